This is an optimization exercise on Yosys and OpenROAD, whose aim is small area, not a production implementation.
Where RTL was checked, it was by simulation tests only, not by an equivalence proof against the original.
Order is by start time. A run may have started before the one above it ended, and the first run may already hold edits.
The series may have gaps, and a smaller design here may also do less where the tests do not look.
The RTL of runs 1, 8 to 14, 20, 22, 23, 26 and 28 was laid out without a check of its function.
Power is estimated from default activity; no workload was simulated.

<file path="design.v">
module alu (
  input signed [31:0] op1,
  input signed [31:0] op2, 
  input [3:0] alu_op,
  output reg zero,
  output reg signed [31:0] result,
  output reg ovf
);
  parameter [3:0] ALUOP_LSR  = 4'b0000;   
  parameter [3:0] ALUOP_LSL  = 4'b0001;   
  parameter [3:0] ALUOP_ASR  = 4'b0010;   
  parameter [3:0] ALUOP_ASL  = 4'b0011;   
  parameter [3:0] ALUOP_ADD  = 4'b0100;   
  parameter [3:0] ALUOP_SUB  = 4'b0101;   
  parameter [3:0] ALUOP_MUL  = 4'b0110;   
  parameter [3:0] ALUOP_AND  = 4'b1000;   
  parameter [3:0] ALUOP_OR   = 4'b1001;   
  parameter [3:0] ALUOP_NOR  = 4'b1010;   
  parameter [3:0] ALUOP_NAND = 4'b1011;   
  parameter [3:0] ALUOP_XOR  = 4'b1100;   
  reg signed [63:0] temp_result;
  always @(*) begin
    case(alu_op)
      ALUOP_LSR: begin  
        result = op1 >> op2;
        ovf = 0;
      end
      ALUOP_LSL: begin  
        result = op1 << op2;
        ovf = 0;
      end
      ALUOP_ASR: begin 
        result = op1 >>> op2;
        ovf = 0;
      end
      ALUOP_ASL: begin  
        result = op1 <<< op2;
        ovf = 0;
      end
      ALUOP_ADD: begin  
        result = op1 + op2;
        ovf = (op1[31] == op2[31]) && (result[31] != op1[31]);
      end
      ALUOP_SUB: begin 
        result = op1 - op2;
        ovf = (op1[31] != op2[31]) && (result[31] != op1[31]);
      end
      ALUOP_MUL: begin  
        temp_result = op1 * op2;
        result = temp_result[31:0];
        ovf = (temp_result[63:32] != {32{temp_result[31]}});
      end
      ALUOP_AND: begin  
        result = op1 & op2;
        ovf = 0;
      end
      ALUOP_OR: begin
        result = op1 | op2;
        ovf = 0;
      end
      ALUOP_NOR: begin  
        result = ~(op1 | op2);
        ovf = 0;
      end
      ALUOP_NAND: begin  
        result = ~(op1 & op2);
        ovf = 0;
      end
      ALUOP_XOR: begin 
        result = op1 ^ op2;
        ovf = 0;
      end
      default: begin
        result = 32'b0;
        ovf = 0;
      end
    endcase
    zero = (result == 0);
  end
endmodule
module calc_enc(input wire btnl,
               input wire btnr,
               input wire btnd,
               output wire [3:0] alu_op);
    wire not_btnl, not_btnr, not_btnd;
    not n1 (not_btnl, btnl);
    not n2 (not_btnr, btnr);
    not n3 (not_btnd, btnd);
    wire op0_and1, op0_and2, op0_and3;
    and (op0_and1, not_btnl, btnd);
    and (op0_and2, btnl, btnr);
    and (op0_and3, op0_and2, not_btnd);
    or  (alu_op[0], op0_and1, op0_and3);
    wire op1_or1;
    or (op1_or1, not_btnr, not_btnd);
    and (alu_op[1], btnl, op1_or1); 
    wire op2_and1, op2_and2, op2_xor, op2_not;
    and (op2_and1, not_btnl, btnr);
    xor (op2_xor, btnd, btnr);
    not (op2_not, op2_xor);
    and (op2_and2, btnl, op2_not);
    or  (alu_op[2], op2_and1, op2_and2);
    wire op3_and1, op3_and2;
    and (op3_and1, btnl, btnr);
    and (op3_and2, btnl, btnd);
    or  (alu_op[3], op3_and1, op3_and2);
endmodule
module accumulator(input wire clk, 
                   input wire btnac,
                   input wire btnc,
                   input wire [15:0] alu_result_low,
                   output reg [15:0] acc_low);
    reg btnc_d;
    always @(posedge clk) btnc_d <= btnc;
    always @(posedge clk) begin
        if (btnac)
            acc_low <= 16'b0;
        else if (btnc & ~btnc_d)   
            acc_low <= alu_result_low;
    end
endmodule
module calc(input wire clk,
            input wire btnac,
            input wire btnl,
            input wire btnr,
            input wire btnc,
            input wire btnd,
            input wire [15:0] sw,
            output wire [15:0] led);
    wire signed [31:0] sw_extended;
    assign sw_extended = {{16{sw[15]}}, sw};
    wire signed [31:0] acc_res_extended;
    assign acc_res_extended = {{16{led[15]}}, led};
    wire [3:0] alu_op;
    wire signed [31:0] alu_result;
    wire zero_flag;
    wire ovf_flag;
    calc_enc alu_decoder (
        .btnl(btnl),
        .btnr(btnr),
        .btnd(btnd),
        .alu_op(alu_op)
    );
    alu alu_inst(
        .op1(acc_res_extended),
        .op2(sw_extended),
        .alu_op(alu_op),
        .zero(zero_flag),
        .result(alu_result),
        .ovf(ovf_flag)
    );
    accumulator acc_inst(
        .clk(clk),
        .btnac(btnac),
        .btnc(btnc),
        .alu_result_low(alu_result[15:0]),
        .acc_low(led)
    );
endmodule
</file>
<file path="run.sh">
#!/bin/bash
# synth_recipe.tcl (not shown) runs the flow's synth.tcl, then flattens the netlist and writes it again
# the make line also repeats each setting of config.mk as NAME=value (left out here)
make -C /OpenROAD-flow-scripts/flow DESIGN_CONFIG=/design/flow/config.mk WORK_HOME=/design/flow/orfs CLKGATE_MAP_FILE= SYNTH_SCRIPT=/design/flow/synth_recipe.tcl finish
</file>
<file path="config.mk">
export PLATFORM = sky130hd
export DESIGN_NAME = calc
export DESIGN_NICKNAME = calc
export VERILOG_FILES = /design/flow/design.v
export SDC_FILE = /design/flow/constraint.sdc
export NUM_CORES = 4
export LEC_CHECK = 0
export CAP_MARGIN = 20
export CORE_MARGIN = 2
export CORE_UTILIZATION = 40
export SLEW_MARGIN = 20
</file>
<file path="constraint.sdc">
create_clock -name core_clock -period 10.0 [get_ports {clk}]
set_input_delay 2.0000 -clock core_clock [delete_from_list [all_inputs] [get_ports {clk}]]
set_output_delay 2.0000 -clock core_clock [all_outputs]
set_load 0.01 [all_outputs]
</file>
==> results.sh, run 1 <==
export IMPL_crit_arrival_ns=8.11
export IMPL_final_common_cell="inv_1"
export IMPL_avgSynthCellArea_um2=7.50
export IMPL_ys_types=85
export IMPL_area_delta_synth_final_pct=7.96
export IMPL_critical_path_class="in -> reg"
export IMPL_cts_tree="done"
export IMPL_clock_power_share_pct=18.9
export IMPL_use_met2_pct=45.6
export IMPL_clock_path_buffers=2
export IMPL_skew_ns=0.00852
export IMPL_grtUsageTotal_pct=29.4
export IMPL_r2r_end="acc_inst.acc_low[15]$_SDFFE_PP0P_"
export IMPL_cts_sinks=17
export IMPL_finalHoldViolCount=0
export IMPL_path_common_cell="fa_1"
export IMPL_synth_edf_count=0
export IMPL_core_area_um2=21800
export IMPL_grt_util_met1_pct=40.3
export IMPL_start_kind="input port"
export IMPL_wirelength_mm=34.7
export IMPL_clkLatencyLatePin_ns=0.27
export IMPL_combPwrFrac_pct=66.1
export IMPL_drtIter0Drc=1343
export IMPL_synth_seq_area_share_pct=3.84
export IMPL_clkTransAtPathRegs_ns=0.06
export IMPL_slew_viol_final=0
export IMPL_die_area_um2=23300
export IMPL_via_per_inst=6.18
export IMPL_ff2ff_setup_slack_ns=4.03
export IMPL_reg2reg_depth=20
export IMPL_antenna_found_initial=2
export IMPL_run_status="complete, no violations"
export IMPL_hold_path_class="reg -> reg"
export IMPL_grt_busiest_layer="met2"
export IMPL_die_height_um=153
export IMPL_rr_startpoint="acc_inst.acc_low[5]$_SDFFE_PP0P_"
export IMPL_dp_hpwl_mm=26.0
export IMPL_powerDensity_nw_per_um2=51.4
export IMPL_die_x_um=153
export IMPL_grt_first_pass_wirelength_mm=53.4
export IMPL_tritoncts_num_buffers=3
export IMPL_fin_setup_tns_ns=0
export IMPL_power_switching_uw=247
export IMPL_fin_crit_sh_pct=79.3
export IMPL_final_cell_mix="inv_1 (158), nand2_1 (145), nor2_1 (128)"
export IMPL_cts_resized=0
export IMPL_slew_headroom_pct=32.5
export IMPL_slowest_stage="clkdlybuf4s50_1"
export IMPL_critPathMaxStageDelay_ns=0.86
export IMPL_maxCapViolCount=0
export IMPL_route_detailed_drc=0
export IMPL_grt_ovfl_total=0
export IMPL_startpoint="sw[5]"
export IMPL_rsz0062_at_grt="false"
export IMPL_fmax_ghz=0.126
export IMPL_setup_worst_path_end="acc_inst.acc_low[15]$_SDFFE_PP0P_"
export IMPL_htree_levels=1
export IMPL_setup_violations=0
export IMPL_io_buffers=37
export IMPL_ys_flop_type="dfxtp_1"
export IMPL_required_ns=10.17
export IMPL_worst_pin_slew_ns=0.987
export IMPL_ioPinCount=38
export IMPL_crit_fanout=10
export IMPL_intPower_uw=244
export IMPL_cts_hold_buf=0
export IMPL_post_cts_setup_buffers=0
export IMPL_place_gp_congestion=1.00
export IMPL_fin_nets=1386
export IMPL_vias=8992
export IMPL_grt_pass1_vias=8850
export IMPL_clock_root_buffer="clkbuf_16"
export IMPL_worstPathCellList="clkdlybuf4s50_1 -> inv_2 -> nor2_1 -> fa_1 -> inv_1 -> fa_1 -> fa_1 -> fa_1 -> inv_1 -> fa_1 -> inv_1 -> fa_1 -> inv_1 -> ha_1 -> a21o_1 -> or3_1 -> o2111ai_1 -> a21oi_1 -> nand3b_1 -> a311oi_1"
export IMPL_syn_area_um2=8850
export IMPL_critPathCaptureType="register"
export IMPL_finalCriticalPeriod_ns=7.93
export IMPL_swShare_pct=50.4
export IMPL_drtPass1Iterations=6
export IMPL_use_met3_pct=5.18
export IMPL_p_leak_nw=4.08
export IMPL_total_power_uw=491
export IMPL_p_seq_share_pct=14.9
export IMPL_postRouteAntennaNets=0
export IMPL_grt_max_degree=44
export IMPL_syn_inst=1180
export IMPL_ir_drop_v=0.0000430
export IMPL_std_cell_rows=54
export IMPL_layout_drive_gt1_share_pct=6.66
export IMPL_ys_warn_count=2
export IMPL_start_util_pct=40.7
export IMPL_wl_per_cell_um=23.9
export IMPL_ys_ff_latch=17
export IMPL_async_flop_share_pct=0
==> through the flow <==
stage                     hold slack [ns]  util (%)  setup slack (ns)  instance area [um2]  instances
final                               0.706      43.9              2.07                 9560       1454
after global routing                0.745      43.9              1.86                 9550       1452
after CTS                           0.685      43.9              2.13                 9550       1452
after detailed placement            0.676      43.5              1.89                 9470       1448
after global placement              0.670      43.5              2.01                 9460       1448
after floorplan                     0.627         -              2.07                 8850       1180
==> cells in the mapped netlist, types with 3 or more instances <==
master	count	area share, %
inv_1	158	6.7
nand2_1	145	6.1
nor2_1	130	5.5
ha_1	112	16
fa_1	79	18
a21oi_1	60	3.4
clkbuf_1	52	2.2
xnor2_1	50	4.9
o21ai_0	35	2.0
nor3_1	23	1.3
a221oi_1	21	2.1
mux2i_1	18	2.0
mux4_2	18	4.6
dfxtp_1	17	3.8
nand3_1	16	0.90
o211ai_1	15	1.3
a31oi_1	14	0.99
o21ai_1	13	0.73
a211oi_1	12	1.0
buf_2	12	0.68
buf_1	10	0.42
o31ai_1	10	0.85
a21o_1	9	0.76
xor2_1	9	0.89
nand2b_1	8	0.57
nor4_1	8	0.57
o21a_1	8	0.68
a222oi_1	6	0.68
or3_1	6	0.42
inv_2	5	0.21
nand3b_1	5	0.42
o22ai_1	5	0.35
or2_1	5	0.35
a311oi_1	4	0.40
o2111ai_1	4	0.40
o221ai_1	4	0.40
a21boi_0	3	0.25
a22oi_1	3	0.25
and2_1	3	0.21
o21bai_1	3	0.25
o41ai_1	3	0.30
or3b_1	3	0.30
==> metal layers <==
| metal | up-vias | part of all wire [%] |
|---|---|---|
| li1 | 4027 | - |
| met5 | - | 0 |
| met2 | 600 | 43 |
| met3 | 143 | 10 |
| met1 | 4222 | 41 |
| met4 | 0 | 5.8 |
==> area by class of cell <==
class | count | area [um2]
Antenna cell | 2 | 5.00
Clock buffer | 4 | 78.8
Fill cell | 2270 | 12200
Inverter | 165 | 622
Multi-Input combinational cell | 920 | 7590
Sequential cell | 17 | 340
Tap cell | 280 | 350
Timing Repair Buffer | 66 | 573
==> flip-flops by register name (all words and copies together), names as in the netlist <==
| signal | flops |
|---|---|
| acc_inst.acc_low | 16 |
| acc_inst.btnc_d | 1 |
==> power groups by stage <==
stage,logic (mW),registers (mW),clock network (mW)
after global placement,0.314,0.0748,0
after CTS,0.318,0.0734,0.0902
final,0.325,0.0735,0.0930
after detailed placement,0.316,0.0749,0
after global routing,0.354,0.0738,0.0958
after floorplan,0.213,0.0757,0
==> kinds of logic (layout without fill, tap and decap cells) <==
| logic type | Yosys count | in the layout | synth area share [%] |
|---|---|---|---|
| AO/OA/AOI/OAI | 260 | 260 | 20.1 |
| XOR/XNOR | 60 | 60 | 6.09 |
| multiplexers | 39 | 39 | 7.00 |
| adder cells (fa/ha/maj) | 191 | 191 | 33.7 |
| flip-flops | 17 | 17 | 3.84 |
| other | 0 | 2 | 0 |
| AND/OR/NAND/NOR | 370 | 370 | 18.5 |
| buffers and inverters | 243 | 235 | 10.8 |
==> worst min path at each step <==
stage / from / endpoint / slack, ns / depth (start not counted)
finish: acc_inst.acc_low[14]$_SDFFE_PP0P_ / acc_inst.acc_low[14]$_SDFFE_PP0P_ / 0.71 / 3
global route: acc_inst.acc_low[14]$_SDFFE_PP0P_ / acc_inst.acc_low[14]$_SDFFE_PP0P_ / 0.74 / 3
CTS: acc_inst.acc_low[14]$_SDFFE_PP0P_ / acc_inst.acc_low[14]$_SDFFE_PP0P_ / 0.68 / 3
detailed placement: acc_inst.acc_low[14]$_SDFFE_PP0P_ / acc_inst.acc_low[14]$_SDFFE_PP0P_ / 0.68 / 3
global placement: acc_inst.acc_low[14]$_SDFFE_PP0P_ / acc_inst.acc_low[14]$_SDFFE_PP0P_ / 0.67 / 3
floorplan: acc_inst.acc_low[13]$_SDFFE_PP0P_ / acc_inst.acc_low[13]$_SDFFE_PP0P_ / 0.63 / 2
==> critical path: cells and delay by family <==
family	cells	cell delay (ns)
compound gates	4	0.84
fa+ha+maj	7	3.25
simple gates	3	0.71
buf+inv	6	1.32
==> run 2, diff against run 1 <==
==> design.v (replaced) <==
module calc(input wire clk,
            input wire btnac,
            input wire btnl,
            input wire btnr,
            input wire btnc,
            input wire btnd,
            input wire [15:0] sw,
            output wire [15:0] led);
    reg [15:0] acc;
    reg        btnc_d;
    reg [4:0]  cnt;       
    assign led = acc;
    wire press = btnc & ~btnc_d;
    wire run   = ~&cnt;
    wire k0    = ~|cnt;
    wire [2:0] op = {btnl, btnr, btnd};
    wire is_shr  = (op == 3'b000);
    wire is_shl  = (op == 3'b001);
    wire is_add  = (op == 3'b010);
    wire is_sub  = (op == 3'b011);
    wire is_mul  = (op == 3'b100);
    wire is_nor  = (op == 3'b101);
    wire is_nand = (op == 3'b110);
    wire is_xor  = (op == 3'b111);
    wire is_sh   = ~btnl & ~btnr;
    wire big     = |sw[15:5];
    wire sh_go   = cnt < sw[4:0];
    wire en = run & (is_sh ? (big ? k0 : sh_go) : is_mul ? ~cnt[4] : k0);
    wire [15:0] m;
    genvar i;
    for (i = 0; i < 16; i = i + 1) begin : g_m
        assign m[i] = (cnt[3:0] >= i);
    end
    wire [15:0] x = (is_sh & big) ? 16'd0 :
                    (is_shl | is_mul) ? {acc[14:0], 1'b0} :
                    is_shr ? {acc[15] & ~cnt[4], acc[15:1]} : acc;
    wire a = acc[15];
    wire [15:0] y = is_mul ? (sw & m & {16{a}}) :
                    (is_add | is_xor) ? sw : is_sub ? ~sw : 16'd0;
    wire [15:0] cm = is_mul ? m : (is_add | is_sub) ? 16'hffff : 16'd0;
    wire [16:0] c;
    wire [15:0] s;
    assign c[0] = is_sub;
    for (i = 0; i < 16; i = i + 1) begin : g_add
        assign s[i] = x[i] ^ y[i] ^ c[i];
        if (i < 15) begin : g_c
            assign c[i+1] = ((x[i] & y[i]) | (x[i] & c[i]) | (y[i] & c[i])) & cm[i+1];
        end
    end
    wire [15:0] nxt = is_nor ? ~(acc | sw) : is_nand ? ~(acc & sw) : s;
    always @(posedge clk) begin
        btnc_d <= btnc;
        if (btnac) begin
            acc <= 16'd0;
            cnt <= 5'd31;
        end else if (press) begin
            cnt <= 5'd0;
        end else begin
            if (run) cnt <= cnt + 5'd1;
            if (en) acc <= nxt;
        end
    end
endmodule
--- a/config.mk
+++ b/config.mk
@@ -5,6 +5,7 @@
 export SDC_FILE = /design/flow/constraint.sdc
 export NUM_CORES = 4
 export LEC_CHECK = 0
+export ABC_AREA = 1
 export CAP_MARGIN = 20
 export CORE_MARGIN = 2
 export CORE_UTILIZATION = 40
==> run 2 against run 1 <==
- still clean on timing, DRC and antenna
- first-iteration DRC count decreased by 85%
- global-route usage shrank 2.1 points
- flip-flop and latch count increased by 5
- power shrank 6.4%
- die area down 69%
- via count fell by 64%
- register-to-register slack lost 2.6 ns
- synthesized cell count decreased by 66%
- critical path type unchanged
- largest power group unchanged
==> results.sh, run 2 <==
export IMPL_p_seq_share_pct=29.2
export IMPL_fmax_ghz=0.103
export IMPL_cts_hold_buf=0
export IMPL_die_area_um2=7340
export IMPL_combPwrFrac_pct=50.6
export IMPL_slew_viol_final=0
export IMPL_swShare_pct=44.4
export IMPL_top_register="acc"
export IMPL_yosysTopAreaCell="dfxtp_1"
export IMPL_fin_setup_tns_ns=0
export IMPL_avgSynthCellArea_um2=6.61
export IMPL_cts_sinks=22
export IMPL_power_switching_uw=204
export IMPL_fin_hold_ws_ns=0.546
export IMPL_run_status="complete, no violations"
export IMPL_start_kind="input port"
export IMPL_clock_root_buffer="clkbuf_8"
export IMPL_hold_path_class="reg -> reg"
export IMPL_largest_reg_flops=16
export IMPL_fin_crit_sh_pct=97.3
export IMPL_rsz0062_at_grt="true"
export IMPL_synth_edf_count=0
export IMPL_via_per_inst=5.72
export IMPL_place_gp_congestion=0.912
export IMPL_critPathCaptureType="register"
export IMPL_wirelength_mm=9.83
export IMPL_ys_warn_count=1
export IMPL_synth_top_area_share_pct=16.5
export IMPL_ys_types=38
export IMPL_synth_top_cells_by_count="nand2_1 (55), inv_1 (48), o21ai_0 (46)"
export IMPL_ir_drop_v=0.0000873
export IMPL_stdcell_count=559
export IMPL_grtUsageTotal_pct=27.3
export IMPL_layout_drive_gt1_share_pct=25.5
export IMPL_reg_largest_list="acc (16), cnt (5), btnc_d (1)"
export IMPL_clock_path_buffers=2
export IMPL_diodes=0
export IMPL_syn_area_um2=2670
export IMPL_crit_family="adder cells"
export IMPL_vias=3195
export IMPL_wl_per_cell_um=17.6
export IMPL_fin_nets=529
export IMPL_die_height_um=85.7
export IMPL_worst_pin_slew_ns=0.666
export IMPL_dp_cells=550
export IMPL_setup_violations=0
export IMPL_pre_cts_ws_ns=-0.860
export IMPL_finalHoldViolCount=0
export IMPL_total_power_uw=460
export IMPL_std_cell_rows=29
export IMPL_drtIter0Drc=208
export IMPL_layout_setup_ws_ns=0.272
export IMPL_skew_ns=0.00440
export IMPL_async_flop_share_pct=0
export IMPL_slowest_stage="fa_2"
export IMPL_maxCapViolCount=0
export IMPL_tritoncts_num_buffers=3
export IMPL_intPower_uw=255
export IMPL_io_buffers=37
export IMPL_synth_most_common_cell="nand2_1"
export IMPL_grt_ovfl_total=0
export IMPL_final_cell_mix="buf_4 (51), nand2_1 (48), inv_1 (44), o21ai_0 (44), a21oi_1 (38)"
export IMPL_grt_max_degree=32
export IMPL_required_ns=10.22
export IMPL_ys_ff_latch=22
export IMPL_drtPass1Iterations=5
export IMPL_path_common_cell="fa_2"
export IMPL_crit_arrival_ns=9.95
export IMPL_finalCriticalPeriod_ns=9.73
export IMPL_p_leak_nw=1.59
export IMPL_synthTopCellsByArea="dfxtp_1 (16%), fa_1 (11%), o21ai_0 (8.6%)"
export IMPL_htree_levels=1
export IMPL_clkTransAtPathRegs_ns=0.11
export IMPL_start_util_pct=41.8
export IMPL_syn_inst=404
export IMPL_core_area_um2=6390
export IMPL_crit_buf_inv=7
export IMPL_final_common_cell="buf_4"
export IMPL_ioPinCount=38
export IMPL_crit_fanout=5
export IMPL_grt_pass1_vias=3105
export IMPL_cts_tree="done"
export IMPL_clkLatencyLatePin_ns=0.28
export IMPL_route_detailed_drc=0
export IMPL_clock_power_share_pct=20.3
export IMPL_synth_seq_area_share_pct=16.5
export IMPL_critical_path_class="in -> reg"
export IMPL_antenna_found_initial=0
export IMPL_postRouteAntennaNets=0
export IMPL_area_delta_synth_final_pct=37.8
export IMPL_ys_flop_type="dfxtp_1"
export IMPL_critPathMaxStageDelay_ns=0.39
export IMPL_die_x_um=85.7
export IMPL_dp_hpwl_mm=7.32
export IMPL_powerDensity_nw_per_um2=125
export IMPL_slew_headroom_pct=55.6
export IMPL_grt_first_pass_wirelength_mm=15.7
run 2: changes by cell type after synthesis, sizes merged, moves of 50 or more:
cell / before / now
fa: 79 / 15
ha: 112 / 9
inv: 164 / 52
nand2: 146 / 58
nor2: 131 / 49
xnor2: 50 / 0
run 2: cell families (layout without fill, tap and decap cells):
logic type                 after synthesis  in the layout  share of synthesized area (%)
and+or+nand+nor                        142            142                           23.9
AOI/OAI and AO/OA                      146            146                           32.9
DFF                                     22             22                           16.5
buffers and inverters                   70            148                           11.2
adders and majority gates               24             24                           15.5
run 2: layer usage:
| layer | up-vias | wire, um | global-route usage, % |
|---|---|---|---|
| met5 | - | 0 | 0 |
| met4 | 0 | 230 | 7.50 |
| met3 | 23 | 560 | 2.60 |
| met2 | 120 | 4520 | 45.0 |
| met1 | 1490 | 4520 | 38.2 |
| li1 | 1562 | - | - |
run 2: cell type report:
| cell class | count | area [um2] |
|---|---|---|
| fill | 623 | 2710 |
| timing repair buffer | 91 | 763 |
| sequential | 22 | 440 |
| tap | 77 | 96.3 |
| multi-input combinational | 312 | 2100 |
| clock inverter | 1 | 30.0 |
| clock buffer | 3 | 41.3 |
| inverter | 53 | 206 |
run 2: worst min-delay path, stage by stage (launching register included):
cell     delay (ns)
dfxtp_1        0.32
o22ai_1        0.09
o21ai_0        0.09
run 2: power by group through the flow:
stage / Sequential [mW] / Clock [mW] / Combinational [mW]
finish: 0.134 / 0.0931 / 0.232
global route: 0.137 / 0.0962 / 0.261
CTS: 0.134 / 0.0936 / 0.226
detailed placement: 0.136 / 0 / 0.223
global placement: 0.135 / 0 / 0.222
floorplan: 0.126 / 0 / 0.143
run 2: through the flow:
| step | utilization [%] | instance area [um2] |
|---|---|---|
| final | 57.6 | 3680 |
| after global routing | 57.6 | 3680 |
| after CTS | 56.5 | 3610 |
| after detailed placement | 54.3 | 3470 |
| after global placement | 54.3 | 3470 |
| after floorplan | - | 2760 |
run 2: final timing paths:
check | start | endpoint | slack, ns | depth (start not counted)
max reg2reg | cnt[1]$_SDFFE_PP1P_ | acc[15]$_SDFFE_PP0P_ | 1.41 | 50
max | btnl | acc[15]$_SDFFE_PP0P_ | 0.27 | 54
min reg2reg | btnc_d$_DFF_P_ | cnt[0]$_SDFFE_PP1P_ | 0.55 | 2
min | btnc_d$_DFF_P_ | cnt[0]$_SDFFE_PP1P_ | 0.55 | 2
run 2: repair_timing:
| action | 4_1_cts | 5_1_grt |
|---|---|---|
| pin swaps | 27 | 31 |
| gates resized for setup | 34 | 26 |
| setup endpoints to repair | 2 | 2 |
| buffers inserted | 4 | 1 |
==> run 3, diff against run 2 <==
==> design.v (replaced) <==
module calc(input wire clk,
            input wire btnac,
            input wire btnl,
            input wire btnr,
            input wire btnc,
            input wire btnd,
            input wire [15:0] sw,
            output wire [15:0] led);
    reg [15:0] acc;
    reg        btnc_d;
    reg [4:0]  cnt;
    reg        s7;       
    reg        cf;       
    assign led = acc;
    wire press = btnc & ~btnc_d;
    wire idle  = (cnt == 5'd0);
    wire act   = press | ~idle;
    wire ph    = cnt[0];
    wire [3:0] k = cnt[4:1];
    wire kz    = (k == 4'd0);
    wire [2:0] op = {btnl, btnr, btnd};
    wire big = |sw[15:5];
    wire n4  = sw[4];
    wire [3:0] nl = sw[3:0];
    wire a   = acc[15];
    wire k_lt = k < nl;
    wire k_le = k <= nl;
    reg clr, L, R, fill, YE, CE, P, NN, mul;
    always @(*) begin
        clr = 0; L = 0; R = 0; fill = 0; YE = 0; CE = 0; P = 0; NN = 0; mul = 0;
        case (op)
        3'b000: if (big) clr = 1;
                else if (!n4) begin
                    if (k_lt) begin R = 1; fill = a; end
                end else if (kz) begin clr = 1; P = a; end
                else if (k_le) R = 1;
        3'b001: if (big | n4) clr = 1;
                else if (k_lt) L = 1;
        3'b100: begin L = 1; YE = a; CE = a; mul = 1; end
        3'b010: if (kz) begin YE = 1; CE = 1; end
        3'b011: if (k == 4'd1) begin YE = 1; CE = 1; end
                else if (k == 4'd0 || k == 4'd2) P = 1;
        3'b111: if (kz) YE = 1;
        3'b110: if (kz) begin YE = 1; NN = 1; end
        3'b101: if (kz) begin YE = 1; NN = 1; P = 1; end
        endcase
    end
    wire run  = act & ~btnac;
    wire lo   = run & ~ph;
    wire hi   = run & ph;
    wire [1:0] hL  = {hi & L,  lo & L};
    wire [1:0] hR  = {hi & R,  lo & R};
    wire [1:0] hC  = {~btnac & ~(hi & (clr | L | R)), ~btnac & ~(lo & (clr | L | R))};
    wire [1:0] hYE = {hi & YE, lo & YE};
    wire [1:0] hCE = {hi & CE, lo & CE};
    wire [1:0] hP  = {hi & P,  lo & P};
    wire [1:0] hNN = {hi & NN, lo & NN};
    wire [3:0] kp = mul ? k : 4'd15;
    wire [15:0] ge;
    genvar i;
    for (i = 0; i < 16; i = i + 1) begin : g_ge
        assign ge[i] = (kp >= i);
    end
    wire [16:0] c;
    wire [15:0] co, nxt;
    assign c[0] = hP[0];
    assign c[8] = (cf & ~btnac) | hP[1];
    for (i = 0; i < 16; i = i + 1) begin : g_bit
        localparam integer H = i / 8;
        wire xl = (i == 0) ? 1'b0 : (i == 8) ? s7 : acc[i-1];
        wire xr = (i == 15) ? fill : acc[i+1];
        wire x  = (hL[H] & xl) | (hC[H] & acc[i]) | (hR[H] & xr);
        wire y  = sw[i] & ge[i] & hYE[H];
        wire s  = x ^ y ^ c[i];
        assign co[i] = (x & y) | (x & c[i]) | (y & c[i]);
        if (i != 7 && i != 15) begin : g_c
            assign c[i+1] = (co[i] & ge[i+1] & hCE[H]) | hP[H];
        end
        assign nxt[i] = hNN[H] ? ~co[i] : s;
    end
    always @(posedge clk) begin
        btnc_d <= btnc;
        s7 <= acc[7];
        cf <= co[7] & ge[8] & hCE[0];
        if (btnac) cnt <= 5'd0;
        else if (act) cnt <= cnt + 5'd1;
        acc <= nxt;
    end
endmodule
--- a/config.mk
+++ b/config.mk
@@ -5,7 +5,8 @@
 export SDC_FILE = /design/flow/constraint.sdc
 export NUM_CORES = 4
 export LEC_CHECK = 0
-export ABC_AREA = 1
+export ABC_AREA = 0
+export ABC_CLOCK_PERIOD_IN_PS = 10000
 export CAP_MARGIN = 20
 export CORE_MARGIN = 2
 export CORE_UTILIZATION = 40
==> run 3 against run 2 <==
- still clean
- sequential power increased by 22%
- die area decreased by 7.3%
- setup slack improved by 0.066 ns
- largest power group unchanged
- highest routed layer unchanged
==> results.sh, run 3 <==
export IMPL_run_status="complete, no violations"
export IMPL_tritoncts_num_buffers=3
export IMPL_largest_reg_flops=16
export IMPL_syn_area_um2=2460
export IMPL_cts_tree="done"
export IMPL_synth_most_common_cell="nand2_1"
export IMPL_reg_largest_list="acc (16), cnt (5)"
export IMPL_grt_ovfl_total=0
export IMPL_setup_violations=0
export IMPL_vias=2193
export IMPL_maxCapViolCount=0
export IMPL_async_flop_share_pct=0
export IMPL_rsz0062_at_grt="false"
export IMPL_clock_root_buffer="clkbuf_8"
export IMPL_grt_first_pass_wirelength_mm=10.8
export IMPL_synth_seq_area_share_pct=19.5
export IMPL_slew_headroom_pct=55.6
export IMPL_place_gp_congestion=0.944
export IMPL_diodes=0
export IMPL_wl_per_cell_um=16.8
export IMPL_fin_setup_tns_ns=0
export IMPL_crit_fanout=4
export IMPL_finalCriticalPeriod_ns=9.66
export IMPL_dp_hpwl_mm=5.07
export IMPL_drtPass1Iterations=5
export IMPL_wirelength_mm=6.51
export IMPL_route_detailed_drc=0
export IMPL_required_ns=10.16
export IMPL_io_buffers=37
export IMPL_ys_flop_type="dfxtp_1"
export IMPL_drtIter0Drc=177
export IMPL_cts_sinks=24
export IMPL_synth_edf_count=0
export IMPL_die_x_um=82.5
export IMPL_hold_path_class="reg -> reg"
export IMPL_synthTopCellsByArea="dfxtp_1 (19%), fa_1 (13%), buf_4 (5.8%)"
export IMPL_skew_ns=0.00229
export IMPL_final_common_cell="clkdlybuf4s50_1"
export IMPL_fin_area_um2=2860
export IMPL_avgSynthCellArea_um2=8.44
export IMPL_antenna_found_initial=0
export IMPL_area_delta_synth_final_pct=15.9
export IMPL_fin_crit_sh_pct=96.6
export IMPL_clock_path_buffers=2
export IMPL_grt_pass1_vias=2198
export IMPL_die_height_um=82.5
export IMPL_crit_arrival_ns=9.83
export IMPL_start_util_pct=41.4
export IMPL_clkLatencyLatePin_ns=0.28
export IMPL_slowest_stage="fa_1"
export IMPL_ioPinCount=38
export IMPL_worst_pin_slew_ns=0.666
export IMPL_layout_drive_gt1_share_pct=10.5
export IMPL_fin_nets=358
export IMPL_path_common_cell="fa_1"
export IMPL_grtUsageTotal_pct=20.7
export IMPL_syn_inst=292
export IMPL_finalHoldViolCount=0
export IMPL_synth_top_cells_by_count="nand2_1 (30), dfxtp_1 (24), nor2_1 (21)"
export IMPL_powerDensity_nw_per_um2=163
export IMPL_critical_path_class="in -> reg"
export IMPL_slew_viol_final=0
export IMPL_postPlaceCellArea_um2=2790
export IMPL_synth_top_area_share_pct=19.5
export IMPL_top_register="acc"
export IMPL_cts_hold_buf=0
export IMPL_clkTransAtPathRegs_ns=0.09
export IMPL_via_per_inst=5.65
export IMPL_critPathCaptureType="register"
export IMPL_postRouteAntennaNets=0
export IMPL_ys_types=54
export IMPL_ys_warn_count=1
export IMPL_start_kind="input port"
export IMPL_grt_max_degree=16
export IMPL_htree_levels=1
export IMPL_ys_ff_latch=24
export IMPL_die_area_um2=6810
export IMPL_yosysTopAreaCell="dfxtp_1"
export IMPL_fmax_ghz=0.103
export IMPL_std_cell_rows=28
export IMPL_p_leak_nw=0.996
export IMPL_ir_drop_v=0.0000870
export IMPL_final_cell_mix="clkdlybuf4s50_1 (37), nand2_1 (30), dfxtp_1 (24)"
export IMPL_core_area_um2=5960
export IMPL_critPathMaxStageDelay_ns=0.55
==> run 3: cell count changes after synthesis, sizes merged, moves of 10 or more <==
cell,before,now
nand2,58,30
nor2,49,26
mux2i,0,10
nand3,26,16
and2,1,12
a221oi,0,11
a21oi,41,16
a211oi,13,0
o21ai,52,15
buf,12,25
inv,52,20
o211ai,12,2
==> run 3: final cells by class <==
type | count | area, um2
fill | 594 | 3100
multi-input combinational | 222 | 1740
sequential | 24 | 480
timing repair buffer | 43 | 415
tap | 75 | 93.8
inverter | 20 | 75.1
clock buffer | 4 | 55.1
==> run 3: cells by family after synthesis <==
group | synth area share [%]
XOR/XNOR | 1.78
flip-flops | 19.5
multiplexers | 4.06
adder cells (fa/ha/maj) | 16.0
AND/OR/NAND/NOR | 26.3
buffers and inverters | 10.7
AO/OA/AOI/OAI | 21.6
==> run 3: path summary, 6_finish.rpt <==
kind                       start             end  slack, ns  depth (start not counted)
max                        sw[1]  acc[7]$_DFF_P_       0.34                         27
min               acc[7]$_DFF_P_      s7$_DFF_P_       0.39                          0
max reg2reg  cnt[2]$_SDFFE_PP0N_  acc[7]$_DFF_P_       1.84                         25
min reg2reg       acc[7]$_DFF_P_      s7$_DFF_P_       0.39                          0
==> run 3: through the flow <==
step	utilization, %	total power [mW]	hold slack [ns]	instances	setup slack [ns]
after global routing	48.0	0.501	0.417	388	0.0163
final	48.0	0.466	0.390	388	0.338
after detailed placement	46.8	0.396	0.380	384	0.0583
after floorplan	-	0.334	0.363	292	0.953
after CTS	47.7	0.468	0.394	388	0.304
after global placement	46.8	0.394	0.383	384	0.149
==> run 3: per-layer routing <==
layer	GRT usage [%]	share of wire, %	vias to the layer above
met5	0	0	-
met3	2.07	5.4	8
met2	34.0	45	81
met4	4.75	1.6	0
met1	29.6	48	1037
li1	-	-	1067
==> run 3: repair_timing <==
action / CTS / global route
setup buffers: 0 / 0
setup endpoints to repair: 0 / 2
resized for setup: 0 / 3
==> run 3: worst max-delay path, delay by kind of cell <==
family	cells	cell delay, ns
simple gates	4	0.61
mux	1	0.06
buf+inv	3	0.62
compound gates	10	2.67
fa+ha+maj	9	3.86
==> run 3: power breakdown <==
group          internal (mW)  switching (mW)
Sequential             0.126          0.0368
Combinational          0.112           0.121
Clock                 0.0353          0.0353
==> run 4, diff against run 3 <==
--- a/config.mk
+++ b/config.mk
@@ -10,4 +10,5 @@
 export CAP_MARGIN = 20
 export CORE_MARGIN = 2
 export CORE_UTILIZATION = 40
+export GPL_TIMING_DRIVEN = 0
 export SLEW_MARGIN = 20
==> run 4 against run 3 <==
- still clean on timing, DRC and antenna
- clock power decreased by 15%
- count of clock-buffer cells in the layout decreased by 1
- utilization increased by 2.1 points
- critical path depth decreased by 2
- combinational power increased by 18%
- final area increased by 4.3%
- die area unchanged
- non-clock buffer count increased by 20
- register-to-register slack improved by 0.17 ns
- via count increased by 2.9%
==> results.sh, run 4 <==
export IMPL_run_status="complete, no violations"
export IMPL_drtIter0Drc=171
export IMPL_cp_depth=25
export IMPL_hold_path_class="reg -> reg"
export IMPL_crit_family="adder cells"
export IMPL_layout_drive_gt1_share_pct=15.4
export IMPL_drtPass1Iterations=5
export IMPL_reg_largest_list="acc (16), cnt (5)"
export IMPL_grt_pass1_vias=2080
export IMPL_powerDensity_nw_per_um2=165
export IMPL_rsz0062_at_grt="false"
export IMPL_path_common_cell="fa_1"
export IMPL_finalCriticalPeriod_ns=9.62
export IMPL_tritoncts_num_buffers=3
export IMPL_die_x_um=82.5
export IMPL_rr_startpoint="cnt[1]$_SDFFE_PP0N_"
export IMPL_fin_hold_ws_ns=0.395
export IMPL_synth_top_cells_by_count="nand2_1 (30), dfxtp_1 (24), nor2_1 (21)"
export IMPL_setup_violations=0
export IMPL_fin_setup_tns_ns=0
export IMPL_power_switching_uw=197
export IMPL_critical_path_class="in -> reg"
export IMPL_start_util_pct=41.4
export IMPL_slowest_stage="nor4_1"
export IMPL_fin_nets=378
export IMPL_fill_cells=604
export IMPL_clock_path_buffers=2
export IMPL_diodes=0
export IMPL_start_kind="input port"
export IMPL_grt_ovfl_total=0
export IMPL_dp_cells=404
export IMPL_skew_ns=0.00325
export IMPL_grt_first_pass_wirelength_mm=10.7
export IMPL_ioPinCount=38
export IMPL_postRouteAntennaNets=0
export IMPL_clock_power_share_pct=12.3
export IMPL_place_gp_congestion=0.851
export IMPL_route_detailed_drc=0
export IMPL_async_flop_share_pct=0
export IMPL_antenna_found_initial=0
export IMPL_synthTopCellsByArea="dfxtp_1 (19%), fa_1 (13%), buf_4 (5.8%)"
export IMPL_startpoint="sw[7]"
export IMPL_synth_top_area_share_pct=19.5
export IMPL_final_common_cell="clkdlybuf4s50_1"
export IMPL_finalHoldViolCount=0
export IMPL_final_util_pct=50.1
export IMPL_swShare_pct=40.1
export IMPL_stdcell_count=407
export IMPL_top_register="acc"
export IMPL_crit_fanout=3
export IMPL_critPathCaptureType="register"
export IMPL_intPower_uw=294
export IMPL_worst_pin_slew_ns=0.635
export IMPL_vias=2257
export IMPL_cts_sinks=24
export IMPL_die_height_um=82.5
export IMPL_dp_hpwl_mm=5.09
export IMPL_final_cell_mix="clkdlybuf4s50_1 (37), nand2_1 (30), dfxtp_1 (24)"
export IMPL_area_delta_synth_final_pct=21.0
export IMPL_reg2reg_depth=26
export IMPL_fin_crit_sh_pct=96.2
export IMPL_cts_hold_buf=0
export IMPL_wl_per_cell_um=15.6
export IMPL_hold_depth=0
export IMPL_wirelength_mm=6.36
export IMPL_io_buffers=37
export IMPL_slew_headroom_pct=57.5
export IMPL_std_cell_rows=28
export IMPL_avgSynthCellArea_um2=8.44
export IMPL_synth_most_common_cell="nand2_1"
export IMPL_die_area_um2=6810
export IMPL_crit_arrival_ns=9.77
export IMPL_grtUsageTotal_pct=20.6
export IMPL_slew_viol_final=0
export IMPL_htree_levels=1
export IMPL_cts_tree="done"
export IMPL_ys_flop_type="dfxtp_1"
export IMPL_clkLatencyLatePin_ns=0.27
export IMPL_via_per_inst=5.55
export IMPL_ys_ff_latch=24
export IMPL_yosysTopAreaCell="dfxtp_1"
export IMPL_required_ns=10.15
export IMPL_combPwrFrac_pct=55.6
export IMPL_largest_reg_flops=16
export IMPL_syn_inst=292
export IMPL_synth_edf_count=0
export IMPL_maxCapViolCount=0
export IMPL_synth_seq_area_share_pct=19.5
export IMPL_ys_types=54
export IMPL_ys_warn_count=1
export IMPL_fmax_ghz=0.104
export IMPL_p_seq_share_pct=32.1
export IMPL_p_leak_nw=1.09
export IMPL_min_delay_start="acc[7]$_DFF_P_"
export IMPL_syn_area_um2=2460
export IMPL_critPathMaxStageDelay_ns=0.54
export IMPL_clock_root_buffer="clkbuf_8"
export IMPL_clkTransAtPathRegs_ns=0.09
export IMPL_core_area_um2=5960
export IMPL_grt_max_degree=13
export IMPL_ir_drop_v=0.000104
export IMPL_crit_buf_inv=2
[run 4: worst register-to-register path: stages, from the launching register on]
cell and delay (ns):
dfxtp_1 0.40, buf_2 0.27, inv_1 0.13, ha_1 0.28
and4_1 0.18, a22oi_2 0.32, o211ai_4 0.17, o221ai_1 0.20
nand2_1 0.11, fa_1 0.45, o31a_1 0.33, fa_2 0.35
o31a_1 0.32, fa_1 0.39, o31a_1 0.33, fa_1 0.41
inv_1 0.08, nand2_1 0.05, o21a_1 0.18, fa_1 0.45
o31a_1 0.34, fa_1 0.45, o31a_1 0.33, fa_1 0.44
o31a_1 0.33, fa_1 0.53, mux2i_1 0.06
[run 4: routing by layer]
metal,share of wire [%],up-vias,GRT usage [%]
met1,48,1058,31.8
met5,0,-,0
met3,5.7,11,1.85
li1,-,1103,-
met2,45,85,31.5
met4,1.2,0,3.77
[run 4: final timing paths]
path | slack [ns] | to
worst min register to register | 0.40 | s7$_DFF_P_
worst min-delay path | 0.40 | s7$_DFF_P_
worst max-delay path | 0.38 | acc[7]$_DFF_P_
worst max register to register | 2.01 | acc[7]$_DFF_P_
[run 4: layout make-up]
cell class / instances / area [um2] / share of cell area, %
inverter: 20 / 75.1 / 2.52
buffer: 26 / 189 / 6.34
tap: 75 / 93.8 / 3.15
sequential: 24 / 480 / 16.1
multi-input combinational: 222 / 1730 / 58.1
timing repair buffer: 37 / 370 / 12.4
clock buffer: 3 / 41.3 / 1.38
[run 4: repair_timing]
item | CTS | global route
resized for setup | 0 | 3
setup endpoints to repair | 0 | 2
setup buffers | 0 | 0
[run 4: metrics by stage]
step | instance area (um2) | power (mW) | setup slack [ns]
2_1_floorplan | 2460 | 0.334 | 0.953
3_3_place_gp | 2930 | 0.428 | 0.0596
3_5_place_dp | 2930 | 0.431 | 0.0370
4_1_cts | 2970 | 0.493 | 0.300
5_1_grt | 2980 | 0.532 | 0.0101
6_report | 2980 | 0.492 | 0.381
[run 4: kinds of logic (layout without fill, tap and decap cells)]
| group | after synthesis | after routing | share of synthesized area, % |
|---|---|---|---|
| AOI/OAI and AO/OA | 71 | 71 | 21.6 |
| xor gates and xnor gates | 5 | 5 | 1.78 |
| adders and majority gates | 22 | 22 | 16.0 |
| buffers and inverters | 46 | 86 | 10.7 |
| DFF | 24 | 24 | 19.5 |
| muxes | 10 | 10 | 4.06 |
| and+or+nand+nor | 114 | 114 | 26.3 |
[run 4: power groups by stage]
stage / registers [mW] / logic [mW] / clock network, mW
2_1_floorplan: 0.150 / 0.184 / 0
5_1_grt: 0.163 / 0.303 / 0.0662
3_5_place_dp: 0.160 / 0.271 / 0
3_3_place_gp: 0.160 / 0.269 / 0
6_report: 0.158 / 0.273 / 0.0603
4_1_cts: 0.158 / 0.273 / 0.0627
==> run 5, diff against run 4 <==
==> flow/run.sh (new file) <==
#!/bin/bash
# Standard layout, but the port buffers are the smallest buffer cell.
cp standard.sh standard_copy.sh.txt 2>/dev/null
export BUFFER_PORTS_ARGS="-buffer_cell sky130_fd_sc_hd__buf_1"
bash standard.sh > standard.log 2>&1
==> standard.sh (new file) <==
#!/bin/bash
# synth_recipe.tcl (not shown) runs the flow's synth.tcl, then flattens the netlist and writes it again
# the make line also repeats each setting of config.mk as NAME=value (left out here)
make -C /OpenROAD-flow-scripts/flow DESIGN_CONFIG=/design/flow/config.mk WORK_HOME=/design/flow/orfs CLKGATE_MAP_FILE= SYNTH_SCRIPT=/design/flow/synth_recipe.tcl "${@:-finish}"
--- a/config.mk
+++ b/config.mk
@@ -10,5 +10,4 @@
 export CAP_MARGIN = 20
 export CORE_MARGIN = 2
 export CORE_UTILIZATION = 40
-export GPL_TIMING_DRIVEN = 0
 export SLEW_MARGIN = 20
removed: run.sh
==> run 5 against run 4 <==
- still clean on timing, DRC and antenna
- sequential share of layout area up 2.6 points
- fmax up 3.2%
- sequential power up 3%
- routed wire length down 1.9%
- combinational power down 29%
- final cell count down 5.7%
- worst hold slack worse by 0.0015 ns
- utilization down 6.9 points
- final area down 14%
- clock skew about the same
- highest routed layer unchanged
==> results.sh, run 5 <==
export IMPL_ys_ff_latch=24
export IMPL_crit_fanout=3
export IMPL_wl_met3_um=358
export IMPL_io_buffers=37
export IMPL_setup_violations=0
export IMPL_yosysTopAreaCell="dfxtp_1"
export IMPL_grtUsageTotal_pct=20.1
export IMPL_worst_pin_slew_ns=0.653
export IMPL_postPlaceCellArea_um2=2530
export IMPL_final_common_cell="buf_1"
export IMPL_ir_drop_v=0.0000728
export IMPL_min_delay_start="acc[7]$_DFF_P_"
export IMPL_grt_ovfl_total=0
export IMPL_p_leak_nw=0.877
export IMPL_drtPass1Iterations=4
export IMPL_slew_headroom_pct=56.4
export IMPL_hold_depth=0
export IMPL_std_cell_rows=28
export IMPL_ys_warn_count=1
export IMPL_reg_largest_list="acc (16), cnt (5)"
export IMPL_ys_flop_type="dfxtp_1"
export IMPL_required_ns=10.19
export IMPL_layout_drive_gt1_share_pct=8.41
export IMPL_fin_nets=355
export IMPL_die_area_um2=6810
export IMPL_wl_met2_mm=2.83
export IMPL_die_x_um=82.5
export IMPL_fin_crit_sh_pct=93.2
export IMPL_finalCriticalPeriod_ns=9.32
export IMPL_postRouteAntennaNets=0
export IMPL_start_util_pct=41.4
export IMPL_critical_path_class="in -> reg"
export IMPL_cts_hold_buf=0
export IMPL_slew_viol_final=0
export IMPL_clkLatencyLatePin_ns=0.27
export IMPL_htree_levels=1
export IMPL_drtIter0Drc=172
export IMPL_grt_max_degree=16
export IMPL_grt_first_pass_wirelength_mm=10.3
export IMPL_ff2ff_setup_slack_ns=1.82
export IMPL_syn_inst=292
export IMPL_avgSynthCellArea_um2=8.44
export IMPL_synth_most_common_cell="nand2_1"
export IMPL_crit_arrival_ns=9.51
export IMPL_clock_path_buffers=2
export IMPL_routedLengthMet1_mm=2.94
export IMPL_wl_per_cell_um=16.3
export IMPL_via_per_inst=5.67
export IMPL_maxCapViolCount=0
export IMPL_synth_edf_count=0
export IMPL_hold_path_class="reg -> reg"
export IMPL_area_delta_synth_final_pct=4.37
export IMPL_grt_pass1_vias=2097
export IMPL_async_flop_share_pct=0
export IMPL_powerDensity_nw_per_um2=162
export IMPL_cts_tree="done"
export IMPL_vias=2176
export IMPL_core_area_um2=5960
export IMPL_die_height_um=82.5
export IMPL_cts_sinks=24
export IMPL_synth_top_cells_by_count="nand2_1 (30), dfxtp_1 (24), nor2_1 (21)"
export IMPL_run_status="complete, no violations"
export IMPL_clock_root_buffer="clkbuf_8"
export IMPL_rr_startpoint="cnt[1]$_SDFFE_PP0N_"
export IMPL_skew_ns=0.00313
export IMPL_synthTopCellsByArea="dfxtp_1 (19%), fa_1 (13%), buf_4 (5.8%)"
export IMPL_tritoncts_num_buffers=3
export IMPL_syn_area_um2=2460
export IMPL_top_register="acc"
export IMPL_fill_cells=639
export IMPL_synth_top_area_share_pct=19.5
export IMPL_reg2reg_depth=26
export IMPL_fin_setup_tns_ns=0
export IMPL_route_detailed_drc=0
export IMPL_synth_seq_area_share_pct=19.5
export IMPL_top_layer="met4"
export IMPL_fmax_ghz=0.107
export IMPL_wirelength_mm=6.24
export IMPL_rsz0062_at_grt="false"
export IMPL_largest_reg_flops=16
export IMPL_antenna_found_initial=0
export IMPL_finalHoldViolCount=0
export IMPL_fin_area_um2=2570
export IMPL_critPathCaptureType="register"
export IMPL_ioPinCount=38
export IMPL_min_to="s7$_DFF_P_"
export IMPL_ys_types=54
export IMPL_post_cts_setup_buffers=0
export IMPL_place_gp_congestion=0.874
export IMPL_final_cell_mix="buf_1 (37), nand2_1 (30), dfxtp_1 (24)"
export IMPL_start_kind="input port"
export IMPL_diodes=0
export IMPL_cts_resized=0
export IMPL_clkTransAtPathRegs_ns=0.09
export IMPL_dp_hpwl_mm=4.87
export IMPL_r2r_end="cf$_DFF_P_"
-- run 5: cell counts after synthesis --
No cell type changed its count.
-- run 5: critical path, cell delays in order --
cell      delay, ns
buf_1          0.10
inv_1          0.06
ha_1           0.30
nor2b_1        0.20
o31ai_1        0.16
a31oi_1        0.30
o211ai_4       0.17
o221ai_1       0.20
nand2_1        0.10
fa_1           0.44
o31a_1         0.33
fa_1           0.38
o31a_1         0.32
fa_1           0.39
o31a_1         0.33
fa_1           0.42
inv_1          0.08
nand2_1        0.05
o21a_1         0.19
fa_1           0.45
o31a_1         0.33
fa_1           0.45
o31a_1         0.33
fa_1           0.44
o31a_1         0.33
fa_1           0.45
nor3b_1        0.22
-- run 5: metal layers --
| layer | global-route usage (%) | up-vias |
|---|---|---|
| met4 | 5.90 | 0 |
| met2 | 32.5 | 70 |
| met1 | 28.0 | 1031 |
| met5 | 0 | - |
| li1 | - | 1065 |
| met3 | 2.61 | 10 |
-- run 5: how the worst max path moves through the flow --
stage / from / end / slack [ns] / cells past startpoint
after floorplan: sw[1] / acc[7]$_DFF_P_ / 0.95 / 26
after detailed placement: sw[1] / cf$_DFF_P_ / 0.42 / 27
final: sw[1] / cf$_DFF_P_ / 0.68 / 27
after global placement: sw[1] / cf$_DFF_P_ / 0.54 / 27
after global routing: sw[1] / cf$_DFF_P_ / 0.30 / 27
after CTS: sw[1] / cf$_DFF_P_ / 0.69 / 27
-- run 5: area by class of cell --
class / instances / area (um2) / area share [%]
multi-input combinational: 222 / 1720 / 66.9
sequential: 24 / 480 / 18.7
clock buffer: 3 / 41.3 / 1.61
timing repair buffer: 40 / 161 / 6.27
tap: 75 / 93.8 / 3.65
inverter: 20 / 75.1 / 2.92
-- run 5: per-stage QoR --
stage | setup WS [ns] | power [mW] | hold WS [ns] | utilization, % | cells
5_1_grt | 0.299 | 0.454 | 0.414 | 43.2 | 384
3_3_place_gp | 0.537 | 0.357 | 0.380 | 42.5 | 381
3_5_place_dp | 0.423 | 0.359 | 0.384 | 42.5 | 381
6_report | 0.678 | 0.417 | 0.394 | 43.2 | 384
4_1_cts | 0.689 | 0.419 | 0.396 | 43.2 | 384
2_1_floorplan | 0.953 | 0.334 | 0.363 | - | 292
-- run 5: where the power goes --
| part | leakage, nW | switching [mW] | internal [mW] | total (mW) |
|---|---|---|---|---|
| Sequential | 0.197 | 0.0370 | 0.126 | 0.163 |
| Combinational | 0.659 | 0.118 | 0.0750 | 0.193 |
| Clock | 0.0216 | 0.0329 | 0.0270 | 0.0599 |
-- run 5: cell families (layout without fill, tap and decap cells) --
kind of cell	after synthesis	after routing	synth area share [%]
compound gates	71	71	21.6
xor+xnor	5	5	1.78
fa+ha+maj	22	22	16.0
buf+inv	46	63	10.7
flops	24	24	19.5
mux	10	10	4.06
simple gates	114	114	26.3
==> run 6, diff against run 5 <==
==> design.v (replaced) <==
module calc(input wire clk,
            input wire btnac,
            input wire btnl,
            input wire btnr,
            input wire btnc,
            input wire btnd,
            input wire [15:0] sw,
            output wire [15:0] led);
    reg [15:0] acc;
    reg        btnc_d;
    reg [4:0]  cnt;
    reg        s7;       
    reg        cf;       
    assign led = acc;
    wire press = btnc & ~btnc_d;
    wire act   = press | (cnt != 5'd0);
    wire [1:0] hL, hC, hR, hYE, hCE, hP, hNN;
    wire fill, mul;
    calc_ctrl u_ctrl (.op({btnl, btnr, btnd}), .sw(sw[15:0]), .k(cnt[4:1]), .ph(cnt[0]),
                      .act(act), .clr_n(~btnac), .a(acc[15]),
                      .hL(hL), .hC(hC), .hR(hR), .hYE(hYE), .hCE(hCE), .hP(hP), .hNN(hNN),
                      .fill(fill), .mul(mul));
    wire [15:0] ge;
    calc_therm u_therm (.k(cnt[4:1]), .mul(mul), .ge(ge));
    wire [16:0] c;
    wire [15:0] nxt;
    wire c8n;
    assign c[0] = hP[0];
    assign c[8] = (cf & ~btnac) | hP[1];
    genvar i;
    for (i = 0; i < 16; i = i + 1) begin : g_bit
        localparam integer H = i / 8;
        wire cn;
        calc_bit u_bit (.xl((i == 0) ? 1'b0 : (i == 8) ? s7 : acc[i-1]), .xc(acc[i]),
                        .xr((i == 15) ? fill : acc[i+1]),
                        .sl(hL[H]), .sc(hC[H]), .sr(hR[H]), .b(sw[i]), .g(ge[i]), .ye(hYE[H]),
                        .ci(c[i]), .nn(hNN[H]), .gn((i == 15) ? 1'b0 : ge[i+1]), .ce(hCE[H]),
                        .p(hP[H]), .q(nxt[i]), .cn(cn));
        if (i == 7) begin : g_c7
            assign c8n = cn;
        end else if (i != 15) begin : g_c
            assign c[i+1] = cn;
        end
    end
    always @(posedge clk) begin
        btnc_d <= btnc;
        s7 <= acc[7];
        cf <= c8n;
        if (btnac) cnt <= 5'd0;
        else if (act) cnt <= cnt + 5'd1;
        acc <= nxt;
    end
endmodule
module calc_ctrl(input wire [2:0] op, input wire [15:0] sw, input wire [3:0] k,
                 input wire ph, act, clr_n, a,
                 output wire [1:0] hL, hC, hR, hYE, hCE, hP, hNN,
                 output wire fill, output wire mul);
    wire l = op[2], r = op[1], d = op[0];
    wire big = |sw[15:5];
    wire n4  = sw[4];
    wire [3:0] nl = sw[3:0];
    wire kz   = (k == 4'd0);
    wire k1   = (k == 4'd1);
    wire k2   = (k == 4'd2);
    wire k_lt = k < nl;
    wire k_le = k <= nl;
    wire sh      = ~l & ~r;
    wire lsr     = sh & ~d;
    wire lsl     = sh & d;
    wire addsub  = ~l & r;
    wire sub     = addsub & d;
    assign mul   = l & ~r & ~d;
    wire logic_  = l & (r | d);
    wire nn      = l & (r ^ d);
    wire nor_    = l & ~r & d;
    wire clr  = sh & (big | (d & n4));
    wire fst  = lsr & ~big & n4 & kz;                  
    wire R    = lsr & ~big & (n4 ? (~kz & k_le) : k_lt);
    wire L    = mul | (lsl & ~big & ~n4 & k_lt);
    wire YE   = (mul & a) | (addsub & k1) | (logic_ & kz);
    wire CE   = (mul & a) | (addsub & k1);
    wire P    = (sub & (kz | k2)) | (nor_ & kz) | (fst & a);
    wire NN   = nn & kz;
    assign fill = a & ~n4;
    wire run = act & clr_n;
    wire lo  = run & ~ph;
    wire hi  = run & ph;
    wire nc  = clr | fst | L | R;
    assign hL  = {hi & L,  lo & L};
    assign hR  = {hi & R,  lo & R};
    assign hC  = {clr_n & ~(hi & nc), clr_n & ~(lo & nc)};
    assign hYE = {hi & YE, lo & YE};
    assign hCE = {hi & CE, lo & CE};
    assign hP  = {hi & P,  lo & P};
    assign hNN = {hi & NN, lo & NN};
endmodule
module calc_therm(input wire [3:0] k, input wire mul, output wire [15:0] ge);
    wire [3:0] kp = mul ? k : 4'd15;
    genvar i;
    for (i = 0; i < 16; i = i + 1) begin : g_ge
        assign ge[i] = (kp >= i);
    end
endmodule
module calc_bit(input wire xl, xc, xr, sl, sc, sr, b, g, ye, ci, nn, gn, ce, p,
                output wire q, cn);
    wire x = (sl & xl) | (sc & xc) | (sr & xr);
    wire y = b & g & ye;
    wire s = x ^ y ^ ci;
    wire co = (x & y) | (x & ci) | (y & ci);
    assign q = nn ? ~co : s;
    assign cn = (co & gn & ce) | p;
endmodule
==> flow/run.sh (replaced) <==
#!/bin/bash
# Standard layout, with two changes: the port buffers are the smallest
# buffer cell, and after floorplan every combinational cell gets the smallest
# drive strength that keeps timing (flow/downsize.tcl).
export BUFFER_PORTS_ARGS="-buffer_cell sky130_fd_sc_hd__buf_1"
export POST_FLOORPLAN_TCL="$PWD/flow/downsize.tcl"
bash standard.sh > standard.log 2>&1
==> flow/downsize.tcl (new file) <==
# Run at the end of floorplan: give every combinational cell the smallest
# drive strength of its kind (drive 1) unless that lowers the worst setup
# slack by more than 20 ps.
set base_ws [sta::worst_slack_cmd max]
set n 0
foreach inst [get_cells *] {
  set ref [get_property $inst ref_name]
  if {![regexp {^(sky130_fd_sc_hd__[a-z0-9]+)_([0-9]+)$} $ref -> base drv]} { continue }
  if {[regexp {df|dl|clk|tap|fill|decap|conb|buf|inv} $base]} { continue }
  if {$drv <= 1} { continue }
  set cand [get_lib_cells -quiet */${base}_1]
  if {[llength $cand] == 0} { continue }
  replace_cell $inst [lindex $cand 0]
  if {[sta::worst_slack_cmd max] < $base_ws - 20e-12} {
    replace_cell $inst [lindex [get_lib_cells */$ref] 0]
  } else {
    incr n
  }
}
puts "downsize: $n cells set to drive 1, worst slack [sta::worst_slack_cmd max] (was $base_ws)"
--- a/config.mk
+++ b/config.mk
@@ -9,5 +9,8 @@
 export ABC_CLOCK_PERIOD_IN_PS = 10000
 export CAP_MARGIN = 20
 export CORE_MARGIN = 2
-export CORE_UTILIZATION = 40
+export CORE_UTILIZATION = 75
+export CTS_BUF_LIST = sky130_fd_sc_hd__clkbuf_8
 export SLEW_MARGIN = 20
+export SYNTH_HIERARCHICAL = 1
+export SYNTH_MINIMUM_KEEP_SIZE = 0
==> run 6 against run 5 <==
- still clean on timing, DRC and antenna
- combinational power fell by 13%
- routed wire length fell by 13%
- final cell count fell by 11%
- clock skew rose by 0.0028 ns
- register-to-register slack barely moved
- clock power rose by 14%
==> results.sh, run 6 <==
export IMPL_run_status="complete, no violations"
export IMPL_setup_violations=0
export IMPL_cts_tree="done"
export IMPL_ir_drop_v=0.000152
export IMPL_grt_ovfl_total=0
export IMPL_worst_pin_slew_ns=0.923
export IMPL_diodes=0
export IMPL_avgSynthCellArea_um2=7.90
export IMPL_critPathCaptureType="register"
export IMPL_fin_hold_ws_ns=0.389
export IMPL_critical_path_class="in -> reg"
export IMPL_power_switching_uw=174
export IMPL_grt_max_degree=17
export IMPL_largest_reg_flops=16
export IMPL_die_area_um2=3280
export IMPL_std_cell_rows=19
export IMPL_wirelength_mm=5.45
export IMPL_route_detailed_drc=0
export IMPL_finalHoldViolCount=0
export IMPL_ff2ff_setup_slack_ns=1.82
export IMPL_syn_area_um2=2130
export IMPL_place_gp_congestion=0.921
export IMPL_die_height_um=57.2
export IMPL_intPower_uw=229
export IMPL_cts_resized=0
export IMPL_ys_warn_count=7
export IMPL_clock_power_share_pct=17.0
export IMPL_swShare_pct=43.1
export IMPL_layout_drive_gt1_share_pct=1.94
export IMPL_fin_area_um2=2310
export IMPL_drtIter0Drc=321
export IMPL_top_register="acc"
export IMPL_grt_first_pass_wirelength_mm=8.97
export IMPL_skew_ns=0.00596
export IMPL_tritoncts_num_buffers=3
export IMPL_fin_setup_tns_ns=0
export IMPL_via_per_inst=6.51
export IMPL_slew_viol_final=0
export IMPL_clkTransAtPathRegs_ns=0.09
export IMPL_start_kind="input port"
export IMPL_p_leak_nw=0.697
export IMPL_final_cell_mix="nand2_1 (49), buf_1 (37), inv_1 (28)"
export IMPL_finalCriticalPeriod_ns=9.33
export IMPL_slowest_stage="nor2_1"
export IMPL_fin_crit_sh_pct=93.3
export IMPL_syn_inst=269
export IMPL_crit_fanout=8
export IMPL_clock_path_buffers=2
export IMPL_hold_path_class="reg -> reg"
export IMPL_postPlaceCellArea_um2=2250
export IMPL_routedLengthMet1_mm=2.24
export IMPL_htree_levels=1
export IMPL_clock_root_buffer="clkbuf_8"
export IMPL_dp_hpwl_mm=4.15
export IMPL_vias=2213
export IMPL_required_ns=10.12
export IMPL_io_buffers=37
export IMPL_final_common_cell="nand2_1"
export IMPL_die_x_um=57.2
export IMPL_cts_sinks=24
export IMPL_grt_pass1_vias=2005
export IMPL_maxCapViolCount=0
export IMPL_ioPinCount=38
export IMPL_postRouteAntennaNets=0
export IMPL_wl_met3_um=502
export IMPL_wl_per_cell_um=16.0
export IMPL_slew_headroom_pct=38.3
export IMPL_post_cts_setup_buffers=0
export IMPL_cts_hold_buf=0
export IMPL_clkLatencyLatePin_ns=0.27
export IMPL_core_area_um2=2730
export IMPL_combPwrFrac_pct=41.5
export IMPL_total_power_uw=403
export IMPL_start_util_pct=77.8
export IMPL_rsz0062_at_grt="false"
export IMPL_drtPass1Iterations=6
export IMPL_fin_nets=355
export IMPL_p_seq_share_pct=41.5
export IMPL_antenna_found_initial=0
export IMPL_area_delta_synth_final_pct=8.65
export IMPL_top_layer="met4"
export IMPL_reg_largest_list="acc (16), cnt (5)"
export IMPL_crit_arrival_ns=9.45
export IMPL_powerDensity_nw_per_um2=174
export IMPL_fmax_ghz=0.107
export IMPL_critPathMaxStageDelay_ns=0.59
export IMPL_grtUsageTotal_pct=34.9
export IMPL_wl_met2_mm=2.54
==> run 6: per-stage QoR <==
step                      util (%)  cells  worst slack (ns)
after floorplan                  -    269              1.46
after global placement        82.5    336             0.822
after detailed placement      82.5    336             0.506
after CTS                     84.5    340             0.816
after global routing          84.5    340             0.256
final                         84.5    340             0.665
==> run 6: routing by layer <==
metal  up-vias  track usage, %
li1       1039               -
met1      1008            46.4
met2       143            57.5
met3        23            5.67
met4         0            13.0
met5         -               0
==> run 6: cell type report <==
class                   instances  area [um2]
multi-input cells             214        1480
flip-flops and latches         24         480
fillers                       174         424
repair buffers                 39         154
inverters                      28         105
clock buffers                   4        55.1
well taps                      31        38.8
==> run 6: power groups by stage <==
stage	sequential, mW	clock [mW]	combinational (mW)
final	0.167	0.0683	0.167
after global routing	0.171	0.0723	0.187
after CTS	0.166	0.0673	0.166
after detailed placement	0.168	0	0.164
after global placement	0.166	0	0.157
after floorplan	0.172	0	0.115
==> run 6: worst max-delay path: cells and delay by family <==
kind | cells | cell delay, ns
AND/OR/NAND/NOR | 3 | 0.98
AO/OA/AOI/OAI | 11 | 1.80
adder cells (fa/ha/maj) | 9 | 3.95
buffers and inverters | 9 | 0.69
==> run 6: path summary, 6_finish.rpt <==
path                       startpoint               to  cells after the start
setup / recovery                sw[1]  acc[15]$_DFF_P_                     32
hold / removal         acc[7]$_DFF_P_       s7$_DFF_P_                      0
setup reg to reg  cnt[2]$_SDFFE_PP0P_  acc[15]$_DFF_P_                     30
hold reg to reg        acc[7]$_DFF_P_       s7$_DFF_P_                      0
==> run 7, diff against run 6 <==
--- a/config.mk
+++ b/config.mk
@@ -9,7 +9,7 @@
 export ABC_CLOCK_PERIOD_IN_PS = 10000
 export CAP_MARGIN = 20
 export CORE_MARGIN = 2
-export CORE_UTILIZATION = 75
+export CORE_UTILIZATION = 60
 export CTS_BUF_LIST = sky130_fd_sc_hd__clkbuf_8
 export SLEW_MARGIN = 20
 export SYNTH_HIERARCHICAL = 1
==> run 7 against run 6 <==
- setup slack improved by 0.44 ns
- clock skew fell by 0.0036 ns
- sequential share of layout area barely moved
- die area rose by 23%
- clock power fell by 17%
- fmax rose by 4.9%
- synthesized area did not move
- combinational power fell by 4%
- register-to-register slack improved by 0.30 ns
- final area fell by 0.11%
- global-route usage fell by 8.1 points
- final cell count rose by 3.8%
- critical endpoint is now acc[7]$_DFF_P_
==> results.sh, run 7 <==
export IMPL_worst_pin_slew_ns=0.895
export IMPL_run_status="complete, no violations"
export IMPL_clkTransAtPathRegs_ns=0.08
export IMPL_fmax_ghz=0.112
export IMPL_slew_headroom_pct=40.1
export IMPL_startpoint="sw[1]"
export IMPL_ys_warn_count=7
export IMPL_critical_path_class="in -> reg"
export IMPL_ir_drop_v=0.000148
export IMPL_skew_ns=0.00232
export IMPL_grt_pass1_vias=1966
export IMPL_fin_nets=354
export IMPL_clock_path_buffers=2
export IMPL_grt_first_pass_wirelength_mm=8.76
export IMPL_fin_crit_sh_pct=89.0
export IMPL_place_gp_congestion=0.875
export IMPL_critPathMaxStageDelay_ns=0.52
export IMPL_drtIter0Drc=135
export IMPL_hold_path_class="reg -> reg"
export IMPL_grt_max_degree=17
export IMPL_critPathCaptureType="register"
export IMPL_cp_depth=32
export IMPL_wirelength_mm=4.92
export IMPL_die_height_um=63.5
export IMPL_start_kind="input port"
export IMPL_ff2ff_setup_slack_ns=2.12
export IMPL_via_per_inst=5.89
export IMPL_final_common_cell="nand2_1"
export IMPL_fill_cells=334
export IMPL_antenna_found_initial=0
export IMPL_ioPinCount=38
export IMPL_postRouteAntennaNets=0
export IMPL_setup_violations=0
export IMPL_avgSynthCellArea_um2=7.90
export IMPL_post_cts_setup_buffers=0
export IMPL_rsz0062_at_grt="false"
export IMPL_rr_startpoint="cnt[1]$_SDFFE_PP0P_"
export IMPL_reg2reg_depth=32
export IMPL_reg_largest_list="acc (16), cnt (5)"
export IMPL_area_delta_synth_final_pct=8.53
export IMPL_std_cell_rows=21
export IMPL_fin_hold_ws_ns=0.397
export IMPL_required_ns=10.12
export IMPL_top_layer="met4"
export IMPL_syn_area_um2=2130
export IMPL_fin_setup_tns_ns=0
export IMPL_slowest_stage="fa_1"
export IMPL_clkLatencyLatePin_ns=0.26
export IMPL_cts_hold_buf=0
export IMPL_crit_family="adder cells"
export IMPL_cts_resized=0
export IMPL_finalCriticalPeriod_ns=8.90
export IMPL_powerDensity_nw_per_um2=167
export IMPL_htree_levels=1
export IMPL_largest_reg_flops=16
export IMPL_multiInputGateArea_um2=1480
export IMPL_maxCapViolCount=0
export IMPL_top_register="acc"
export IMPL_stdcell_count=353
export IMPL_cts_sinks=24
export IMPL_crit_buf_inv=9
export IMPL_start_util_pct=63.2
export IMPL_wl_met2_mm=2.39
export IMPL_route_detailed_drc=0
export IMPL_dp_cells=350
export IMPL_slew_viol_final=0
export IMPL_hold_depth=0
export IMPL_layout_drive_gt1_share_pct=1.30
export IMPL_finalHoldViolCount=0
export IMPL_cts_tree="done"
export IMPL_clock_root_buffer="clkbuf_8"
export IMPL_drtPass1Iterations=5
export IMPL_core_area_um2=3360
export IMPL_io_buffers=37
export IMPL_seq_area_um2=480
export IMPL_syn_inst=269
export IMPL_dp_hpwl_mm=3.85
export IMPL_p_leak_nw=0.685
export IMPL_diodes=0
export IMPL_wl_per_cell_um=13.9
export IMPL_die_x_um=63.5
export IMPL_grtUsageTotal_pct=26.8
export IMPL_crit_fanout=8
export IMPL_grt_ovfl_total=0
export IMPL_r2r_end="acc[15]$_DFF_P_"
export IMPL_setup_worst_path_end="acc[7]$_DFF_P_"
export IMPL_vias=2080
export IMPL_tritoncts_num_buffers=3
export IMPL_crit_arrival_ns=9.02
export IMPL_final_cell_mix="nand2_1 (49), buf_1 (37), inv_1 (28)"
export IMPL_wl_met3_um=209
export IMPL_routedLengthMet1_mm=2.29
export IMPL_die_area_um2=4030
-- run 7: how the worst min path moves through the flow --
stage | slack, ns | start | to
CTS | 0.40 | acc[7]$_DFF_P_ | s7$_DFF_P_
detailed placement | 0.38 | acc[7]$_DFF_P_ | s7$_DFF_P_
global placement | 0.38 | acc[7]$_DFF_P_ | s7$_DFF_P_
floorplan | 0.40 | acc[7]$_DFF_P_ | s7$_DFF_P_
global route | 0.41 | acc[7]$_DFF_P_ | s7$_DFF_P_
finish | 0.40 | acc[7]$_DFF_P_ | s7$_DFF_P_
-- run 7: final cells by class --
class,instances,area share [%]
flip-flops and latches,24,20.8
inverters,28,4.56
repair buffers,38,6.34
multi-input cells,214,64.0
clock buffers,3,1.79
well taps,46,2.49
-- run 7: through the flow --
stage / total power [mW] / area (um2) / setup slack [ns] / util (%)
6_report: 0.385 / 2310 / 1.10 / 68.6
3_5_place_dp: 0.330 / 2270 / 0.809 / 67.4
2_1_floorplan: 0.286 / 2130 / 1.46 / -
5_1_grt: 0.421 / 2310 / 0.410 / 68.6
3_3_place_gp: 0.327 / 2270 / 0.922 / 67.4
4_1_cts: 0.388 / 2310 / 1.09 / 68.6
-- run 7: report_power, final --
group          internal, mW  total, mW  switching, mW
combinational        0.0651      0.161         0.0963
sequential            0.128      0.166         0.0381
clock                0.0269     0.0569         0.0299
total                 0.220      0.385          0.164
-- run 7: metal layers --
metal  vias up  global-route usage (%)
met4         0                    5.43
met2        53                    45.8
met1       985                    35.7
met3         4                    4.46
met5         -                       0
li1       1038                       -
==> run 8, diff against run 7 <==
--- a/design.v
+++ b/design.v
@@ -22,24 +22,24 @@
                       .fill(fill), .mul(mul));
     wire [15:0] ge;
     calc_therm u_therm (.k(cnt[4:1]), .mul(mul), .ge(ge));
-    wire [16:0] c;
+    wire [16:0] cn;      
     wire [15:0] nxt;
     wire c8n;
-    assign c[0] = hP[0];
-    assign c[8] = (cf & ~btnac) | hP[1];
+    assign cn[0] = ~hP[0];
+    assign cn[8] = ~((cf & ~btnac) | hP[1]);
     genvar i;
     for (i = 0; i < 16; i = i + 1) begin : g_bit
         localparam integer H = i / 8;
-        wire cn;
+        wire con;
         calc_bit u_bit (.xl((i == 0) ? 1'b0 : (i == 8) ? s7 : acc[i-1]), .xc(acc[i]),
                         .xr((i == 15) ? fill : acc[i+1]),
                         .sl(hL[H]), .sc(hC[H]), .sr(hR[H]), .b(sw[i]), .g(ge[i]), .ye(hYE[H]),
-                        .ci(c[i]), .nn(hNN[H]), .gn((i == 15) ? 1'b0 : ge[i+1]), .ce(hCE[H]),
-                        .p(hP[H]), .q(nxt[i]), .cn(cn));
+                        .cin_n(cn[i]), .nn(hNN[H]), .gn((i == 15) ? 1'b0 : ge[i+1]), .ce(hCE[H]),
+                        .p(hP[H]), .q(nxt[i]), .cout_n(con));
         if (i == 7) begin : g_c7
-            assign c8n = cn;
+            assign c8n = ~con;
         end else if (i != 15) begin : g_c
-            assign c[i+1] = cn;
+            assign cn[i+1] = con;
         end
     end
     always @(posedge clk) begin
@@ -95,18 +95,17 @@
     assign hNN = {hi & NN, lo & NN};
 endmodule
 module calc_therm(input wire [3:0] k, input wire mul, output wire [15:0] ge);
-    wire [3:0] kp = mul ? k : 4'd15;
-    genvar i;
-    for (i = 0; i < 16; i = i + 1) begin : g_ge
-        assign ge[i] = (kp >= i);
-    end
+    wire [3:0] kp = k | {4{~mul}};
+    wire [3:0] t2 = {kp[1] & kp[0], kp[1], kp[1] | kp[0], 1'b1};
+    wire [7:0] t3 = {t2 & {4{kp[2]}}, t2 | {4{kp[2]}}};
+    assign ge = {t3 & {8{kp[3]}}, t3 | {8{kp[3]}}};
 endmodule
-module calc_bit(input wire xl, xc, xr, sl, sc, sr, b, g, ye, ci, nn, gn, ce, p,
-                output wire q, cn);
-    wire x = (sl & xl) | (sc & xc) | (sr & xr);
-    wire y = b & g & ye;
-    wire s = x ^ y ^ ci;
-    wire co = (x & y) | (x & ci) | (y & ci);
-    assign q = nn ? ~co : s;
-    assign cn = (co & gn & ce) | p;
+module calc_bit(input wire xl, xc, xr, sl, sc, sr, b, g, ye, cin_n, nn, gn, ce, p,
+                output wire q, cout_n);
+    wire xn = ~((sl & xl) | (sc & xc) | (sr & xr));
+    wire yn = ~(b & g & ye);
+    wire sn = xn ^ yn ^ cin_n;
+    wire con = (xn & yn) | (xn & cin_n) | (yn & cin_n);
+    assign q = nn ? con : ~sn;
+    assign cout_n = ~((~con & gn & ce) | p);
 endmodule
==> run 8 against run 7 <==
- still clean on timing, DRC and antenna
- register-to-register slack improved by 0.27 ns
- critical path depth decreased by 2
- routed wire length up 0.45%
- critical path type unchanged
==> results.sh, run 8 <==
export IMPL_run_status="complete, no violations"
export IMPL_slew_viol_final=0
export IMPL_rsz0062_at_grt="false"
export IMPL_critPathCaptureType="register"
export IMPL_final_cell_mix="buf_1 (37), nand2_1 (34), inv_1 (31)"
export IMPL_vias=2027
export IMPL_die_x_um=62.5
export IMPL_fin_setup_tns_ns=0
export IMPL_grt_ovfl_total=0
export IMPL_post_cts_setup_buffers=0
export IMPL_start_kind="input port"
export IMPL_cp_depth=30
export IMPL_grt_pass1_vias=1890
export IMPL_reg2reg_depth=32
export IMPL_antenna_found_initial=0
export IMPL_clock_path_buffers=2
export IMPL_cts_hold_buf=0
export IMPL_p_leak_nw=0.824
export IMPL_cts_tree="done"
export IMPL_slew_headroom_pct=40.7
export IMPL_critPathMaxStageDelay_ns=0.55
export IMPL_grt_first_pass_wirelength_mm=8.55
export IMPL_clkTransAtPathRegs_ns=0.08
export IMPL_powerDensity_nw_per_um2=175
export IMPL_worst_pin_slew_ns=0.886
export IMPL_fmax_ghz=0.115
export IMPL_io_buffers=37
export IMPL_postRouteAntennaNets=0
export IMPL_wirelength_mm=4.94
export IMPL_ff2ff_setup_slack_ns=2.39
export IMPL_ir_drop_v=0.000161
export IMPL_top_register="acc"
export IMPL_syn_inst=254
export IMPL_grtUsageTotal_pct=26.6
export IMPL_skew_ns=0.00707
export IMPL_cts_resized=0
export IMPL_fin_crit_sh_pct=87.0
export IMPL_drtIter0Drc=212
export IMPL_place_gp_congestion=0.896
export IMPL_crit_family="adder cells"
export IMPL_std_cell_rows=21
export IMPL_ioPinCount=38
export IMPL_hold_depth=0
export IMPL_dp_hpwl_mm=3.89
export IMPL_final_common_cell="buf_1"
export IMPL_die_area_um2=3900
export IMPL_wl_per_cell_um=14.4
export IMPL_clkLatencyLatePin_ns=0.27
export IMPL_clock_root_buffer="clkbuf_8"
export IMPL_tritoncts_num_buffers=3
export IMPL_slowest_stage="fa_1"
export IMPL_cts_sinks=24
export IMPL_core_area_um2=3310
export IMPL_start_util_pct=61.9
export IMPL_grt_max_degree=17
export IMPL_crit_fanout=11
export IMPL_drtPass1Iterations=5
export IMPL_fin_hold_ws_ns=0.392
export IMPL_area_delta_synth_final_pct=10.0
export IMPL_crit_buf_inv=8
export IMPL_finalCriticalPeriod_ns=8.70
export IMPL_maxCapViolCount=0
export IMPL_crit_arrival_ns=8.82
export IMPL_fin_nets=342
export IMPL_finalHoldViolCount=0
export IMPL_route_detailed_drc=0
export IMPL_hold_path_class="reg -> reg"
export IMPL_syn_area_um2=2050
export IMPL_setup_violations=0
export IMPL_largest_reg_flops=16
export IMPL_die_height_um=62.5
export IMPL_htree_levels=1
export IMPL_via_per_inst=5.93
export IMPL_required_ns=10.12
export IMPL_avgSynthCellArea_um2=8.07
export IMPL_reg_largest_list="acc (16), cnt (5)"
export IMPL_critical_path_class="in -> reg"
export IMPL_diodes=0
export IMPL_path_common_cell="fa_1"
export IMPL_layout_drive_gt1_share_pct=2.70
export IMPL_ys_warn_count=7
run 8: final timing paths:
path                                     startpoint              to
worst min register to register       acc[7]$_DFF_P_      s7$_DFF_P_
worst max register to register  cnt[1]$_SDFFE_PP0P_  acc[7]$_DFF_P_
worst min-delay path                 acc[7]$_DFF_P_      s7$_DFF_P_
worst max-delay path                           btnl  acc[7]$_DFF_P_
run 8: cell type report:
type	instances	area, um2
timing repair buffer	40	161
inverter	32	120
clock buffer	4	55.1
fill	306	1050
multi-input combinational	196	1380
sequential	24	480
tap	46	57.6
run 8: stage by stage:
stage                     cell area, um2  setup WS (ns)  cells  power (mW)  util, %
after floorplan                     2050           1.70    254       0.285        -
after global placement              2200           1.08    338       0.326     66.5
after detailed placement            2200           1.04    338       0.329     66.5
after CTS                           2260           1.32    342       0.397     68.1
after global routing                2260          0.676    342       0.429     68.1
final                               2260           1.30    342       0.395     68.1
run 8: worst reg2reg max path: cells and delay by family (launching register included):
kind	cells	cell delay (ns)
adder cells (fa/ha/maj)	9	3.92
flip-flops	1	0.42
buffers and inverters	9	0.66
AO/OA/AOI/OAI	11	1.69
AND/OR/NAND/NOR	3	0.78
run 8: where the power goes:
group,switching [mW],total (mW),internal [mW]
clock,0.0314,0.0665,0.0351
combinational,0.100,0.163,0.0631
sequential,0.0373,0.166,0.128
total,0.169,0.395,0.227
run 8: per-layer routing:
layer,vias up,global-route usage [%],share of wire [%]
li1,1011,-,-
met3,7,5.23,6.1
met1,936,35.6,45
met5,-,0,0
met4,0,5.56,0.93
met2,73,44.9,48
==> run 9, diff against run 8 <==
==> design.v (replaced) <==
module calc(input wire clk,
            input wire btnac,
            input wire btnl,
            input wire btnr,
            input wire btnc,
            input wire btnd,
            input wire [15:0] sw,
            output wire [15:0] led);
    reg [15:0] acc;
    reg        btnc_d;
    reg [4:0]  cnt;
    reg        s7;       
    reg        cf;       
    assign led = acc;
    wire press = btnc & ~btnc_d;
    wire act   = press | (cnt != 5'd0);
    wire [1:0] hL, hC, hR, hYE, hP, hNN;
    wire CE, fill, mul, lsl;
    calc_ctrl u_ctrl (.op({btnl, btnr, btnd}), .sw(sw[15:0]), .cnt(cnt),
                      .act(act), .clr_n(~btnac), .a(acc[15]),
                      .hL(hL), .hC(hC), .hR(hR), .hYE(hYE), .hP(hP), .hNN(hNN),
                      .CE(CE), .fill(fill), .mul(mul), .lsl(lsl));
    wire [15:0] ge;
    calc_therm u_therm (.k(cnt[4:1]), .mul(mul), .ge(ge));
    wire [16:0] cn;      
    wire [15:0] nxt;
    wire c8n;
    assign cn[0] = ~hP[0];
    assign cn[8] = ~((cf & ~btnac) | hP[1]);
    genvar i;
    for (i = 0; i < 16; i = i + 1) begin : g_bit
        localparam integer H = i / 8;
        wire con;
        calc_bit u_bit (.xl((i == 0) ? 1'b0 : (i == 8) ? (lsl ? acc[7] : s7) : acc[i-1]), .xc(acc[i]),
                        .xr((i == 15) ? fill : acc[i+1]),
                        .sl(hL[H]), .sc(hC[H]), .sr(hR[H]), .b(sw[i]), .g(ge[i]), .ye(hYE[H]),
                        .cin_n(cn[i]), .nn(hNN[H]), .gn((i == 15) ? 1'b0 : ge[i+1]), .ce(CE),
                        .p(hP[H]), .q(nxt[i]), .cout_n(con));
        if (i == 7) begin : g_c7
            assign c8n = ~con;
        end else if (i != 15) begin : g_c
            assign cn[i+1] = con;
        end
    end
    always @(posedge clk) begin
        btnc_d <= btnc;
        s7 <= acc[7];
        cf <= c8n;
        if (btnac) cnt <= 5'd0;
        else if (act) cnt <= cnt + 5'd1;
        acc <= nxt;
    end
endmodule
module calc_ctrl(input wire [2:0] op, input wire [15:0] sw, input wire [4:0] cnt,
                 input wire act, clr_n, a,
                 output wire [1:0] hL, hC, hR, hYE, hP, hNN,
                 output wire CE, fill, mul, lsl);
    wire l = op[2], r = op[1], d = op[0];
    wire [3:0] k = cnt[4:1];
    wire ph  = cnt[0];
    wire big = |sw[15:5];
    wire kz  = (k == 4'd0);
    wire k1  = (k == 4'd1);
    wire k2  = (k == 4'd2);
    wire sh      = ~l & ~r;
    assign lsl   = sh & d;
    wire addsub  = ~l & r;
    wire sub     = addsub & d;
    assign mul   = l & ~r & ~d;
    wire logic_  = l & (r | d);
    wire nn      = l & (r ^ d);
    wire nor_    = l & ~r & d;
    wire [5:0] lt;
    assign lt[0] = 1'b0;
    genvar j;
    for (j = 0; j < 5; j = j + 1) begin : g_lt
        assign lt[j+1] = (~cnt[j] & sw[j]) | (~cnt[j] & lt[j]) | (sw[j] & lt[j]);
    end
    wire shgo = ~big & lt[5];
    wire clr  = sh & (big | (d & sw[4]));
    wire R    = sh & ~d & shgo;
    wire L    = mul | (lsl & shgo);
    wire YE   = (mul & a) | (addsub & k1) | (logic_ & kz);
    assign CE = (mul & a) | (addsub & k1);
    wire P    = (sub & (kz | k2)) | (nor_ & kz);
    wire NN   = nn & kz;
    assign fill = a & ~cnt[4];
    wire run = act & clr_n;
    wire lo  = run & (sh | ~ph);
    wire hi  = run & (sh | ph);
    wire nc  = clr | L | R;
    assign hL  = {hi & L,  lo & L};
    assign hR  = {hi & R,  lo & R};
    assign hC  = {clr_n & ~(hi & nc), clr_n & ~(lo & nc)};
    assign hYE = {hi & YE, lo & YE};
    assign hP  = {hi & P,  lo & P};
    assign hNN = {hi & NN, lo & NN};
endmodule
module calc_therm(input wire [3:0] k, input wire mul, output wire [15:0] ge);
    wire [3:0] kp = k | {4{~mul}};
    wire [3:0] t2 = {kp[1] & kp[0], kp[1], kp[1] | kp[0], 1'b1};
    wire [7:0] t3 = {t2 & {4{kp[2]}}, t2 | {4{kp[2]}}};
    assign ge = {t3 & {8{kp[3]}}, t3 | {8{kp[3]}}};
endmodule
module calc_bit(input wire xl, xc, xr, sl, sc, sr, b, g, ye, cin_n, nn, gn, ce, p,
                output wire q, cout_n);
    wire xn = ~((sl & xl) | (sc & xc) | (sr & xr));
    wire yn = ~(b & g & ye);
    wire sn = xn ^ yn ^ cin_n;
    wire con = (xn & yn) | (xn & cin_n) | (yn & cin_n);
    assign q = nn ? con : ~sn;
    assign cout_n = ~((~con & gn & ce) | p);
endmodule
==> run 9 against run 8 <==
- count of clock-buffer cells in the layout is the same
- synthesized area shrank 0.92%
- utilization shrank 0.18 points
- clock power grew 0.8%
- non-clock buffer count grew 2
- global-route usage grew 1.1 points
- synthesized cell count shrank 3.5%
- power shrank 1.5%
- final area shrank 1.1%
- worst hold slack gained 0.029 ns
==> results.sh, run 9 <==
export IMPL_wirelength_mm=5.02
export IMPL_antenna_found_initial=0
export IMPL_grt_pass1_vias=1937
export IMPL_die_height_um=62.2
export IMPL_layout_drive_gt1_share_pct=4.17
export IMPL_layout_setup_ws_ns=1.31
export IMPL_io_buffers=37
export IMPL_fmax_ghz=0.115
export IMPL_final_common_cell="buf_1"
export IMPL_area_delta_synth_final_pct=9.85
export IMPL_wl_per_cell_um=15.0
export IMPL_reg2reg_depth=31
export IMPL_seq_area_um2=480
export IMPL_top_register="acc"
export IMPL_finalCriticalPeriod_ns=8.69
export IMPL_drtPass1Iterations=8
export IMPL_crit_arrival_ns=8.81
export IMPL_ys_warn_count=7
export IMPL_clkLatencyLatePin_ns=0.26
export IMPL_fin_setup_tns_ns=0
export IMPL_min_delay_start="acc[7]$_DFF_P_"
export IMPL_tritoncts_num_buffers=3
export IMPL_std_cell_rows=21
export IMPL_fill_cells=307
export IMPL_power_switching_uw=167
export IMPL_largest_reg_flops=16
export IMPL_clock_power_share_pct=17.2
export IMPL_avgSynthCellArea_um2=8.29
export IMPL_ioPinCount=38
export IMPL_critPathCaptureType="register"
export IMPL_clock_root_buffer="clkbuf_8"
export IMPL_rr_startpoint="cnt[1]$_SDFFE_PP0P_"
export IMPL_grt_first_pass_wirelength_mm=8.80
export IMPL_grt_max_degree=17
export IMPL_core_area_um2=3280
export IMPL_cts_tree="done"
export IMPL_diodes=0
export IMPL_combPwrFrac_pct=40.7
export IMPL_hold_depth=0
export IMPL_intPower_uw=222
export IMPL_worst_pin_slew_ns=0.903
export IMPL_reg_largest_list="acc (16), cnt (5)"
export IMPL_pre_cts_ws_ns=1.05
export IMPL_via_per_inst=6.13
export IMPL_clock_path_buffers=2
export IMPL_final_cell_mix="buf_1 (37), inv_1 (31), nand2_1 (28)"
export IMPL_p_seq_share_pct=42.1
export IMPL_powerDensity_nw_per_um2=175
export IMPL_die_x_um=62.2
export IMPL_slew_viol_final=0
export IMPL_route_detailed_drc=0
export IMPL_rsz0062_at_grt="false"
export IMPL_postRouteAntennaNets=0
export IMPL_drtIter0Drc=161
export IMPL_maxCapViolCount=0
export IMPL_critical_path_class="in -> reg"
export IMPL_cts_hold_buf=0
export IMPL_dp_hpwl_mm=3.88
export IMPL_die_area_um2=3870
export IMPL_start_util_pct=61.9
export IMPL_fin_nets=330
export IMPL_grt_ovfl_total=0
export IMPL_grtUsageTotal_pct=27.7
export IMPL_run_status="complete, no violations"
export IMPL_cts_resized=0
export IMPL_startpoint="sw[11]"
export IMPL_vias=2046
export IMPL_place_gp_congestion=0.952
export IMPL_syn_area_um2=2030
export IMPL_htree_levels=1
export IMPL_slowest_stage="fa_1"
export IMPL_fin_crit_sh_pct=86.9
export IMPL_multiInputGateArea_um2=1340
export IMPL_slew_headroom_pct=39.6
export IMPL_swShare_pct=42.9
export IMPL_p_leak_nw=0.783
export IMPL_path_common_cell="fa_1"
export IMPL_finalHoldViolCount=0
export IMPL_post_cts_setup_buffers=0
export IMPL_setup_violations=0
export IMPL_required_ns=10.12
export IMPL_start_kind="input port"
export IMPL_ir_drop_v=0.000160
export IMPL_clkTransAtPathRegs_ns=0.09
export IMPL_hold_path_class="reg -> reg"
export IMPL_critPathMaxStageDelay_ns=0.55
export IMPL_crit_fanout=8
export IMPL_syn_inst=245
export IMPL_cts_sinks=24
export IMPL_skew_ns=0.00328
## run 9: cell type report
class | instances | area share [%]
Timing Repair Buffer | 42 | 7.90
Clock buffer | 4 | 2.47
Tap cell | 46 | 2.58
Inverter | 33 | 5.55
Multi-Input combinational cell | 185 | 60.0
Sequential cell | 24 | 21.5
## run 9: critical path, delay by kind of cell
| kind | cells | cell delay [ns] |
|---|---|---|
| adder cells (fa/ha/maj) | 8 | 3.74 |
| buffers and inverters | 8 | 0.54 |
| AND/OR/NAND/NOR | 4 | 1.36 |
| AO/OA/AOI/OAI | 10 | 1.15 |
## run 9: stage by stage
stage	cell area (um2)	power, mW	cells	hold slack (ns)	utilization (%)
finish	2230	0.390	334	0.421	68.0
global route	2230	0.420	334	0.444	68.0
CTS	2230	0.391	334	0.424	68.0
detailed placement	2180	0.322	330	0.410	66.3
global placement	2180	0.320	330	0.419	66.3
floorplan	2030	0.275	245	0.412	-
## run 9: final timing paths
kind	to	slack, ns
min reg2reg	s7$_DFF_P_	0.42
max reg2reg	acc[7]$_DFF_P_	2.41
max	acc[15]$_DFF_P_	1.31
min	s7$_DFF_P_	0.42
## run 9: per-layer routing
layer  routed length [um]  GRT usage [%]  vias to the layer above  part of all wire, %
met5                    0              0                        -                    0
met4                   49           9.72                        0                 0.98
met3                  325           4.35                        6                  6.5
met2                 2450           45.7                       78                   49
met1                 2190           37.4                      969                   44
li1                     -              -                      993                    -
## run 9: power groups by stage
stage | registers, mW | logic [mW] | clock network, mW
2_1_floorplan | 0.167 | 0.108 | 0
3_3_place_gp | 0.164 | 0.157 | 0
3_5_place_dp | 0.165 | 0.157 | 0
4_1_cts | 0.163 | 0.159 | 0.0692
5_1_grt | 0.168 | 0.181 | 0.0714
6_report | 0.164 | 0.159 | 0.0670
==> run 10, diff against run 9 <==
--- a/config.mk
+++ b/config.mk
@@ -11,6 +11,8 @@
 export CORE_MARGIN = 2
 export CORE_UTILIZATION = 60
 export CTS_BUF_LIST = sky130_fd_sc_hd__clkbuf_8
+export CTS_CLUSTER_DIAMETER = 200
+export CTS_CLUSTER_SIZE = 30
 export SLEW_MARGIN = 20
 export SYNTH_HIERARCHICAL = 1
 export SYNTH_MINIMUM_KEEP_SIZE = 0
==> run 10 against run 9 <==
- still clean on timing, DRC and antenna
- combinational power hardly changed
- clock power hardly changed
- flip-flop and latch count stayed put
- via count stayed put
- clock skew stayed put
- synthesized cell count stayed put
- critical path depth stayed put
- global-route usage stayed put
- first-iteration DRC count stayed put
- critical path type unchanged
- critical endpoint unchanged
- largest power group unchanged
==> results.sh, run 10 <==
export IMPL_run_status="complete, no violations"
export IMPL_grt_first_pass_wirelength_mm=8.80
export IMPL_vias=2046
export IMPL_core_area_um2=3280
export IMPL_min_delay_start="acc[7]$_DFF_P_"
export IMPL_syn_inst=245
export IMPL_die_x_um=62.2
export IMPL_via_per_inst=6.13
export IMPL_start_kind="input port"
export IMPL_slew_headroom_pct=39.6
export IMPL_rsz0062_at_grt="false"
export IMPL_rr_startpoint="cnt[1]$_SDFFE_PP0P_"
export IMPL_htree_levels=1
export IMPL_path_common_cell="fa_1"
export IMPL_post_cts_setup_buffers=0
export IMPL_hold_path_class="reg -> reg"
export IMPL_grtUsageTotal_pct=27.7
export IMPL_io_buffers=37
export IMPL_maxCapViolCount=0
export IMPL_hold_depth=0
export IMPL_cts_sinks=24
export IMPL_cts_hold_buf=0
export IMPL_clock_path_buffers=2
export IMPL_cts_resized=0
export IMPL_largest_reg_flops=16
export IMPL_critPathCaptureType="register"
export IMPL_skew_ns=0.00328
export IMPL_worst_pin_slew_ns=0.903
export IMPL_postPlaceCellArea_um2=2180
export IMPL_crit_fanout=8
export IMPL_power_switching_uw=167
export IMPL_postRouteAntennaNets=0
export IMPL_clkTransAtPathRegs_ns=0.09
export IMPL_min_to="s7$_DFF_P_"
export IMPL_grt_pass1_vias=1937
export IMPL_final_cell_mix="buf_1 (37), inv_1 (31), nand2_1 (28)"
export IMPL_tritoncts_num_buffers=3
export IMPL_powerDensity_nw_per_um2=175
export IMPL_slowest_stage="fa_1"
export IMPL_stdcell_count=334
export IMPL_die_height_um=62.2
export IMPL_dp_hpwl_mm=3.88
export IMPL_finalCriticalPeriod_ns=8.69
export IMPL_fin_nets=330
export IMPL_r2r_end="acc[7]$_DFF_P_"
export IMPL_place_gp_congestion=0.952
export IMPL_ys_warn_count=7
export IMPL_clock_power_share_pct=17.2
export IMPL_ir_drop_v=0.000160
export IMPL_route_detailed_drc=0
export IMPL_top_register="acc"
export IMPL_reg_largest_list="acc (16), cnt (5)"
export IMPL_dp_cells=330
export IMPL_p_leak_nw=0.783
export IMPL_start_util_pct=61.9
export IMPL_crit_buf_inv=8
export IMPL_grt_max_degree=17
export IMPL_critPathMaxStageDelay_ns=0.55
export IMPL_std_cell_rows=21
export IMPL_clock_root_buffer="clkbuf_8"
export IMPL_layout_drive_gt1_share_pct=4.17
export IMPL_clkLatencyLatePin_ns=0.26
export IMPL_fin_area_um2=2230
export IMPL_critical_path_class="in -> reg"
export IMPL_setup_violations=0
export IMPL_slew_viol_final=0
export IMPL_fmax_ghz=0.115
export IMPL_finalHoldViolCount=0
export IMPL_cts_tree="done"
export IMPL_reg2reg_depth=31
export IMPL_crit_family="adder cells"
export IMPL_antenna_found_initial=0
export IMPL_syn_area_um2=2030
export IMPL_grt_ovfl_total=0
export IMPL_drtPass1Iterations=8
export IMPL_final_util_pct=68.0
export IMPL_die_area_um2=3870
export IMPL_ff2ff_setup_slack_ns=2.41
export IMPL_intPower_uw=222
export IMPL_drtIter0Drc=161
export IMPL_final_common_cell="buf_1"
export IMPL_crit_arrival_ns=8.81
export IMPL_fin_setup_tns_ns=0
export IMPL_area_delta_synth_final_pct=9.85
export IMPL_diodes=0
export IMPL_combPwrFrac_pct=40.7
export IMPL_p_seq_share_pct=42.1
export IMPL_avgSynthCellArea_um2=8.29
export IMPL_fin_crit_sh_pct=86.9
export IMPL_wirelength_mm=5.02
export IMPL_swShare_pct=42.9
export IMPL_ioPinCount=38
export IMPL_required_ns=10.12
export IMPL_wl_per_cell_um=15.0
==> run 10: worst register-to-register path: cells and delay by family (launching register included) <==
kind,cells,cell delay (ns)
fa+ha+maj,9,3.92
buf+inv,9,0.67
flops,1,0.42
simple gates,1,0.43
compound gates,12,2.01
==> run 10: area by class of cell <==
type / count / area, um2
multi-input cells: 185 / 1340
fillers: 307 / 1050
flip-flops and latches: 24 / 480
repair buffers: 42 / 176
inverters: 33 / 124
well taps: 46 / 57.6
clock buffers: 4 / 55.1
==> run 10: per-stage QoR <==
step                      hold slack, ns  worst slack [ns]  total power, mW
after CTS                          0.424              1.37            0.391
after global routing               0.444             0.666            0.420
final                              0.421              1.31            0.390
after floorplan                    0.412              1.68            0.275
after detailed placement           0.410              1.05            0.322
after global placement             0.419              1.15            0.320
==> run 10: power by group through the flow <==
| stage | Sequential (mW) | Clock, mW | Combinational, mW |
|---|---|---|---|
| floorplan | 0.167 | 0 | 0.108 |
| detailed placement | 0.165 | 0 | 0.157 |
| finish | 0.164 | 0.0670 | 0.159 |
| global route | 0.168 | 0.0714 | 0.181 |
| CTS | 0.163 | 0.0692 | 0.159 |
| global placement | 0.164 | 0 | 0.157 |
==> run 10: worst max-delay path by stage <==
stage          cells past startpoint    from               to
6_report                          30  sw[11]  acc[15]$_DFF_P_
5_1_grt                           30  sw[11]  acc[15]$_DFF_P_
4_1_cts                           30  sw[11]  acc[15]$_DFF_P_
3_5_place_dp                      30  sw[11]  acc[15]$_DFF_P_
3_3_place_gp                      30  sw[11]   acc[7]$_DFF_P_
2_1_floorplan                     29  sw[11]  acc[15]$_DFF_P_
==> run 10: routing by layer <==
layer | share of wire, % | wire, um | up-vias | track usage, %
li1 | - | - | 993 | -
met1 | 44 | 2190 | 969 | 37.4
met2 | 49 | 2450 | 78 | 45.7
met3 | 6.5 | 325 | 6 | 4.35
met4 | 0.98 | 49 | 0 | 9.72
met5 | 0 | 0 | - | 0
==> run 11, diff against run 10 <==
--- a/config.mk
+++ b/config.mk
@@ -10,7 +10,7 @@
 export CAP_MARGIN = 20
 export CORE_MARGIN = 2
 export CORE_UTILIZATION = 60
-export CTS_BUF_LIST = sky130_fd_sc_hd__clkbuf_8
+export CTS_BUF_LIST = sky130_fd_sc_hd__clkbuf_16
 export CTS_CLUSTER_DIAMETER = 200
 export CTS_CLUSTER_SIZE = 30
 export SLEW_MARGIN = 20
==> run 11 against run 10 <==
- still clean
- sequential share of layout area down 0.23 points
- sequential power about the same
- worst hold slack worse by 0.00052 ns
- setup slack improved by 0.038 ns
- register-to-register slack better by 0.03 ns
- synthesized cell count stayed put
- synthesized area stayed put
- utilization is 0.72 points higher
- clock skew fell by 0.0020 ns
- critical path type unchanged
- critical endpoint unchanged
- largest power group unchanged
- highest routed layer unchanged
==> results.sh, run 11 <==
export IMPL_startpoint="sw[11]"
export IMPL_skew_ns=0.00132
export IMPL_maxCapViolCount=0
export IMPL_grtUsageTotal_pct=28.2
export IMPL_avgSynthCellArea_um2=8.29
export IMPL_path_common_cell="fa_1"
export IMPL_finalCriticalPeriod_ns=8.65
export IMPL_die_area_um2=3870
export IMPL_clock_root_buffer="clkbuf_16"
export IMPL_largest_reg_flops=16
export IMPL_cts_hold_buf=0
export IMPL_slowest_stage="fa_1"
export IMPL_fin_crit_sh_pct=86.5
export IMPL_dp_hpwl_mm=3.88
export IMPL_clock_power_share_pct=21.2
export IMPL_grt_max_degree=17
export IMPL_min_delay_start="acc[7]$_DFF_P_"
export IMPL_cts_tree="done"
export IMPL_intPower_uw=241
export IMPL_htree_levels=1
export IMPL_reg_largest_list="acc (16), cnt (5)"
export IMPL_fin_hold_ws_ns=0.421
export IMPL_worst_pin_slew_ns=0.896
export IMPL_critical_path_class="in -> reg"
export IMPL_drtPass1Iterations=5
export IMPL_clock_path_buffers=2
export IMPL_cts_resized=0
export IMPL_final_common_cell="buf_1"
export IMPL_setup_violations=0
export IMPL_area_delta_synth_final_pct=11.0
export IMPL_ir_drop_v=0.000171
export IMPL_fin_nets=330
export IMPL_crit_fanout=8
export IMPL_crit_arrival_ns=8.76
export IMPL_start_util_pct=61.9
export IMPL_antenna_found_initial=0
export IMPL_ys_warn_count=7
export IMPL_drtIter0Drc=168
export IMPL_clkLatencyLatePin_ns=0.26
export IMPL_postPlaceCellArea_um2=2180
export IMPL_postRouteAntennaNets=0
export IMPL_post_cts_setup_buffers=0
export IMPL_grt_pass1_vias=1944
export IMPL_final_cell_mix="buf_1 (37), inv_1 (31), nand2_1 (28)"
export IMPL_critPathCaptureType="register"
export IMPL_tritoncts_num_buffers=3
export IMPL_slew_viol_final=0
export IMPL_hold_path_class="reg -> reg"
export IMPL_syn_inst=245
export IMPL_route_detailed_drc=0
export IMPL_grt_ovfl_total=0
export IMPL_top_register="acc"
export IMPL_cts_sinks=24
export IMPL_swShare_pct=41.2
export IMPL_finalHoldViolCount=0
export IMPL_clkTransAtPathRegs_ns=0.06
export IMPL_fin_area_um2=2260
export IMPL_powerDensity_nw_per_um2=182
export IMPL_p_leak_nw=0.793
export IMPL_syn_area_um2=2030
export IMPL_vias=2052
export IMPL_power_switching_uw=169
export IMPL_layout_drive_gt1_share_pct=3.82
export IMPL_ioPinCount=38
export IMPL_rsz0062_at_grt="false"
export IMPL_wirelength_mm=5.05
export IMPL_start_kind="input port"
export IMPL_required_ns=10.11
export IMPL_die_x_um=62.2
export IMPL_diodes=0
export IMPL_die_height_um=62.2
export IMPL_via_per_inst=6.14
export IMPL_core_area_um2=3280
export IMPL_rr_startpoint="cnt[1]$_SDFFE_PP0P_"
export IMPL_io_buffers=37
export IMPL_fill_cells=303
export IMPL_place_gp_congestion=0.952
export IMPL_fmax_ghz=0.116
export IMPL_critPathMaxStageDelay_ns=0.55
export IMPL_run_status="complete, no violations"
export IMPL_grt_first_pass_wirelength_mm=8.89
export IMPL_total_power_uw=410
export IMPL_fin_setup_tns_ns=0
export IMPL_p_seq_share_pct=40.1
export IMPL_combPwrFrac_pct=38.7
export IMPL_std_cell_rows=21
export IMPL_wl_per_cell_um=15.1
export IMPL_slew_headroom_pct=40.0
[run 11: cell types whose count changed in the layout (fill, tap and decap cells not counted), sizes merged]
cell,before,now
clkbuf,4,3
clkinv,0,1
[run 11: worst paths after layout]
check,end,slack [ns],cells past startpoint
hold reg to reg,s7$_DFF_P_,0.42,0
hold / removal,s7$_DFF_P_,0.42,0
setup reg to reg,acc[7]$_DFF_P_,2.44,31
setup / recovery,acc[15]$_DFF_P_,1.35,30
[run 11: metal layers]
metal | vias up | routed length [um] | track usage, %
li1 | 996 | - | -
met1 | 963 | 2150 | 38.3
met2 | 84 | 2520 | 46.7
met3 | 9 | 314 | 3.62
met4 | 0 | 70 | 9.44
met5 | - | 0 | 0
[run 11: per-stage QoR]
step / setup slack [ns] / utilization, % / cells
after floorplan: 1.68 / - / 245
after global placement: 1.15 / 66.3 / 330
after detailed placement: 1.05 / 66.3 / 330
after CTS: 1.36 / 68.7 / 334
after global routing: 0.658 / 68.7 / 334
final: 1.35 / 68.7 / 334
[run 11: cell type report]
type | count | area [um2] | share of cell area, %
Clock inverter | 1 | 3.75 | 0.166
Tap cell | 46 | 57.6 | 2.55
Timing Repair Buffer | 42 | 176 | 7.82
Sequential cell | 24 | 480 | 21.3
Inverter | 33 | 124 | 5.49
Multi-Input combinational cell | 185 | 1340 | 59.3
Clock buffer | 3 | 75.1 | 3.33
[run 11: power groups by stage]
stage | combinational [mW] | clock, mW | sequential [mW]
after floorplan | 0.108 | 0 | 0.167
after global placement | 0.157 | 0 | 0.164
after detailed placement | 0.157 | 0 | 0.165
after CTS | 0.159 | 0.0886 | 0.163
after global routing | 0.181 | 0.0919 | 0.168
final | 0.159 | 0.0868 | 0.164
[run 11: critical path, delay by kind of cell]
kind | cells | cell delay [ns]
and+or+nand+nor | 4 | 1.32
AOI/OAI and AO/OA | 10 | 1.14
adders and majority gates | 8 | 3.74
buffers and inverters | 8 | 0.55
==> run 12, diff against run 11 <==
==> design.v (replaced) <==
module calc(input wire clk,
            input wire btnac,
            input wire btnl,
            input wire btnr,
            input wire btnc,
            input wire btnd,
            input wire [15:0] sw,
            output wire [15:0] led);
    reg [15:0] acc;
    reg        btnc_d;
    reg [4:0]  cnt;
    reg        s7;       
    reg        cf;       
    assign led = acc;
    wire press = btnc & ~btnc_d;
    wire act   = press | (cnt != 5'd0);
    wire [1:0] hL, hC, hR, hYE, hP, hNN;
    wire CE, fill, mul, lsl;
    wire [2:0] op = {btnl, btnr, btnd};
    wire clr_n = ~btnac;
    wire a = acc[15];
    wire l = op[2], r = op[1], d = op[0];
    wire [3:0] k = cnt[4:1];
    wire ph  = cnt[0];
    wire big = |sw[15:5];
    wire kz  = (k == 4'd0);
    wire k1  = (k == 4'd1);
    wire k2  = (k == 4'd2);
    wire sh      = ~l & ~r;
    assign lsl   = sh & d;
    wire addsub  = ~l & r;
    wire sub     = addsub & d;
    assign mul   = l & ~r & ~d;
    wire logic_  = l & (r | d);
    wire nn      = l & (r ^ d);
    wire nor_    = l & ~r & d;
    wire [5:0] lt;
    assign lt[0] = 1'b0;
    genvar j;
    for (j = 0; j < 5; j = j + 1) begin : g_lt
        assign lt[j+1] = (~cnt[j] & sw[j]) | (~cnt[j] & lt[j]) | (sw[j] & lt[j]);
    end
    wire shgo = ~big & lt[5];
    wire clr  = sh & (big | (d & sw[4]));
    wire R    = sh & ~d & shgo;
    wire L    = mul | (lsl & shgo);
    wire YE   = (mul & a) | (addsub & k1) | (logic_ & kz);
    assign CE = (mul & a) | (addsub & k1);
    wire P    = (sub & (kz | k2)) | (nor_ & kz);
    wire NN   = nn & kz;
    assign fill = a & ~cnt[4];
    wire run = act & clr_n;
    wire lo  = run & (sh | ~ph);
    wire hi  = run & (sh | ph);
    wire nc  = clr | L | R;
    assign hL  = {hi & L,  lo & L};
    assign hR  = {hi & R,  lo & R};
    assign hC  = {clr_n & ~(hi & nc), clr_n & ~(lo & nc)};
    assign hYE = {hi & YE, lo & YE};
    assign hP  = {hi & P,  lo & P};
    assign hNN = {hi & NN, lo & NN};
    wire [3:0] k_m = cnt[4:1];
    wire [15:0] ge;
    wire [3:0] kp = k_m | {4{~mul}};
    wire [3:0] t2 = {kp[1] & kp[0], kp[1], kp[1] | kp[0], 1'b1};
    wire [7:0] t3 = {t2 & {4{kp[2]}}, t2 | {4{kp[2]}}};
    assign ge = {t3 & {8{kp[3]}}, t3 | {8{kp[3]}}};
    wire [16:0] cn;      
    wire [15:0] nxt;
    wire c8n;
    assign cn[0] = ~hP[0];
    assign cn[8] = ~((cf & ~btnac) | hP[1]);
    genvar i;
    for (i = 0; i < 16; i = i + 1) begin : g_bit
        localparam integer H = i / 8;
        wire con;
        calc_bit u_bit (.xl((i == 0) ? 1'b0 : (i == 8) ? (lsl ? acc[7] : s7) : acc[i-1]), .xc(acc[i]),
                        .xr((i == 15) ? fill : acc[i+1]),
                        .sl(hL[H]), .sc(hC[H]), .sr(hR[H]), .b(sw[i]), .g(ge[i]), .ye(hYE[H]),
                        .cin_n(cn[i]), .nn(hNN[H]), .gn((i == 15) ? 1'b0 : ge[i+1]), .ce(CE),
                        .p(hP[H]), .q(nxt[i]), .cout_n(con));
        if (i == 7) begin : g_c7
            assign c8n = ~con;
        end else if (i != 15) begin : g_c
            assign cn[i+1] = con;
        end
    end
    always @(posedge clk) begin
        btnc_d <= btnc;
        s7 <= acc[7];
        cf <= c8n;
        if (btnac) cnt <= 5'd0;
        else if (act) cnt <= cnt + 5'd1;
        acc <= nxt;
    end
endmodule
module calc_bit(input wire xl, xc, xr, sl, sc, sr, b, g, ye, cin_n, nn, gn, ce, p,
                output wire q, cout_n);
    wire xn = ~((sl & xl) | (sc & xc) | (sr & xr));
    wire yn = ~(b & g & ye);
    wire sn = xn ^ yn ^ cin_n;
    wire con = (xn & yn) | (xn & cin_n) | (yn & cin_n);
    assign q = nn ? con : ~sn;
    assign cout_n = ~((~con & gn & ce) | p);
endmodule
--- a/config.mk
+++ b/config.mk
@@ -10,9 +10,7 @@
 export CAP_MARGIN = 20
 export CORE_MARGIN = 2
 export CORE_UTILIZATION = 60
-export CTS_BUF_LIST = sky130_fd_sc_hd__clkbuf_16
-export CTS_CLUSTER_DIAMETER = 200
-export CTS_CLUSTER_SIZE = 30
+export CTS_BUF_LIST = sky130_fd_sc_hd__clkbuf_8
 export SLEW_MARGIN = 20
 export SYNTH_HIERARCHICAL = 1
 export SYNTH_MINIMUM_KEEP_SIZE = 0
==> run 12 against run 11 <==
- still clean on timing, DRC and antenna
- global-route usage is 1.0 points higher
- synthesized cell count is 6.1% lower
- power rose by 6.5%
- routed wire length rose by 1.4%
- clock power grew 2%
- sequential power is 4% higher
- non-clock buffer count shrank 5
- highest routed layer unchanged
==> results.sh, run 12 <==
export IMPL_largest_reg_flops=16
export IMPL_ioPinCount=38
export IMPL_start_util_pct=63.7
export IMPL_wl_per_cell_um=16.6
export IMPL_cts_resized=0
export IMPL_clock_root_buffer="clkbuf_8"
export IMPL_finalCriticalPeriod_ns=8.75
export IMPL_cts_hold_buf=0
export IMPL_powerDensity_nw_per_um2=199
export IMPL_dp_hpwl_mm=3.95
export IMPL_die_height_um=61.2
export IMPL_start_kind="input port"
export IMPL_fin_area_um2=2200
export IMPL_postPlaceCellArea_um2=2130
export IMPL_avgSynthCellArea_um2=8.52
export IMPL_layout_drive_gt1_share_pct=2.64
export IMPL_reg_largest_list="acc (16), cnt (5)"
export IMPL_fmax_ghz=0.114
export IMPL_fin_nets=307
export IMPL_area_delta_synth_final_pct=12.2
export IMPL_seq_area_um2=480
export IMPL_syn_inst=230
export IMPL_run_status="complete, no violations"
export IMPL_p_leak_nw=0.787
export IMPL_post_cts_setup_buffers=0
export IMPL_worst_pin_slew_ns=1.06
export IMPL_fin_setup_tns_ns=0
export IMPL_startpoint="btnl"
export IMPL_clock_power_share_pct=20.2
export IMPL_tritoncts_num_buffers=3
export IMPL_combPwrFrac_pct=40.7
export IMPL_fin_crit_sh_pct=87.5
export IMPL_finalHoldViolCount=0
export IMPL_hold_path_class="reg -> reg"
export IMPL_clock_path_buffers=2
export IMPL_critPathMaxStageDelay_ns=0.62
export IMPL_core_area_um2=3080
export IMPL_drtPass1Iterations=5
export IMPL_swShare_pct=41.6
export IMPL_ys_warn_count=7
export IMPL_die_area_um2=3740
export IMPL_final_common_cell="buf_1"
export IMPL_crit_fanout=16
export IMPL_critical_path_class="in -> reg"
export IMPL_crit_family="adder cells"
export IMPL_clkTransAtPathRegs_ns=0.10
export IMPL_cts_sinks=24
export IMPL_clkLatencyLatePin_ns=0.27
export IMPL_rsz0062_at_grt="false"
export IMPL_die_x_um=61.2
export IMPL_critPathCaptureType="register"
export IMPL_via_per_inst=6.24
export IMPL_slew_headroom_pct=29.1
export IMPL_fill_cells=270
export IMPL_wirelength_mm=5.12
export IMPL_slew_viol_final=0
export IMPL_final_cell_mix="buf_1 (37), inv_1 (28), dfxtp_1 (24)"
export IMPL_syn_area_um2=1960
export IMPL_antenna_found_initial=0
export IMPL_p_seq_share_pct=39.1
export IMPL_multiInputGateArea_um2=1340
export IMPL_ir_drop_v=0.000115
export IMPL_skew_ns=0.00554
export IMPL_vias=1927
export IMPL_htree_levels=1
export IMPL_drtIter0Drc=203
export IMPL_maxCapViolCount=0
export IMPL_rr_startpoint="cnt[2]$_SDFFE_PP0N_"
export IMPL_required_ns=10.13
export IMPL_slowest_stage="a32o_1"
export IMPL_crit_buf_inv=8
export IMPL_grt_ovfl_total=0
export IMPL_path_common_cell="fa_1"
export IMPL_min_delay_start="acc[7]$_DFF_P_"
export IMPL_setup_violations=0
export IMPL_cts_tree="done"
export IMPL_top_register="acc"
export IMPL_intPower_uw=255
export IMPL_grt_first_pass_wirelength_mm=8.27
export IMPL_power_switching_uw=182
export IMPL_std_cell_rows=20
export IMPL_route_detailed_drc=0
export IMPL_grt_max_degree=17
export IMPL_postRouteAntennaNets=0
export IMPL_crit_arrival_ns=8.88
export IMPL_io_buffers=37
export IMPL_grt_pass1_vias=1803
export IMPL_place_gp_congestion=0.897
export IMPL_diodes=0
export IMPL_grtUsageTotal_pct=29.2
-- run 12: area by class of cell --
| type | count | area share, % |
|---|---|---|
| Tap cell | 44 | 2.50 |
| Multi-Input combinational cell | 170 | 61.0 |
| Timing Repair Buffer | 37 | 6.31 |
| Sequential cell | 24 | 21.8 |
| Clock buffer | 3 | 1.88 |
| Inverter | 30 | 5.12 |
| Clock inverter | 1 | 1.37 |
-- run 12: final timing paths --
path | end | slack [ns] | depth (start not counted)
min reg2reg | s7$_DFF_P_ | 0.41 | 0
min | s7$_DFF_P_ | 0.41 | 0
max reg2reg | acc[15]$_DFF_P_ | 2.66 | 29
max | acc[15]$_DFF_P_ | 1.25 | 30
-- run 12: through the flow --
step	hold slack [ns]	instances	setup slack, ns	power, mW	util (%)
finish	0.409	309	1.25	0.437	71.5
global route	0.420	309	0.743	0.468	71.5
CTS	0.407	309	1.35	0.435	71.5
detailed placement	0.393	305	1.09	0.348	69.1
global placement	0.396	305	1.13	0.345	69.1
floorplan	0.413	230	2.20	0.290	-
-- run 12: power groups by stage --
stage                     registers, mW  logic (mW)  clock network [mW]
after CTS                         0.170       0.178              0.0882
after global routing              0.176       0.201              0.0920
after global placement            0.171       0.173                   0
after floorplan                   0.175       0.114                   0
final                             0.171       0.178              0.0882
after detailed placement          0.172       0.175                   0
-- run 12: layer usage --
| layer | wire length (um) | vias to the layer above | global-route usage, % |
|---|---|---|---|
| met5 | 0 | - | 0 |
| met2 | 2410 | 100 | 49.7 |
| li1 | - | 924 | - |
| met4 | 95 | 0 | 7.14 |
| met1 | 2270 | 893 | 40.1 |
| met3 | 348 | 10 | 2.52 |
==> run 13, diff against run 12 <==
--- a/flow/run.sh
+++ b/flow/run.sh
@@ -4,4 +4,5 @@
 # drive strength that keeps timing (flow/downsize.tcl).
 export BUFFER_PORTS_ARGS="-buffer_cell sky130_fd_sc_hd__buf_1"
 export POST_FLOORPLAN_TCL="$PWD/flow/downsize.tcl"
+export CTS_ARGS="-sink_clustering_enable -repair_clock_nets -dont_use_dummy_load -buf_list sky130_fd_sc_hd__clkbuf_8"
 bash standard.sh > standard.log 2>&1
==> run 13 against run 12 <==
- still clean on timing, DRC and antenna
- critical path depth unchanged
- worst hold slack about the same
- register-to-register slack improved by 0.05 ns
- setup slack improved by 0.0091 ns
- routed wire length decreased by 0.76%
- final cell count decreased by 0.32%
- clock power decreased by 34%
- critical endpoint unchanged
- largest cell class unchanged
- largest power group unchanged
==> results.sh, run 13 <==
export IMPL_diodes=0
export IMPL_avgSynthCellArea_um2=8.52
export IMPL_die_height_um=61.2
export IMPL_slew_headroom_pct=32.0
export IMPL_postPlaceCellArea_um2=2130
export IMPL_clock_power_share_pct=14.3
export IMPL_cts_hold_buf=0
export IMPL_die_area_um2=3740
export IMPL_r2r_end="acc[15]$_DFF_P_"
export IMPL_critPathCaptureType="register"
export IMPL_skew_ns=0.0141
export IMPL_clkLatencyLatePin_ns=0.27
export IMPL_ff2ff_setup_slack_ns=2.71
export IMPL_start_kind="input port"
export IMPL_syn_area_um2=1960
export IMPL_grt_max_degree=17
export IMPL_rsz0062_at_grt="false"
export IMPL_route_detailed_drc=0
export IMPL_fill_cells=273
export IMPL_tritoncts_num_buffers=3
export IMPL_place_gp_congestion=0.897
export IMPL_rr_startpoint="cnt[2]$_SDFFE_PP0N_"
export IMPL_reg2reg_depth=29
export IMPL_cts_tree="done"
export IMPL_crit_buf_inv=8
export IMPL_clkTransAtPathRegs_ns=0.09
export IMPL_drtIter0Drc=208
export IMPL_syn_inst=230
export IMPL_top_register="acc"
export IMPL_path_common_cell="fa_1"
export IMPL_htree_levels=1
export IMPL_grt_pass1_vias=1771
export IMPL_core_area_um2=3080
export IMPL_vias=1936
export IMPL_hold_path_class="reg -> reg"
export IMPL_final_common_cell="buf_1"
export IMPL_finalCriticalPeriod_ns=8.74
export IMPL_io_buffers=37
export IMPL_slowest_stage="a32o_1"
export IMPL_postRouteAntennaNets=0
export IMPL_powerDensity_nw_per_um2=188
export IMPL_crit_family="adder cells"
export IMPL_cts_sinks=24
export IMPL_std_cell_rows=20
export IMPL_crit_arrival_ns=8.86
export IMPL_setup_violations=0
export IMPL_maxCapViolCount=0
export IMPL_slew_viol_final=0
export IMPL_ir_drop_v=0.000106
export IMPL_fin_crit_sh_pct=87.4
export IMPL_combPwrFrac_pct=43.7
export IMPL_fmax_ghz=0.114
export IMPL_cts_resized=0
export IMPL_p_seq_share_pct=42.0
export IMPL_grt_ovfl_total=0
export IMPL_crit_fanout=16
export IMPL_intPower_uw=228
export IMPL_reg_largest_list="acc (16), cnt (5)"
export IMPL_ys_warn_count=7
export IMPL_clock_root_buffer="clkbuf_8"
export IMPL_critPathMaxStageDelay_ns=0.62
export IMPL_p_leak_nw=0.773
export IMPL_critical_path_class="in -> reg"
export IMPL_swShare_pct=43.9
export IMPL_wirelength_mm=5.08
export IMPL_ioPinCount=38
export IMPL_fin_nets=307
export IMPL_worst_pin_slew_ns=1.02
export IMPL_fin_setup_tns_ns=0
export IMPL_required_ns=10.11
export IMPL_clock_path_buffers=2
export IMPL_finalHoldViolCount=0
export IMPL_min_to="s7$_DFF_P_"
export IMPL_post_cts_setup_buffers=0
export IMPL_wl_per_cell_um=16.5
export IMPL_power_switching_uw=179
export IMPL_grt_first_pass_wirelength_mm=8.25
export IMPL_drtPass1Iterations=6
export IMPL_antenna_found_initial=0
export IMPL_final_cell_mix="buf_1 (37), inv_1 (28), dfxtp_1 (24)"
export IMPL_hold_depth=0
export IMPL_run_status="complete, no violations"
export IMPL_layout_drive_gt1_share_pct=2.27
export IMPL_dp_hpwl_mm=3.95
export IMPL_via_per_inst=6.29
export IMPL_area_delta_synth_final_pct=10.7
export IMPL_grtUsageTotal_pct=29.2
export IMPL_min_delay_start="acc[7]$_DFF_P_"
export IMPL_fin_area_um2=2170
export IMPL_die_x_um=61.2
export IMPL_start_util_pct=63.7
export IMPL_largest_reg_flops=16
[run 13: area by class of cell]
class                      count  area, um2  share of cell area [%]
timing repair buffer          37        139                    6.40
tap                           44       55.1                    2.54
sequential                    24        480                    22.1
multi-input combinational    170       1340                    61.8
clock buffer                   3       41.3                    1.90
inverter                      30        113                    5.19
[run 13: worst max-delay path by stage]
stage	end	cells after the start	slack [ns]	start
CTS	acc[15]$_DFF_P_	30	1.35	btnl
detailed placement	acc[15]$_DFF_P_	30	1.09	btnl
finish	acc[15]$_DFF_P_	30	1.26	btnl
floorplan	acc[7]$_DFF_P_	29	2.20	sw[0]
global route	acc[15]$_DFF_P_	30	0.72	btnl
global placement	acc[15]$_DFF_P_	30	1.13	btnl
[run 13: per-stage QoR]
| step | std cells | power, mW | util (%) | hold WS, ns | worst slack (ns) |
|---|---|---|---|---|---|
| 6_report | 308 | 0.407 | 70.5 | 0.409 | 1.26 |
| 3_5_place_dp | 305 | 0.348 | 69.1 | 0.393 | 1.09 |
| 3_3_place_gp | 305 | 0.345 | 69.1 | 0.396 | 1.13 |
| 4_1_cts | 308 | 0.408 | 70.5 | 0.407 | 1.35 |
| 2_1_floorplan | 230 | 0.290 | - | 0.413 | 2.20 |
| 5_1_grt | 308 | 0.440 | 70.5 | 0.420 | 0.724 |
[run 13: power by group through the flow]
stage,Combinational (mW),Sequential [mW],Clock [mW]
2_1_floorplan,0.114,0.175,0
3_3_place_gp,0.173,0.171,0
3_5_place_dp,0.175,0.172,0
4_1_cts,0.178,0.170,0.0604
5_1_grt,0.201,0.176,0.0635
6_report,0.178,0.171,0.0583
[run 13: layer usage]
| metal | vias to the layer above | part of all wire, % | track usage [%] |
|---|---|---|---|
| li1 | 919 | - | - |
| met1 | 902 | 43 | 40.9 |
| met2 | 107 | 47 | 49.1 |
| met3 | 8 | 8.4 | 2.52 |
| met4 | 0 | 1.6 | 6.83 |
| met5 | - | 0 | 0 |
[run 13: worst register-to-register path, delay by kind of cell (launching register included)]
family	cells	cell delay [ns]
adders and majority gates	8	3.27
and+or+nand+nor	4	1.35
AOI/OAI and AO/OA	9	1.24
DFF	1	0.65
buffers and inverters	7	0.59
muxes	1	0.06
==> run 14, diff against run 13 <==
==> flow/run.sh (replaced) <==
#!/bin/bash
# Standard layout, with two changes: the port buffers are the smallest
# buffer cell, and after floorplan every combinational cell gets the smallest
# drive strength that keeps timing (flow/downsize.tcl).
export BUFFER_PORTS_ARGS="-buffer_cell sky130_fd_sc_hd__buf_1"
export POST_FLOORPLAN_TCL="$PWD/flow/downsize.tcl"
export CTS_ARGS="-sink_clustering_enable -repair_clock_nets -dont_use_dummy_load -buf_list sky130_fd_sc_hd__clkbuf_8 -sink_clustering_size 30 -sink_clustering_max_diameter 300"
bash standard.sh > standard.log 2>&1
==> run 14 against run 13 <==
- still clean on timing, DRC and antenna
- setup slack stayed put
- final area stayed put
- non-clock buffer count unchanged
- first-iteration DRC count is the same
- utilization stayed put
- global-route usage stayed put
- clock skew stayed put
- flip-flop and latch count stayed put
- via count is the same
- critical path type unchanged
==> results.sh, run 14 <==
export IMPL_run_status="complete, no violations"
export IMPL_ir_drop_v=0.000106
export IMPL_startpoint="btnl"
export IMPL_routedLengthMet1_mm=2.18
export IMPL_grt_ovfl_total=0
export IMPL_wl_met3_um=429
export IMPL_cts_sinks=24
export IMPL_worst_pin_slew_ns=1.02
export IMPL_top_layer="met4"
export IMPL_grt_first_pass_wirelength_mm=8.25
export IMPL_clock_path_buffers=2
export IMPL_path_common_cell="fa_1"
export IMPL_grtUsageTotal_pct=29.2
export IMPL_wl_per_cell_um=16.5
export IMPL_crit_fanout=16
export IMPL_setup_violations=0
export IMPL_start_util_pct=63.7
export IMPL_cts_hold_buf=0
export IMPL_hold_path_class="reg -> reg"
export IMPL_post_cts_setup_buffers=0
export IMPL_layout_setup_ws_ns=1.26
export IMPL_tritoncts_num_buffers=3
export IMPL_syn_inst=230
export IMPL_dp_hpwl_mm=3.95
export IMPL_place_gp_congestion=0.897
export IMPL_finalHoldViolCount=0
export IMPL_fin_hold_ws_ns=0.409
export IMPL_wl_met2_mm=2.39
export IMPL_grt_pass1_vias=1771
export IMPL_std_cell_rows=20
export IMPL_grt_max_degree=17
export IMPL_area_delta_synth_final_pct=10.7
export IMPL_final_cell_mix="buf_1 (37), inv_1 (28), dfxtp_1 (24)"
export IMPL_largest_reg_flops=16
export IMPL_crit_arrival_ns=8.86
export IMPL_via_per_inst=6.29
export IMPL_skew_ns=0.0141
export IMPL_vias=1936
export IMPL_critPathCaptureType="register"
export IMPL_diodes=0
export IMPL_fmax_ghz=0.114
export IMPL_rr_startpoint="cnt[2]$_SDFFE_PP0N_"
export IMPL_clkTransAtPathRegs_ns=0.09
export IMPL_reg_largest_list="acc (16), cnt (5)"
export IMPL_die_x_um=61.2
export IMPL_wirelength_mm=5.08
export IMPL_cts_resized=0
export IMPL_avgSynthCellArea_um2=8.52
export IMPL_postRouteAntennaNets=0
export IMPL_finalCriticalPeriod_ns=8.74
export IMPL_layout_drive_gt1_share_pct=2.27
export IMPL_drtIter0Drc=208
export IMPL_clkLatencyLatePin_ns=0.27
export IMPL_fin_nets=307
export IMPL_route_detailed_drc=0
export IMPL_multiInputGateArea_um2=1340
export IMPL_core_area_um2=3080
export IMPL_powerDensity_nw_per_um2=188
export IMPL_die_height_um=61.2
export IMPL_slew_headroom_pct=32.0
export IMPL_die_area_um2=3740
export IMPL_pre_cts_ws_ns=1.09
export IMPL_antenna_found_initial=0
export IMPL_slowest_stage="a32o_1"
export IMPL_ys_warn_count=7
export IMPL_ioPinCount=38
export IMPL_required_ns=10.11
export IMPL_min_delay_start="acc[7]$_DFF_P_"
export IMPL_seq_area_um2=480
export IMPL_maxCapViolCount=0
export IMPL_p_leak_nw=0.773
export IMPL_fill_cells=273
export IMPL_start_kind="input port"
export IMPL_htree_levels=1
export IMPL_rsz0062_at_grt="false"
export IMPL_drtPass1Iterations=6
export IMPL_critPathMaxStageDelay_ns=0.62
export IMPL_syn_area_um2=1960
export IMPL_top_register="acc"
export IMPL_cts_tree="done"
export IMPL_fin_crit_sh_pct=87.4
export IMPL_final_common_cell="buf_1"
export IMPL_io_buffers=37
export IMPL_fin_setup_tns_ns=0
export IMPL_slew_viol_final=0
export IMPL_clock_root_buffer="clkbuf_8"
export IMPL_critical_path_class="in -> reg"
-- run 14: report_power, final --
group	total [mW]	leakage (nW)	switching (mW)	internal [mW]
Sequential	0.171	0.197	0.0395	0.131
Clock	0.0583	0.0216	0.0313	0.0269
Combinational	0.178	0.554	0.108	0.0698
-- run 14: metal layers --
metal	global-route usage (%)	up-vias
met5	0	-
met4	6.83	0
met3	2.52	8
met2	49.1	107
met1	40.9	902
li1	-	919
-- run 14: path summary, 6_finish.rpt --
| kind | endpoint | slack [ns] | depth (start not counted) |
|---|---|---|---|
| setup / recovery | acc[15]$_DFF_P_ | 1.26 | 30 |
| hold / removal | s7$_DFF_P_ | 0.41 | 0 |
| setup reg to reg | acc[15]$_DFF_P_ | 2.71 | 29 |
| hold reg to reg | s7$_DFF_P_ | 0.41 | 0 |
-- run 14: layout make-up --
type / instances / share of cell area (%)
flip-flops and latches: 24 / 22.1
well taps: 44 / 2.54
repair buffers: 37 / 6.40
inverters: 30 / 5.19
clock buffers: 3 / 1.90
multi-input cells: 170 / 61.8
-- run 14: metrics by stage --
stage / cells / util [%] / total power [mW] / instance area [um2]
final: 308 / 70.5 / 0.407 / 2170
after global routing: 308 / 70.5 / 0.440 / 2170
after CTS: 308 / 70.5 / 0.408 / 2170
after detailed placement: 305 / 69.1 / 0.348 / 2130
after global placement: 305 / 69.1 / 0.345 / 2130
after floorplan: 230 / - / 0.290 / 1960
-- run 14: worst max-delay path: cells and delay by family --
family | cells | cell delay [ns]
adders and majority gates | 8 | 3.23
AOI/OAI and AO/OA | 9 | 1.42
and+or+nand+nor | 4 | 1.30
buffers and inverters | 8 | 0.85
muxes | 1 | 0.06
==> run 15, diff against run 14 <==
--- a/design.v
+++ b/design.v
@@ -44,7 +44,7 @@
     wire clr  = sh & (big | (d & sw[4]));
     wire R    = sh & ~d & shgo;
     wire L    = mul | (lsl & shgo);
-    wire YE   = (mul & a) | (addsub & k1) | (logic_ & kz);
+    wire YE   = (mul & a & (k[3] | ~ph)) | (addsub & k1) | (logic_ & kz);
     assign CE = (mul & a) | (addsub & k1);
     wire P    = (sub & (kz | k2)) | (nor_ & kz);
     wire NN   = nn & kz;
@@ -59,12 +59,11 @@
     assign hYE = {hi & YE, lo & YE};
     assign hP  = {hi & P,  lo & P};
     assign hNN = {hi & NN, lo & NN};
-    wire [3:0] k_m = cnt[4:1];
-    wire [15:0] ge;
-    wire [3:0] kp = k_m | {4{~mul}};
-    wire [3:0] t2 = {kp[1] & kp[0], kp[1], kp[1] | kp[0], 1'b1};
-    wire [7:0] t3 = {t2 & {4{kp[2]}}, t2 | {4{kp[2]}}};
-    assign ge = {t3 & {8{kp[3]}}, t3 | {8{kp[3]}}};
+    wire [3:0] t2 = {k[1] & k[0], k[1], k[1] | k[0], 1'b1};
+    wire [7:0] t3 = {t2 & {4{k[2]}}, t2 | {4{k[2]}}};
+    wire mf = ~mul | (k[3] & ~ph);
+    wire [7:0] m = t3 | {8{mf}};
+    wire m8 = ~mul | k[3];           
     wire [16:0] cn;      
     wire [15:0] nxt;
     wire c8n;
@@ -76,8 +75,8 @@
         wire con;
         calc_bit u_bit (.xl((i == 0) ? 1'b0 : (i == 8) ? (lsl ? acc[7] : s7) : acc[i-1]), .xc(acc[i]),
                         .xr((i == 15) ? fill : acc[i+1]),
-                        .sl(hL[H]), .sc(hC[H]), .sr(hR[H]), .b(sw[i]), .g(ge[i]), .ye(hYE[H]),
-                        .cin_n(cn[i]), .nn(hNN[H]), .gn((i == 15) ? 1'b0 : ge[i+1]), .ce(CE),
+                        .sl(hL[H]), .sc(hC[H]), .sr(hR[H]), .b(sw[i]), .g(m[i % 8]), .ye(hYE[H]),
+                        .cin_n(cn[i]), .nn(hNN[H]), .gn((i == 15) ? 1'b0 : (i == 7) ? m8 : m[(i + 1) % 8]), .ce(CE),
                         .p(hP[H]), .q(nxt[i]), .cout_n(con));
         if (i == 7) begin : g_c7
             assign c8n = ~con;
==> flow/run.sh (replaced) <==
#!/bin/bash
# Standard layout, with three changes: the port buffers are the smallest
# buffer cell, after floorplan every combinational cell gets the smallest
# drive strength that keeps timing (flow/downsize.tcl), and clock tree
# synthesis uses clkbuf_8 without a dummy load.
export BUFFER_PORTS_ARGS="-buffer_cell sky130_fd_sc_hd__buf_1"
export POST_FLOORPLAN_TCL="$PWD/flow/downsize.tcl"
export CTS_ARGS="-repair_clock_nets -dont_use_dummy_load -buf_list sky130_fd_sc_hd__clkbuf_8"
bash standard.sh > standard.log 2>&1
==> run 15 against run 14 <==
- first-iteration DRC count increased by 2.9%
- critical path type unchanged
- power decreased by 11%
- worst hold slack got worse by 0.013 ns
- sequential power decreased by 6%
- final area decreased by 1.2%
==> results.sh, run 15 <==
export IMPL_start_util_pct=63.3
export IMPL_place_gp_congestion=0.944
export IMPL_layout_drive_gt1_share_pct=2.56
export IMPL_hold_path_class="reg -> reg"
export IMPL_clock_power_share_pct=16.0
export IMPL_std_cell_rows=20
export IMPL_tritoncts_num_buffers=3
export IMPL_die_height_um=61.0
export IMPL_vias=1976
export IMPL_skew_ns=0.00359
export IMPL_syn_inst=238
export IMPL_crit_family="adder cells"
export IMPL_route_detailed_drc=0
export IMPL_largest_reg_flops=16
export IMPL_critical_path_class="in -> reg"
export IMPL_crit_buf_inv=8
export IMPL_finalCriticalPeriod_ns=8.38
export IMPL_path_common_cell="fa_1"
export IMPL_die_area_um2=3720
export IMPL_avgSynthCellArea_um2=8.19
export IMPL_htree_levels=1
export IMPL_postRouteAntennaNets=0
export IMPL_grt_max_degree=17
export IMPL_syn_area_um2=1950
export IMPL_reg_largest_list="acc (16), cnt (5)"
export IMPL_setup_violations=0
export IMPL_rsz0062_at_grt="false"
export IMPL_clkTransAtPathRegs_ns=0.08
export IMPL_worst_pin_slew_ns=0.922
export IMPL_slew_headroom_pct=38.3
export IMPL_ioPinCount=38
export IMPL_cts_resized=0
export IMPL_io_buffers=37
export IMPL_fin_nets=316
export IMPL_slew_viol_final=0
export IMPL_grtUsageTotal_pct=29.5
export IMPL_post_cts_setup_buffers=0
export IMPL_cts_hold_buf=0
export IMPL_drtIter0Drc=214
export IMPL_run_status="complete, no violations"
export IMPL_slowest_stage="nor2_1"
export IMPL_diodes=0
export IMPL_cts_tree="done"
export IMPL_core_area_um2=3080
export IMPL_pre_cts_ws_ns=1.41
export IMPL_required_ns=10.12
export IMPL_grt_pass1_vias=1773
export IMPL_swShare_pct=42.7
export IMPL_final_cell_mix="buf_1 (37), inv_1 (26), nand2_1 (24), dfxtp_1 (24), nand3_1 (21)"
export IMPL_dp_hpwl_mm=3.94
export IMPL_top_register="acc"
export IMPL_clock_root_buffer="clkbuf_8"
export IMPL_fmax_ghz=0.119
export IMPL_p_seq_share_pct=44.4
export IMPL_crit_fanout=8
export IMPL_crit_arrival_ns=8.50
export IMPL_fin_crit_sh_pct=83.8
export IMPL_maxCapViolCount=0
export IMPL_fill_cells=291
export IMPL_layout_setup_ws_ns=1.62
export IMPL_grt_ovfl_total=0
export IMPL_start_kind="input port"
export IMPL_clock_path_buffers=2
export IMPL_power_switching_uw=155
export IMPL_grt_first_pass_wirelength_mm=8.14
export IMPL_combPwrFrac_pct=39.6
export IMPL_area_delta_synth_final_pct=10.0
export IMPL_ir_drop_v=0.000126
export IMPL_final_common_cell="buf_1"
export IMPL_powerDensity_nw_per_um2=169
export IMPL_drtPass1Iterations=5
export IMPL_die_x_um=61.0
export IMPL_critPathCaptureType="register"
export IMPL_fin_setup_tns_ns=0
export IMPL_intPower_uw=208
export IMPL_ys_warn_count=7
export IMPL_antenna_found_initial=0
export IMPL_p_leak_nw=0.747
export IMPL_critPathMaxStageDelay_ns=0.53
export IMPL_finalHoldViolCount=0
export IMPL_wl_per_cell_um=15.9
export IMPL_via_per_inst=6.23
export IMPL_cts_sinks=24
export IMPL_clkLatencyLatePin_ns=0.27
export IMPL_wirelength_mm=5.04
export IMPL_final_util_pct=69.6
## run 15: worst register-to-register path, delay by kind of cell (launching register included)
family	cells	cell delay (ns)
flip-flops	1	0.44
AO/OA/AOI/OAI	13	2.10
buffers and inverters	7	0.47
adder cells (fa/ha/maj)	8	3.49
AND/OR/NAND/NOR	1	0.51
## run 15: final timing paths
kind	cells past startpoint	to	start	slack (ns)
setup / recovery	30	acc[15]$_DFF_P_	sw[5]	1.62
hold / removal	0	s7$_DFF_P_	acc[7]$_DFF_P_	0.40
setup reg to reg	29	acc[15]$_DFF_P_	cnt[2]$_SDFFE_PP0N_	2.86
hold reg to reg	0	s7$_DFF_P_	acc[7]$_DFF_P_	0.40
## run 15: area by class of cell
class                           instances  area [um2]  area share, %
Sequential cell                        24         480           22.4
Tap cell                               44        55.1           2.57
Clock buffer                            3        41.3           1.93
Inverter                               27         101           4.73
Multi-Input combinational cell        180        1310           61.2
Timing Repair Buffer                   39         154           7.18
## run 15: through the flow
step | power [mW] | cell area, um2 | instances | hold slack [ns]
2_1_floorplan | 0.261 | 1950 | 239 | 0.413
3_3_place_gp | 0.303 | 2100 | 314 | 0.387
3_5_place_dp | 0.306 | 2100 | 314 | 0.386
4_1_cts | 0.364 | 2140 | 317 | 0.398
5_1_grt | 0.396 | 2140 | 317 | 0.410
6_report | 0.363 | 2140 | 317 | 0.397
## run 15: layer usage
layer | up-vias | part of all wire (%) | track usage [%]
li1 | 950 | - | -
met1 | 920 | 45 | 43.3
met2 | 98 | 46 | 46.9
met3 | 8 | 7.6 | 1.92
met4 | 0 | 1.3 | 9.01
met5 | - | 0 | 0
## run 15: power by group through the flow
stage	clock network [mW]	registers (mW)	logic (mW)
finish	0.0580	0.161	0.144
global route	0.0627	0.167	0.167
CTS	0.0583	0.161	0.144
detailed placement	0	0.163	0.143
global placement	0	0.163	0.140
floorplan	0	0.163	0.0987
==> run 16, diff against run 15 <==
--- a/flow/run.sh
+++ b/flow/run.sh
@@ -5,5 +5,5 @@
 # synthesis uses clkbuf_8 without a dummy load.
 export BUFFER_PORTS_ARGS="-buffer_cell sky130_fd_sc_hd__buf_1"
 export POST_FLOORPLAN_TCL="$PWD/flow/downsize.tcl"
-export CTS_ARGS="-repair_clock_nets -dont_use_dummy_load -buf_list sky130_fd_sc_hd__clkbuf_8"
+export CTS_ARGS="-sink_clustering_enable -repair_clock_nets -dont_use_dummy_load -buf_list sky130_fd_sc_hd__clkbuf_16 -sink_clustering_size 30 -sink_clustering_max_diameter 500"
 bash standard.sh > standard.log 2>&1
==> run 16 against run 15 <==
- still clean
- via count down 0.20%
- die area unchanged
- largest cell class unchanged
- register-to-register slack better by 0.02 ns
- flip-flop and latch count unchanged
- setup slack worse by 0.052 ns
- routed wire length up 0.64%
- power up 8.1%
- synthesized cell count unchanged
- worst hold slack worse by 0.0025 ns
==> results.sh, run 16 <==
export IMPL_total_power_uw=393
export IMPL_critPathMaxStageDelay_ns=0.56
export IMPL_fin_setup_tns_ns=0
export IMPL_pre_cts_ws_ns=1.41
export IMPL_fin_area_um2=2180
export IMPL_postRouteAntennaNets=0
export IMPL_place_gp_congestion=0.944
export IMPL_drtIter0Drc=219
export IMPL_htree_levels=1
export IMPL_clock_path_buffers=2
export IMPL_run_status="complete, no violations"
export IMPL_slowest_stage="nor2_1"
export IMPL_core_area_um2=3080
export IMPL_rsz0062_at_grt="false"
export IMPL_dp_hpwl_mm=3.94
export IMPL_clkLatencyLatePin_ns=0.25
export IMPL_stdcell_count=317
export IMPL_grt_first_pass_wirelength_mm=8.18
export IMPL_clkTransAtPathRegs_ns=0.06
export IMPL_top_register="acc"
export IMPL_start_util_pct=63.3
export IMPL_post_cts_setup_buffers=0
export IMPL_reg2reg_depth=29
export IMPL_route_detailed_drc=0
export IMPL_grt_pass1_vias=1785
export IMPL_reg_largest_list="acc (16), cnt (5)"
export IMPL_grt_max_degree=17
export IMPL_final_util_pct=70.7
export IMPL_io_buffers=37
export IMPL_drtPass1Iterations=5
export IMPL_use_met2_pct=47.2
export IMPL_fin_nets=316
export IMPL_hold_path_class="reg -> reg"
export IMPL_grt_ovfl_total=0
export IMPL_largest_reg_flops=16
export IMPL_fmax_ghz=0.119
export IMPL_finalHoldViolCount=0
export IMPL_cts_tree="done"
export IMPL_area_delta_synth_final_pct=11.8
export IMPL_diodes=0
export IMPL_syn_inst=238
export IMPL_tritoncts_num_buffers=3
export IMPL_clock_root_buffer="clkbuf_16"
export IMPL_critical_path_class="in -> reg"
export IMPL_layout_setup_ws_ns=1.57
export IMPL_hold_depth=0
export IMPL_start_kind="input port"
export IMPL_die_height_um=61.0
export IMPL_fin_hold_ws_ns=0.394
export IMPL_final_common_cell="buf_1"
export IMPL_postPlaceCellArea_um2=2100
export IMPL_critPathCaptureType="register"
export IMPL_skew_ns=0.000871
export IMPL_grtUsageTotal_pct=29.6
export IMPL_syn_area_um2=1950
export IMPL_worst_pin_slew_ns=0.907
export IMPL_wirelength_mm=5.07
export IMPL_required_ns=10.11
export IMPL_dp_cells=314
export IMPL_finalCriticalPeriod_ns=8.43
export IMPL_fill_cells=283
export IMPL_maxCapViolCount=0
export IMPL_cts_sinks=24
export IMPL_vias=1972
export IMPL_final_cell_mix="buf_1 (37), inv_1 (26), nand2_1 (24), dfxtp_1 (24), nand3_1 (21)"
export IMPL_ioPinCount=38
export IMPL_grt_busiest_layer="met2"
export IMPL_via_per_inst=6.22
export IMPL_slew_headroom_pct=39.3
export IMPL_ys_warn_count=7
export IMPL_die_x_um=61.0
export IMPL_use_met3_pct=1.92
export IMPL_cts_resized=0
export IMPL_cts_hold_buf=0
export IMPL_slew_viol_final=0
export IMPL_fin_crit_sh_pct=84.3
export IMPL_antenna_found_initial=0
export IMPL_avgSynthCellArea_um2=8.19
export IMPL_crit_fanout=8
export IMPL_wl_per_cell_um=16.0
export IMPL_setup_violations=0
export IMPL_std_cell_rows=20
export IMPL_ir_drop_v=0.000131
export IMPL_grt_util_met1_pct=43.4
export IMPL_die_area_um2=3720
export IMPL_p_leak_nw=0.763
export IMPL_layout_drive_gt1_share_pct=2.56
export IMPL_path_common_cell="fa_1"
export IMPL_crit_arrival_ns=8.54
export IMPL_powerDensity_nw_per_um2=180
run 16: worst max-delay path: cells and delay by family:
kind            cells  cell delay, ns
compound gates     10            1.21
fa+ha+maj           8            3.47
buf+inv             8            0.58
simple gates        4            1.26
run 16: power breakdown:
part           internal (mW)  switching (mW)  leakage, nW
registers              0.127          0.0351        0.197
logic                 0.0545          0.0899        0.529
clock network         0.0529          0.0335       0.0370
run 16: cell type report:
class,instances,area [um2],share of cell area (%)
Sequential cell,24,480,22.1
Timing Repair Buffer,39,154,7.07
Clock buffer,3,75.1,3.45
Inverter,27,101,4.66
Multi-Input combinational cell,180,1310,60.2
Tap cell,44,55.1,2.53
run 16: per-layer routing:
| layer | up-vias | wire, um |
|---|---|---|
| li1 | 948 | - |
| met2 | 88 | 2370 |
| met3 | 4 | 366 |
| met4 | 0 | 37 |
| met5 | - | 0 |
| met1 | 932 | 2290 |
run 16: final timing paths:
kind / startpoint / slack [ns] / to
setup / recovery: sw[5] / 1.57 / acc[15]$_DFF_P_
hold / removal: acc[7]$_DFF_P_ / 0.39 / s7$_DFF_P_
setup reg to reg: cnt[2]$_SDFFE_PP0N_ / 2.88 / acc[15]$_DFF_P_
hold reg to reg: acc[7]$_DFF_P_ / 0.39 / s7$_DFF_P_
==> run 17, diff against run 16 <==
==> flow/run.sh (replaced) <==
#!/bin/bash
# Standard layout, with three changes: the port buffers are the smallest
# buffer cell, after floorplan every combinational cell gets the smallest
# drive strength that keeps timing (flow/downsize.tcl), and clock tree
# synthesis uses clkbuf_8 without a dummy load.
export BUFFER_PORTS_ARGS="-buffer_cell sky130_fd_sc_hd__buf_1"
export POST_FLOORPLAN_TCL="$PWD/flow/downsize.tcl"
export CTS_ARGS="-sink_clustering_enable -repair_clock_nets -dont_use_dummy_load -buf_list sky130_fd_sc_hd__clkbuf_8"
bash standard.sh > standard.log 2>&1
==> run 17 against run 16 <==
- still clean
- non-clock buffer count unchanged
- clock power down 33%
- combinational power about the same
- critical path type unchanged
- largest cell class unchanged
==> results.sh, run 17 <==
export IMPL_run_status="complete, no violations"
export IMPL_crit_arrival_ns=8.50
export IMPL_startpoint="sw[5]"
export IMPL_reg_largest_list="acc (16), cnt (5)"
export IMPL_via_per_inst=6.23
export IMPL_antenna_found_initial=0
export IMPL_grtUsageTotal_pct=29.5
export IMPL_power_switching_uw=155
export IMPL_slowest_stage="nor2_1"
export IMPL_io_buffers=37
export IMPL_required_ns=10.12
export IMPL_post_cts_setup_buffers=0
export IMPL_worst_pin_slew_ns=0.922
export IMPL_postRouteAntennaNets=0
export IMPL_grt_max_degree=17
export IMPL_clock_power_share_pct=16.0
export IMPL_rr_startpoint="cnt[2]$_SDFFE_PP0N_"
export IMPL_layout_setup_ws_ns=1.62
export IMPL_clkLatencyLatePin_ns=0.27
export IMPL_tritoncts_num_buffers=3
export IMPL_cts_resized=0
export IMPL_routedLengthMet1_mm=2.26
export IMPL_final_common_cell="buf_1"
export IMPL_critical_path_class="in -> reg"
export IMPL_fin_nets=316
export IMPL_intPower_uw=208
export IMPL_maxCapViolCount=0
export IMPL_pre_cts_ws_ns=1.41
export IMPL_combPwrFrac_pct=39.6
export IMPL_dp_cells=314
export IMPL_clkTransAtPathRegs_ns=0.08
export IMPL_slew_headroom_pct=38.3
export IMPL_setup_violations=0
export IMPL_rsz0062_at_grt="false"
export IMPL_syn_area_um2=1950
export IMPL_powerDensity_nw_per_um2=169
export IMPL_critPathMaxStageDelay_ns=0.53
export IMPL_layout_drive_gt1_share_pct=2.56
export IMPL_slew_viol_final=0
export IMPL_dp_hpwl_mm=3.94
export IMPL_total_power_uw=363
export IMPL_grt_pass1_vias=1773
export IMPL_start_util_pct=63.3
export IMPL_min_delay_start="acc[7]$_DFF_P_"
export IMPL_drtPass1Iterations=5
export IMPL_finalHoldViolCount=0
export IMPL_vias=1976
export IMPL_top_layer="met4"
export IMPL_area_delta_synth_final_pct=10.0
export IMPL_std_cell_rows=20
export IMPL_reg2reg_depth=29
export IMPL_grt_ovfl_total=0
export IMPL_cts_tree="done"
export IMPL_wl_met2_mm=2.33
export IMPL_die_area_um2=3720
export IMPL_cts_sinks=24
export IMPL_stdcell_count=317
export IMPL_wl_per_cell_um=15.9
export IMPL_hold_path_class="reg -> reg"
export IMPL_clock_root_buffer="clkbuf_8"
export IMPL_path_common_cell="fa_1"
export IMPL_core_area_um2=3080
export IMPL_place_gp_congestion=0.944
export IMPL_ioPinCount=38
export IMPL_hold_depth=0
export IMPL_fin_setup_tns_ns=0
export IMPL_fill_cells=291
export IMPL_ys_warn_count=7
export IMPL_die_x_um=61.0
export IMPL_ir_drop_v=0.000126
export IMPL_cts_hold_buf=0
export IMPL_wl_met3_um=383
export IMPL_skew_ns=0.00359
export IMPL_top_register="acc"
export IMPL_finalCriticalPeriod_ns=8.38
export IMPL_fmax_ghz=0.119
export IMPL_syn_inst=238
export IMPL_route_detailed_drc=0
export IMPL_start_kind="input port"
export IMPL_largest_reg_flops=16
export IMPL_grt_first_pass_wirelength_mm=8.14
export IMPL_swShare_pct=42.7
export IMPL_critPathCaptureType="register"
export IMPL_p_leak_nw=0.747
export IMPL_avgSynthCellArea_um2=8.19
export IMPL_final_cell_mix="buf_1 (37), inv_1 (26), nand2_1 (24), dfxtp_1 (24), nand3_1 (21)"
export IMPL_diodes=0
export IMPL_crit_fanout=8
export IMPL_wirelength_mm=5.04
export IMPL_p_seq_share_pct=44.4
export IMPL_clock_path_buffers=2
export IMPL_htree_levels=1
export IMPL_die_height_um=61.0
export IMPL_fin_crit_sh_pct=83.8
export IMPL_drtIter0Drc=214
run 17: stage by stage:
| stage | instance area, um2 | util [%] | hold WS [ns] |
|---|---|---|---|
| floorplan | 1950 | - | 0.413 |
| global placement | 2100 | 68.3 | 0.387 |
| detailed placement | 2100 | 68.3 | 0.386 |
| CTS | 2140 | 69.6 | 0.398 |
| global route | 2140 | 69.6 | 0.410 |
| finish | 2140 | 69.6 | 0.397 |
run 17: final timing paths:
kind | to | slack [ns]
hold reg to reg | s7$_DFF_P_ | 0.40
setup / recovery | acc[15]$_DFF_P_ | 1.62
setup reg to reg | acc[15]$_DFF_P_ | 2.86
hold / removal | s7$_DFF_P_ | 0.40
run 17: routing by layer:
layer | GRT usage, % | up-vias
met2 | 46.9 | 98
li1 | - | 950
met4 | 9.01 | 0
met3 | 1.92 | 8
met1 | 43.3 | 920
met5 | 0 | -
run 17: power by group through the flow:
stage / clock network (mW) / registers, mW / logic [mW]
after floorplan: 0 / 0.163 / 0.0987
after global routing: 0.0627 / 0.167 / 0.167
after detailed placement: 0 / 0.163 / 0.143
after global placement: 0 / 0.163 / 0.140
final: 0.0580 / 0.161 / 0.144
after CTS: 0.0583 / 0.161 / 0.144
run 17: final cells by class:
type / count / area [um2] / area share, %
Clock buffer: 3 / 41.3 / 1.93
Sequential cell: 24 / 480 / 22.4
Inverter: 27 / 101 / 4.73
Tap cell: 44 / 55.1 / 2.57
Multi-Input combinational cell: 180 / 1310 / 61.2
Timing Repair Buffer: 39 / 154 / 7.18
run 17: worst max-delay path: cells and delay by family:
kind / cells / cell delay [ns]
buffers and inverters: 8 / 0.58
AOI/OAI and AO/OA: 10 / 1.20
and+or+nand+nor: 4 / 1.23
adders and majority gates: 8 / 3.49
==> run 18, diff against run 17 <==
--- a/design.v
+++ b/design.v
@@ -73,10 +73,10 @@
     for (i = 0; i < 16; i = i + 1) begin : g_bit
         localparam integer H = i / 8;
         wire con;
-        calc_bit u_bit (.xl((i == 0) ? 1'b0 : (i == 8) ? (lsl ? acc[7] : s7) : acc[i-1]), .xc(acc[i]),
+        calc_bit u_bit (.xl((i == 0) ? hR[0] : (i == 8) ? (lsl ? acc[7] : s7) : acc[i-1]), .xc(acc[i]),
                         .xr((i == 15) ? fill : acc[i+1]),
-                        .sl(hL[H]), .sc(hC[H]), .sr(hR[H]), .b(sw[i]), .g(m[i % 8]), .ye(hYE[H]),
-                        .cin_n(cn[i]), .nn(hNN[H]), .gn((i == 15) ? 1'b0 : (i == 7) ? m8 : m[(i + 1) % 8]), .ce(CE),
+                        .sl(hL[H]), .sc(hC[H]), .sr(hR[H]), .b(sw[i]), .g((i % 8 == 0) ? hYE[H] : m[i % 8]), .ye(hYE[H]),
+                        .cin_n(cn[i]), .nn(hNN[H]), .gn((i == 15) ? m[7] : (i == 7) ? m8 : m[(i + 1) % 8]), .ce(CE),
                         .p(hP[H]), .q(nxt[i]), .cout_n(con));
         if (i == 7) begin : g_c7
             assign c8n = ~con;
==> run 18 against run 17 <==
- sequential power barely moved
- final cell count fell by 1.3%
- via count fell by 0.56%
- clock power barely moved
- sequential share of layout area rose by 0.20 points
- utilization barely moved
- flip-flop and latch count did not move
- first-iteration DRC count fell by 6.5%
- non-clock buffer count fell by 1
==> results.sh, run 18 <==
export IMPL_largest_reg_flops=16
export IMPL_fmax_ghz=0.117
export IMPL_critPathCaptureType="register"
export IMPL_grt_first_pass_wirelength_mm=8.36
export IMPL_crit_arrival_ns=8.63
export IMPL_antenna_found_initial=0
export IMPL_clock_path_buffers=2
export IMPL_ff2ff_setup_slack_ns=2.90
export IMPL_ir_drop_v=0.000109
export IMPL_maxCapViolCount=0
export IMPL_run_status="complete, no violations"
export IMPL_syn_area_um2=1940
export IMPL_crit_fanout=8
export IMPL_hold_path_class="reg -> reg"
export IMPL_finalHoldViolCount=0
export IMPL_setup_violations=0
export IMPL_cts_tree="done"
export IMPL_critPathMaxStageDelay_ns=0.75
export IMPL_path_common_cell="fa_1"
export IMPL_fin_area_um2=2120
export IMPL_r2r_end="acc[7]$_DFF_P_"
export IMPL_postPlaceCellArea_um2=2080
export IMPL_cts_hold_buf=0
export IMPL_fill_cells=279
export IMPL_wl_per_cell_um=16.2
export IMPL_via_per_inst=6.28
export IMPL_tritoncts_num_buffers=3
export IMPL_top_register="acc"
export IMPL_rsz0062_at_grt="false"
export IMPL_io_buffers=37
export IMPL_grt_ovfl_total=0
export IMPL_htree_levels=1
export IMPL_die_x_um=60.9
export IMPL_dp_hpwl_mm=3.91
export IMPL_final_cell_mix="buf_1 (37), inv_1 (26), nand2_1 (24), dfxtp_1 (24), nand3_1 (21)"
export IMPL_required_ns=10.11
export IMPL_min_delay_start="acc[7]$_DFF_P_"
export IMPL_slowest_stage="nor3_1"
export IMPL_final_common_cell="buf_1"
export IMPL_clock_root_buffer="clkbuf_8"
export IMPL_crit_buf_inv=8
export IMPL_drtIter0Drc=200
export IMPL_wirelength_mm=5.08
export IMPL_diodes=0
export IMPL_ys_warn_count=7
export IMPL_powerDensity_nw_per_um2=170
export IMPL_ioPinCount=38
export IMPL_skew_ns=0.0112
export IMPL_p_leak_nw=0.731
export IMPL_fin_setup_tns_ns=0
export IMPL_rr_startpoint="cnt[1]$_SDFFE_PP0N_"
export IMPL_syn_inst=236
export IMPL_fin_nets=312
export IMPL_slew_headroom_pct=37.2
export IMPL_grt_max_degree=17
export IMPL_clkTransAtPathRegs_ns=0.08
export IMPL_route_detailed_drc=0
export IMPL_clkLatencyLatePin_ns=0.27
export IMPL_worst_pin_slew_ns=0.939
export IMPL_post_cts_setup_buffers=0
export IMPL_hold_depth=0
export IMPL_finalCriticalPeriod_ns=8.52
export IMPL_die_area_um2=3710
export IMPL_slew_viol_final=0
export IMPL_reg2reg_depth=29
export IMPL_avgSynthCellArea_um2=8.22
export IMPL_fin_crit_sh_pct=85.2
export IMPL_die_height_um=60.9
export IMPL_grt_pass1_vias=1841
export IMPL_drtPass1Iterations=8
export IMPL_postRouteAntennaNets=0
export IMPL_place_gp_congestion=0.963
export IMPL_cts_resized=0
export IMPL_cts_sinks=24
export IMPL_crit_family="adder cells"
export IMPL_start_kind="input port"
export IMPL_min_to="s7$_DFF_P_"
export IMPL_critical_path_class="in -> reg"
export IMPL_area_delta_synth_final_pct=9.48
export IMPL_vias=1965
export IMPL_layout_drive_gt1_share_pct=2.23
export IMPL_core_area_um2=3050
export IMPL_grtUsageTotal_pct=30.0
export IMPL_reg_largest_list="acc (16), cnt (5)"
export IMPL_std_cell_rows=20
export IMPL_start_util_pct=63.6
run 18: final cells by class:
| cell class | instances | area (um2) | area share (%) |
|---|---|---|---|
| multi-input cells | 177 | 1300 | 61.2 |
| flip-flops and latches | 24 | 480 | 22.6 |
| repair buffers | 38 | 146 | 6.89 |
| inverters | 27 | 101 | 4.77 |
| well taps | 44 | 55.1 | 2.59 |
| clock buffers | 3 | 41.3 | 1.94 |
run 18: power by group:
part	switching [mW]	internal, mW	total [mW]
clock network	0.0311	0.0270	0.0580
logic	0.0887	0.0533	0.142
registers	0.0344	0.126	0.160
total	0.154	0.206	0.360
run 18: stage by stage:
stage | hold slack (ns) | worst slack, ns | util [%] | instances | power [mW]
2_1_floorplan | 0.413 | 2.10 | - | 236 | 0.259
3_3_place_gp | 0.385 | 1.50 | 68.2 | 310 | 0.300
3_5_place_dp | 0.390 | 1.30 | 68.2 | 310 | 0.303
4_1_cts | 0.402 | 1.59 | 69.6 | 313 | 0.361
5_1_grt | 0.413 | 0.938 | 69.6 | 313 | 0.392
6_report | 0.400 | 1.48 | 69.6 | 313 | 0.360
run 18: routing by layer:
metal	vias to the layer above	part of all wire [%]	track usage (%)	wire length, um
li1	944	-	-	-
met2	101	46	47.3	2330
met5	-	0	0	0
met3	9	7.9	3.62	401
met1	911	45	43.6	2270
met4	0	1.5	8.39	77
run 18: worst max-delay path by stage:
stage	startpoint	endpoint	slack, ns	cells past startpoint
after detailed placement	sw[6]	acc[7]$_DFF_P_	1.30	30
after floorplan	sw[7]	acc[7]$_DFF_P_	2.10	29
after CTS	sw[6]	acc[7]$_DFF_P_	1.59	30
after global placement	sw[5]	acc[7]$_DFF_P_	1.50	30
final	sw[5]	acc[7]$_DFF_P_	1.48	30
after global routing	sw[6]	acc[7]$_DFF_P_	0.94	31
==> run 19, diff against run 18 <==
--- a/config.mk
+++ b/config.mk
@@ -9,7 +9,7 @@
 export ABC_CLOCK_PERIOD_IN_PS = 10000
 export CAP_MARGIN = 20
 export CORE_MARGIN = 2
-export CORE_UTILIZATION = 60
+export CORE_UTILIZATION = 67
 export CTS_BUF_LIST = sky130_fd_sc_hd__clkbuf_8
 export SLEW_MARGIN = 20
 export SYNTH_HIERARCHICAL = 1
==> run 19 against run 18 <==
- fmax is 3.1% higher
- non-clock buffer count is 1 higher
- worst hold slack better by 0.00074 ns
- sequential share of layout area is 0.094 points higher
- sequential power hardly changed
- clock skew is 0.0094 ns lower
- die area is 9.8% lower
- critical endpoint unchanged
==> results.sh, run 19 <==
export IMPL_final_util_pct=76.7
export IMPL_crit_arrival_ns=8.38
export IMPL_ir_drop_v=0.000181
export IMPL_ff2ff_setup_slack_ns=2.99
export IMPL_drtPass1Iterations=5
export IMPL_postRouteAntennaNets=0
export IMPL_postPlaceCellArea_um2=2070
export IMPL_slew_viol_final=0
export IMPL_cts_hold_buf=0
export IMPL_fin_hold_ws_ns=0.401
export IMPL_pre_cts_ws_ns=1.56
export IMPL_layout_drive_gt1_share_pct=2.59
export IMPL_min_to="s7$_DFF_P_"
export IMPL_p_leak_nw=0.737
export IMPL_wirelength_mm=4.84
export IMPL_run_status="complete, no violations"
export IMPL_wl_per_cell_um=16.1
export IMPL_fin_crit_sh_pct=82.6
export IMPL_min_delay_start="acc[7]$_DFF_P_"
export IMPL_hold_depth=0
export IMPL_clock_root_buffer="clkbuf_8"
export IMPL_intPower_uw=207
export IMPL_post_cts_setup_buffers=0
export IMPL_cts_sinks=24
export IMPL_crit_fanout=9
export IMPL_fin_setup_tns_ns=0
export IMPL_combPwrFrac_pct=39.4
export IMPL_antenna_found_initial=0
export IMPL_fin_area_um2=2120
export IMPL_grtUsageTotal_pct=31.2
export IMPL_critPathMaxStageDelay_ns=0.56
export IMPL_syn_area_um2=1940
export IMPL_path_common_cell="fa_1"
export IMPL_core_area_um2=2760
export IMPL_avgSynthCellArea_um2=8.22
export IMPL_reg_largest_list="acc (16), cnt (5)"
export IMPL_critPathCaptureType="register"
export IMPL_start_util_pct=70.4
export IMPL_dp_hpwl_mm=3.78
export IMPL_fin_nets=313
export IMPL_die_area_um2=3340
export IMPL_diodes=0
export IMPL_die_x_um=57.8
export IMPL_place_gp_congestion=0.980
export IMPL_clkLatencyLatePin_ns=0.26
export IMPL_cts_tree="done"
export IMPL_layout_setup_ws_ns=1.74
export IMPL_clock_path_buffers=2
export IMPL_grt_ovfl_total=0
export IMPL_fill_cells=215
export IMPL_required_ns=10.12
export IMPL_setup_violations=0
export IMPL_via_per_inst=6.47
export IMPL_rr_startpoint="cnt[2]$_SDFFE_PP0N_"
export IMPL_syn_inst=236
export IMPL_p_seq_share_pct=44.6
export IMPL_slowest_stage="nor2_1"
export IMPL_die_height_um=57.8
export IMPL_htree_levels=1
export IMPL_tritoncts_num_buffers=3
export IMPL_area_delta_synth_final_pct=9.03
export IMPL_rsz0062_at_grt="false"
export IMPL_std_cell_rows=19
export IMPL_grt_max_degree=17
export IMPL_start_kind="input port"
export IMPL_top_register="acc"
export IMPL_powerDensity_nw_per_um2=170
export IMPL_swShare_pct=42.5
export IMPL_vias=1946
export IMPL_seq_area_um2=480
export IMPL_final_cell_mix="buf_1 (37), inv_1 (26), nand2_1 (24), dfxtp_1 (24), nand3_1 (21)"
export IMPL_power_switching_uw=153
export IMPL_drtIter0Drc=245
export IMPL_maxCapViolCount=0
export IMPL_slew_headroom_pct=37.1
export IMPL_route_detailed_drc=0
export IMPL_r2r_end="acc[15]$_DFF_P_"
export IMPL_ys_warn_count=7
export IMPL_grt_pass1_vias=1775
export IMPL_final_common_cell="buf_1"
export IMPL_ioPinCount=38
export IMPL_hold_path_class="reg -> reg"
export IMPL_io_buffers=37
export IMPL_critical_path_class="in -> reg"
export IMPL_cts_resized=0
export IMPL_multiInputGateArea_um2=1300
export IMPL_finalHoldViolCount=0
export IMPL_largest_reg_flops=16
export IMPL_grt_first_pass_wirelength_mm=8.06
export IMPL_fmax_ghz=0.121
export IMPL_clock_power_share_pct=16.0
export IMPL_finalCriticalPeriod_ns=8.26
export IMPL_worst_pin_slew_ns=0.940
export IMPL_clkTransAtPathRegs_ns=0.08
export IMPL_skew_ns=0.00177
export IMPL_reg2reg_depth=29
## run 19: cell count changes in the layout (fill, tap and decap cells not counted), sizes merged
cell  before  now
buf       38   39
## run 19: worst max path at each step
| stage | from | to | slack (ns) |
|---|---|---|---|
| 2_1_floorplan | sw[7] | acc[7]$_DFF_P_ | 2.10 |
| 3_3_place_gp | sw[6] | acc[7]$_DFF_P_ | 1.51 |
| 3_5_place_dp | sw[6] | acc[7]$_DFF_P_ | 1.56 |
| 4_1_cts | sw[6] | acc[7]$_DFF_P_ | 1.81 |
| 5_1_grt | sw[6] | acc[7]$_DFF_P_ | 1.22 |
| 6_report | sw[6] | acc[7]$_DFF_P_ | 1.74 |
## run 19: cell type report
class / count / share of cell area, %
clock buffers: 3 / 1.95
repair buffers: 39 / 7.27
flip-flops and latches: 24 / 22.7
well taps: 31 / 1.83
inverters: 27 / 4.79
multi-input cells: 177 / 61.4
## run 19: power by group through the flow
stage               clock network (mW)  registers [mW]  logic [mW]
floorplan                            0           0.162      0.0977
global placement                     0           0.161       0.138
detailed placement                   0           0.161       0.142
CTS                             0.0581           0.159       0.142
global route                    0.0620           0.164       0.164
finish                          0.0575           0.160       0.142
## run 19: per-layer routing
| layer | wire length (um) | GRT usage (%) | vias up |
|---|---|---|---|
| met1 | 2050 | 46.2 | 880 |
| li1 | - | - | 942 |
| met2 | 2190 | 45.3 | 110 |
| met4 | 124 | 13.3 | 0 |
| met3 | 474 | 5.13 | 14 |
| met5 | 0 | 0 | - |
## run 19: worst max-delay path, delay by kind of cell
family	cells	cell delay [ns]
AND/OR/NAND/NOR	4	1.19
adder cells (fa/ha/maj)	8	3.45
buffers and inverters	8	0.57
AO/OA/AOI/OAI	10	1.17
## run 19: through the flow
step	instances	total power, mW
after floorplan	236	0.259
after global placement	298	0.298
after detailed placement	298	0.303
after CTS	301	0.360
after global routing	301	0.390
final	301	0.359
==> run 20, diff against run 19 <==
--- a/design.v
+++ b/design.v
@@ -40,8 +40,7 @@
     for (j = 0; j < 5; j = j + 1) begin : g_lt
         assign lt[j+1] = (~cnt[j] & sw[j]) | (~cnt[j] & lt[j]) | (sw[j] & lt[j]);
     end
-    wire shgo = ~big & lt[5];
-    wire clr  = sh & (big | (d & sw[4]));
+    wire shgo = big | lt[5];
     wire R    = sh & ~d & shgo;
     wire L    = mul | (lsl & shgo);
     wire YE   = (mul & a & (k[3] | ~ph)) | (addsub & k1) | (logic_ & kz);
@@ -52,10 +51,9 @@
     wire run = act & clr_n;
     wire lo  = run & (sh | ~ph);
     wire hi  = run & (sh | ph);
-    wire nc  = clr | L | R;
     assign hL  = {hi & L,  lo & L};
-    assign hR  = {hi & R,  lo & R};
-    assign hC  = {clr_n & ~(hi & nc), clr_n & ~(lo & nc)};
+    assign hR  = {run & R, run & R};
+    assign hC  = {clr_n & ~(hi & (L | R)), clr_n & ~(lo & (L | R))};
     assign hYE = {hi & YE, lo & YE};
     assign hP  = {hi & P,  lo & P};
     assign hNN = {hi & NN, lo & NN};
@@ -73,7 +71,7 @@
     for (i = 0; i < 16; i = i + 1) begin : g_bit
         localparam integer H = i / 8;
         wire con;
-        calc_bit u_bit (.xl((i == 0) ? hR[0] : (i == 8) ? (lsl ? acc[7] : s7) : acc[i-1]), .xc(acc[i]),
+        calc_bit u_bit (.xl((i == 0) ? hR[0] : (i == 8) ? (l ? s7 : acc[7]) : acc[i-1]), .xc(acc[i]),
                         .xr((i == 15) ? fill : acc[i+1]),
                         .sl(hL[H]), .sc(hC[H]), .sr(hR[H]), .b(sw[i]), .g((i % 8 == 0) ? hYE[H] : m[i % 8]), .ye(hYE[H]),
                         .cin_n(cn[i]), .nn(hNN[H]), .gn((i == 15) ? m[7] : (i == 7) ? m8 : m[(i + 1) % 8]), .ce(CE),
--- a/config.mk
+++ b/config.mk
@@ -9,7 +9,7 @@
 export ABC_CLOCK_PERIOD_IN_PS = 10000
 export CAP_MARGIN = 20
 export CORE_MARGIN = 2
-export CORE_UTILIZATION = 67
+export CORE_UTILIZATION = 60
 export CTS_BUF_LIST = sky130_fd_sc_hd__clkbuf_8
 export SLEW_MARGIN = 20
 export SYNTH_HIERARCHICAL = 1
==> run 20 against run 19 <==
- power increased by 12%
- largest cell class unchanged
- combinational power rose by 25%
- clock skew is 0.011 ns higher
- final cell count grew 5.3%
- die area grew 13%
- setup slack improved by 0.17 ns
- sequential power rose by 4%
- clock power barely moved
==> results.sh, run 20 <==
export IMPL_dp_cells=314
export IMPL_avgSynthCellArea_um2=8.38
export IMPL_pre_cts_ws_ns=1.69
export IMPL_finalCriticalPeriod_ns=8.09
export IMPL_cts_resized=0
export IMPL_ir_drop_v=0.000145
export IMPL_slowest_stage="a31oi_1"
export IMPL_tritoncts_num_buffers=3
export IMPL_p_leak_nw=0.791
export IMPL_hold_depth=0
export IMPL_via_per_inst=6.31
export IMPL_start_util_pct=64.0
export IMPL_std_cell_rows=20
export IMPL_required_ns=10.15
export IMPL_area_delta_synth_final_pct=11.5
export IMPL_drtIter0Drc=227
export IMPL_drtPass1Iterations=5
export IMPL_route_detailed_drc=0
export IMPL_io_buffers=37
export IMPL_critical_path_class="in -> reg"
export IMPL_layout_setup_ws_ns=1.91
export IMPL_syn_area_um2=1990
export IMPL_slew_viol_final=0
export IMPL_grt_max_degree=18
export IMPL_fmax_ghz=0.124
export IMPL_slew_headroom_pct=51.7
export IMPL_skew_ns=0.0128
export IMPL_critPathMaxStageDelay_ns=0.65
export IMPL_reg_largest_list="acc (16), cnt (5)"
export IMPL_grt_first_pass_wirelength_mm=8.47
export IMPL_clock_root_buffer="clkbuf_8"
export IMPL_wl_per_cell_um=16.7
export IMPL_ys_warn_count=7
export IMPL_maxCapViolCount=0
export IMPL_finalHoldViolCount=0
export IMPL_die_area_um2=3790
export IMPL_fin_nets=316
export IMPL_ioPinCount=38
export IMPL_setup_violations=0
export IMPL_htree_levels=1
export IMPL_hold_path_class="reg -> reg"
export IMPL_fin_hold_ws_ns=0.449
export IMPL_syn_inst=237
export IMPL_intPower_uw=223
export IMPL_cts_sinks=24
export IMPL_fin_crit_sh_pct=80.9
export IMPL_core_area_um2=3100
export IMPL_antenna_found_initial=0
export IMPL_place_gp_congestion=0.962
export IMPL_largest_reg_flops=16
export IMPL_diodes=0
export IMPL_post_cts_setup_buffers=0
export IMPL_start_kind="input port"
export IMPL_top_register="acc"
export IMPL_cts_hold_buf=0
export IMPL_final_common_cell="buf_1"
export IMPL_power_switching_uw=180
export IMPL_layout_drive_gt1_share_pct=5.13
export IMPL_powerDensity_nw_per_um2=182
export IMPL_p_seq_share_pct=41.6
export IMPL_combPwrFrac_pct=44.1
export IMPL_wirelength_mm=5.28
export IMPL_clkLatencyLatePin_ns=0.27
export IMPL_reg2reg_depth=29
export IMPL_crit_arrival_ns=8.24
export IMPL_vias=2001
export IMPL_dp_hpwl_mm=4.09
export IMPL_cts_tree="done"
export IMPL_die_height_um=61.5
export IMPL_fin_setup_tns_ns=0
export IMPL_grt_pass1_vias=1828
export IMPL_clock_path_buffers=2
export IMPL_swShare_pct=44.7
export IMPL_clkTransAtPathRegs_ns=0.09
export IMPL_die_x_um=61.5
export IMPL_worst_pin_slew_ns=0.720
export IMPL_rsz0062_at_grt="false"
export IMPL_stdcell_count=317
export IMPL_final_cell_mix="buf_1 (37), inv_1 (27), dfxtp_1 (24)"
export IMPL_critPathCaptureType="register"
export IMPL_run_status="complete, no violations"
export IMPL_clock_power_share_pct=14.3
export IMPL_grt_ovfl_total=0
export IMPL_grtUsageTotal_pct=30.4
export IMPL_postRouteAntennaNets=0
export IMPL_crit_fanout=8
-- run 20: routing by layer --
layer	global-route usage, %	wire length [um]	vias to the layer above
met5	0	0	-
met4	11.6	140	0
met3	3.99	447	14
met2	48.4	2500	104
met1	41.9	2200	913
li1	-	-	970
-- run 20: stage by stage --
stage / area (um2) / power (mW) / utilization (%)
floorplan: 1990 / 0.291 / -
global placement: 2170 / 0.340 / 69.8
detailed placement: 2170 / 0.342 / 69.8
CTS: 2210 / 0.401 / 71.1
global route: 2220 / 0.436 / 71.4
finish: 2220 / 0.403 / 71.4
-- run 20: power groups by stage --
stage | Sequential, mW | Clock (mW) | Combinational, mW
floorplan | 0.162 | 0 | 0.130
global placement | 0.168 | 0 | 0.172
detailed placement | 0.169 | 0 | 0.173
CTS | 0.166 | 0.0589 | 0.175
global route | 0.172 | 0.0616 | 0.202
finish | 0.167 | 0.0577 | 0.178
-- run 20: worst paths after layout --
check / slack [ns] / from / endpoint
worst min-delay path: 0.45 / acc[7]$_DFF_P_ / s7$_DFF_P_
worst min register to register: 0.45 / acc[7]$_DFF_P_ / s7$_DFF_P_
worst max register to register: 2.99 / cnt[1]$_SDFFE_PP0N_ / acc[15]$_DFF_P_
worst max-delay path: 1.91 / sw[2] / acc[15]$_DFF_P_
-- run 20: critical path, delay by kind of cell --
| kind | cells | cell delay (ns) |
|---|---|---|
| buffers and inverters | 8 | 0.58 |
| and+or+nand+nor | 2 | 0.37 |
| AOI/OAI and AO/OA | 11 | 1.79 |
| adders and majority gates | 8 | 3.48 |
-- run 20: cell type report --
type	instances	area (um2)
Clock buffer	3	41.3
Fill cell	278	887
Inverter	29	109
Multi-Input combinational cell	175	1350
Sequential cell	24	480
Tap cell	44	55.1
Timing Repair Buffer	42	176
==> run 21, diff against run 20 <==
--- a/design.v
+++ b/design.v
@@ -40,7 +40,8 @@
     for (j = 0; j < 5; j = j + 1) begin : g_lt
         assign lt[j+1] = (~cnt[j] & sw[j]) | (~cnt[j] & lt[j]) | (sw[j] & lt[j]);
     end
-    wire shgo = big | lt[5];
+    wire shgo = ~big & lt[5];
+    wire clr  = sh & (big | (d & sw[4]));
     wire R    = sh & ~d & shgo;
     wire L    = mul | (lsl & shgo);
     wire YE   = (mul & a & (k[3] | ~ph)) | (addsub & k1) | (logic_ & kz);
@@ -51,9 +52,10 @@
     wire run = act & clr_n;
     wire lo  = run & (sh | ~ph);
     wire hi  = run & (sh | ph);
+    wire nc  = clr | L | R;
     assign hL  = {hi & L,  lo & L};
-    assign hR  = {run & R, run & R};
-    assign hC  = {clr_n & ~(hi & (L | R)), clr_n & ~(lo & (L | R))};
+    assign hR  = {hi & R,  lo & R};
+    assign hC  = {clr_n & ~(hi & nc), clr_n & ~(lo & nc)};
     assign hYE = {hi & YE, lo & YE};
     assign hP  = {hi & P,  lo & P};
     assign hNN = {hi & NN, lo & NN};
@@ -71,7 +73,7 @@
     for (i = 0; i < 16; i = i + 1) begin : g_bit
         localparam integer H = i / 8;
         wire con;
-        calc_bit u_bit (.xl((i == 0) ? hR[0] : (i == 8) ? (l ? s7 : acc[7]) : acc[i-1]), .xc(acc[i]),
+        calc_bit u_bit (.xl((i == 0) ? hR[0] : (i == 8) ? (lsl ? acc[7] : s7) : acc[i-1]), .xc(acc[i]),
                         .xr((i == 15) ? fill : acc[i+1]),
                         .sl(hL[H]), .sc(hC[H]), .sr(hR[H]), .b(sw[i]), .g((i % 8 == 0) ? hYE[H] : m[i % 8]), .ye(hYE[H]),
                         .cin_n(cn[i]), .nn(hNN[H]), .gn((i == 15) ? m[7] : (i == 7) ? m8 : m[(i + 1) % 8]), .ce(CE),
--- a/flow/downsize.tcl
+++ b/flow/downsize.tcl
@@ -1,6 +1,8 @@
 # Run at the end of floorplan: give every combinational cell the smallest
 # drive strength of its kind (drive 1) unless that lowers the worst setup
 # slack by more than 20 ps.
+# Buffers from synthesis go first; the resizer buffers what needs it later.
+remove_buffers
 set base_ws [sta::worst_slack_cmd max]
 set n 0
 foreach inst [get_cells *] {
--- a/config.mk
+++ b/config.mk
@@ -11,6 +11,7 @@
 export CORE_MARGIN = 2
 export CORE_UTILIZATION = 60
 export CTS_BUF_LIST = sky130_fd_sc_hd__clkbuf_8
+export GPL_TIMING_DRIVEN = 0
 export SLEW_MARGIN = 20
 export SYNTH_HIERARCHICAL = 1
 export SYNTH_MINIMUM_KEEP_SIZE = 0
==> run 21 against run 20 <==
- sequential power fell by 4%
- worst hold slack got worse by 0.046 ns
- setup slack got worse by 0.51 ns
- clock power rose by 1%
- critical path depth rose by 1
- sequential share of layout area rose by 1.0 points
- combinational power fell by 22%
- die area fell by 2.2%
- final area fell by 4.5%
- synthesized area fell by 2.3%
- via count fell by 2.8%
- routed wire length fell by 6.1%
==> results.sh, run 21 <==
export IMPL_grt_pass1_vias=1667
export IMPL_slowest_stage="nor3_1"
export IMPL_drtIter0Drc=209
export IMPL_rr_startpoint="cnt[1]$_SDFFE_PP0N_"
export IMPL_postPlaceCellArea_um2=2080
export IMPL_worst_pin_slew_ns=0.998
export IMPL_clkLatencyLatePin_ns=0.27
export IMPL_route_detailed_drc=0
export IMPL_finalHoldViolCount=0
export IMPL_grtUsageTotal_pct=28.4
export IMPL_run_status="complete, no violations"
export IMPL_stdcell_count=312
export IMPL_grt_max_degree=17
export IMPL_r2r_end="acc[15]$_DFF_P_"
export IMPL_path_common_cell="fa_1"
export IMPL_skew_ns=0.00954
export IMPL_powerDensity_nw_per_um2=169
export IMPL_clock_path_buffers=2
export IMPL_ff2ff_setup_slack_ns=2.85
export IMPL_setup_violations=0
export IMPL_min_to="s7$_DFF_P_"
export IMPL_swShare_pct=42.7
export IMPL_ioPinCount=38
export IMPL_largest_reg_flops=16
export IMPL_hold_path_class="reg -> reg"
export IMPL_grt_util_met1_pct=41.2
export IMPL_fin_hold_ws_ns=0.403
export IMPL_syn_area_um2=1940
export IMPL_layout_drive_gt1_share_pct=1.87
export IMPL_crit_fanout=8
export IMPL_critPathCaptureType="register"
export IMPL_std_cell_rows=20
export IMPL_grt_ovfl_total=0
export IMPL_finalCriticalPeriod_ns=8.60
export IMPL_intPower_uw=206
export IMPL_htree_levels=1
export IMPL_grt_busiest_layer="met2"
export IMPL_slew_headroom_pct=33.0
export IMPL_die_x_um=60.9
export IMPL_syn_inst=236
export IMPL_fmax_ghz=0.116
export IMPL_ys_warn_count=7
export IMPL_fin_setup_tns_ns=0
export IMPL_power_switching_uw=153
export IMPL_min_delay_start="acc[7]$_DFF_P_"
export IMPL_final_common_cell="buf_1"
export IMPL_fin_crit_sh_pct=86.0
export IMPL_vias=1945
export IMPL_use_met2_pct=45.6
export IMPL_required_ns=10.13
export IMPL_die_area_um2=3710
export IMPL_area_delta_synth_final_pct=9.09
export IMPL_postRouteAntennaNets=0
export IMPL_reg2reg_depth=29
export IMPL_cts_tree="done"
export IMPL_critPathMaxStageDelay_ns=0.83
export IMPL_dp_cells=309
export IMPL_fin_nets=311
export IMPL_final_cell_mix="buf_1 (37), inv_1 (26), nand2_1 (24), dfxtp_1 (24), nand3_1 (21)"
export IMPL_startpoint="sw[5]"
export IMPL_use_met3_pct=2.99
export IMPL_pre_cts_ws_ns=1.17
export IMPL_hold_depth=0
export IMPL_tritoncts_num_buffers=3
export IMPL_wirelength_mm=4.96
export IMPL_place_gp_congestion=0.972
export IMPL_total_power_uw=358
export IMPL_critical_path_class="in -> reg"
export IMPL_post_cts_setup_buffers=0
export IMPL_fin_area_um2=2120
export IMPL_diodes=0
export IMPL_avgSynthCellArea_um2=8.22
export IMPL_drtPass1Iterations=6
export IMPL_via_per_inst=6.23
export IMPL_clock_root_buffer="clkbuf_8"
export IMPL_combPwrFrac_pct=38.8
export IMPL_final_util_pct=69.3
export IMPL_reg_largest_list="acc (16), cnt (5)"
export IMPL_top_register="acc"
export IMPL_die_height_um=60.9
export IMPL_start_kind="input port"
export IMPL_ir_drop_v=0.000116
export IMPL_p_seq_share_pct=44.9
export IMPL_dp_hpwl_mm=3.79
export IMPL_clkTransAtPathRegs_ns=0.09
export IMPL_cts_resized=0
export IMPL_crit_arrival_ns=8.73
export IMPL_rsz0062_at_grt="false"
export IMPL_io_buffers=37
export IMPL_grt_first_pass_wirelength_mm=7.79
export IMPL_clock_power_share_pct=16.3
export IMPL_cts_sinks=24
export IMPL_layout_setup_ws_ns=1.40
export IMPL_p_leak_nw=0.726
export IMPL_cts_hold_buf=0
export IMPL_start_util_pct=63.6
export IMPL_wl_per_cell_um=15.9
export IMPL_maxCapViolCount=0
export IMPL_core_area_um2=3050
export IMPL_slew_viol_final=0
export IMPL_antenna_found_initial=0
## run 21: area by class of cell
cell class	instances	area (um2)
tap	44	55.1
inverter	27	101
timing repair buffer	37	139
clock buffer	3	41.3
sequential	24	480
fill	280	936
multi-input combinational	177	1300
## run 21: routing by layer
| metal | wire (um) | vias up |
|---|---|---|
| met2 | 2280 | 98 |
| met1 | 2150 | 898 |
| met3 | 465 | 8 |
| met5 | 0 | - |
| met4 | 59 | 0 |
| li1 | - | 941 |
## run 21: power groups by stage
stage	sequential (mW)	combinational (mW)	clock (mW)
2_1_floorplan	0.162	0.0977	0
3_3_place_gp	0.162	0.137	0
3_5_place_dp	0.163	0.139	0
4_1_cts	0.160	0.140	0.0611
5_1_grt	0.167	0.160	0.0637
6_report	0.161	0.139	0.0585
## run 21: worst max-delay path, delay by kind of cell
kind / cells / cell delay (ns)
fa+ha+maj: 8 / 3.47
simple gates: 4 / 1.52
buf+inv: 8 / 0.56
compound gates: 10 / 1.17
## run 21: how the worst max path moves through the flow
stage / end / cells past startpoint
after floorplan: acc[7]$_DFF_P_ / 29
after global placement: acc[7]$_DFF_P_ / 30
after detailed placement: acc[7]$_DFF_P_ / 30
after CTS: acc[7]$_DFF_P_ / 30
after global routing: acc[7]$_DFF_P_ / 30
final: acc[7]$_DFF_P_ / 30
==> run 22, diff against run 21 <==
--- a/design.v
+++ b/design.v
@@ -40,8 +40,7 @@
     for (j = 0; j < 5; j = j + 1) begin : g_lt
         assign lt[j+1] = (~cnt[j] & sw[j]) | (~cnt[j] & lt[j]) | (sw[j] & lt[j]);
     end
-    wire shgo = ~big & lt[5];
-    wire clr  = sh & (big | (d & sw[4]));
+    wire shgo = big | lt[5];
     wire R    = sh & ~d & shgo;
     wire L    = mul | (lsl & shgo);
     wire YE   = (mul & a & (k[3] | ~ph)) | (addsub & k1) | (logic_ & kz);
@@ -52,10 +51,9 @@
     wire run = act & clr_n;
     wire lo  = run & (sh | ~ph);
     wire hi  = run & (sh | ph);
-    wire nc  = clr | L | R;
     assign hL  = {hi & L,  lo & L};
-    assign hR  = {hi & R,  lo & R};
-    assign hC  = {clr_n & ~(hi & nc), clr_n & ~(lo & nc)};
+    assign hR  = {run & R, run & R};
+    assign hC  = {clr_n & ~(hi & (L | R)), clr_n & ~(lo & (L | R))};
     assign hYE = {hi & YE, lo & YE};
     assign hP  = {hi & P,  lo & P};
     assign hNN = {hi & NN, lo & NN};
@@ -73,7 +71,7 @@
     for (i = 0; i < 16; i = i + 1) begin : g_bit
         localparam integer H = i / 8;
         wire con;
-        calc_bit u_bit (.xl((i == 0) ? hR[0] : (i == 8) ? (lsl ? acc[7] : s7) : acc[i-1]), .xc(acc[i]),
+        calc_bit u_bit (.xl((i == 0) ? hR[0] : (i == 8) ? (l ? s7 : acc[7]) : acc[i-1]), .xc(acc[i]),
                         .xr((i == 15) ? fill : acc[i+1]),
                         .sl(hL[H]), .sc(hC[H]), .sr(hR[H]), .b(sw[i]), .g((i % 8 == 0) ? hYE[H] : m[i % 8]), .ye(hYE[H]),
                         .cin_n(cn[i]), .nn(hNN[H]), .gn((i == 15) ? m[7] : (i == 7) ? m8 : m[(i + 1) % 8]), .ce(CE),
==> run 22 against run 21 <==
- final area grew 5.0%
- fmax shrank 2.3%
- first-iteration DRC count grew 15%
- clock skew grew 0.0016 ns
- worst hold slack lost 0.0023 ns
- count of clock-buffer cells in the layout is the same
- die area grew 2.2%
- sequential share of layout area shrank 1.1 points
- register-to-register slack lost 0.06 ns
==> results.sh, run 22 <==
export IMPL_postRouteAntennaNets=0
export IMPL_syn_area_um2=1990
export IMPL_die_height_um=61.5
export IMPL_place_gp_congestion=0.882
export IMPL_p_leak_nw=0.782
export IMPL_power_switching_uw=181
export IMPL_clkTransAtPathRegs_ns=0.09
export IMPL_tritoncts_num_buffers=3
export IMPL_cts_hold_buf=0
export IMPL_clock_path_buffers=2
export IMPL_std_cell_rows=20
export IMPL_grt_max_degree=16
export IMPL_fin_nets=314
export IMPL_clkLatencyLatePin_ns=0.27
export IMPL_fmax_ghz=0.114
export IMPL_diodes=0
export IMPL_avgSynthCellArea_um2=8.38
export IMPL_drtPass1Iterations=8
export IMPL_crit_arrival_ns=8.97
export IMPL_setup_violations=0
export IMPL_wirelength_mm=5.34
export IMPL_grtUsageTotal_pct=30.7
export IMPL_start_util_pct=64.0
export IMPL_cts_sinks=24
export IMPL_route_detailed_drc=0
export IMPL_maxCapViolCount=0
export IMPL_stdcell_count=315
export IMPL_skew_ns=0.0111
export IMPL_dp_hpwl_mm=4.06
export IMPL_die_x_um=61.5
export IMPL_slew_headroom_pct=37.8
export IMPL_final_cell_mix="buf_1 (37), inv_1 (27), dfxtp_1 (24)"
export IMPL_io_buffers=37
export IMPL_layout_setup_ws_ns=1.21
export IMPL_area_delta_synth_final_pct=11.8
export IMPL_cts_tree="done"
export IMPL_grt_first_pass_wirelength_mm=8.53
export IMPL_ys_warn_count=7
export IMPL_core_area_um2=3100
export IMPL_top_register="acc"
export IMPL_via_per_inst=6.48
export IMPL_powerDensity_nw_per_um2=181
export IMPL_finalCriticalPeriod_ns=8.79
export IMPL_p_seq_share_pct=41.0
export IMPL_grt_pass1_vias=1898
export IMPL_die_area_um2=3790
export IMPL_largest_reg_flops=16
export IMPL_hold_path_class="reg -> reg"
export IMPL_intPower_uw=221
export IMPL_reg_largest_list="acc (16), cnt (5)"
export IMPL_layout_drive_gt1_share_pct=5.54
export IMPL_drtIter0Drc=240
export IMPL_required_ns=10.17
export IMPL_final_util_pct=71.6
export IMPL_critPathCaptureType="register"
export IMPL_fin_setup_tns_ns=0
export IMPL_clock_power_share_pct=14.4
export IMPL_clock_root_buffer="clkbuf_8"
export IMPL_critPathMaxStageDelay_ns=0.80
export IMPL_antenna_found_initial=0
export IMPL_cts_resized=0
export IMPL_slew_viol_final=0
export IMPL_post_cts_setup_buffers=0
export IMPL_worst_pin_slew_ns=0.926
export IMPL_wl_per_cell_um=17.0
export IMPL_path_common_cell="fa_1"
export IMPL_crit_buf_inv=8
export IMPL_swShare_pct=45.0
export IMPL_combPwrFrac_pct=44.6
export IMPL_ioPinCount=38
export IMPL_grt_ovfl_total=0
export IMPL_start_kind="input port"
export IMPL_rsz0062_at_grt="false"
export IMPL_syn_inst=237
export IMPL_crit_fanout=10
export IMPL_pre_cts_ws_ns=1.20
export IMPL_htree_levels=1
export IMPL_run_status="complete, no violations"
export IMPL_slowest_stage="nor4_2"
export IMPL_final_common_cell="buf_1"
export IMPL_fin_crit_sh_pct=87.9
export IMPL_crit_family="adder cells"
export IMPL_dp_cells=312
export IMPL_finalHoldViolCount=0
export IMPL_critical_path_class="in -> reg"
export IMPL_ir_drop_v=0.000115
export IMPL_vias=2041
run 22: cell types whose count changed in the layout (fill, tap and decap cells not counted), sizes merged, moves of 2 or more:
cell,change
o2bb2ai,-2
nor3b,+2
nor2,-12
o22ai,+2
inv,+2
nor4,+4
a211oi,-2
a41o,+2
a31oi,+2
buf,+3
run 22: path summary, 6_finish.rpt:
path                        from              to  slack (ns)  cells after the start
max                         btnl  acc[7]$_DFF_P_        1.21                     28
min               acc[7]$_DFF_P_      s7$_DFF_P_        0.40                      0
max reg2reg  cnt[1]$_SDFFE_PP0N_  acc[7]$_DFF_P_        2.79                     29
min reg2reg       acc[7]$_DFF_P_      s7$_DFF_P_        0.40                      0
run 22: power by group through the flow:
stage	registers [mW]	clock network [mW]	logic, mW
after CTS	0.164	0.0590	0.179
after floorplan	0.162	0	0.130
after detailed placement	0.166	0	0.178
after global routing	0.169	0.0617	0.204
after global placement	0.165	0	0.166
final	0.165	0.0580	0.180
run 22: metal layers:
layer | vias to the layer above | wire length [um] | global-route usage, %
met2 | 99 | 2520 | 48.0
met5 | - | 0 | 0
met4 | 0 | 106 | 13.4
met1 | 965 | 2340 | 42.4
li1 | 967 | - | -
met3 | 10 | 379 | 4.41
run 22: cell type report:
cell class | count | area [um2]
multi-input combinational | 175 | 1380
fill | 297 | 881
sequential | 24 | 480
timing repair buffer | 40 | 160
inverter | 29 | 109
tap | 44 | 55.1
clock buffer | 3 | 41.3
run 22: per-stage QoR:
step           power, mW  cell area (um2)  hold slack [ns]
2_1_floorplan      0.291             1990            0.413
3_3_place_gp       0.331             2120            0.387
3_5_place_dp       0.344             2180            0.386
4_1_cts            0.402             2220            0.399
5_1_grt            0.435             2220            0.411
6_report           0.403             2220            0.401
run 22: worst reg2reg max path: cells and delay by family (launching register included):
kind	cells	cell delay [ns]
adders and majority gates	9	3.67
and+or+nand+nor	1	0.19
DFF	1	0.59
AOI/OAI and AO/OA	11	2.05
buffers and inverters	8	0.63
==> run 23, diff against run 22 <==
--- a/flow/downsize.tcl
+++ b/flow/downsize.tcl
@@ -1,6 +1,6 @@
 # Run at the end of floorplan: give every combinational cell the smallest
 # drive strength of its kind (drive 1) unless that lowers the worst setup
-# slack by more than 20 ps.
+# slack below 1 ns (or by more than 20 ps if it is already below).
 # Buffers from synthesis go first; the resizer buffers what needs it later.
 remove_buffers
 set base_ws [sta::worst_slack_cmd max]
@@ -13,7 +13,7 @@
   set cand [get_lib_cells -quiet */${base}_1]
   if {[llength $cand] == 0} { continue }
   replace_cell $inst [lindex $cand 0]
-  if {[sta::worst_slack_cmd max] < $base_ws - 20e-12} {
+  if {[sta::worst_slack_cmd max] < min($base_ws - 20e-12, 1.0e-9)} {
     replace_cell $inst [lindex [get_lib_cells */$ref] 0]
   } else {
     incr n
==> run 23 against run 22 <==
- die area unchanged
- critical path depth did not move
- final area is 0.28% lower
- routed wire length is 0.51% lower
- sequential share of layout area grew 0.061 points
- clock skew is 0.0089 ns lower
- critical endpoint is now acc[15]$_DFF_P_
- largest cell class unchanged
==> results.sh, run 23 <==
export IMPL_drtIter0Drc=237
export IMPL_place_gp_congestion=0.880
export IMPL_antenna_found_initial=0
export IMPL_syn_inst=237
export IMPL_postPlaceCellArea_um2=2170
export IMPL_syn_area_um2=1990
export IMPL_cts_tree="done"
export IMPL_wirelength_mm=5.32
export IMPL_postRouteAntennaNets=0
export IMPL_die_height_um=61.5
export IMPL_fin_hold_ws_ns=0.402
export IMPL_clkTransAtPathRegs_ns=0.08
export IMPL_htree_levels=1
export IMPL_maxCapViolCount=0
export IMPL_powerDensity_nw_per_um2=180
export IMPL_cts_hold_buf=0
export IMPL_skew_ns=0.00219
export IMPL_stdcell_count=315
export IMPL_clkLatencyLatePin_ns=0.26
export IMPL_die_x_um=61.5
export IMPL_area_delta_synth_final_pct=11.5
export IMPL_min_to="s7$_DFF_P_"
export IMPL_clock_root_buffer="clkbuf_8"
export IMPL_fmax_ghz=0.115
export IMPL_dp_hpwl_mm=4.01
export IMPL_ioPinCount=38
export IMPL_fin_nets=314
export IMPL_ir_drop_v=0.000129
export IMPL_hold_depth=0
export IMPL_slew_viol_final=0
export IMPL_drtPass1Iterations=5
export IMPL_cts_resized=0
export IMPL_vias=2031
export IMPL_fin_area_um2=2220
export IMPL_post_cts_setup_buffers=0
export IMPL_reg_largest_list="acc (16), cnt (5)"
export IMPL_grt_ovfl_total=0
export IMPL_cts_sinks=24
export IMPL_fin_crit_sh_pct=87.3
export IMPL_total_power_uw=399
export IMPL_crit_fanout=10
export IMPL_tritoncts_num_buffers=3
export IMPL_wl_per_cell_um=16.9
export IMPL_worst_pin_slew_ns=0.866
export IMPL_grt_first_pass_wirelength_mm=8.74
export IMPL_die_area_um2=3790
export IMPL_pre_cts_ws_ns=1.17
export IMPL_required_ns=10.13
export IMPL_largest_reg_flops=16
export IMPL_crit_arrival_ns=8.86
export IMPL_top_register="acc"
export IMPL_grt_pass1_vias=1841
export IMPL_r2r_end="acc[15]$_DFF_P_"
export IMPL_hold_path_class="reg -> reg"
export IMPL_run_status="complete, no violations"
export IMPL_rsz0062_at_grt="false"
export IMPL_final_util_pct=71.4
export IMPL_ys_warn_count=7
export IMPL_std_cell_rows=20
export IMPL_grt_max_degree=16
export IMPL_final_common_cell="buf_1"
export IMPL_finalHoldViolCount=0
export IMPL_p_leak_nw=0.780
export IMPL_critPathCaptureType="register"
export IMPL_layout_setup_ws_ns=1.27
export IMPL_io_buffers=37
export IMPL_grtUsageTotal_pct=31.1
export IMPL_min_delay_start="acc[7]$_DFF_P_"
export IMPL_core_area_um2=3100
export IMPL_ff2ff_setup_slack_ns=2.82
export IMPL_rr_startpoint="cnt[1]$_SDFFE_PP0N_"
export IMPL_start_kind="input port"
export IMPL_setup_violations=0
export IMPL_clock_path_buffers=2
export IMPL_slew_headroom_pct=41.8
export IMPL_route_detailed_drc=0
export IMPL_layout_drive_gt1_share_pct=5.17
export IMPL_fin_setup_tns_ns=0
export IMPL_diodes=0
export IMPL_avgSynthCellArea_um2=8.38
export IMPL_dp_cells=312
export IMPL_critical_path_class="in -> reg"
export IMPL_via_per_inst=6.45
export IMPL_reg2reg_depth=29
export IMPL_start_util_pct=64.0
export IMPL_finalCriticalPeriod_ns=8.73
export IMPL_final_cell_mix="buf_1 (37), inv_1 (27), dfxtp_1 (24)"
[run 23: layer usage]
layer  up-vias  GRT usage (%)  part of all wire, %
met3         9           2.73                  8.3
met4         0           6.38                  1.3
met5         -              0                    0
met1       958           47.9                   45
li1        961              -                    -
met2       103           47.5                   45
[run 23: cell type report]
cell class / instances / area (um2)
multi-input combinational: 175 / 1370
fill: 285 / 887
sequential: 24 / 480
timing repair buffer: 40 / 160
inverter: 29 / 109
tap: 44 / 55.1
clock buffer: 3 / 41.3
[run 23: where the power goes]
part / switching (mW) / internal (mW) / total (mW)
registers: 0.0379 / 0.127 / 0.165
clock network: 0.0305 / 0.0269 / 0.0574
logic: 0.110 / 0.0665 / 0.176
[run 23: critical path: stages]
cell	delay, ns
buf_1	0.44
nor3b_1	0.50
a32oi_1	0.25
nor4_2	0.76
nand3_1	0.21
fa_1	0.46
inv_1	0.06
a31oi_1	0.09
fa_1	0.43
inv_1	0.07
a31oi_1	0.10
fa_1	0.42
inv_1	0.07
a31oi_1	0.09
fa_1	0.44
inv_1	0.07
a31oi_1	0.08
fa_1	0.42
inv_1	0.07
a31oi_1	0.08
fa_1	0.43
inv_1	0.07
a31oi_1	0.08
fa_1	0.42
inv_1	0.07
a31oi_1	0.09
fa_1	0.52
o21ai_0	0.08
[run 23: worst max-delay path by stage]
stage | start | to | slack (ns)
2_1_floorplan | sw[2] | acc[15]$_DFF_P_ | 1.63
3_3_place_gp | sw[2] | acc[15]$_DFF_P_ | 0.34
3_5_place_dp | btnl | acc[15]$_DFF_P_ | 1.17
4_1_cts | btnl | acc[15]$_DFF_P_ | 1.40
5_1_grt | btnl | acc[15]$_DFF_P_ | 0.63
6_report | btnl | acc[15]$_DFF_P_ | 1.27
==> run 24, diff against run 23 <==
--- a/design.v
+++ b/design.v
@@ -40,7 +40,8 @@
     for (j = 0; j < 5; j = j + 1) begin : g_lt
         assign lt[j+1] = (~cnt[j] & sw[j]) | (~cnt[j] & lt[j]) | (sw[j] & lt[j]);
     end
-    wire shgo = big | lt[5];
+    wire shgo = ~big & lt[5];
+    wire clr  = sh & (big | (d & sw[4]));
     wire R    = sh & ~d & shgo;
     wire L    = mul | (lsl & shgo);
     wire YE   = (mul & a & (k[3] | ~ph)) | (addsub & k1) | (logic_ & kz);
@@ -51,9 +52,10 @@
     wire run = act & clr_n;
     wire lo  = run & (sh | ~ph);
     wire hi  = run & (sh | ph);
+    wire nc  = clr | L | R;
     assign hL  = {hi & L,  lo & L};
-    assign hR  = {run & R, run & R};
-    assign hC  = {clr_n & ~(hi & (L | R)), clr_n & ~(lo & (L | R))};
+    assign hR  = {hi & R,  lo & R};
+    assign hC  = {clr_n & ~(hi & nc), clr_n & ~(lo & nc)};
     assign hYE = {hi & YE, lo & YE};
     assign hP  = {hi & P,  lo & P};
     assign hNN = {hi & NN, lo & NN};
@@ -71,7 +73,7 @@
     for (i = 0; i < 16; i = i + 1) begin : g_bit
         localparam integer H = i / 8;
         wire con;
-        calc_bit u_bit (.xl((i == 0) ? hR[0] : (i == 8) ? (l ? s7 : acc[7]) : acc[i-1]), .xc(acc[i]),
+        calc_bit u_bit (.xl((i == 0) ? hR[0] : (i == 8) ? (lsl ? acc[7] : s7) : acc[i-1]), .xc(acc[i]),
                         .xr((i == 15) ? fill : acc[i+1]),
                         .sl(hL[H]), .sc(hC[H]), .sr(hR[H]), .b(sw[i]), .g((i % 8 == 0) ? hYE[H] : m[i % 8]), .ye(hYE[H]),
                         .cin_n(cn[i]), .nn(hNN[H]), .gn((i == 15) ? m[7] : (i == 7) ? m8 : m[(i + 1) % 8]), .ce(CE),
==> run 24 against run 23 <==
- synthesized cell count decreased by 0.42%
- routed wire length fell by 9.6%
- die area fell by 2.2%
- flip-flop and latch count is the same
- clock power up 2%
- via count decreased by 5.1%
- global-route usage down 2.7 points
- utilization down 2.3 points
- fmax down 0.19%
- register-to-register slack barely moved
- combinational power is 21% lower
==> results.sh, run 24 <==
export IMPL_crit_fanout=8
export IMPL_path_common_cell="fa_1"
export IMPL_drtPass1Iterations=5
export IMPL_hold_depth=0
export IMPL_std_cell_rows=20
export IMPL_die_x_um=60.9
export IMPL_slowest_stage="nor3_1"
export IMPL_finalCriticalPeriod_ns=8.75
export IMPL_grtUsageTotal_pct=28.4
export IMPL_ir_drop_v=0.000108
export IMPL_required_ns=10.13
export IMPL_fill_cells=285
export IMPL_crit_buf_inv=8
export IMPL_crit_family="adder cells"
export IMPL_clkLatencyLatePin_ns=0.27
export IMPL_route_detailed_drc=0
export IMPL_reg_largest_list="acc (16), cnt (5)"
export IMPL_largest_reg_flops=16
export IMPL_final_common_cell="buf_1"
export IMPL_use_met3_pct=4.05
export IMPL_rsz0062_at_grt="false"
export IMPL_reg2reg_depth=29
export IMPL_cts_tree="done"
export IMPL_grt_pass1_vias=1634
export IMPL_diodes=0
export IMPL_avgSynthCellArea_um2=8.22
export IMPL_clock_path_buffers=2
export IMPL_ff2ff_setup_slack_ns=2.83
export IMPL_seq_area_um2=480
export IMPL_maxCapViolCount=0
export IMPL_via_per_inst=6.18
export IMPL_core_area_um2=3050
export IMPL_start_util_pct=63.6
export IMPL_grt_ovfl_total=0
export IMPL_wl_per_cell_um=15.4
export IMPL_die_area_um2=3710
export IMPL_grt_busiest_layer="met1"
export IMPL_critPathCaptureType="register"
export IMPL_use_met2_pct=41.3
export IMPL_antenna_found_initial=0
export IMPL_clock_root_buffer="clkbuf_8"
export IMPL_io_buffers=37
export IMPL_postRouteAntennaNets=0
export IMPL_slew_viol_final=0
export IMPL_multiInputGateArea_um2=1290
export IMPL_critPathMaxStageDelay_ns=0.82
export IMPL_r2r_end="acc[15]$_DFF_P_"
export IMPL_wirelength_mm=4.81
export IMPL_grt_util_met1_pct=42.8
export IMPL_fin_nets=311
export IMPL_powerDensity_nw_per_um2=170
export IMPL_critical_path_class="in -> reg"
export IMPL_place_gp_congestion=0.978
export IMPL_cts_resized=0
export IMPL_top_register="acc"
export IMPL_grt_first_pass_wirelength_mm=7.73
export IMPL_vias=1927
export IMPL_die_height_um=60.9
export IMPL_ioPinCount=38
export IMPL_ys_warn_count=7
export IMPL_p_leak_nw=0.726
export IMPL_layout_drive_gt1_share_pct=1.49
export IMPL_fin_hold_ws_ns=0.399
export IMPL_fin_setup_tns_ns=0
export IMPL_finalHoldViolCount=0
export IMPL_rr_startpoint="cnt[1]$_SDFFE_PP0N_"
export IMPL_worst_pin_slew_ns=0.969
export IMPL_area_delta_synth_final_pct=8.77
export IMPL_fmax_ghz=0.114
export IMPL_syn_inst=236
export IMPL_min_delay_start="acc[7]$_DFF_P_"
export IMPL_total_power_uw=359
export IMPL_start_kind="input port"
export IMPL_grt_max_degree=17
export IMPL_fin_crit_sh_pct=87.5
export IMPL_cts_sinks=24
export IMPL_drtIter0Drc=293
export IMPL_clkTransAtPathRegs_ns=0.08
export IMPL_min_to="s7$_DFF_P_"
export IMPL_setup_violations=0
export IMPL_slew_headroom_pct=34.9
export IMPL_final_util_pct=69.1
export IMPL_tritoncts_num_buffers=3
export IMPL_skew_ns=0.00182
export IMPL_final_cell_mix="buf_1 (37), inv_1 (26), nand2_1 (24), dfxtp_1 (24), nand3_1 (21)"
export IMPL_run_status="complete, no violations"
export IMPL_hold_path_class="reg -> reg"
export IMPL_post_cts_setup_buffers=0
export IMPL_cts_hold_buf=0
export IMPL_crit_arrival_ns=8.87
export IMPL_htree_levels=1
export IMPL_syn_area_um2=1940
export IMPL_dp_hpwl_mm=3.77
[run 24: how the worst max path moves through the flow]
stage	from	endpoint	slack, ns	cells past startpoint
after floorplan	sw[7]	acc[7]$_DFF_P_	2.10	29
after global placement	sw[6]	acc[7]$_DFF_P_	1.09	30
after global routing	sw[7]	acc[15]$_DFF_P_	0.63	30
final	sw[5]	acc[7]$_DFF_P_	1.25	30
after CTS	sw[5]	acc[7]$_DFF_P_	1.36	30
after detailed placement	sw[5]	acc[15]$_DFF_P_	1.07	30
[run 24: layout make-up]
class                   count  share of cell area [%]
repair buffers             37                    6.58
multi-input cells         177                    61.3
inverters                  27                    4.80
flip-flops and latches     24                    22.8
clock buffers               3                    1.96
well taps                  44                    2.61
[run 24: routing by layer]
metal | wire, um | vias up
li1 | - | 942
met1 | 2060 | 878
met2 | 2200 | 101
met3 | 476 | 6
met4 | 68 | 0
met5 | 0 | -
[run 24: report_power, final]
part           switching [mW]  internal (mW)  total, mW
combinational          0.0864         0.0525      0.139
sequential             0.0357          0.126      0.162
clock                  0.0315         0.0270     0.0585
total                   0.154          0.205      0.359
[run 24: through the flow]
| stage | instances | cell area (um2) | setup WS [ns] |
|---|---|---|---|
| after floorplan | 236 | 1940 | 2.10 |
| after global placement | 309 | 2070 | 1.09 |
| after detailed placement | 309 | 2070 | 1.07 |
| after CTS | 312 | 2110 | 1.36 |
| after global routing | 312 | 2110 | 0.627 |
| final | 312 | 2110 | 1.25 |
==> run 25, diff against run 24 <==
--- a/config.mk
+++ b/config.mk
@@ -7,11 +7,11 @@
 export LEC_CHECK = 0
 export ABC_AREA = 0
 export ABC_CLOCK_PERIOD_IN_PS = 10000
-export CAP_MARGIN = 20
+export CAP_MARGIN = 0
 export CORE_MARGIN = 2
 export CORE_UTILIZATION = 60
 export CTS_BUF_LIST = sky130_fd_sc_hd__clkbuf_8
 export GPL_TIMING_DRIVEN = 0
-export SLEW_MARGIN = 20
+export SLEW_MARGIN = 0
 export SYNTH_HIERARCHICAL = 1
 export SYNTH_MINIMUM_KEEP_SIZE = 0
==> run 25 against run 24 <==
- flip-flop and latch count unchanged
- fmax stayed put
- clock skew is the same
- routed wire length is the same
- critical path depth did not move
- clock power hardly changed
- sequential power barely moved
- combinational power is essentially flat
- final cell count is the same
- critical path type unchanged
==> results.sh, run 25 <==
export IMPL_min_to="s7$_DFF_P_"
export IMPL_reg2reg_depth=29
export IMPL_cts_tree="done"
export IMPL_ioPinCount=38
export IMPL_dp_cells=309
export IMPL_fmax_ghz=0.114
export IMPL_powerDensity_nw_per_um2=170
export IMPL_crit_arrival_ns=8.87
export IMPL_via_per_inst=6.18
export IMPL_fin_nets=311
export IMPL_area_delta_synth_final_pct=8.77
export IMPL_core_area_um2=3050
export IMPL_hold_depth=0
export IMPL_path_common_cell="fa_1"
export IMPL_run_status="complete, no violations"
export IMPL_route_detailed_drc=0
export IMPL_syn_area_um2=1940
export IMPL_final_cell_mix="buf_1 (37), inv_1 (26), nand2_1 (24), dfxtp_1 (24), nand3_1 (21)"
export IMPL_worst_pin_slew_ns=0.969
export IMPL_p_seq_share_pct=45.0
export IMPL_grt_ovfl_total=0
export IMPL_critPathMaxStageDelay_ns=0.82
export IMPL_grtUsageTotal_pct=28.4
export IMPL_syn_inst=236
export IMPL_fill_cells=285
export IMPL_setup_violations=0
export IMPL_top_layer="met4"
export IMPL_start_kind="input port"
export IMPL_wirelength_mm=4.81
export IMPL_slew_viol_final=0
export IMPL_die_height_um=60.9
export IMPL_antenna_found_initial=0
export IMPL_cts_sinks=24
export IMPL_clkTransAtPathRegs_ns=0.08
export IMPL_wl_met3_um=476
export IMPL_grt_first_pass_wirelength_mm=7.73
export IMPL_required_ns=10.13
export IMPL_avgSynthCellArea_um2=8.22
export IMPL_layout_drive_gt1_share_pct=1.49
export IMPL_final_common_cell="buf_1"
export IMPL_swShare_pct=42.8
export IMPL_stdcell_count=312
export IMPL_io_buffers=37
export IMPL_maxCapViolCount=0
export IMPL_wl_per_cell_um=15.4
export IMPL_die_x_um=60.9
export IMPL_ff2ff_setup_slack_ns=2.83
export IMPL_p_leak_nw=0.726
export IMPL_critical_path_class="in -> reg"
export IMPL_seq_area_um2=480
export IMPL_post_cts_setup_buffers=0
export IMPL_power_switching_uw=154
export IMPL_slowest_stage="nor3_1"
export IMPL_postRouteAntennaNets=0
export IMPL_drtPass1Iterations=5
export IMPL_clock_path_buffers=2
export IMPL_place_gp_congestion=0.978
export IMPL_top_register="acc"
export IMPL_slew_headroom_pct=34.9
export IMPL_intPower_uw=205
export IMPL_htree_levels=1
export IMPL_ys_warn_count=7
export IMPL_hold_path_class="reg -> reg"
export IMPL_drtIter0Drc=293
export IMPL_die_area_um2=3710
export IMPL_largest_reg_flops=16
export IMPL_std_cell_rows=20
export IMPL_ir_drop_v=0.000108
export IMPL_rsz0062_at_grt="false"
export IMPL_combPwrFrac_pct=38.7
export IMPL_total_power_uw=359
export IMPL_diodes=0
export IMPL_finalHoldViolCount=0
export IMPL_clkLatencyLatePin_ns=0.27
export IMPL_fin_crit_sh_pct=87.5
export IMPL_cts_resized=0
export IMPL_wl_met2_mm=2.20
export IMPL_vias=1927
export IMPL_clock_root_buffer="clkbuf_8"
export IMPL_dp_hpwl_mm=3.77
export IMPL_crit_fanout=8
export IMPL_min_delay_start="acc[7]$_DFF_P_"
export IMPL_tritoncts_num_buffers=3
export IMPL_critPathCaptureType="register"
export IMPL_skew_ns=0.00182
export IMPL_multiInputGateArea_um2=1290
export IMPL_fin_setup_tns_ns=0
export IMPL_routedLengthMet1_mm=2.06
export IMPL_start_util_pct=63.6
export IMPL_clock_power_share_pct=16.3
export IMPL_grt_pass1_vias=1634
export IMPL_r2r_end="acc[15]$_DFF_P_"
export IMPL_finalCriticalPeriod_ns=8.75
export IMPL_reg_largest_list="acc (16), cnt (5)"
export IMPL_grt_max_degree=17
export IMPL_cts_hold_buf=0
export IMPL_rr_startpoint="cnt[1]$_SDFFE_PP0N_"
[run 25: worst max-delay path by stage]
stage	slack, ns	cells past startpoint	end	from
floorplan	2.10	29	acc[7]$_DFF_P_	sw[7]
global placement	1.09	30	acc[7]$_DFF_P_	sw[6]
detailed placement	1.07	30	acc[15]$_DFF_P_	sw[5]
CTS	1.36	30	acc[7]$_DFF_P_	sw[5]
global route	0.63	30	acc[15]$_DFF_P_	sw[7]
finish	1.25	30	acc[7]$_DFF_P_	sw[5]
[run 25: area by class of cell]
cell class | instances | share of cell area, %
Multi-Input combinational cell | 177 | 61.3
Clock buffer | 3 | 1.96
Tap cell | 44 | 2.61
Sequential cell | 24 | 22.8
Timing Repair Buffer | 37 | 6.58
Inverter | 27 | 4.80
[run 25: worst max-delay path: cells and delay by family]
| family | cells | cell delay, ns |
|---|---|---|
| AOI/OAI and AO/OA | 10 | 1.16 |
| and+or+nand+nor | 4 | 1.64 |
| buffers and inverters | 8 | 0.58 |
| adders and majority gates | 8 | 3.47 |
[run 25: stage by stage]
stage	utilization, %	setup WS [ns]	area [um2]	hold WS [ns]
after CTS	69.1	1.36	2110	0.398
after floorplan	-	2.10	1940	0.413
after global placement	67.8	1.09	2070	0.386
after global routing	69.1	0.627	2110	0.409
final	69.1	1.25	2110	0.399
after detailed placement	67.8	1.07	2070	0.386
[run 25: power groups by stage]
stage	logic, mW	clock network, mW	registers (mW)
global placement	0.137	0	0.162
floorplan	0.0977	0	0.162
CTS	0.140	0.0593	0.161
detailed placement	0.139	0	0.163
finish	0.139	0.0585	0.162
global route	0.160	0.0620	0.166
[run 25: routing by layer]
layer | up-vias | track usage [%]
met5 | - | 0
met4 | 0 | 10.2
met3 | 6 | 4.05
met2 | 101 | 41.3
met1 | 878 | 42.8
li1 | 942 | -
==> run 26, diff against run 25 <==
--- a/design.v
+++ b/design.v
@@ -40,8 +40,7 @@
     for (j = 0; j < 5; j = j + 1) begin : g_lt
         assign lt[j+1] = (~cnt[j] & sw[j]) | (~cnt[j] & lt[j]) | (sw[j] & lt[j]);
     end
-    wire shgo = ~big & lt[5];
-    wire clr  = sh & (big | (d & sw[4]));
+    wire shgo = big | lt[5];
     wire R    = sh & ~d & shgo;
     wire L    = mul | (lsl & shgo);
     wire YE   = (mul & a & (k[3] | ~ph)) | (addsub & k1) | (logic_ & kz);
@@ -52,10 +51,9 @@
     wire run = act & clr_n;
     wire lo  = run & (sh | ~ph);
     wire hi  = run & (sh | ph);
-    wire nc  = clr | L | R;
     assign hL  = {hi & L,  lo & L};
-    assign hR  = {hi & R,  lo & R};
-    assign hC  = {clr_n & ~(hi & nc), clr_n & ~(lo & nc)};
+    assign hR  = {run & R, run & R};
+    assign hC  = {clr_n & ~(hi & (L | R)), clr_n & ~(lo & (L | R))};
     assign hYE = {hi & YE, lo & YE};
     assign hP  = {hi & P,  lo & P};
     assign hNN = {hi & NN, lo & NN};
@@ -73,7 +71,7 @@
     for (i = 0; i < 16; i = i + 1) begin : g_bit
         localparam integer H = i / 8;
         wire con;
-        calc_bit u_bit (.xl((i == 0) ? hR[0] : (i == 8) ? (lsl ? acc[7] : s7) : acc[i-1]), .xc(acc[i]),
+        calc_bit u_bit (.xl((i == 0) ? hR[0] : (i == 8) ? (l ? s7 : acc[7]) : acc[i-1]), .xc(acc[i]),
                         .xr((i == 15) ? fill : acc[i+1]),
                         .sl(hL[H]), .sc(hC[H]), .sr(hR[H]), .b(sw[i]), .g((i % 8 == 0) ? hYE[H] : m[i % 8]), .ye(hYE[H]),
                         .cin_n(cn[i]), .nn(hNN[H]), .gn((i == 15) ? m[7] : (i == 7) ? m8 : m[(i + 1) % 8]), .ce(CE),
==> run 26 against run 25 <==
- synthesized cell count is 0.42% higher
- setup slack got worse by 0.13 ns
- fmax decreased by 1.5%
- via count rose by 4.9%
- combinational power up 25%
- clock power about the same
- sequential power about the same
- clock skew about the same
- critical path depth fell by 2
- largest cell class unchanged
- largest power group is now combinational cells
==> results.sh, run 26 <==
export IMPL_final_cell_mix="buf_1 (37), inv_1 (27), dfxtp_1 (24)"
export IMPL_start_kind="input port"
export IMPL_ir_drop_v=0.000123
export IMPL_via_per_inst=6.42
export IMPL_io_buffers=37
export IMPL_crit_family="adder cells"
export IMPL_fin_crit_sh_pct=88.8
export IMPL_slowest_stage="nor4_2"
export IMPL_p_seq_share_pct=41.3
export IMPL_route_detailed_drc=0
export IMPL_layout_drive_gt1_share_pct=4.43
export IMPL_largest_reg_flops=16
export IMPL_htree_levels=1
export IMPL_cts_sinks=24
export IMPL_maxCapViolCount=0
export IMPL_fin_nets=314
export IMPL_fmax_ghz=0.113
export IMPL_critPathMaxStageDelay_ns=0.75
export IMPL_std_cell_rows=20
export IMPL_fill_cells=278
export IMPL_slew_headroom_pct=14.6
export IMPL_grt_first_pass_wirelength_mm=8.47
export IMPL_run_status="complete, no violations"
export IMPL_grt_max_degree=18
export IMPL_cts_resized=0
export IMPL_start_util_pct=64.0
export IMPL_clkLatencyLatePin_ns=0.26
export IMPL_die_x_um=61.5
export IMPL_final_common_cell="buf_1"
export IMPL_final_util_pct=71.0
export IMPL_cts_tree="done"
export IMPL_grt_pass1_vias=1825
export IMPL_crit_fanout=10
export IMPL_syn_area_um2=1990
export IMPL_top_register="acc"
export IMPL_slew_viol_final=0
export IMPL_grt_busiest_layer="met1"
export IMPL_crit_arrival_ns=9.03
export IMPL_multiInputGateArea_um2=1360
export IMPL_drtIter0Drc=238
export IMPL_die_area_um2=3790
export IMPL_seq_area_um2=480
export IMPL_core_area_um2=3100
export IMPL_use_met2_pct=45.0
export IMPL_path_common_cell="fa_1"
export IMPL_swShare_pct=44.5
export IMPL_ioPinCount=38
export IMPL_clkTransAtPathRegs_ns=0.09
export IMPL_wirelength_mm=5.22
export IMPL_post_cts_setup_buffers=0
export IMPL_syn_inst=237
export IMPL_critPathCaptureType="register"
export IMPL_worst_pin_slew_ns=1.27
export IMPL_combPwrFrac_pct=43.9
export IMPL_reg_largest_list="acc (16), cnt (5)"
export IMPL_postRouteAntennaNets=0
export IMPL_rsz0062_at_grt="false"
export IMPL_antenna_found_initial=0
export IMPL_dp_hpwl_mm=3.90
export IMPL_grtUsageTotal_pct=30.5
export IMPL_fin_setup_tns_ns=0
export IMPL_clock_root_buffer="clkbuf_8"
export IMPL_avgSynthCellArea_um2=8.38
export IMPL_intPower_uw=220
export IMPL_skew_ns=0.00146
export IMPL_crit_buf_inv=8
export IMPL_wl_per_cell_um=16.6
export IMPL_diodes=0
export IMPL_p_leak_nw=0.778
export IMPL_finalHoldViolCount=0
export IMPL_grt_ovfl_total=0
export IMPL_drtPass1Iterations=5
export IMPL_cts_hold_buf=0
export IMPL_use_met3_pct=3.15
export IMPL_ys_warn_count=7
export IMPL_power_switching_uw=176
export IMPL_critical_path_class="in -> reg"
export IMPL_vias=2022
export IMPL_required_ns=10.16
export IMPL_place_gp_congestion=0.880
export IMPL_clock_power_share_pct=14.8
export IMPL_clock_path_buffers=2
export IMPL_finalCriticalPeriod_ns=8.88
export IMPL_tritoncts_num_buffers=3
export IMPL_fin_hold_ws_ns=0.406
export IMPL_die_height_um=61.5
export IMPL_setup_violations=0
export IMPL_grt_util_met1_pct=46.1
export IMPL_area_delta_synth_final_pct=10.8
export IMPL_hold_path_class="reg -> reg"
export IMPL_powerDensity_nw_per_um2=180
run 26: changes by cell type in the layout (fill, tap and decap cells not counted), moves of 2 or more:
| cell | previous run | this run |
|---|---|---|
| o22ai_1 | 0 | 2 |
| a41o_1 | 0 | 2 |
| buf_4 | 0 | 2 |
| nor3b_1 | 0 | 2 |
| a211oi_1 | 2 | 0 |
| nor2_1 | 19 | 7 |
| o2bb2ai_1 | 2 | 0 |
| a31oi_1 | 16 | 18 |
| nor4_2 | 0 | 3 |
run 26: power groups by stage:
stage               Clock, mW  Sequential [mW]  Combinational (mW)
floorplan                   0            0.162               0.130
global placement            0            0.165               0.165
detailed placement          0            0.166               0.171
CTS                    0.0592            0.164               0.173
global route           0.0632            0.170               0.199
finish                 0.0586            0.164               0.174
run 26: worst paths after layout:
path / from / endpoint / slack, ns / depth (start not counted)
setup / recovery: btnl / acc[15]$_DFF_P_ / 1.12 / 28
hold / removal: acc[7]$_DFF_P_ / s7$_DFF_P_ / 0.41 / 0
setup reg to reg: cnt[2]$_SDFFE_PP0N_ / acc[15]$_DFF_P_ / 2.46 / 28
hold reg to reg: acc[7]$_DFF_P_ / s7$_DFF_P_ / 0.41 / 0
run 26: metal layers:
| metal | vias up | part of all wire, % |
|---|---|---|
| met5 | - | 0 |
| met3 | 14 | 8.7 |
| met1 | 936 | 43 |
| met2 | 105 | 46 |
| li1 | 967 | - |
| met4 | 0 | 2.5 |
run 26: stage by stage:
step                      instances  power [mW]  area, um2  worst slack [ns]
final                           315       0.396       2200              1.12
after global placement          309       0.330       2110             0.339
after CTS                       315       0.396       2200             0.771
after detailed placement        312       0.337       2150             0.587
after global routing            315       0.432       2200             0.474
after floorplan                 237       0.291       1990              1.63
run 26: area by class of cell:
cell class	instances	share of cell area [%]
clock buffer	3	1.88
tap	44	2.50
multi-input combinational	175	61.6
inverter	29	4.94
timing repair buffer	40	7.22
sequential	24	21.8
==> run 27, diff against run 26 <==
--- a/design.v
+++ b/design.v
@@ -40,7 +40,8 @@
     for (j = 0; j < 5; j = j + 1) begin : g_lt
         assign lt[j+1] = (~cnt[j] & sw[j]) | (~cnt[j] & lt[j]) | (sw[j] & lt[j]);
     end
-    wire shgo = big | lt[5];
+    wire shgo = ~big & lt[5];
+    wire clr  = sh & (big | (d & sw[4]));
     wire R    = sh & ~d & shgo;
     wire L    = mul | (lsl & shgo);
     wire YE   = (mul & a & (k[3] | ~ph)) | (addsub & k1) | (logic_ & kz);
@@ -51,9 +52,10 @@
     wire run = act & clr_n;
     wire lo  = run & (sh | ~ph);
     wire hi  = run & (sh | ph);
+    wire nc  = clr | L | R;
     assign hL  = {hi & L,  lo & L};
-    assign hR  = {run & R, run & R};
-    assign hC  = {clr_n & ~(hi & (L | R)), clr_n & ~(lo & (L | R))};
+    assign hR  = {hi & R,  lo & R};
+    assign hC  = {clr_n & ~(hi & nc), clr_n & ~(lo & nc)};
     assign hYE = {hi & YE, lo & YE};
     assign hP  = {hi & P,  lo & P};
     assign hNN = {hi & NN, lo & NN};
@@ -71,7 +73,7 @@
     for (i = 0; i < 16; i = i + 1) begin : g_bit
         localparam integer H = i / 8;
         wire con;
-        calc_bit u_bit (.xl((i == 0) ? hR[0] : (i == 8) ? (l ? s7 : acc[7]) : acc[i-1]), .xc(acc[i]),
+        calc_bit u_bit (.xl((i == 0) ? hR[0] : (i == 8) ? (lsl ? acc[7] : s7) : acc[i-1]), .xc(acc[i]),
                         .xr((i == 15) ? fill : acc[i+1]),
                         .sl(hL[H]), .sc(hC[H]), .sr(hR[H]), .b(sw[i]), .g((i % 8 == 0) ? hYE[H] : m[i % 8]), .ye(hYE[H]),
                         .cin_n(cn[i]), .nn(hNN[H]), .gn((i == 15) ? m[7] : (i == 7) ? m8 : m[(i + 1) % 8]), .ce(CE),
==> flow/run.sh (replaced) <==
#!/bin/bash
# Standard layout (standard.sh) with these changes:
# - the port buffers are the smallest buffer cell (buf_1);
# - at the end of floorplan, flow/downsize.tcl removes synthesis buffers and
#   gives combinational cells drive strength 1 where timing allows;
# - clock tree synthesis uses clkbuf_8 and no dummy load.
# Every tool's output is in standard.log and in ORFS's logs under orfs/logs.
export BUFFER_PORTS_ARGS="-buffer_cell sky130_fd_sc_hd__buf_1"
export POST_FLOORPLAN_TCL="$PWD/flow/downsize.tcl"
export CTS_ARGS="-sink_clustering_enable -repair_clock_nets -dont_use_dummy_load -buf_list sky130_fd_sc_hd__clkbuf_8"
bash standard.sh > standard.log 2>&1
--- a/config.mk
+++ b/config.mk
@@ -7,11 +7,11 @@
 export LEC_CHECK = 0
 export ABC_AREA = 0
 export ABC_CLOCK_PERIOD_IN_PS = 10000
-export CAP_MARGIN = 0
+export CAP_MARGIN = 20
 export CORE_MARGIN = 2
 export CORE_UTILIZATION = 60
 export CTS_BUF_LIST = sky130_fd_sc_hd__clkbuf_8
 export GPL_TIMING_DRIVEN = 0
-export SLEW_MARGIN = 0
+export SLEW_MARGIN = 20
 export SYNTH_HIERARCHICAL = 1
 export SYNTH_MINIMUM_KEEP_SIZE = 0
==> run 27 against run 26 <==
- fmax rose by 1.5%
- utilization down 1.8 points
- power down 9.4%
- setup slack improved by 0.13 ns
- final area decreased by 4.1%
- flip-flop and latch count unchanged
- global-route usage shrank 2.1 points
- synthesized cell count decreased by 0.42%
- highest routed layer unchanged
- largest power group is now sequential cells
- synthesized area shrank 2.3%
- routed wire length decreased by 8.0%
==> results.sh, run 27 <==
export IMPL_place_gp_congestion=0.978
export IMPL_avgSynthCellArea_um2=8.22
export IMPL_layout_drive_gt1_share_pct=1.49
export IMPL_grt_ovfl_total=0
export IMPL_finalCriticalPeriod_ns=8.75
export IMPL_wirelength_mm=4.81
export IMPL_min_to="s7$_DFF_P_"
export IMPL_clock_path_buffers=2
export IMPL_die_x_um=60.9
export IMPL_cts_resized=0
export IMPL_std_cell_rows=20
export IMPL_final_cell_mix="buf_1 (37), inv_1 (26), nand2_1 (24), dfxtp_1 (24), nand3_1 (21)"
export IMPL_top_register="acc"
export IMPL_diodes=0
export IMPL_vias=1927
export IMPL_tritoncts_num_buffers=3
export IMPL_hold_depth=0
export IMPL_finalHoldViolCount=0
export IMPL_r2r_end="acc[15]$_DFF_P_"
export IMPL_io_buffers=37
export IMPL_die_area_um2=3710
export IMPL_area_delta_synth_final_pct=8.77
export IMPL_rsz0062_at_grt="false"
export IMPL_final_common_cell="buf_1"
export IMPL_drtPass1Iterations=5
export IMPL_via_per_inst=6.18
export IMPL_grtUsageTotal_pct=28.4
export IMPL_cts_sinks=24
export IMPL_clkLatencyLatePin_ns=0.27
export IMPL_slowest_stage="nor3_1"
export IMPL_core_area_um2=3050
export IMPL_grt_first_pass_wirelength_mm=7.73
export IMPL_die_height_um=60.9
export IMPL_start_util_pct=63.6
export IMPL_start_kind="input port"
export IMPL_crit_fanout=8
export IMPL_fmax_ghz=0.114
export IMPL_wl_per_cell_um=15.4
export IMPL_antenna_found_initial=0
export IMPL_required_ns=10.13
export IMPL_reg_largest_list="acc (16), cnt (5)"
export IMPL_grt_max_degree=17
export IMPL_skew_ns=0.00182
export IMPL_clock_root_buffer="clkbuf_8"
export IMPL_fin_crit_sh_pct=87.5
export IMPL_final_util_pct=69.1
export IMPL_rr_startpoint="cnt[1]$_SDFFE_PP0N_"
export IMPL_ir_drop_v=0.000108
export IMPL_hold_path_class="reg -> reg"
export IMPL_crit_arrival_ns=8.87
export IMPL_syn_area_um2=1940
export IMPL_ioPinCount=38
export IMPL_clkTransAtPathRegs_ns=0.08
export IMPL_powerDensity_nw_per_um2=170
export IMPL_worst_pin_slew_ns=0.969
export IMPL_fin_hold_ws_ns=0.399
export IMPL_startpoint="sw[5]"
export IMPL_reg2reg_depth=29
export IMPL_run_status="complete, no violations"
export IMPL_min_delay_start="acc[7]$_DFF_P_"
export IMPL_fin_nets=311
export IMPL_path_common_cell="fa_1"
export IMPL_p_leak_nw=0.726
export IMPL_htree_levels=1
export IMPL_cts_tree="done"
export IMPL_largest_reg_flops=16
export IMPL_maxCapViolCount=0
export IMPL_syn_inst=236
export IMPL_drtIter0Drc=293
export IMPL_critPathMaxStageDelay_ns=0.82
export IMPL_fin_setup_tns_ns=0
export IMPL_postRouteAntennaNets=0
export IMPL_post_cts_setup_buffers=0
export IMPL_ff2ff_setup_slack_ns=2.83
export IMPL_grt_pass1_vias=1634
export IMPL_setup_violations=0
export IMPL_cts_hold_buf=0
export IMPL_slew_headroom_pct=34.9
export IMPL_critical_path_class="in -> reg"
export IMPL_dp_hpwl_mm=3.77
export IMPL_slew_viol_final=0
export IMPL_route_detailed_drc=0
export IMPL_critPathCaptureType="register"
export IMPL_ys_warn_count=7
==> run 27: stage by stage <==
stage               total power [mW]  cell area, um2  worst slack, ns  std cells
floorplan                      0.259            1940             2.10        236
global placement               0.299            2070             1.09        309
detailed placement             0.302            2070             1.07        309
CTS                            0.360            2110             1.36        312
global route                   0.387            2110            0.627        312
finish                         0.359            2110             1.25        312
==> run 27: cell type report <==
class | count | area, um2
tap | 44 | 55.1
timing repair buffer | 37 | 139
sequential | 24 | 480
fill | 285 | 942
inverter | 27 | 101
multi-input combinational | 177 | 1290
clock buffer | 3 | 41.3
==> run 27: worst max-delay path by stage <==
stage,endpoint,slack (ns),cells past startpoint
after floorplan,acc[7]$_DFF_P_,2.10,29
after global placement,acc[7]$_DFF_P_,1.09,30
after detailed placement,acc[15]$_DFF_P_,1.07,30
after CTS,acc[7]$_DFF_P_,1.36,30
after global routing,acc[15]$_DFF_P_,0.63,30
final,acc[7]$_DFF_P_,1.25,30
==> run 27: power by group <==
| group | switching (mW) | internal (mW) | leakage, nW | total, mW |
|---|---|---|---|---|
| clock network | 0.0315 | 0.0270 | 0.0216 | 0.0585 |
| logic | 0.0864 | 0.0525 | 0.507 | 0.139 |
| registers | 0.0357 | 0.126 | 0.197 | 0.162 |
| total | 0.154 | 0.205 | 0.726 | 0.359 |
==> run 27: critical path: cells and delay by family <==
kind            cells  cell delay, ns
buf+inv             8            0.58
simple gates        4            1.64
compound gates     10            1.16
fa+ha+maj           8            3.47
==> run 27: metal layers <==
metal / share of wire, % / global-route usage [%] / up-vias / routed length [um]
li1: - / - / 942 / -
met1: 43 / 42.8 / 878 / 2060
met2: 46 / 41.3 / 101 / 2200
met3: 9.9 / 4.05 / 6 / 476
met4: 1.4 / 10.2 / 0 / 68
met5: 0 / 0 / - / 0
==> run 28, diff against run 27 <==
--- a/design.v
+++ b/design.v
@@ -59,10 +59,10 @@
     assign hYE = {hi & YE, lo & YE};
     assign hP  = {hi & P,  lo & P};
     assign hNN = {hi & NN, lo & NN};
-    wire [3:0] t2 = {k[1] & k[0], k[1], k[1] | k[0], 1'b1};
-    wire [7:0] t3 = {t2 & {4{k[2]}}, t2 | {4{k[2]}}};
     wire mf = ~mul | (k[3] & ~ph);
-    wire [7:0] m = t3 | {8{mf}};
+    wire [3:1] t2 = {(k[1] & k[0]) | mf, k[1] | mf, k[1] | k[0] | mf};
+    wire k2f = k[2] | mf;
+    wire [7:0] m = {t2 & {3{k2f}}, k2f, t2 | {3{k[2]}}, 1'b1};
     wire m8 = ~mul | k[3];           
     wire [16:0] cn;      
     wire [15:0] nxt;
==> run 28 against run 27 <==
- fmax rose by 2.6%
- flip-flop and latch count did not move
- sequential power rose by 4%
- critical path depth did not move
- clock skew rose by 0.0070 ns
- combinational power rose by 11%
- largest power group unchanged
- highest routed layer unchanged
==> results.sh, run 28 <==
export IMPL_diodes=0
export IMPL_ioPinCount=38
export IMPL_start_util_pct=62.7
export IMPL_clkTransAtPathRegs_ns=0.09
export IMPL_path_common_cell="fa_1"
export IMPL_route_detailed_drc=0
export IMPL_p_leak_nw=0.757
export IMPL_grt_pass1_vias=1728
export IMPL_crit_arrival_ns=8.66
export IMPL_post_cts_setup_buffers=0
export IMPL_run_status="complete, no violations"
export IMPL_reg_largest_list="acc (16), cnt (5)"
export IMPL_postRouteAntennaNets=0
export IMPL_drtPass1Iterations=5
export IMPL_cts_hold_buf=0
export IMPL_syn_inst=236
export IMPL_fmax_ghz=0.117
export IMPL_crit_fanout=9
export IMPL_clkLatencyLatePin_ns=0.27
export IMPL_clock_root_buffer="clkbuf_8"
export IMPL_ir_drop_v=0.000130
export IMPL_worst_pin_slew_ns=1.07
export IMPL_die_height_um=60.3
export IMPL_cts_resized=0
export IMPL_start_kind="input port"
export IMPL_total_power_uw=382
export IMPL_layout_setup_ws_ns=1.47
export IMPL_dp_hpwl_mm=3.85
export IMPL_critPathMaxStageDelay_ns=0.84
export IMPL_fin_setup_tns_ns=0
export IMPL_tritoncts_num_buffers=3
export IMPL_maxCapViolCount=0
export IMPL_required_ns=10.13
export IMPL_ys_warn_count=7
export IMPL_cts_tree="done"
export IMPL_die_x_um=60.3
export IMPL_fin_crit_sh_pct=85.3
export IMPL_htree_levels=1
export IMPL_grt_max_degree=17
export IMPL_finalHoldViolCount=0
export IMPL_rsz0062_at_grt="false"
export IMPL_powerDensity_nw_per_um2=181
export IMPL_critPathCaptureType="register"
export IMPL_slew_headroom_pct=28.0
export IMPL_io_buffers=37
export IMPL_wirelength_mm=4.96
export IMPL_slowest_stage="nor3_1"
export IMPL_critical_path_class="in -> reg"
export IMPL_area_delta_synth_final_pct=11.1
export IMPL_avgSynthCellArea_um2=8.05
export IMPL_std_cell_rows=20
export IMPL_fin_hold_ws_ns=0.405
export IMPL_grt_first_pass_wirelength_mm=7.95
export IMPL_antenna_found_initial=0
export IMPL_fin_nets=314
export IMPL_fin_area_um2=2110
export IMPL_seq_area_um2=480
export IMPL_largest_reg_flops=16
export IMPL_hold_path_class="reg -> reg"
export IMPL_wl_per_cell_um=15.7
export IMPL_slew_viol_final=0
export IMPL_final_cell_mix="buf_1 (37), inv_1 (28), nand2_1 (24), dfxtp_1 (24), o21ai_0 (23)"
export IMPL_syn_area_um2=1900
export IMPL_place_gp_congestion=0.923
export IMPL_grt_ovfl_total=0
export IMPL_cts_sinks=24
export IMPL_multiInputGateArea_um2=1280
export IMPL_fill_cells=295
export IMPL_die_area_um2=3630
export IMPL_clock_path_buffers=2
export IMPL_vias=1932
export IMPL_setup_violations=0
export IMPL_core_area_um2=3030
export IMPL_top_register="acc"
export IMPL_drtIter0Drc=180
export IMPL_via_per_inst=6.13
export IMPL_skew_ns=0.00882
export IMPL_layout_drive_gt1_share_pct=1.48
export IMPL_postPlaceCellArea_um2=2070
export IMPL_finalCriticalPeriod_ns=8.53
export IMPL_final_common_cell="buf_1"
export IMPL_pre_cts_ws_ns=1.32
export IMPL_grtUsageTotal_pct=30.0
## run 28: metrics by stage
step	util, %	std cells
floorplan	-	236
global route	69.7	315
finish	69.7	315
global placement	68.3	312
detailed placement	68.3	312
CTS	69.7	315
## run 28: power by group
part / internal (mW) / switching [mW] / total, mW
registers: 0.131 / 0.0381 / 0.169
clock network: 0.0270 / 0.0313 / 0.0583
logic: 0.0579 / 0.0959 / 0.154
total: 0.216 / 0.165 / 0.382
## run 28: final timing paths
kind | start | end | slack, ns | cells past startpoint
max | sw[7] | acc[7]$_DFF_P_ | 1.47 | 30
max reg2reg | cnt[0]$_SDFFE_PP0N_ | acc[7]$_DFF_P_ | 2.83 | 29
min | acc[7]$_DFF_P_ | s7$_DFF_P_ | 0.40 | 0
min reg2reg | acc[7]$_DFF_P_ | s7$_DFF_P_ | 0.40 | 0
## run 28: final cells by class
cell class,instances,area share [%]
multi-input combinational,178,60.9
sequential,24,22.8
timing repair buffer,37,6.58
inverter,29,5.16
tap,44,2.61
clock buffer,3,1.96
## run 28: metal layers
layer  vias up  share of wire (%)  routed length (um)  GRT usage, %
met2        95                 46                2270          47.2
met4         0                2.5                 124          8.57
met3        18                7.5                 372          3.46
li1        944                  -                   -             -
met1       875                 44                2190          43.4
met5         -                  0                   0             0
## run 28: critical path: cells and delay by family
kind,cells,cell delay (ns)
buffers and inverters,8,0.56
AO/OA/AOI/OAI,9,0.97
AND/OR/NAND/NOR,5,1.66
adder cells (fa/ha/maj),8,3.46

-- what the ideal ports hide --
In the flow no input, the clock included, has a driving cell. The finished layouts below were timed again as built, in two steps. Step 1 sets driving cells, clkbuf_16 on the clock port and buf_2 on the other inputs (assumed; they add their load-dependent delay and slew). Step 2, shift: input delay + t, output delay - t, t = (earliest + latest rising clock arrival at the registers) / 2. This alone moves slack from input paths to output paths. a / b / c = no drivers / after step 1 / after step 2; a / b = the first two.
run	t, ns	slack for setup (ns)	worst slew at a driven data input, ns
run 1	0.299	2.066 / 2.081 / 1.782	0.04
run 2	0.311	0.272 / 0.279 / -0.032	0.03
run 3	0.303	0.338 / 0.335 / 0.032	0.04
run 4	0.296	0.381 / 0.386 / 0.090	0.03
run 5	0.300	0.678 / 0.685 / 0.385	0.03
run 6	0.295	0.665 / 0.671 / 0.376	0.03
run 7	0.288	1.103 / 1.104 / 0.816	0.03
run 8	0.291	1.303 / 1.310 / 1.018	0.04
run 9	0.289	1.312 / 1.319 / 1.030	0.03
run 10	0.289	1.312 / 1.319 / 1.030	0.03
run 11	0.288	1.350 / 1.363 / 1.074	0.03
run 12	0.294	1.247 / 1.248 / 0.954	0.03
run 13	0.286	1.256 / 1.257 / 0.971	0.03
run 14	0.286	1.256 / 1.257 / 0.971	0.03
run 15	0.290	1.622 / 1.628 / 1.338	0.03
run 16	0.283	1.571 / 1.581 / 1.297	0.03
run 17	0.290	1.622 / 1.628 / 1.338	0.03
run 18	0.289	1.481 / 1.487 / 1.198	0.03
run 19	0.288	1.740 / 1.744 / 1.456	0.03
run 20	0.289	1.913 / 1.916 / 1.626	0.03
run 21	0.292	1.404 / 1.411 / 1.119	0.03
run 22	0.295	1.205 / 1.210 / 0.915	0.03
run 23	0.286	1.270 / 1.274 / 0.988	0.03
run 24	0.293	1.254 / 1.259 / 0.965	0.03
run 25	0.293	1.254 / 1.259 / 0.965	0.03
run 26	0.287	1.125 / 1.124 / 0.836	0.03
run 27	0.293	1.254 / 1.259 / 0.965	0.03
run 28	0.292	1.472 / 1.477 / 1.184	0.03
With both steps, setup timing fails in run 2, where it was met with ideal ports. For run 3, which loses most, drivers alone change the setup slack by -0.003 ns; drivers and shift together by -0.306 ns.
